Context: an optimization exercise on an open-source flow, tuned for small area, a short achievable clock period and few clock cycles per item. The choices shown serve that exercise and are no tape-out recipe.
RTL that was checked went through simulation tests only; none was proved equivalent to the original.
Order is by start time. A run may have started before the one above it ended, and the first run may already hold edits.
The series may have gaps, and a smaller design here may also do less where the tests do not look.
Function not checked in runs 3 and 4: the RTL went through the layout flow alone.
Power is estimated from default activity; no workload was simulated.

<file path="design.v">
`timescale 1ns/1ps
module CHIP(CLK, RESET, ENABLE, DATA_IN, DATA_OUT, READY);
input           CLK;         
input           RESET;       
input           ENABLE;      
input   [7:0]   DATA_IN;     
output  [7:0]   DATA_OUT;    
output          READY;       
reg change;
reg jump;
reg READY;
reg [2:0] state, next_state;
reg [5:0] data_count;
reg [7:0] DATA_OUT;
reg [7:0] A[0:7];
reg [7:0] B[0:7];
reg store_sign;
reg [10:0] store_exp;
reg [51:0] store_frac;
reg [105:0] calc_frac;
reg [10:0] calc_exp;
reg [52:0] frac_A;
reg [52:0] frac_B;
reg round_up;
reg [105:0] shift;
wire [63:0] result;
parameter data=3'd0, count=3'd1, show=3'd2;
integer i;
assign result = {store_sign, store_exp, store_frac};
always @(posedge CLK or posedge RESET) begin
    if(RESET) state<=data;
    else state<=next_state;
end
always @(*) begin
    case(state)
        data: next_state = (data_count==6'd0 && change==1'b1) ? count : data;
        count: next_state = (jump==1'b1) ? show : ((data_count==6'd56) ? show : count);
        show: next_state = (data_count==6'd8) ? data : show;
        default: next_state = data;
    endcase
end
always @(posedge CLK or posedge RESET) begin
    if(RESET) data_count<=6'd7;
    else if(state==data) begin
        if(data_count==6'd0 && change==1'b1) data_count<=6'd0;
        else if(data_count==6'd0) data_count<=6'd7;
        else if(ENABLE==1'b1) data_count<=data_count-6'd1;
    end
    else if(state==count) begin
        if(data_count<=6'd1 && jump==1'b1) data_count<=6'd0;
        else if(data_count==6'd56) data_count<=6'd0;
        else data_count<=data_count+6'd1;
    end
    else if(state==show) begin
        if(data_count==6'd8) data_count<=6'd7;
        else data_count<=data_count+6'd1;
    end
end
always @(posedge CLK or posedge RESET) begin
    if(RESET) change<=1'b0;
    else if(state==data) begin
        if(change==1'b1) begin
            if(data_count==6'd0) change<=1'b0;
        end
        else if(data_count==6'd0) change<=1'b1;
    end
end
always @(posedge CLK or posedge RESET) begin
    if(RESET) begin
        for(i=0; i<8; i=i+1) A[i]<=8'd0;
    end
    else if(state==data) begin
        if(change==1'b0 && ENABLE==1'b1) A[data_count]<=DATA_IN;
    end
end
always @(posedge CLK or posedge RESET) begin
    if(RESET) begin
        for(i=0; i<8; i=i+1) B[i]<=8'd0;
    end
    else if(state==data) begin
        if(change==1'b1 && ENABLE==1'b1) B[data_count]<=DATA_IN;
    end
end
always @(posedge CLK or posedge RESET) begin
    if(RESET) store_sign<=1'b0;
    else if(state==count) begin
        if({(A[0][6:0]), A[1][7:4]}==11'b11111111111) begin
            if(({(A[1][3:0]), A[2], A[3], A[4], A[5], A[6], A[7]})==52'd0) store_sign<=A[0][7];
            else if({B[0][6:0], B[1][7:4]}==11'b11111111111 && {(B[1][3:0]), B[2], B[3], B[4], B[5], B[6], B[7]}!=52'd0) store_sign<=B[0][7];
            else if({A[1][3:0], A[2], A[3], A[4], A[5], A[6], A[7]}==52'd0 && {B[1][3:0], B[2], B[3], B[4], B[5], B[6], B[7]}==52'd0) begin
                if({A[0][6:0], A[1][7:4]}==11'b11111111111 && {B[0][6:0], B[1][7:4]}==11'b11111111111)begin
                    store_sign<=(A[0][7])^(B[0][7]);
                end
                else store_sign<=1'b1;            
            end
            else store_sign<=(A[0][7])^(B[0][7]);
        end
        else if({B[0][6:0], B[1][7:4]}==11'b11111111111) begin
            if({A[0][6:0], A[1][7:4]}==11'b11111111111 && {(A[1][3:0]), A[2], A[3], A[4], A[5], A[6], A[7]}!=52'd0) store_sign<=A[0][7];
            else if({B[0][6:0], B[1][7:4]}==11'b11111111111 && {(B[1][3:0]), B[2], B[3], B[4], B[5], B[6], B[7]}!=52'd0) store_sign<=B[0][7];
            else if({(A[1][3:0]), A[2], A[3], A[4], A[5], A[6], A[7]}==52'd0 && {B[1][3:0], B[2], B[3], B[4], B[5], B[6], B[7]}==52'd0) begin
                if({A[0][6:0], A[1][7:4]}==11'b11111111111 && {B[0][6:0], B[1][7:4]}==11'b11111111111) begin
                    store_sign<=(A[0][7])^(B[0][7]);
                end
                else store_sign<=1'b1;
            end
            else store_sign<=(A[0][7])^(B[0][7]);
        end
        else if(data_count==6'd0) store_sign<=(A[0][7])^(B[0][7]);
    end
end
always @(posedge CLK or posedge RESET) begin
    if(RESET) store_exp<=11'd0;
    else if(state==count) begin
        if(({A[0][6:0], A[1][7:4]}==11'b11111111111) || ({B[0][6:0], B[1][7:4]}==11'b11111111111)) store_exp<=11'b11111111111;
        else if(({A[0][6:0], A[1][7:4]}==11'd0 && ({A[1][3:0], A[2], A[3], A[4], A[5], A[6], A[7]})==52'd0) || ({B[0][6:0], B[1][7:4]}==11'd0 && {B[1][3:0], B[2], B[3], B[4], B[5], B[6], B[7]}==52'd0)) store_exp<=11'b00000000000;
        else if(data_count==6'd55) store_exp<=calc_exp;
    end
end
always @(posedge CLK or posedge RESET) begin
    if(RESET) store_frac<=52'd0;
    else if(state==count) begin
        if({A[0][6:0], A[1][7:4]}==11'b11111111111 || {B[0][6:0], B[1][7:4]}==11'b11111111111) begin
            if({A[0][6:0], A[1][7:4]}==11'b11111111111 && {A[1][3:0], A[2], A[3], A[4], A[5], A[6], A[7]}==52'd0) begin
                store_frac[51]<=1'b1;
                store_frac[50:0]<={A[1][2:0], A[2], A[3], A[4], A[5], A[6], A[7]};
            end
            else if({B[0][6:0], B[1][7:4]}==11'b11111111111 && {B[1][3:0], B[2], B[3], B[4], B[5], B[6], B[7]}==52'd0) begin
                store_frac[51]<=1'b1;
                store_frac[50:0]<={B[1][2:0], B[2], B[3], B[4], B[5], B[6], B[7]};
            end
            else if({A[1][3:0], A[2], A[3], A[4], A[5], A[6], A[7]}==52'd0 && {B[1][3:0], B[2], B[3], B[4], B[5], B[6], B[7]}==52'd0) begin
                if({A[0][6:0], A[1][7:4]}==11'b11111111111 && {B[0][6:0], B[1][7:4]}==11'b11111111111) begin
                    store_frac[51]<=1'b0;
                    store_frac[50:0]<=51'b0;
                end
                else begin
                    store_frac[51]<=1'b1;
                    store_frac[50:0]<=51'b0;
                end
            end
            else store_frac<=52'd0;
        end
        else if(({A[0][6:0], A[1][7:4]}==11'd0 && {A[1][3:0], A[2], A[3], A[4], A[5], A[6], A[7]}==52'd0) || ({B[0][6:0], B[1][7:4]}==11'd0 && {B[1][3:0], B[2], B[3], B[4], B[5], B[6], B[7]}==52'd0)) store_frac<=52'd0;
        else if(data_count==6'd55) store_frac<=shift[104:53] + round_up;
    end
end
always @(posedge CLK or posedge RESET) begin
    if(RESET) frac_A<=53'd0;
    else if(state==data) begin
        if(data_count==6'd0) begin
            frac_A<={1'b1, {A[1][3:0], A[2], A[3], A[4], A[5], A[6], A[7]}};
        end
    end
end
always @(posedge CLK or posedge RESET) begin
    if(RESET) frac_B<=53'd0;
    else if(state==data) begin
        if(data_count==6'd0) begin
            frac_B<={1'b1, {B[1][3:0], B[2], B[3], B[4], B[5], B[6], B[7]}};
        end
    end
end
always @(posedge CLK or posedge RESET) begin
    if(RESET) calc_frac<=106'd0;
    else if(state==count) begin
        if(data_count<6'd53) begin
            if(data_count==6'd0) begin
                if(frac_B[0]==1'b0) begin
                    if(frac_B[1]==1'b1) calc_frac[53:0]<={frac_A, 1'b0};
                end
                else if(frac_B[0]==1'b1)begin
                    if(frac_B[1]==1'b0) calc_frac[52:0]<=frac_A;
                    else calc_frac<=(frac_A)+({frac_A, 1'b0});
                end    
            end
            else if(data_count>6'd1) begin
                if(frac_B[data_count]==1'b1) calc_frac<=calc_frac+(frac_A<<(data_count));
            end
        end
    end
    else if(state==show) begin
        calc_frac<=106'd0;
    end
end
always @(posedge CLK or posedge RESET) begin
    if(RESET) calc_exp<=11'd0;
    else if(state==count) begin
        if(data_count==6'd53) calc_exp<={A[0][6:0], A[1][7:4]}+{B[0][6:0], B[1][7:4]}+calc_frac[105];
        else if(data_count==6'd54) calc_exp<=calc_exp-11'b01111111111;
    end
end
always @(posedge CLK or posedge RESET) begin
    if(RESET) READY<=1'b0;
    else if(state==show) begin
        if(data_count==4'd8) READY<=1'b0;
        else READY<=1'b1;
    end
end
always @(posedge CLK or posedge RESET) begin
    if(RESET) DATA_OUT<=8'd0;
    else if(state==show) begin
        case(data_count)
            4'd0: DATA_OUT<=result[7:0];
            4'd1: DATA_OUT<=result[15:8];
            4'd2: DATA_OUT<=result[23:16];
            4'd3: DATA_OUT<=result[31:24];
            4'd4: DATA_OUT<=result[39:32];
            4'd5: DATA_OUT<=result[47:40];
            4'd6: DATA_OUT<=result[55:48];
            4'd7: DATA_OUT<=result[63:56];
        endcase
    end
end
always @(posedge CLK or posedge RESET) begin
    if(RESET) jump<=1'b0;
    else if(state==count) begin
        if({A[0][6:0], A[1][7:4]}==11'b11111111111 || {B[0][6:0], B[1][7:4]}==11'b11111111111) jump<=1'b1;
        else if(({A[0][6:0], A[1][7:4]}==11'd0 && {A[1][3:0], A[2], A[3], A[4], A[5], A[6], A[7]}==52'd0) || ({B[0][6:0], B[1][7:4]}==11'd0 && {B[1][3:0], B[2], B[3], B[4], B[5], B[6], B[7]}==52'd0)) jump<=1'b1;
    end
    else if(state==show) begin
        jump<=1'b0;
    end
end
always @(posedge CLK or posedge RESET) begin
    if(RESET) shift<=106'd0;
    else if(state==count) begin
        if(data_count==6'd53) begin
            shift<=(calc_frac[105]==1'b1) ? calc_frac : (calc_frac<<1);
        end
    end
end
always @(posedge CLK or posedge RESET) begin
    if(RESET) round_up<=1'b0;
    else if(state==count) begin
        if(data_count==6'd54) round_up<=shift[52] & (shift[51] | (|shift[50:0]) | shift[104:53]);
    end
end
endmodule
</file>
<file path="run.sh">
#!/bin/bash
# synth_recipe.tcl (not shown) runs the flow's synth.tcl, then flattens the netlist and writes it again
# the make line also repeats each setting of config.mk as NAME=value (left out here)
make -C /OpenROAD-flow-scripts/flow DESIGN_CONFIG=/design/flow/config.mk WORK_HOME=/design/flow/orfs CLKGATE_MAP_FILE= SYNTH_SCRIPT=/design/flow/synth_recipe.tcl finish
</file>
<file path="config.mk">
export PLATFORM = sky130hd
export DESIGN_NAME = CHIP
export DESIGN_NICKNAME = CHIP
export VERILOG_FILES = /design/flow/design.v
export SDC_FILE = /design/flow/constraint.sdc
export NUM_CORES = 4
export LEC_CHECK = 0
export CAP_MARGIN = 20
export CORE_MARGIN = 2
export CORE_UTILIZATION = 40
export SLEW_MARGIN = 20
</file>
<file path="constraint.sdc">
create_clock -name core_clock -period 8.0 [get_ports {CLK}]
set_input_delay 1.6000 -clock core_clock [delete_from_list [all_inputs] [get_ports {CLK}]]
set_output_delay 1.6000 -clock core_clock [all_outputs]
set_load 0.01 [all_outputs]
</file>
==> impl_metrics.ini, run 1 <==
[worst_setup_path]
slowest_delay_ps = 1250
cpLargestDelayFamily = compound AO/OA/AOI/OAI gates
worstPathRequired_ps = 8550
reg2reg_depth = 19
path_class = register to register
start_kind = register
cp.arrival_ps = 7890
r2r-start = data_count[1]
path_buf_inv = 0
cp-end-kind = register
rrSetupSlack_ps = 660
cpMaxStageDelayCell = dfstp_4
path_max_fanout = 84
crit_chain = mux2i_1 > a21oi_1 > mux2i_1 > nand2_1 > o21ai_0 > nor2_1 > nor2_1 > mux2i_1 > ha_1 > nand2_1 > nor3_1 > and3_1 > o211ai_1 > a2111oi_1 > nor3_1 > o21ai_0 > a21oi_1 > xor2_1 > o21ai_0
timing.rr.end = calc_frac[93]

[worst_hold_path]
min_from = shift[0]
hp-class = register to register
min_delay_path_depth = 2
holdPathEnd = shift[0]

[timing]
setup_viol = 0
fmax_mhz = 136
fin_skew_ps = 30.7
fin_crit_sh = 0.918
worstMarginPinSlew_ps = 1050
fin_crit_ps = 7340
relSlewSlack = 0.298
hold_violations = 0
rsz0062_at_grt = false
maxSlewViolCount = 0

[yosys]
ys_warn_count = 3
synth_area_per_cell_um2 = 8.85
synth_top_flop_cell = dfrtp_1
synthCells = 4382
async_flop_share = 1.00
synthDistinctLibCells = 89
ys_seq_area_frac = 0.348
synth_edf_count = 0
syn_area_mm2 = 0.0388
ys_ff_latch = 539

[cts]
cts_made_buffers = 67
worstSkewPairLatency_ps = 650
cts_setup_buffers = 0
cts_sinks = 539
cts_resized = 0
ctsRootBufferMaster = clkbuf_16
cts_tree = built
clk_pin_slew_worst_paths_ps = 70
cts_hold_buf = 0
cts-htree-levels = 3
cts_buffer_depth = 3

[grt]
grt_overflow = 0
grt_pass1_wl_mm = 208
grt_use_total = 0.274
grt_max_degree = 149
grt_pass1_vias = 32682
antenna_found_initial = 2

[pwr]
irDropWorstVdd_v = 0.000243
power.leakage_uw = 0.0181
total_power_uw = 18100
p_per_area_mw_per_mm2 = 428

[drt]
route.detailed.drc = 0
drt-total-wl_mm = 138
ant_nets = 0
dr_total_vias = 34212
drt-pass1-iter-count = 8
drtIter0Drc = 3762
vias_per_cell = 6.15
wl_per_cell_um = 24.8

[die]
die-width_um = 315
core_mm2 = 0.0964
initial_core_util = 0.402
die_y_um = 315
dieArea_mm2 = 0.0994
row_count = 114
pin_count = 20

[finish]
syn_to_final_growth_pct = 8.94
seqCellArea_mm2 = 0.0135
layout.nets = 4436
drive_gt1_frac = 0.118
multi_input_area_mm2 = 0.0239
final_area_mm2 = 0.0422
layout_common_cells = 600 x nand2_1, 530 x dfrtp_1, 395 x o21ai_0
nFillCells = 9572
mostFrequentLayoutCell = nand2_1

[run]
drv_cap = 0

[placement]
routabilityCongestion = 1.04
post_dp_cell_area_mm2 = 0.0399
post-dp-hpwl_mm = 103
io_buffer_count = 19

[outcome]
status = no timing/DRC/antenna violations
-- logic make-up (layout without fill, tap and decap cells) --
kind of cell,Yosys count,after routing,share of synthesized area
AND/OR/NAND/NOR,1340,1340,0.154
AO/OA/AOI/OAI,1271,1271,0.204
flip-flops,539,539,0.348
multiplexers,483,483,0.151
buffers and inverters,358,264,0.0361
XOR/XNOR,203,203,0.0459
adder cells (fa/ha/maj),188,188,0.0615
other,0,1,0
-- layer usage --
metal,share of wire,global-route usage,vias up
met5,0.00016,0,-
met4,0.041,0.107,4
met3,0.072,0.0462,290
met2,0.44,0.416,1367
met1,0.45,0.388,16783
li1,-,-,15768
-- per-stage QoR --
step	worst slack (ps)	util	hold slack, ps	instances	setup TNS, ps
4_1_cts	939	0.438	474	5564	0
2_1_floorplan	-928	-	440	4382	-497160
3_5_place_dp	998	0.414	461	5444	0
3_3_place_gp	574	0.414	455	5443	0
5_1_grt	478	0.438	493	5564	0
6_report	658	0.438	467	5565	0
-- state kept, by name, summed over array words and instances (netlist names) --
register and cells:
state 2, change 1, B 64, calc_exp 11, jump 1, store_sign 1, frac_B 53, DATA_OUT 8
round_up 1, frac_A 52, data_count 6, store_exp 11, store_frac 52, A 64, calc_frac 106, READY 1
shift 105
-- Yosys cell counts (all sizes together) (79+ instances only) --
library cell | number | share of area
ha | 184 | 0.059
nand2 | 602 | 0.058
o21ai | 416 | 0.054
nor2 | 321 | 0.031
a21oi | 326 | 0.042
xnor2 | 97 | 0.022
clkbuf | 213 | 0.021
inv | 79 | 0.0077
xor2 | 106 | 0.024
mux2i | 185 | 0.048
dfrtp | 536 | 0.35
nand4 | 79 | 0.013
mux2 | 240 | 0.070
a21o | 96 | 0.019
nand3 | 79 | 0.010
-- worst min-delay path, stage by stage (launching register included) --
cell     delay (ps)
dfrtp_1         340
nand2_1          50
nand2_1          50
-- power by group --
part	leakage, µW	switching [µW]	internal, µW
registers	0.00721	1320	3480
logic	0.00976	6340	3680
clock network	0.00113	1320	1910
total	0.0181	8990	9080
-- worst max-delay path by stage --
| stage | end | startpoint | cells past startpoint | slack (ps) |
|---|---|---|---|---|
| after CTS | calc_frac[93] | data_count[1] | 19 | 940 |
| final | calc_frac[93] | data_count[1] | 19 | 660 |
| after global placement | calc_frac[93] | data_count[1] | 20 | 570 |
| after detailed placement | calc_frac[93] | data_count[1] | 19 | 1000 |
| after global routing | calc_frac[93] | data_count[1] | 19 | 480 |
| after floorplan | A[0][0] | RESET | 1 | -930 |
-- layout make-up --
type,count,area share
multi-input cells,3485,0.567
flip-flops and latches,539,0.320
clock buffers,89,0.0445
well taps,1276,0.0378
repair buffers,63,0.0129
clock inverters,31,0.0106
inverters,81,0.00729
diodes,1,0.0000593
Testbench counts, summed over its fixed seeds: cycles 31,488, items 384.
==> run 2: changes to the inputs <==
==> design.v (replaced) <==
`timescale 1ns/1ps
module CHIP(CLK, RESET, ENABLE, DATA_IN, DATA_OUT, READY);
input           CLK;
input           RESET;
input           ENABLE;
input   [7:0]   DATA_IN;
output  [7:0]   DATA_OUT;
output          READY;
reg     [7:0]   DATA_OUT;
reg             READY;
reg     [4:0]   ph;
reg             stp;         
reg             st6;         
reg     [63:0]  A;
reg     [7:0]   bb;          
reg     [3:0]   eblo;        
reg             prevb;       
reg     [53:0]  S;
reg     [53:0]  C;
reg     [7:0]   S_lo;
reg     [7:0]   C_lo;
reg             rcar;
reg             sticky;
reg     [7:0]   prev;
reg             p105;
reg     [10:0]  E;
reg             zf;
reg             nanf;
reg             sgn;
reg             fbnz;
reg             cy;
reg     [4:0]   ph_n;
always @(*) begin
    if (ph == 5'd0) ph_n = ENABLE ? 5'd1 : 5'd0;
    else if (ph == 5'd25) ph_n = 5'd0;
    else ph_n = ph + 5'd1;
end
always @(posedge CLK or posedge RESET) begin
    if (RESET) begin
        ph <= 5'd0;
        READY <= 1'b0;
    end else begin
        ph <= ph_n;
        READY <= (ph >= 5'd17) && (ph <= 5'd24);
    end
end
always @(posedge CLK) begin
    stp <= (ph_n >= 5'd9) && (ph_n <= 5'd15);
    st6 <= (ph_n == 5'd15);
end
always @(posedge CLK) begin
    if (ENABLE && ph[4:3] == 2'b00) A <= {DATA_IN, A[63:8]};
    bb <= DATA_IN;
    eblo <= bb[7:4];
    prevb <= stp & ~st6 & bb[7];
end
wire [7:0]  m   = stp ? (st6 ? {4'b0001, bb[3:0]} : bb) : 8'd0;
wire [8:0]  mx  = {m, prevb};
wire [54:0] am  = {1'b0, 1'b1, A[51:0], 1'b0};    
reg  [3:0]  one, two, neg;
integer k;
always @(*) begin
    for (k = 0; k < 4; k = k + 1) begin
        one[k] = mx[2*k+1] ^ mx[2*k];
        two[k] = (mx[2*k+2] & ~mx[2*k+1] & ~mx[2*k]) | (~mx[2*k+2] & mx[2*k+1] & mx[2*k]);
        neg[k] = mx[2*k+2] & ~(mx[2*k+1] & mx[2*k]);
    end
end
wire [3:0]  bias = {4{stp}} & ~neg;
wire [51:0] kc = 52'hAAAAAAAAAAAAB;
wire [53:0] x0 = (({54{one[0]}} & am[54:1]) | ({54{two[0]}} & am[53:0])) ^ {54{neg[0]}};
wire [53:0] x1 = (({54{one[1]}} & am[54:1]) | ({54{two[1]}} & am[53:0])) ^ {54{neg[1]}};
wire [53:0] x2 = (({54{one[2]}} & am[54:1]) | ({54{two[2]}} & am[53:0])) ^ {54{neg[2]}};
wire [53:0] x3 = ((({54{one[3]}} & am[54:1]) | ({54{two[3]}} & am[53:0])) ^ {54{neg[3]}})
                 | {2'b00, {52{st6}} & kc};
wire [61:0] Sn, Cn;
wire s1, c2, s3, c4, s5, c6, s7, c8, s9, c10, s11, c12, s13, c14, s15, c16, s17, c18, s19, c20, s21, c22, s23, c24, s25, c26, s27, c28, s29, c30, s31, c32, s33, c34, s35, c36, s37, c38, s39, c40, s41, c42, s43, c44, s45, c46, s47, c48, s49, c50, s51, c52, s53, c54, s55, c56, s57, c58, s59, c60, s61, c62, s63, c64, s65, c66, s67, c68, s69, c70, s71, c72, s73, c74, s75, c76, s77, c78, s79, c80, s81, c82, s83, c84, s85, c86, s87, c88, s89, c90, s91, c92, s93, c94, s95, c96, s97, c98, s99, c100, s101, c102, s103, c104, s105, c106, s107, c108, s109, c110, s111, c112, s113, c114, s115, c116, s117, c118, s119, c120, s121, c122, s123, c124, s125, c126, s127, c128, s129, c130, s131, c132, s133, c134, s135, c136, s137, c138, s139, c140, s141, c142, s143, c144, s145, c146, s147, c148, s149, c150, s151, c152, s153, c154, s155, c156, s157, c158, s159, c160, s161, c162, s163, c164, s165, c166, s167, c168, s169, c170, s171, c172, s173, c174, s175, c176, s177, c178, s179, c180, s181, c182, s183, c184, s185, c186, s187, c188, s189, c190, s191, c192, s193, c194, s195, c196, s197, c198, s199, c200, s201, c202, s203, c204, s205, c206, s207, c208, s209, c210, s211, c212, s213, c214, s215, c216, s217, c218, s219, c220, s221, c222, s223, c224, s225, c226, s227, c228, s229, c230, s231, c232, s233, c234, s235, c236, s237, c238, s239, c240, s241, c242, s243, c244, s245, c246, s247, c248, s249, c250, s251, c252, s253, c254, s255, c256, s257, c258, s259, c260, s261, c262, s263, c264, s265, c266, s267, c268, s269, c270, s271, c272, s273, c274, s275, c276, s277, c278, s279, c280, s281, c282, s283, c284, s285, c286, s287, c288, s289, c290, s291, c292, s293, c294, s295, c296, s297, c298, s299, c300, s301, c302, s303, c304, s305, c306, s307, c308, s309, c310, s311, c312, s313, c314, s315, c316, s317, c318, s319, c320, s321, c322, s323, c324, s325, c326, s327, c328, s329, c330, s331, c332, s333, c334, s335, c336, s337, c338, s339, c340, s341, c342, s343, c344, s345, c346, s347, c348, s349, c350, s351, c352, s353, c354, s355, c356, s357, c358, s359, c360, s361, c362, s363, c364, s365, c366, s367, c368, s369, c370, s371, c372, s373, c374, s375, c376, s377, c378, s379, c380, s381, c382, s383, c384, s385, c386, s387, c388, s389, c390, s391, c392, s393, c394, s395, c396, s397, c398, s399, c400, s401, c402, s403, c404, s405, c406, s407, c408, s409, c410, s411, c412, s413, c414, s415, c416, s417, c418, s419, c420, s421, c422, s423, c424, s425, c426;
assign s1 = S[0] ^ C[0] ^ neg[0];
assign c2 = (S[0] & C[0]) | (S[0] & neg[0]) | (C[0] & neg[0]);
assign s3 = S[1] ^ C[1] ^ x0[1];
assign c4 = (S[1] & C[1]) | (S[1] & x0[1]) | (C[1] & x0[1]);
assign s5 = S[2] ^ C[2] ^ neg[1];
assign c6 = (S[2] & C[2]) | (S[2] & neg[1]) | (C[2] & neg[1]);
assign s7 = x0[2] ^ x1[0] ^ s5;
assign c8 = (x0[2] & x1[0]) | (x0[2] & s5) | (x1[0] & s5);
assign s9 = S[3] ^ C[3] ^ x0[3];
assign c10 = (S[3] & C[3]) | (S[3] & x0[3]) | (C[3] & x0[3]);
assign s11 = x1[1] ^ c6 ^ s9;
assign c12 = (x1[1] & c6) | (x1[1] & s9) | (c6 & s9);
assign s13 = S[4] ^ C[4] ^ neg[2];
assign c14 = (S[4] & C[4]) | (S[4] & neg[2]) | (C[4] & neg[2]);
assign s15 = x0[4] ^ x1[2] ^ x2[0];
assign c16 = (x0[4] & x1[2]) | (x0[4] & x2[0]) | (x1[2] & x2[0]);
assign s17 = s13 ^ c10 ^ s15;
assign c18 = (s13 & c10) | (s13 & s15) | (c10 & s15);
assign s19 = S[5] ^ C[5] ^ x0[5];
assign c20 = (S[5] & C[5]) | (S[5] & x0[5]) | (C[5] & x0[5]);
assign s21 = x1[3] ^ x2[1] ^ c14;
assign c22 = (x1[3] & x2[1]) | (x1[3] & c14) | (x2[1] & c14);
assign s23 = c16 ^ s19 ^ s21;
assign c24 = (c16 & s19) | (c16 & s21) | (s19 & s21);
assign s25 = S[6] ^ C[6] ^ neg[3];
assign c26 = (S[6] & C[6]) | (S[6] & neg[3]) | (C[6] & neg[3]);
assign s27 = x0[6] ^ x1[4] ^ x2[2];
assign c28 = (x0[6] & x1[4]) | (x0[6] & x2[2]) | (x1[4] & x2[2]);
assign s29 = x3[0] ^ s25 ^ c20;
assign c30 = (x3[0] & s25) | (x3[0] & c20) | (s25 & c20);
assign s31 = s27 ^ c22 ^ s29;
assign c32 = (s27 & c22) | (s27 & s29) | (c22 & s29);
assign s33 = S[7] ^ C[7] ^ x0[7];
assign c34 = (S[7] & C[7]) | (S[7] & x0[7]) | (C[7] & x0[7]);
assign s35 = x1[5] ^ x2[3] ^ x3[1];
assign c36 = (x1[5] & x2[3]) | (x1[5] & x3[1]) | (x2[3] & x3[1]);
assign s37 = c26 ^ c28 ^ s33;
assign c38 = (c26 & c28) | (c26 & s33) | (c28 & s33);
assign s39 = s35 ^ c30 ^ s37;
assign c40 = (s35 & c30) | (s35 & s37) | (c30 & s37);
assign s41 = S[8] ^ C[8] ^ x0[8];
assign c42 = (S[8] & C[8]) | (S[8] & x0[8]) | (C[8] & x0[8]);
assign s43 = x1[6] ^ x2[4] ^ x3[2];
assign c44 = (x1[6] & x2[4]) | (x1[6] & x3[2]) | (x2[4] & x3[2]);
assign s45 = c34 ^ c36 ^ s41;
assign c46 = (c34 & c36) | (c34 & s41) | (c36 & s41);
assign s47 = s43 ^ c38 ^ s45;
assign c48 = (s43 & c38) | (s43 & s45) | (c38 & s45);
assign s49 = S[9] ^ C[9] ^ x0[9];
assign c50 = (S[9] & C[9]) | (S[9] & x0[9]) | (C[9] & x0[9]);
assign s51 = x1[7] ^ x2[5] ^ x3[3];
assign c52 = (x1[7] & x2[5]) | (x1[7] & x3[3]) | (x2[5] & x3[3]);
assign s53 = c42 ^ c44 ^ s49;
assign c54 = (c42 & c44) | (c42 & s49) | (c44 & s49);
assign s55 = s51 ^ c46 ^ s53;
assign c56 = (s51 & c46) | (s51 & s53) | (c46 & s53);
assign s57 = S[10] ^ C[10] ^ x0[10];
assign c58 = (S[10] & C[10]) | (S[10] & x0[10]) | (C[10] & x0[10]);
assign s59 = x1[8] ^ x2[6] ^ x3[4];
assign c60 = (x1[8] & x2[6]) | (x1[8] & x3[4]) | (x2[6] & x3[4]);
assign s61 = c50 ^ c52 ^ s57;
assign c62 = (c50 & c52) | (c50 & s57) | (c52 & s57);
assign s63 = s59 ^ c54 ^ s61;
assign c64 = (s59 & c54) | (s59 & s61) | (c54 & s61);
assign s65 = S[11] ^ C[11] ^ x0[11];
assign c66 = (S[11] & C[11]) | (S[11] & x0[11]) | (C[11] & x0[11]);
assign s67 = x1[9] ^ x2[7] ^ x3[5];
assign c68 = (x1[9] & x2[7]) | (x1[9] & x3[5]) | (x2[7] & x3[5]);
assign s69 = c58 ^ c60 ^ s65;
assign c70 = (c58 & c60) | (c58 & s65) | (c60 & s65);
assign s71 = s67 ^ c62 ^ s69;
assign c72 = (s67 & c62) | (s67 & s69) | (c62 & s69);
assign s73 = S[12] ^ C[12] ^ x0[12];
assign c74 = (S[12] & C[12]) | (S[12] & x0[12]) | (C[12] & x0[12]);
assign s75 = x1[10] ^ x2[8] ^ x3[6];
assign c76 = (x1[10] & x2[8]) | (x1[10] & x3[6]) | (x2[8] & x3[6]);
assign s77 = c66 ^ c68 ^ s73;
assign c78 = (c66 & c68) | (c66 & s73) | (c68 & s73);
assign s79 = s75 ^ c70 ^ s77;
assign c80 = (s75 & c70) | (s75 & s77) | (c70 & s77);
assign s81 = S[13] ^ C[13] ^ x0[13];
assign c82 = (S[13] & C[13]) | (S[13] & x0[13]) | (C[13] & x0[13]);
assign s83 = x1[11] ^ x2[9] ^ x3[7];
assign c84 = (x1[11] & x2[9]) | (x1[11] & x3[7]) | (x2[9] & x3[7]);
assign s85 = c74 ^ c76 ^ s81;
assign c86 = (c74 & c76) | (c74 & s81) | (c76 & s81);
assign s87 = s83 ^ c78 ^ s85;
assign c88 = (s83 & c78) | (s83 & s85) | (c78 & s85);
assign s89 = S[14] ^ C[14] ^ x0[14];
assign c90 = (S[14] & C[14]) | (S[14] & x0[14]) | (C[14] & x0[14]);
assign s91 = x1[12] ^ x2[10] ^ x3[8];
assign c92 = (x1[12] & x2[10]) | (x1[12] & x3[8]) | (x2[10] & x3[8]);
assign s93 = c82 ^ c84 ^ s89;
assign c94 = (c82 & c84) | (c82 & s89) | (c84 & s89);
assign s95 = s91 ^ c86 ^ s93;
assign c96 = (s91 & c86) | (s91 & s93) | (c86 & s93);
assign s97 = S[15] ^ C[15] ^ x0[15];
assign c98 = (S[15] & C[15]) | (S[15] & x0[15]) | (C[15] & x0[15]);
assign s99 = x1[13] ^ x2[11] ^ x3[9];
assign c100 = (x1[13] & x2[11]) | (x1[13] & x3[9]) | (x2[11] & x3[9]);
assign s101 = c90 ^ c92 ^ s97;
assign c102 = (c90 & c92) | (c90 & s97) | (c92 & s97);
assign s103 = s99 ^ c94 ^ s101;
assign c104 = (s99 & c94) | (s99 & s101) | (c94 & s101);
assign s105 = S[16] ^ C[16] ^ x0[16];
assign c106 = (S[16] & C[16]) | (S[16] & x0[16]) | (C[16] & x0[16]);
assign s107 = x1[14] ^ x2[12] ^ x3[10];
assign c108 = (x1[14] & x2[12]) | (x1[14] & x3[10]) | (x2[12] & x3[10]);
assign s109 = c98 ^ c100 ^ s105;
assign c110 = (c98 & c100) | (c98 & s105) | (c100 & s105);
assign s111 = s107 ^ c102 ^ s109;
assign c112 = (s107 & c102) | (s107 & s109) | (c102 & s109);
assign s113 = S[17] ^ C[17] ^ x0[17];
assign c114 = (S[17] & C[17]) | (S[17] & x0[17]) | (C[17] & x0[17]);
assign s115 = x1[15] ^ x2[13] ^ x3[11];
assign c116 = (x1[15] & x2[13]) | (x1[15] & x3[11]) | (x2[13] & x3[11]);
assign s117 = c106 ^ c108 ^ s113;
assign c118 = (c106 & c108) | (c106 & s113) | (c108 & s113);
assign s119 = s115 ^ c110 ^ s117;
assign c120 = (s115 & c110) | (s115 & s117) | (c110 & s117);
assign s121 = S[18] ^ C[18] ^ x0[18];
assign c122 = (S[18] & C[18]) | (S[18] & x0[18]) | (C[18] & x0[18]);
assign s123 = x1[16] ^ x2[14] ^ x3[12];
assign c124 = (x1[16] & x2[14]) | (x1[16] & x3[12]) | (x2[14] & x3[12]);
assign s125 = c114 ^ c116 ^ s121;
assign c126 = (c114 & c116) | (c114 & s121) | (c116 & s121);
assign s127 = s123 ^ c118 ^ s125;
assign c128 = (s123 & c118) | (s123 & s125) | (c118 & s125);
assign s129 = S[19] ^ C[19] ^ x0[19];
assign c130 = (S[19] & C[19]) | (S[19] & x0[19]) | (C[19] & x0[19]);
assign s131 = x1[17] ^ x2[15] ^ x3[13];
assign c132 = (x1[17] & x2[15]) | (x1[17] & x3[13]) | (x2[15] & x3[13]);
assign s133 = c122 ^ c124 ^ s129;
assign c134 = (c122 & c124) | (c122 & s129) | (c124 & s129);
assign s135 = s131 ^ c126 ^ s133;
assign c136 = (s131 & c126) | (s131 & s133) | (c126 & s133);
assign s137 = S[20] ^ C[20] ^ x0[20];
assign c138 = (S[20] & C[20]) | (S[20] & x0[20]) | (C[20] & x0[20]);
assign s139 = x1[18] ^ x2[16] ^ x3[14];
assign c140 = (x1[18] & x2[16]) | (x1[18] & x3[14]) | (x2[16] & x3[14]);
assign s141 = c130 ^ c132 ^ s137;
assign c142 = (c130 & c132) | (c130 & s137) | (c132 & s137);
assign s143 = s139 ^ c134 ^ s141;
assign c144 = (s139 & c134) | (s139 & s141) | (c134 & s141);
assign s145 = S[21] ^ C[21] ^ x0[21];
assign c146 = (S[21] & C[21]) | (S[21] & x0[21]) | (C[21] & x0[21]);
assign s147 = x1[19] ^ x2[17] ^ x3[15];
assign c148 = (x1[19] & x2[17]) | (x1[19] & x3[15]) | (x2[17] & x3[15]);
assign s149 = c138 ^ c140 ^ s145;
assign c150 = (c138 & c140) | (c138 & s145) | (c140 & s145);
assign s151 = s147 ^ c142 ^ s149;
assign c152 = (s147 & c142) | (s147 & s149) | (c142 & s149);
assign s153 = S[22] ^ C[22] ^ x0[22];
assign c154 = (S[22] & C[22]) | (S[22] & x0[22]) | (C[22] & x0[22]);
assign s155 = x1[20] ^ x2[18] ^ x3[16];
assign c156 = (x1[20] & x2[18]) | (x1[20] & x3[16]) | (x2[18] & x3[16]);
assign s157 = c146 ^ c148 ^ s153;
assign c158 = (c146 & c148) | (c146 & s153) | (c148 & s153);
assign s159 = s155 ^ c150 ^ s157;
assign c160 = (s155 & c150) | (s155 & s157) | (c150 & s157);
assign s161 = S[23] ^ C[23] ^ x0[23];
assign c162 = (S[23] & C[23]) | (S[23] & x0[23]) | (C[23] & x0[23]);
assign s163 = x1[21] ^ x2[19] ^ x3[17];
assign c164 = (x1[21] & x2[19]) | (x1[21] & x3[17]) | (x2[19] & x3[17]);
assign s165 = c154 ^ c156 ^ s161;
assign c166 = (c154 & c156) | (c154 & s161) | (c156 & s161);
assign s167 = s163 ^ c158 ^ s165;
assign c168 = (s163 & c158) | (s163 & s165) | (c158 & s165);
assign s169 = S[24] ^ C[24] ^ x0[24];
assign c170 = (S[24] & C[24]) | (S[24] & x0[24]) | (C[24] & x0[24]);
assign s171 = x1[22] ^ x2[20] ^ x3[18];
assign c172 = (x1[22] & x2[20]) | (x1[22] & x3[18]) | (x2[20] & x3[18]);
assign s173 = c162 ^ c164 ^ s169;
assign c174 = (c162 & c164) | (c162 & s169) | (c164 & s169);
assign s175 = s171 ^ c166 ^ s173;
assign c176 = (s171 & c166) | (s171 & s173) | (c166 & s173);
assign s177 = S[25] ^ C[25] ^ x0[25];
assign c178 = (S[25] & C[25]) | (S[25] & x0[25]) | (C[25] & x0[25]);
assign s179 = x1[23] ^ x2[21] ^ x3[19];
assign c180 = (x1[23] & x2[21]) | (x1[23] & x3[19]) | (x2[21] & x3[19]);
assign s181 = c170 ^ c172 ^ s177;
assign c182 = (c170 & c172) | (c170 & s177) | (c172 & s177);
assign s183 = s179 ^ c174 ^ s181;
assign c184 = (s179 & c174) | (s179 & s181) | (c174 & s181);
assign s185 = S[26] ^ C[26] ^ x0[26];
assign c186 = (S[26] & C[26]) | (S[26] & x0[26]) | (C[26] & x0[26]);
assign s187 = x1[24] ^ x2[22] ^ x3[20];
assign c188 = (x1[24] & x2[22]) | (x1[24] & x3[20]) | (x2[22] & x3[20]);
assign s189 = c178 ^ c180 ^ s185;
assign c190 = (c178 & c180) | (c178 & s185) | (c180 & s185);
assign s191 = s187 ^ c182 ^ s189;
assign c192 = (s187 & c182) | (s187 & s189) | (c182 & s189);
assign s193 = S[27] ^ C[27] ^ x0[27];
assign c194 = (S[27] & C[27]) | (S[27] & x0[27]) | (C[27] & x0[27]);
assign s195 = x1[25] ^ x2[23] ^ x3[21];
assign c196 = (x1[25] & x2[23]) | (x1[25] & x3[21]) | (x2[23] & x3[21]);
assign s197 = c186 ^ c188 ^ s193;
assign c198 = (c186 & c188) | (c186 & s193) | (c188 & s193);
assign s199 = s195 ^ c190 ^ s197;
assign c200 = (s195 & c190) | (s195 & s197) | (c190 & s197);
assign s201 = S[28] ^ C[28] ^ x0[28];
assign c202 = (S[28] & C[28]) | (S[28] & x0[28]) | (C[28] & x0[28]);
assign s203 = x1[26] ^ x2[24] ^ x3[22];
assign c204 = (x1[26] & x2[24]) | (x1[26] & x3[22]) | (x2[24] & x3[22]);
assign s205 = c194 ^ c196 ^ s201;
assign c206 = (c194 & c196) | (c194 & s201) | (c196 & s201);
assign s207 = s203 ^ c198 ^ s205;
assign c208 = (s203 & c198) | (s203 & s205) | (c198 & s205);
assign s209 = S[29] ^ C[29] ^ x0[29];
assign c210 = (S[29] & C[29]) | (S[29] & x0[29]) | (C[29] & x0[29]);
assign s211 = x1[27] ^ x2[25] ^ x3[23];
assign c212 = (x1[27] & x2[25]) | (x1[27] & x3[23]) | (x2[25] & x3[23]);
assign s213 = c202 ^ c204 ^ s209;
assign c214 = (c202 & c204) | (c202 & s209) | (c204 & s209);
assign s215 = s211 ^ c206 ^ s213;
assign c216 = (s211 & c206) | (s211 & s213) | (c206 & s213);
assign s217 = S[30] ^ C[30] ^ x0[30];
assign c218 = (S[30] & C[30]) | (S[30] & x0[30]) | (C[30] & x0[30]);
assign s219 = x1[28] ^ x2[26] ^ x3[24];
assign c220 = (x1[28] & x2[26]) | (x1[28] & x3[24]) | (x2[26] & x3[24]);
assign s221 = c210 ^ c212 ^ s217;
assign c222 = (c210 & c212) | (c210 & s217) | (c212 & s217);
assign s223 = s219 ^ c214 ^ s221;
assign c224 = (s219 & c214) | (s219 & s221) | (c214 & s221);
assign s225 = S[31] ^ C[31] ^ x0[31];
assign c226 = (S[31] & C[31]) | (S[31] & x0[31]) | (C[31] & x0[31]);
assign s227 = x1[29] ^ x2[27] ^ x3[25];
assign c228 = (x1[29] & x2[27]) | (x1[29] & x3[25]) | (x2[27] & x3[25]);
assign s229 = c218 ^ c220 ^ s225;
assign c230 = (c218 & c220) | (c218 & s225) | (c220 & s225);
assign s231 = s227 ^ c222 ^ s229;
assign c232 = (s227 & c222) | (s227 & s229) | (c222 & s229);
assign s233 = S[32] ^ C[32] ^ x0[32];
assign c234 = (S[32] & C[32]) | (S[32] & x0[32]) | (C[32] & x0[32]);
assign s235 = x1[30] ^ x2[28] ^ x3[26];
assign c236 = (x1[30] & x2[28]) | (x1[30] & x3[26]) | (x2[28] & x3[26]);
assign s237 = c226 ^ c228 ^ s233;
assign c238 = (c226 & c228) | (c226 & s233) | (c228 & s233);
assign s239 = s235 ^ c230 ^ s237;
assign c240 = (s235 & c230) | (s235 & s237) | (c230 & s237);
assign s241 = S[33] ^ C[33] ^ x0[33];
assign c242 = (S[33] & C[33]) | (S[33] & x0[33]) | (C[33] & x0[33]);
assign s243 = x1[31] ^ x2[29] ^ x3[27];
assign c244 = (x1[31] & x2[29]) | (x1[31] & x3[27]) | (x2[29] & x3[27]);
assign s245 = c234 ^ c236 ^ s241;
assign c246 = (c234 & c236) | (c234 & s241) | (c236 & s241);
assign s247 = s243 ^ c238 ^ s245;
assign c248 = (s243 & c238) | (s243 & s245) | (c238 & s245);
assign s249 = S[34] ^ C[34] ^ x0[34];
assign c250 = (S[34] & C[34]) | (S[34] & x0[34]) | (C[34] & x0[34]);
assign s251 = x1[32] ^ x2[30] ^ x3[28];
assign c252 = (x1[32] & x2[30]) | (x1[32] & x3[28]) | (x2[30] & x3[28]);
assign s253 = c242 ^ c244 ^ s249;
assign c254 = (c242 & c244) | (c242 & s249) | (c244 & s249);
assign s255 = s251 ^ c246 ^ s253;
assign c256 = (s251 & c246) | (s251 & s253) | (c246 & s253);
assign s257 = S[35] ^ C[35] ^ x0[35];
assign c258 = (S[35] & C[35]) | (S[35] & x0[35]) | (C[35] & x0[35]);
assign s259 = x1[33] ^ x2[31] ^ x3[29];
assign c260 = (x1[33] & x2[31]) | (x1[33] & x3[29]) | (x2[31] & x3[29]);
assign s261 = c250 ^ c252 ^ s257;
assign c262 = (c250 & c252) | (c250 & s257) | (c252 & s257);
assign s263 = s259 ^ c254 ^ s261;
assign c264 = (s259 & c254) | (s259 & s261) | (c254 & s261);
assign s265 = S[36] ^ C[36] ^ x0[36];
assign c266 = (S[36] & C[36]) | (S[36] & x0[36]) | (C[36] & x0[36]);
assign s267 = x1[34] ^ x2[32] ^ x3[30];
assign c268 = (x1[34] & x2[32]) | (x1[34] & x3[30]) | (x2[32] & x3[30]);
assign s269 = c258 ^ c260 ^ s265;
assign c270 = (c258 & c260) | (c258 & s265) | (c260 & s265);
assign s271 = s267 ^ c262 ^ s269;
assign c272 = (s267 & c262) | (s267 & s269) | (c262 & s269);
assign s273 = S[37] ^ C[37] ^ x0[37];
assign c274 = (S[37] & C[37]) | (S[37] & x0[37]) | (C[37] & x0[37]);
assign s275 = x1[35] ^ x2[33] ^ x3[31];
assign c276 = (x1[35] & x2[33]) | (x1[35] & x3[31]) | (x2[33] & x3[31]);
assign s277 = c266 ^ c268 ^ s273;
assign c278 = (c266 & c268) | (c266 & s273) | (c268 & s273);
assign s279 = s275 ^ c270 ^ s277;
assign c280 = (s275 & c270) | (s275 & s277) | (c270 & s277);
assign s281 = S[38] ^ C[38] ^ x0[38];
assign c282 = (S[38] & C[38]) | (S[38] & x0[38]) | (C[38] & x0[38]);
assign s283 = x1[36] ^ x2[34] ^ x3[32];
assign c284 = (x1[36] & x2[34]) | (x1[36] & x3[32]) | (x2[34] & x3[32]);
assign s285 = c274 ^ c276 ^ s281;
assign c286 = (c274 & c276) | (c274 & s281) | (c276 & s281);
assign s287 = s283 ^ c278 ^ s285;
assign c288 = (s283 & c278) | (s283 & s285) | (c278 & s285);
assign s289 = S[39] ^ C[39] ^ x0[39];
assign c290 = (S[39] & C[39]) | (S[39] & x0[39]) | (C[39] & x0[39]);
assign s291 = x1[37] ^ x2[35] ^ x3[33];
assign c292 = (x1[37] & x2[35]) | (x1[37] & x3[33]) | (x2[35] & x3[33]);
assign s293 = c282 ^ c284 ^ s289;
assign c294 = (c282 & c284) | (c282 & s289) | (c284 & s289);
assign s295 = s291 ^ c286 ^ s293;
assign c296 = (s291 & c286) | (s291 & s293) | (c286 & s293);
assign s297 = S[40] ^ C[40] ^ x0[40];
assign c298 = (S[40] & C[40]) | (S[40] & x0[40]) | (C[40] & x0[40]);
assign s299 = x1[38] ^ x2[36] ^ x3[34];
assign c300 = (x1[38] & x2[36]) | (x1[38] & x3[34]) | (x2[36] & x3[34]);
assign s301 = c290 ^ c292 ^ s297;
assign c302 = (c290 & c292) | (c290 & s297) | (c292 & s297);
assign s303 = s299 ^ c294 ^ s301;
assign c304 = (s299 & c294) | (s299 & s301) | (c294 & s301);
assign s305 = S[41] ^ C[41] ^ x0[41];
assign c306 = (S[41] & C[41]) | (S[41] & x0[41]) | (C[41] & x0[41]);
assign s307 = x1[39] ^ x2[37] ^ x3[35];
assign c308 = (x1[39] & x2[37]) | (x1[39] & x3[35]) | (x2[37] & x3[35]);
assign s309 = c298 ^ c300 ^ s305;
assign c310 = (c298 & c300) | (c298 & s305) | (c300 & s305);
assign s311 = s307 ^ c302 ^ s309;
assign c312 = (s307 & c302) | (s307 & s309) | (c302 & s309);
assign s313 = S[42] ^ C[42] ^ x0[42];
assign c314 = (S[42] & C[42]) | (S[42] & x0[42]) | (C[42] & x0[42]);
assign s315 = x1[40] ^ x2[38] ^ x3[36];
assign c316 = (x1[40] & x2[38]) | (x1[40] & x3[36]) | (x2[38] & x3[36]);
assign s317 = c306 ^ c308 ^ s313;
assign c318 = (c306 & c308) | (c306 & s313) | (c308 & s313);
assign s319 = s315 ^ c310 ^ s317;
assign c320 = (s315 & c310) | (s315 & s317) | (c310 & s317);
assign s321 = S[43] ^ C[43] ^ x0[43];
assign c322 = (S[43] & C[43]) | (S[43] & x0[43]) | (C[43] & x0[43]);
assign s323 = x1[41] ^ x2[39] ^ x3[37];
assign c324 = (x1[41] & x2[39]) | (x1[41] & x3[37]) | (x2[39] & x3[37]);
assign s325 = c314 ^ c316 ^ s321;
assign c326 = (c314 & c316) | (c314 & s321) | (c316 & s321);
assign s327 = s323 ^ c318 ^ s325;
assign c328 = (s323 & c318) | (s323 & s325) | (c318 & s325);
assign s329 = S[44] ^ C[44] ^ x0[44];
assign c330 = (S[44] & C[44]) | (S[44] & x0[44]) | (C[44] & x0[44]);
assign s331 = x1[42] ^ x2[40] ^ x3[38];
assign c332 = (x1[42] & x2[40]) | (x1[42] & x3[38]) | (x2[40] & x3[38]);
assign s333 = c322 ^ c324 ^ s329;
assign c334 = (c322 & c324) | (c322 & s329) | (c324 & s329);
assign s335 = s331 ^ c326 ^ s333;
assign c336 = (s331 & c326) | (s331 & s333) | (c326 & s333);
assign s337 = S[45] ^ C[45] ^ x0[45];
assign c338 = (S[45] & C[45]) | (S[45] & x0[45]) | (C[45] & x0[45]);
assign s339 = x1[43] ^ x2[41] ^ x3[39];
assign c340 = (x1[43] & x2[41]) | (x1[43] & x3[39]) | (x2[41] & x3[39]);
assign s341 = c330 ^ c332 ^ s337;
assign c342 = (c330 & c332) | (c330 & s337) | (c332 & s337);
assign s343 = s339 ^ c334 ^ s341;
assign c344 = (s339 & c334) | (s339 & s341) | (c334 & s341);
assign s345 = S[46] ^ C[46] ^ x0[46];
assign c346 = (S[46] & C[46]) | (S[46] & x0[46]) | (C[46] & x0[46]);
assign s347 = x1[44] ^ x2[42] ^ x3[40];
assign c348 = (x1[44] & x2[42]) | (x1[44] & x3[40]) | (x2[42] & x3[40]);
assign s349 = c338 ^ c340 ^ s345;
assign c350 = (c338 & c340) | (c338 & s345) | (c340 & s345);
assign s351 = s347 ^ c342 ^ s349;
assign c352 = (s347 & c342) | (s347 & s349) | (c342 & s349);
assign s353 = S[47] ^ C[47] ^ x0[47];
assign c354 = (S[47] & C[47]) | (S[47] & x0[47]) | (C[47] & x0[47]);
assign s355 = x1[45] ^ x2[43] ^ x3[41];
assign c356 = (x1[45] & x2[43]) | (x1[45] & x3[41]) | (x2[43] & x3[41]);
assign s357 = c346 ^ c348 ^ s353;
assign c358 = (c346 & c348) | (c346 & s353) | (c348 & s353);
assign s359 = s355 ^ c350 ^ s357;
assign c360 = (s355 & c350) | (s355 & s357) | (c350 & s357);
assign s361 = S[48] ^ C[48] ^ x0[48];
assign c362 = (S[48] & C[48]) | (S[48] & x0[48]) | (C[48] & x0[48]);
assign s363 = x1[46] ^ x2[44] ^ x3[42];
assign c364 = (x1[46] & x2[44]) | (x1[46] & x3[42]) | (x2[44] & x3[42]);
assign s365 = c354 ^ c356 ^ s361;
assign c366 = (c354 & c356) | (c354 & s361) | (c356 & s361);
assign s367 = s363 ^ c358 ^ s365;
assign c368 = (s363 & c358) | (s363 & s365) | (c358 & s365);
assign s369 = S[49] ^ C[49] ^ x0[49];
assign c370 = (S[49] & C[49]) | (S[49] & x0[49]) | (C[49] & x0[49]);
assign s371 = x1[47] ^ x2[45] ^ x3[43];
assign c372 = (x1[47] & x2[45]) | (x1[47] & x3[43]) | (x2[45] & x3[43]);
assign s373 = c362 ^ c364 ^ s369;
assign c374 = (c362 & c364) | (c362 & s369) | (c364 & s369);
assign s375 = s371 ^ c366 ^ s373;
assign c376 = (s371 & c366) | (s371 & s373) | (c366 & s373);
assign s377 = S[50] ^ C[50] ^ x0[50];
assign c378 = (S[50] & C[50]) | (S[50] & x0[50]) | (C[50] & x0[50]);
assign s379 = x1[48] ^ x2[46] ^ x3[44];
assign c380 = (x1[48] & x2[46]) | (x1[48] & x3[44]) | (x2[46] & x3[44]);
assign s381 = c370 ^ c372 ^ s377;
assign c382 = (c370 & c372) | (c370 & s377) | (c372 & s377);
assign s383 = s379 ^ c374 ^ s381;
assign c384 = (s379 & c374) | (s379 & s381) | (c374 & s381);
assign s385 = S[51] ^ C[51] ^ x0[51];
assign c386 = (S[51] & C[51]) | (S[51] & x0[51]) | (C[51] & x0[51]);
assign s387 = x1[49] ^ x2[47] ^ x3[45];
assign c388 = (x1[49] & x2[47]) | (x1[49] & x3[45]) | (x2[47] & x3[45]);
assign s389 = c378 ^ c380 ^ s385;
assign c390 = (c378 & c380) | (c378 & s385) | (c380 & s385);
assign s391 = s387 ^ c382 ^ s389;
assign c392 = (s387 & c382) | (s387 & s389) | (c382 & s389);
assign s393 = S[52] ^ C[52] ^ x0[52];
assign c394 = (S[52] & C[52]) | (S[52] & x0[52]) | (C[52] & x0[52]);
assign s395 = x1[50] ^ x2[48] ^ x3[46];
assign c396 = (x1[50] & x2[48]) | (x1[50] & x3[46]) | (x2[48] & x3[46]);
assign s397 = c386 ^ c388 ^ s393;
assign c398 = (c386 & c388) | (c386 & s393) | (c388 & s393);
assign s399 = s395 ^ c390 ^ s397;
assign c400 = (s395 & c390) | (s395 & s397) | (c390 & s397);
assign s401 = S[53] ^ C[53] ^ x0[53];
assign c402 = (S[53] & C[53]) | (S[53] & x0[53]) | (C[53] & x0[53]);
assign s403 = x1[51] ^ x2[49] ^ x3[47];
assign c404 = (x1[51] & x2[49]) | (x1[51] & x3[47]) | (x2[49] & x3[47]);
assign s405 = c394 ^ c396 ^ s401;
assign c406 = (c394 & c396) | (c394 & s401) | (c396 & s401);
assign s407 = s403 ^ c398 ^ s405;
assign c408 = (s403 & c398) | (s403 & s405) | (c398 & s405);
assign s409 = bias[0] ^ x1[52] ^ x2[50];
assign c410 = (bias[0] & x1[52]) | (bias[0] & x2[50]) | (x1[52] & x2[50]);
assign s411 = x3[48] ^ c402 ^ c404;
assign c412 = (x3[48] & c402) | (x3[48] & c404) | (c402 & c404);
assign s413 = s409 ^ c406 ^ s411;
assign c414 = (s409 & c406) | (s409 & s411) | (c406 & s411);
assign s415 = x1[53] ^ x2[51] ^ x3[49];
assign c416 = (x1[53] & x2[51]) | (x1[53] & x3[49]) | (x2[51] & x3[49]);
assign s417 = c410 ^ s415 ^ c412;
assign c418 = (c410 & s415) | (c410 & c412) | (s415 & c412);
assign s419 = bias[1] ^ x2[52] ^ x3[50];
assign c420 = (bias[1] & x2[52]) | (bias[1] & x3[50]) | (x2[52] & x3[50]);
assign s421 = c416 ^ s419 ^ c418;
assign c422 = (c416 & s419) | (c416 & c418) | (s419 & c418);
assign s423 = x2[53] ^ x3[51] ^ c420;
assign c424 = (x2[53] & x3[51]) | (x2[53] & c420) | (x3[51] & c420);
assign s425 = bias[2] ^ x3[52] ^ c424;
assign c426 = (bias[2] & x3[52]) | (bias[2] & c424) | (x3[52] & c424);
assign Sn = {1'b0, bias[3], x3[53], s425, c422, s421, c414, c408, c400, c392, c384, c376, c368, c360, c352, c344, c336, c328, c320, c312, c304, c296, c288, c280, c272, c264, c256, c248, c240, c232, c224, c216, c208, c200, c192, c184, c176, c168, c160, c152, c144, c136, c128, c120, c112, c104, c96, c88, c80, c72, c64, c56, c48, c40, c32, c24, c18, c12, c8, c4, c2, x0[0]};
assign Cn = {1'b0, 1'b0, c426, 1'b0, s423, 1'b0, s417, s413, s407, s399, s391, s383, s375, s367, s359, s351, s343, s335, s327, s319, s311, s303, s295, s287, s279, s271, s263, s255, s247, s239, s231, s223, s215, s207, s199, s191, s183, s175, s167, s159, s151, s143, s135, s127, s119, s111, s103, s95, s87, s79, s71, s63, s55, s47, s39, s31, s23, s17, s11, s7, s3, s1};
always @(posedge CLK) begin
    S <= Sn[61:8];
    C <= Cn[61:8];
    S_lo <= Sn[7:0];
    C_lo <= Cn[7:0];
end
wire        rcin = rcar & (ph != 5'd10);
wire [8:0]  rsum = {1'b0, S_lo} + {1'b0, C_lo} + {8'd0, rcin};
wire [7:0]  res  = rsum[7:0];
wire        rco  = rsum[8];
always @(posedge CLK) begin
    rcar <= rco;
    prev <= res;
    if (ph >= 5'd10 && ph <= 5'd15)
        sticky <= ((ph == 5'd10) ? 1'b0 : sticky) | (|res);
end
wire [50:0] hsum = {S[49:0], rco} + {C[49:0], rco};
wire        fa0 = ~|A[51:0];
wire        aE  = &A[62:52];
wire        aZ  = ~|A[62:52] & fa0;
wire [10:0] eb  = {bb[6:0], eblo};
wire        bE  = &eb;
wire        bZ  = ~|eb & ~fbnz;
wire        sa  = A[63];
wire        sb  = bb[7];
wire        s_n = aE ? (fa0 ? sa : ((bE & fbnz) ? sb : sa ^ sb))
                : bE ? (fbnz ? sb : (fa0 ? 1'b1 : sa ^ sb))
                : sa ^ sb;
always @(posedge CLK) begin
    if (stp)
        fbnz <= ((ph == 5'd9) ? 1'b0 : fbnz) | (|(st6 ? {4'd0, bb[3:0]} : bb));
    if (ph == 5'd16) begin
        p105 <= hsum[50];
        zf   <= aE | bE | aZ | bZ;
        nanf <= (aE & fa0) | (bE & ~fbnz);
        sgn  <= s_n;
        E    <= (aE | bE) ? 11'h7ff : (aZ | bZ) ? 11'd0 : A[62:52] + eb + 11'd1025;
    end else if (ph == 5'd17) begin
        E    <= E + {10'd0, p105 & ~zf};
    end
end
wire        ru1 = prev[4] & (prev[3] | prev[2] | prev[1] | prev[0] | sticky | prev[5]);
wire        ru0 = prev[3] & (prev[2] | prev[1] | prev[0] | sticky | prev[4]);
wire        ru  = p105 ? ru1 : ru0;
wire [7:0]  win = p105 ? {res[4:0], prev[7:5]} : {res[3:0], prev[7:4]};
wire        cin = (ph == 5'd17) ? ru : cy;
wire [7:0]  inc = win + {7'd0, cin};
always @(posedge CLK) begin
    cy <= cin & (&win);
    if (ph == 5'd24)
        DATA_OUT <= {sgn, E[10:4]};
    else if (ph == 5'd23)
        DATA_OUT <= {E[3:0], zf ? {nanf, 3'b000} : inc[3:0]};
    else
        DATA_OUT <= zf ? 8'd0 : inc;
end
endmodule
==> impl_metrics.ini, run 2 <==
[outcome]
status = no timing/DRC/antenna violations

[timing]
fin_crit_ps = 4120
relSlewSlack = 0.276
fin_crit_sh = 0.515
worstMarginPinSlew_ps = 1090
maxSlewViolCount = 0
final.setup.tns_ps = 0
fmax_mhz = 243
hold_violations = 0
rsz0062_at_grt = false
setup_viol = 0
fin_skew_ps = 16.8

[die]
core_mm2 = 0.0456
die_y_um = 220
die-width_um = 220
pin_count = 20
initial_core_util = 0.408
row_count = 78
dieArea_mm2 = 0.0482

[drt]
wl_per_cell_um = 19.4
drt-pass1-iter-count = 5
drt-total-wl_mm = 46.0
route.detailed.drc = 0
dr_total_vias = 12708
top_layer_used = met4
met3_length_mm = 2.75
vias_per_cell = 5.38
ant_nets = 0
met1_length_mm = 20.7
drtIter0Drc = 983
met2_length_mm = 21.4

[finish]
diodes = 0
mostFrequentLayoutCell = inv_1
drive_gt1_frac = 0.0516
final_cells = 2364
layout_common_cells = 281 x inv_1, 226 x xnor2_1, 211 x fa_1
reg_top3 = A (64), S (53), C (50)
largest-register = A
layout.nets = 2054
largest_reg_flops = 64
syn_to_final_growth_pct = 8.39

[yosys]
ys_seq_area_frac = 0.303
async_flop_share = 0.0251
synth_edf_count = 81
synth_area_per_cell_um2 = 10.2
yosys.area.top_type = fa_1
synthCells = 1821
synth_top_cell_area_share = 0.227
synthDistinctLibCells = 68
ys_warn_count = 1
syn_area_mm2 = 0.0186
yosysMostFrequentCell = inv_1
ys_ff_latch = 239
synth_area_leaders = fa_1 23%, dfxtp_1 16%, edfxtp_1 13%
synth_top_flop_cell = dfxtp_1
synth_common_cells = 282 x inv_1, 226 x xnor2_1, 211 x fa_1

[placement]
post-dp-hpwl_mm = 32.5
place_inst = 2309
io_buffer_count = 19
routabilityCongestion = 0.827

[pwr]
power.leakage_uw = 0.00805
total_power_uw = 9680
p_per_area_mw_per_mm2 = 481
irDropWorstVdd_v = 0.000328

[worst_setup_path]
path_max_fanout = 52
cp.arrival_ps = 4560
start_kind = register
path_class = register to register
cp-end-kind = register
rrSetupSlack_ps = 3880
worstPathRequired_ps = 8440

[grt]
grt_max_degree = 65
grt_pass1_vias = 13384
grt_pass1_wl_mm = 74.9
antenna_found_initial = 0
grt_use_total = 0.197
grt_overflow = 0

[cts]
clk_pin_slew_worst_paths_ps = 60
ctsRootBufferMaster = clkbuf_16
cts_made_buffers = 29
cts_sinks = 239
cts-htree-levels = 1
cts_resized = 0
cts_setup_buffers = 0
worstSkewPairLatency_ps = 580
cts_hold_buf = 0
cts_buffer_depth = 3
cts_tree = built

[worst_hold_path]
hp-class = register to register

[run]
drv_cap = 0
## run 2: cell count changes in the layout (fill, tap and decap cells not counted), sizes merged, moves of 207 or more
cell   before  now
nor2      321   60
mux2      240    2
nand2     602   67
o21ai     416   35
dfrtp     536    6
a21oi     326   53
fa          4  211
## run 2: worst paths after layout
check | start | to | cells after the start
max in group asynchronous | RESET | ph[2] | 2
min in group asynchronous | RESET | READY | 2
worst max register to register | stp | C[42] | 10
worst min-delay path | bb[7] | eblo[3] | 0
worst max-delay path | stp | C[42] | 10
worst min register to register | bb[7] | eblo[3] | 0
## run 2: logic make-up (layout without fill, tap and decap cells)
group           Yosys count  in the layout  synth area share
buf+inv                 428            371            0.0887
compound gates          347            347             0.131
fa+ha+maj               302            302             0.289
simple gates            258            258            0.0721
xor+xnor                241            241             0.114
flops                   239            239             0.303
mux                       6              6           0.00337
## run 2: layer usage
| metal | track usage | vias to the layer above |
|---|---|---|
| li1 | - | 5852 |
| met1 | 0.282 | 6346 |
| met2 | 0.316 | 437 |
| met3 | 0.0195 | 73 |
| met4 | 0.0586 | 0 |
| met5 | 0 | - |
## run 2: worst max-delay path, stage by stage (launching register included)
cell and delay [ps]:
dfxtp_1 570, and2_1 230, ha_4 130, nand2b_4 740, clkinv_1 610, xnor2_1 290
ha_1 280, inv_1 50, fa_1 550, inv_1 80, fa_1 450
## run 2: cell type report
| type | instances | area [µm²] |
|---|---|---|
| Clock buffer | 44 | 927 |
| Clock inverter | 10 | 92.6 |
| Fill cell | 4228 | 25400 |
| Inverter | 288 | 1080 |
| Multi-Input combinational cell | 1154 | 11400 |
| Sequential cell | 239 | 5630 |
| Tap cell | 600 | 751 |
| Timing Repair Buffer | 29 | 305 |
## run 2: metrics by stage
step	hold slack [ps]	utilization	setup WS [ps]	cell area, µm²
floorplan	395	-	4620	18600
global placement	449	0.418	3540	19100
detailed placement	435	0.419	3400	19100
CTS	450	0.441	3380	20100
global route	484	0.442	3640	20100
finish	454	0.442	3880	20100
## run 2: report_power, final
group / switching, µW / internal [µW] / total, µW
logic: 3470 / 2450 / 5930
clock network: 552 / 833 / 1390
registers: 469 / 1900 / 2370
total: 4490 / 5190 / 9680
Testbench counts for the RTL of run 2, summed over its fixed seeds: cycles 9,984, items 384.
==> run 3: changes to the inputs <==
==> design.v (replaced) <==
`timescale 1ns/1ps
module CHIP(CLK, RESET, ENABLE, DATA_IN, DATA_OUT, READY);
input           CLK;
input           RESET;
input           ENABLE;
input   [7:0]   DATA_IN;
output  [7:0]   DATA_OUT;
output          READY;
reg     [7:0]   DATA_OUT;
reg             READY;
reg     [4:0]   ph;
reg             stp;         
reg             st6;         
reg     [3:0]   one, two, neg;   
reg     [63:0]  A;
reg     [7:0]   bb;          
reg     [3:0]   eblo;        
reg     [53:0]  S;
reg     [53:0]  C;
reg     [7:0]   S_lo;
reg     [7:0]   C_lo;
reg             rcar;
reg             sticky;
reg     [7:0]   prev;
reg             p105;
reg     [10:0]  E;
reg             zf;
reg             nanf;
reg             sgn;
reg             fbnz;
reg             cy;
reg     [4:0]   ph_n;
always @(*) begin
    if (ph == 5'd0) ph_n = ENABLE ? 5'd1 : 5'd0;
    else if (ph == 5'd25) ph_n = 5'd0;
    else ph_n = ph + 5'd1;
end
always @(posedge CLK or posedge RESET) begin
    if (RESET) begin
        ph <= 5'd0;
        READY <= 1'b0;
    end else begin
        ph <= ph_n;
        READY <= (ph >= 5'd17) && (ph <= 5'd24);
    end
end
always @(posedge CLK) begin
    stp <= (ph_n >= 5'd9) && (ph_n <= 5'd15);
    st6 <= (ph_n == 5'd15);
end
always @(posedge CLK) begin
    if (ENABLE && ph[4:3] == 2'b00) A <= {DATA_IN, A[63:8]};
    bb <= DATA_IN;
    eblo <= bb[7:4];
end
wire        enc  = (ph >= 5'd8) && (ph <= 5'd14);
wire [7:0]  m_n  = enc ? ((ph == 5'd14) ? {4'b0001, DATA_IN[3:0]} : DATA_IN) : 8'd0;
wire [8:0]  mx   = {m_n, enc & (ph != 5'd8) & bb[7]};
wire [54:0] am   = {1'b0, 1'b1, A[51:0], 1'b0};    
reg  [3:0]  one_n, two_n, neg_n;
integer k;
always @(*) begin
    for (k = 0; k < 4; k = k + 1) begin
        one_n[k] = mx[2*k+1] ^ mx[2*k];
        two_n[k] = (mx[2*k+2] & ~mx[2*k+1] & ~mx[2*k]) | (~mx[2*k+2] & mx[2*k+1] & mx[2*k]);
        neg_n[k] = mx[2*k+2] & ~(mx[2*k+1] & mx[2*k]);
    end
end
always @(posedge CLK) begin
    one <= one_n;
    two <= two_n;
    neg <= neg_n;
end
wire [3:0]  bias = {4{stp}} & ~neg;
wire [51:0] kc = 52'hAAAAAAAAAAAAB;
wire [53:0] x0 = (({54{one[0]}} & am[54:1]) | ({54{two[0]}} & am[53:0])) ^ {54{neg[0]}};
wire [53:0] x1 = (({54{one[1]}} & am[54:1]) | ({54{two[1]}} & am[53:0])) ^ {54{neg[1]}};
wire [53:0] x2 = (({54{one[2]}} & am[54:1]) | ({54{two[2]}} & am[53:0])) ^ {54{neg[2]}};
wire [53:0] x3 = ((({54{one[3]}} & am[54:1]) | ({54{two[3]}} & am[53:0])) ^ {54{neg[3]}})
                 | {2'b00, {52{st6}} & kc};
wire [61:0] Sn, Cn;
wire s1, c2, s3, c4, s5, c6, s7, c8, s9, c10, s11, c12, s13, c14, s15, c16, s17, c18, s19, c20, s21, c22, s23, c24, s25, c26, s27, c28, s29, c30, s31, c32, s33, c34, s35, c36, s37, c38, s39, c40, s41, c42, s43, c44, s45, c46, s47, c48, s49, c50, s51, c52, s53, c54, s55, c56, s57, c58, s59, c60, s61, c62, s63, c64, s65, c66, s67, c68, s69, c70, s71, c72, s73, c74, s75, c76, s77, c78, s79, c80, s81, c82, s83, c84, s85, c86, s87, c88, s89, c90, s91, c92, s93, c94, s95, c96, s97, c98, s99, c100, s101, c102, s103, c104, s105, c106, s107, c108, s109, c110, s111, c112, s113, c114, s115, c116, s117, c118, s119, c120, s121, c122, s123, c124, s125, c126, s127, c128, s129, c130, s131, c132, s133, c134, s135, c136, s137, c138, s139, c140, s141, c142, s143, c144, s145, c146, s147, c148, s149, c150, s151, c152, s153, c154, s155, c156, s157, c158, s159, c160, s161, c162, s163, c164, s165, c166, s167, c168, s169, c170, s171, c172, s173, c174, s175, c176, s177, c178, s179, c180, s181, c182, s183, c184, s185, c186, s187, c188, s189, c190, s191, c192, s193, c194, s195, c196, s197, c198, s199, c200, s201, c202, s203, c204, s205, c206, s207, c208, s209, c210, s211, c212, s213, c214, s215, c216, s217, c218, s219, c220, s221, c222, s223, c224, s225, c226, s227, c228, s229, c230, s231, c232, s233, c234, s235, c236, s237, c238, s239, c240, s241, c242, s243, c244, s245, c246, s247, c248, s249, c250, s251, c252, s253, c254, s255, c256, s257, c258, s259, c260, s261, c262, s263, c264, s265, c266, s267, c268, s269, c270, s271, c272, s273, c274, s275, c276, s277, c278, s279, c280, s281, c282, s283, c284, s285, c286, s287, c288, s289, c290, s291, c292, s293, c294, s295, c296, s297, c298, s299, c300, s301, c302, s303, c304, s305, c306, s307, c308, s309, c310, s311, c312, s313, c314, s315, c316, s317, c318, s319, c320, s321, c322, s323, c324, s325, c326, s327, c328, s329, c330, s331, c332, s333, c334, s335, c336, s337, c338, s339, c340, s341, c342, s343, c344, s345, c346, s347, c348, s349, c350, s351, c352, s353, c354, s355, c356, s357, c358, s359, c360, s361, c362, s363, c364, s365, c366, s367, c368, s369, c370, s371, c372, s373, c374, s375, c376, s377, c378, s379, c380, s381, c382, s383, c384, s385, c386, s387, c388, s389, c390, s391, c392, s393, c394, s395, c396, s397, c398, s399, c400, s401, c402, s403, c404, s405, c406, s407, c408, s409, c410, s411, c412, s413, c414, s415, c416, s417, c418, s419, c420, s421, c422, s423, c424, s425, c426;
fa u2 (.a(S[0]), .b(C[0]), .c(neg[0]), .s(s1), .co(c2));
fa u4 (.a(S[1]), .b(C[1]), .c(x0[1]), .s(s3), .co(c4));
fa u6 (.a(S[2]), .b(C[2]), .c(neg[1]), .s(s5), .co(c6));
fa u8 (.a(x0[2]), .b(x1[0]), .c(s5), .s(s7), .co(c8));
fa u10 (.a(S[3]), .b(C[3]), .c(x0[3]), .s(s9), .co(c10));
fa u12 (.a(x1[1]), .b(c6), .c(s9), .s(s11), .co(c12));
fa u14 (.a(S[4]), .b(C[4]), .c(neg[2]), .s(s13), .co(c14));
fa u16 (.a(x0[4]), .b(x1[2]), .c(x2[0]), .s(s15), .co(c16));
fa u18 (.a(s13), .b(c10), .c(s15), .s(s17), .co(c18));
fa u20 (.a(S[5]), .b(C[5]), .c(x0[5]), .s(s19), .co(c20));
fa u22 (.a(x1[3]), .b(x2[1]), .c(c14), .s(s21), .co(c22));
fa u24 (.a(c16), .b(s19), .c(s21), .s(s23), .co(c24));
fa u26 (.a(S[6]), .b(C[6]), .c(neg[3]), .s(s25), .co(c26));
fa u28 (.a(x0[6]), .b(x1[4]), .c(x2[2]), .s(s27), .co(c28));
fa u30 (.a(x3[0]), .b(s25), .c(c20), .s(s29), .co(c30));
fa u32 (.a(s27), .b(c22), .c(s29), .s(s31), .co(c32));
fa u34 (.a(S[7]), .b(C[7]), .c(x0[7]), .s(s33), .co(c34));
fa u36 (.a(x1[5]), .b(x2[3]), .c(x3[1]), .s(s35), .co(c36));
fa u38 (.a(c26), .b(c28), .c(s33), .s(s37), .co(c38));
fa u40 (.a(s35), .b(c30), .c(s37), .s(s39), .co(c40));
fa u42 (.a(S[8]), .b(C[8]), .c(x0[8]), .s(s41), .co(c42));
fa u44 (.a(x1[6]), .b(x2[4]), .c(x3[2]), .s(s43), .co(c44));
fa u46 (.a(c34), .b(c36), .c(s41), .s(s45), .co(c46));
fa u48 (.a(s43), .b(c38), .c(s45), .s(s47), .co(c48));
fa u50 (.a(S[9]), .b(C[9]), .c(x0[9]), .s(s49), .co(c50));
fa u52 (.a(x1[7]), .b(x2[5]), .c(x3[3]), .s(s51), .co(c52));
fa u54 (.a(c42), .b(c44), .c(s49), .s(s53), .co(c54));
fa u56 (.a(s51), .b(c46), .c(s53), .s(s55), .co(c56));
fa u58 (.a(S[10]), .b(C[10]), .c(x0[10]), .s(s57), .co(c58));
fa u60 (.a(x1[8]), .b(x2[6]), .c(x3[4]), .s(s59), .co(c60));
fa u62 (.a(c50), .b(c52), .c(s57), .s(s61), .co(c62));
fa u64 (.a(s59), .b(c54), .c(s61), .s(s63), .co(c64));
fa u66 (.a(S[11]), .b(C[11]), .c(x0[11]), .s(s65), .co(c66));
fa u68 (.a(x1[9]), .b(x2[7]), .c(x3[5]), .s(s67), .co(c68));
fa u70 (.a(c58), .b(c60), .c(s65), .s(s69), .co(c70));
fa u72 (.a(s67), .b(c62), .c(s69), .s(s71), .co(c72));
fa u74 (.a(S[12]), .b(C[12]), .c(x0[12]), .s(s73), .co(c74));
fa u76 (.a(x1[10]), .b(x2[8]), .c(x3[6]), .s(s75), .co(c76));
fa u78 (.a(c66), .b(c68), .c(s73), .s(s77), .co(c78));
fa u80 (.a(s75), .b(c70), .c(s77), .s(s79), .co(c80));
fa u82 (.a(S[13]), .b(C[13]), .c(x0[13]), .s(s81), .co(c82));
fa u84 (.a(x1[11]), .b(x2[9]), .c(x3[7]), .s(s83), .co(c84));
fa u86 (.a(c74), .b(c76), .c(s81), .s(s85), .co(c86));
fa u88 (.a(s83), .b(c78), .c(s85), .s(s87), .co(c88));
fa u90 (.a(S[14]), .b(C[14]), .c(x0[14]), .s(s89), .co(c90));
fa u92 (.a(x1[12]), .b(x2[10]), .c(x3[8]), .s(s91), .co(c92));
fa u94 (.a(c82), .b(c84), .c(s89), .s(s93), .co(c94));
fa u96 (.a(s91), .b(c86), .c(s93), .s(s95), .co(c96));
fa u98 (.a(S[15]), .b(C[15]), .c(x0[15]), .s(s97), .co(c98));
fa u100 (.a(x1[13]), .b(x2[11]), .c(x3[9]), .s(s99), .co(c100));
fa u102 (.a(c90), .b(c92), .c(s97), .s(s101), .co(c102));
fa u104 (.a(s99), .b(c94), .c(s101), .s(s103), .co(c104));
fa u106 (.a(S[16]), .b(C[16]), .c(x0[16]), .s(s105), .co(c106));
fa u108 (.a(x1[14]), .b(x2[12]), .c(x3[10]), .s(s107), .co(c108));
fa u110 (.a(c98), .b(c100), .c(s105), .s(s109), .co(c110));
fa u112 (.a(s107), .b(c102), .c(s109), .s(s111), .co(c112));
fa u114 (.a(S[17]), .b(C[17]), .c(x0[17]), .s(s113), .co(c114));
fa u116 (.a(x1[15]), .b(x2[13]), .c(x3[11]), .s(s115), .co(c116));
fa u118 (.a(c106), .b(c108), .c(s113), .s(s117), .co(c118));
fa u120 (.a(s115), .b(c110), .c(s117), .s(s119), .co(c120));
fa u122 (.a(S[18]), .b(C[18]), .c(x0[18]), .s(s121), .co(c122));
fa u124 (.a(x1[16]), .b(x2[14]), .c(x3[12]), .s(s123), .co(c124));
fa u126 (.a(c114), .b(c116), .c(s121), .s(s125), .co(c126));
fa u128 (.a(s123), .b(c118), .c(s125), .s(s127), .co(c128));
fa u130 (.a(S[19]), .b(C[19]), .c(x0[19]), .s(s129), .co(c130));
fa u132 (.a(x1[17]), .b(x2[15]), .c(x3[13]), .s(s131), .co(c132));
fa u134 (.a(c122), .b(c124), .c(s129), .s(s133), .co(c134));
fa u136 (.a(s131), .b(c126), .c(s133), .s(s135), .co(c136));
fa u138 (.a(S[20]), .b(C[20]), .c(x0[20]), .s(s137), .co(c138));
fa u140 (.a(x1[18]), .b(x2[16]), .c(x3[14]), .s(s139), .co(c140));
fa u142 (.a(c130), .b(c132), .c(s137), .s(s141), .co(c142));
fa u144 (.a(s139), .b(c134), .c(s141), .s(s143), .co(c144));
fa u146 (.a(S[21]), .b(C[21]), .c(x0[21]), .s(s145), .co(c146));
fa u148 (.a(x1[19]), .b(x2[17]), .c(x3[15]), .s(s147), .co(c148));
fa u150 (.a(c138), .b(c140), .c(s145), .s(s149), .co(c150));
fa u152 (.a(s147), .b(c142), .c(s149), .s(s151), .co(c152));
fa u154 (.a(S[22]), .b(C[22]), .c(x0[22]), .s(s153), .co(c154));
fa u156 (.a(x1[20]), .b(x2[18]), .c(x3[16]), .s(s155), .co(c156));
fa u158 (.a(c146), .b(c148), .c(s153), .s(s157), .co(c158));
fa u160 (.a(s155), .b(c150), .c(s157), .s(s159), .co(c160));
fa u162 (.a(S[23]), .b(C[23]), .c(x0[23]), .s(s161), .co(c162));
fa u164 (.a(x1[21]), .b(x2[19]), .c(x3[17]), .s(s163), .co(c164));
fa u166 (.a(c154), .b(c156), .c(s161), .s(s165), .co(c166));
fa u168 (.a(s163), .b(c158), .c(s165), .s(s167), .co(c168));
fa u170 (.a(S[24]), .b(C[24]), .c(x0[24]), .s(s169), .co(c170));
fa u172 (.a(x1[22]), .b(x2[20]), .c(x3[18]), .s(s171), .co(c172));
fa u174 (.a(c162), .b(c164), .c(s169), .s(s173), .co(c174));
fa u176 (.a(s171), .b(c166), .c(s173), .s(s175), .co(c176));
fa u178 (.a(S[25]), .b(C[25]), .c(x0[25]), .s(s177), .co(c178));
fa u180 (.a(x1[23]), .b(x2[21]), .c(x3[19]), .s(s179), .co(c180));
fa u182 (.a(c170), .b(c172), .c(s177), .s(s181), .co(c182));
fa u184 (.a(s179), .b(c174), .c(s181), .s(s183), .co(c184));
fa u186 (.a(S[26]), .b(C[26]), .c(x0[26]), .s(s185), .co(c186));
fa u188 (.a(x1[24]), .b(x2[22]), .c(x3[20]), .s(s187), .co(c188));
fa u190 (.a(c178), .b(c180), .c(s185), .s(s189), .co(c190));
fa u192 (.a(s187), .b(c182), .c(s189), .s(s191), .co(c192));
fa u194 (.a(S[27]), .b(C[27]), .c(x0[27]), .s(s193), .co(c194));
fa u196 (.a(x1[25]), .b(x2[23]), .c(x3[21]), .s(s195), .co(c196));
fa u198 (.a(c186), .b(c188), .c(s193), .s(s197), .co(c198));
fa u200 (.a(s195), .b(c190), .c(s197), .s(s199), .co(c200));
fa u202 (.a(S[28]), .b(C[28]), .c(x0[28]), .s(s201), .co(c202));
fa u204 (.a(x1[26]), .b(x2[24]), .c(x3[22]), .s(s203), .co(c204));
fa u206 (.a(c194), .b(c196), .c(s201), .s(s205), .co(c206));
fa u208 (.a(s203), .b(c198), .c(s205), .s(s207), .co(c208));
fa u210 (.a(S[29]), .b(C[29]), .c(x0[29]), .s(s209), .co(c210));
fa u212 (.a(x1[27]), .b(x2[25]), .c(x3[23]), .s(s211), .co(c212));
fa u214 (.a(c202), .b(c204), .c(s209), .s(s213), .co(c214));
fa u216 (.a(s211), .b(c206), .c(s213), .s(s215), .co(c216));
fa u218 (.a(S[30]), .b(C[30]), .c(x0[30]), .s(s217), .co(c218));
fa u220 (.a(x1[28]), .b(x2[26]), .c(x3[24]), .s(s219), .co(c220));
fa u222 (.a(c210), .b(c212), .c(s217), .s(s221), .co(c222));
fa u224 (.a(s219), .b(c214), .c(s221), .s(s223), .co(c224));
fa u226 (.a(S[31]), .b(C[31]), .c(x0[31]), .s(s225), .co(c226));
fa u228 (.a(x1[29]), .b(x2[27]), .c(x3[25]), .s(s227), .co(c228));
fa u230 (.a(c218), .b(c220), .c(s225), .s(s229), .co(c230));
fa u232 (.a(s227), .b(c222), .c(s229), .s(s231), .co(c232));
fa u234 (.a(S[32]), .b(C[32]), .c(x0[32]), .s(s233), .co(c234));
fa u236 (.a(x1[30]), .b(x2[28]), .c(x3[26]), .s(s235), .co(c236));
fa u238 (.a(c226), .b(c228), .c(s233), .s(s237), .co(c238));
fa u240 (.a(s235), .b(c230), .c(s237), .s(s239), .co(c240));
fa u242 (.a(S[33]), .b(C[33]), .c(x0[33]), .s(s241), .co(c242));
fa u244 (.a(x1[31]), .b(x2[29]), .c(x3[27]), .s(s243), .co(c244));
fa u246 (.a(c234), .b(c236), .c(s241), .s(s245), .co(c246));
fa u248 (.a(s243), .b(c238), .c(s245), .s(s247), .co(c248));
fa u250 (.a(S[34]), .b(C[34]), .c(x0[34]), .s(s249), .co(c250));
fa u252 (.a(x1[32]), .b(x2[30]), .c(x3[28]), .s(s251), .co(c252));
fa u254 (.a(c242), .b(c244), .c(s249), .s(s253), .co(c254));
fa u256 (.a(s251), .b(c246), .c(s253), .s(s255), .co(c256));
fa u258 (.a(S[35]), .b(C[35]), .c(x0[35]), .s(s257), .co(c258));
fa u260 (.a(x1[33]), .b(x2[31]), .c(x3[29]), .s(s259), .co(c260));
fa u262 (.a(c250), .b(c252), .c(s257), .s(s261), .co(c262));
fa u264 (.a(s259), .b(c254), .c(s261), .s(s263), .co(c264));
fa u266 (.a(S[36]), .b(C[36]), .c(x0[36]), .s(s265), .co(c266));
fa u268 (.a(x1[34]), .b(x2[32]), .c(x3[30]), .s(s267), .co(c268));
fa u270 (.a(c258), .b(c260), .c(s265), .s(s269), .co(c270));
fa u272 (.a(s267), .b(c262), .c(s269), .s(s271), .co(c272));
fa u274 (.a(S[37]), .b(C[37]), .c(x0[37]), .s(s273), .co(c274));
fa u276 (.a(x1[35]), .b(x2[33]), .c(x3[31]), .s(s275), .co(c276));
fa u278 (.a(c266), .b(c268), .c(s273), .s(s277), .co(c278));
fa u280 (.a(s275), .b(c270), .c(s277), .s(s279), .co(c280));
fa u282 (.a(S[38]), .b(C[38]), .c(x0[38]), .s(s281), .co(c282));
fa u284 (.a(x1[36]), .b(x2[34]), .c(x3[32]), .s(s283), .co(c284));
fa u286 (.a(c274), .b(c276), .c(s281), .s(s285), .co(c286));
fa u288 (.a(s283), .b(c278), .c(s285), .s(s287), .co(c288));
fa u290 (.a(S[39]), .b(C[39]), .c(x0[39]), .s(s289), .co(c290));
fa u292 (.a(x1[37]), .b(x2[35]), .c(x3[33]), .s(s291), .co(c292));
fa u294 (.a(c282), .b(c284), .c(s289), .s(s293), .co(c294));
fa u296 (.a(s291), .b(c286), .c(s293), .s(s295), .co(c296));
fa u298 (.a(S[40]), .b(C[40]), .c(x0[40]), .s(s297), .co(c298));
fa u300 (.a(x1[38]), .b(x2[36]), .c(x3[34]), .s(s299), .co(c300));
fa u302 (.a(c290), .b(c292), .c(s297), .s(s301), .co(c302));
fa u304 (.a(s299), .b(c294), .c(s301), .s(s303), .co(c304));
fa u306 (.a(S[41]), .b(C[41]), .c(x0[41]), .s(s305), .co(c306));
fa u308 (.a(x1[39]), .b(x2[37]), .c(x3[35]), .s(s307), .co(c308));
fa u310 (.a(c298), .b(c300), .c(s305), .s(s309), .co(c310));
fa u312 (.a(s307), .b(c302), .c(s309), .s(s311), .co(c312));
fa u314 (.a(S[42]), .b(C[42]), .c(x0[42]), .s(s313), .co(c314));
fa u316 (.a(x1[40]), .b(x2[38]), .c(x3[36]), .s(s315), .co(c316));
fa u318 (.a(c306), .b(c308), .c(s313), .s(s317), .co(c318));
fa u320 (.a(s315), .b(c310), .c(s317), .s(s319), .co(c320));
fa u322 (.a(S[43]), .b(C[43]), .c(x0[43]), .s(s321), .co(c322));
fa u324 (.a(x1[41]), .b(x2[39]), .c(x3[37]), .s(s323), .co(c324));
fa u326 (.a(c314), .b(c316), .c(s321), .s(s325), .co(c326));
fa u328 (.a(s323), .b(c318), .c(s325), .s(s327), .co(c328));
fa u330 (.a(S[44]), .b(C[44]), .c(x0[44]), .s(s329), .co(c330));
fa u332 (.a(x1[42]), .b(x2[40]), .c(x3[38]), .s(s331), .co(c332));
fa u334 (.a(c322), .b(c324), .c(s329), .s(s333), .co(c334));
fa u336 (.a(s331), .b(c326), .c(s333), .s(s335), .co(c336));
fa u338 (.a(S[45]), .b(C[45]), .c(x0[45]), .s(s337), .co(c338));
fa u340 (.a(x1[43]), .b(x2[41]), .c(x3[39]), .s(s339), .co(c340));
fa u342 (.a(c330), .b(c332), .c(s337), .s(s341), .co(c342));
fa u344 (.a(s339), .b(c334), .c(s341), .s(s343), .co(c344));
fa u346 (.a(S[46]), .b(C[46]), .c(x0[46]), .s(s345), .co(c346));
fa u348 (.a(x1[44]), .b(x2[42]), .c(x3[40]), .s(s347), .co(c348));
fa u350 (.a(c338), .b(c340), .c(s345), .s(s349), .co(c350));
fa u352 (.a(s347), .b(c342), .c(s349), .s(s351), .co(c352));
fa u354 (.a(S[47]), .b(C[47]), .c(x0[47]), .s(s353), .co(c354));
fa u356 (.a(x1[45]), .b(x2[43]), .c(x3[41]), .s(s355), .co(c356));
fa u358 (.a(c346), .b(c348), .c(s353), .s(s357), .co(c358));
fa u360 (.a(s355), .b(c350), .c(s357), .s(s359), .co(c360));
fa u362 (.a(S[48]), .b(C[48]), .c(x0[48]), .s(s361), .co(c362));
fa u364 (.a(x1[46]), .b(x2[44]), .c(x3[42]), .s(s363), .co(c364));
fa u366 (.a(c354), .b(c356), .c(s361), .s(s365), .co(c366));
fa u368 (.a(s363), .b(c358), .c(s365), .s(s367), .co(c368));
fa u370 (.a(S[49]), .b(C[49]), .c(x0[49]), .s(s369), .co(c370));
fa u372 (.a(x1[47]), .b(x2[45]), .c(x3[43]), .s(s371), .co(c372));
fa u374 (.a(c362), .b(c364), .c(s369), .s(s373), .co(c374));
fa u376 (.a(s371), .b(c366), .c(s373), .s(s375), .co(c376));
fa u378 (.a(S[50]), .b(C[50]), .c(x0[50]), .s(s377), .co(c378));
fa u380 (.a(x1[48]), .b(x2[46]), .c(x3[44]), .s(s379), .co(c380));
fa u382 (.a(c370), .b(c372), .c(s377), .s(s381), .co(c382));
fa u384 (.a(s379), .b(c374), .c(s381), .s(s383), .co(c384));
fa u386 (.a(S[51]), .b(C[51]), .c(x0[51]), .s(s385), .co(c386));
fa u388 (.a(x1[49]), .b(x2[47]), .c(x3[45]), .s(s387), .co(c388));
fa u390 (.a(c378), .b(c380), .c(s385), .s(s389), .co(c390));
fa u392 (.a(s387), .b(c382), .c(s389), .s(s391), .co(c392));
fa u394 (.a(S[52]), .b(C[52]), .c(x0[52]), .s(s393), .co(c394));
fa u396 (.a(x1[50]), .b(x2[48]), .c(x3[46]), .s(s395), .co(c396));
fa u398 (.a(c386), .b(c388), .c(s393), .s(s397), .co(c398));
fa u400 (.a(s395), .b(c390), .c(s397), .s(s399), .co(c400));
fa u402 (.a(S[53]), .b(C[53]), .c(x0[53]), .s(s401), .co(c402));
fa u404 (.a(x1[51]), .b(x2[49]), .c(x3[47]), .s(s403), .co(c404));
fa u406 (.a(c394), .b(c396), .c(s401), .s(s405), .co(c406));
fa u408 (.a(s403), .b(c398), .c(s405), .s(s407), .co(c408));
fa u410 (.a(bias[0]), .b(x1[52]), .c(x2[50]), .s(s409), .co(c410));
fa u412 (.a(x3[48]), .b(c402), .c(c404), .s(s411), .co(c412));
fa u414 (.a(s409), .b(c406), .c(s411), .s(s413), .co(c414));
fa u416 (.a(x1[53]), .b(x2[51]), .c(x3[49]), .s(s415), .co(c416));
fa u418 (.a(c410), .b(s415), .c(c412), .s(s417), .co(c418));
fa u420 (.a(bias[1]), .b(x2[52]), .c(x3[50]), .s(s419), .co(c420));
fa u422 (.a(c416), .b(s419), .c(c418), .s(s421), .co(c422));
fa u424 (.a(x2[53]), .b(x3[51]), .c(c420), .s(s423), .co(c424));
fa u426 (.a(bias[2]), .b(x3[52]), .c(c424), .s(s425), .co(c426));
assign Sn = {1'b0, bias[3], x3[53], s425, c422, s421, c414, c408, c400, c392, c384, c376, c368, c360, c352, c344, c336, c328, c320, c312, c304, c296, c288, c280, c272, c264, c256, c248, c240, c232, c224, c216, c208, c200, c192, c184, c176, c168, c160, c152, c144, c136, c128, c120, c112, c104, c96, c88, c80, c72, c64, c56, c48, c40, c32, c24, c18, c12, c8, c4, c2, x0[0]};
assign Cn = {1'b0, 1'b0, c426, 1'b0, s423, 1'b0, s417, s413, s407, s399, s391, s383, s375, s367, s359, s351, s343, s335, s327, s319, s311, s303, s295, s287, s279, s271, s263, s255, s247, s239, s231, s223, s215, s207, s199, s191, s183, s175, s167, s159, s151, s143, s135, s127, s119, s111, s103, s95, s87, s79, s71, s63, s55, s47, s39, s31, s23, s17, s11, s7, s3, s1};
always @(posedge CLK) begin
    S <= Sn[61:8];
    C <= Cn[61:8];
    S_lo <= Sn[7:0];
    C_lo <= Cn[7:0];
end
wire        rcin = rcar & (ph != 5'd10);
wire [8:0]  rsum = {1'b0, S_lo} + {1'b0, C_lo} + {8'd0, rcin};
wire [7:0]  res  = rsum[7:0];
wire        rco  = rsum[8];
always @(posedge CLK) begin
    rcar <= rco;
    prev <= res;
    if (ph >= 5'd10 && ph <= 5'd15)
        sticky <= ((ph == 5'd10) ? 1'b0 : sticky) | (|res);
end
reg  [48:0] tg, tp;
integer l, q;
always @(*) begin
    tg = S[48:0] & C[48:0];
    tp = S[48:0] | C[48:0];
    for (l = 1; l < 64; l = l * 2)
        for (q = 0; q < 49; q = q + 1)
            if ((q % (2 * l)) == 0 && q + l < 49) begin
                tg[q] = tg[q + l] | (tp[q + l] & tg[q]);
                tp[q] = tp[q + l] & tp[q];
            end
end
wire        c49  = tg[0] | (tp[0] & rco);
wire        hs49 = S[49] ^ C[49] ^ c49;
wire        fa0 = ~|A[51:0];
wire        aE  = &A[62:52];
wire        aZ  = ~|A[62:52] & fa0;
wire [10:0] eb  = {bb[6:0], eblo};
wire        bE  = &eb;
wire        bZ  = ~|eb & ~fbnz;
wire        sa  = A[63];
wire        sb  = bb[7];
wire        s_n = aE ? (fa0 ? sa : ((bE & fbnz) ? sb : sa ^ sb))
                : bE ? (fbnz ? sb : (fa0 ? 1'b1 : sa ^ sb))
                : sa ^ sb;
always @(posedge CLK) begin
    if (stp)
        fbnz <= ((ph == 5'd9) ? 1'b0 : fbnz) | (|(st6 ? {4'd0, bb[3:0]} : bb));
    if (ph == 5'd16) begin
        p105 <= hs49;
        zf   <= aE | bE | aZ | bZ;
        nanf <= (aE & fa0) | (bE & ~fbnz);
        sgn  <= s_n;
        E    <= (aE | bE) ? 11'h7ff : (aZ | bZ) ? 11'd0 : A[62:52] + eb + 11'd1025;
    end else if (ph == 5'd17) begin
        E    <= E + {10'd0, p105 & ~zf};
    end
end
wire        ru1 = prev[4] & (prev[3] | prev[2] | prev[1] | prev[0] | sticky | prev[5]);
wire        ru0 = prev[3] & (prev[2] | prev[1] | prev[0] | sticky | prev[4]);
wire        ru  = p105 ? ru1 : ru0;
wire [7:0]  win = p105 ? {res[4:0], prev[7:5]} : {res[3:0], prev[7:4]};
wire        cin = (ph == 5'd17) ? ru : cy;
wire [7:0]  inc = win + {7'd0, cin};
always @(posedge CLK) begin
    cy <= cin & (&win);
    if (ph == 5'd24)
        DATA_OUT <= {sgn, E[10:4]};
    else if (ph == 5'd23)
        DATA_OUT <= {E[3:0], zf ? {nanf, 3'b000} : inc[3:0]};
    else
        DATA_OUT <= zf ? 8'd0 : inc;
end
endmodule
module fa(a, b, c, s, co);
input a, b, c;
output s, co;
assign s = a ^ b ^ c;
assign co = (a & b) | (a & c) | (b & c);
endmodule
--- a/config.mk
+++ b/config.mk
@@ -9,3 +9,6 @@
 export CORE_MARGIN = 2
 export CORE_UTILIZATION = 40
+export SETUP_SLACK_MARGIN = 5
 export SLEW_MARGIN = 20
+export SYNTH_HIERARCHICAL = 1
+export SYNTH_MINIMUM_KEEP_SIZE = 0
==> impl_metrics.ini, run 3 <==
[outcome]
status = no timing/DRC/antenna violations

[worst_setup_path]
path_buf_inv = 1
critPathLaunch = ph[4]
crit_chain = inv_2 > nand2_4 > nor2_4 > nand3_2 > and2_4 > fa_2 > fa_2 > a211oi_2 > nor2_2 > o31a_1 > o41ai_2 > o21a_1 > o32a_1 > nand4_1
path_class = register to register
cpMaxStageDelayCell = dfrtp_1
slowest_delay_ps = 410
start_kind = register
path_max_fanout = 3
cpLargestDelayFamily = compound AO/OA/AOI/OAI gates
cp.arrival_ps = 3640
cp-end-kind = register
worstPathRequired_ps = 8330
r2r-start = ph[4]
cp_common_cell = fa_2

[timing]
hold_violations = 0
final.setup.tns_ps = 0
fin_crit_sh = 0.414
rsz0062_at_grt = true
relSlewSlack = 0.276
worstMarginPinSlew_ps = 1080
setup_viol = 0
fin_crit_ps = 3320
maxSlewViolCount = 0
fmax_mhz = 302
fin_skew_ps = 24.8

[yosys]
ys_seq_area_frac = 0.334
synth_top_flop_cell = dfxtp_1
synthCells = 1547
ys_warn_count = 7
yosysMostFrequentCell = fa_1
ys_ff_latch = 250
synth_common_cells = 216 x fa_1, 211 x a22oi_1, 201 x xnor2_1
yosys.area.top_type = fa_1
synth_edf_count = 81
syn_area_mm2 = 0.0175
async_flop_share = 0.0240
synth_area_per_cell_um2 = 11.3
synthDistinctLibCells = 68
synth_top_cell_area_share = 0.247
synth_area_leaders = fa_1 25%, dfxtp_1 19%, edfxtp_1 14%

[placement]
routabilityCongestion = 0.851
post-dp-hpwl_mm = 29.7
io_buffer_count = 19
post_dp_cell_area_mm2 = 0.0179

[pwr]
p_per_area_mw_per_mm2 = 429
internal-power_uw = 4750
switching_power_uw = 3570
irDropWorstVdd_v = 0.000267
clkPwrFrac = 0.168
pwr-share-seq = 0.317
p_comb_frac = 0.515
swShare = 0.429
power.leakage_uw = 0.00727

[grt]
grt_overflow = 0
antenna_found_initial = 0
grt_pass1_wl_mm = 71.3
grt_pass1_vias = 12478
grt_use_total = 0.201
grt_max_degree = 66

[cts]
cts_hold_buf = 0
clk_pin_slew_worst_paths_ps = 60
cts_made_buffers = 30
cts_sinks = 250
worstSkewPairLatency_ps = 590
cts-htree-levels = 1
cts_tree = built
ctsRootBufferMaster = clkbuf_16
cts_buffer_depth = 3

[die]
dieArea_mm2 = 0.0455
pin_count = 20
die_y_um = 213
core_mm2 = 0.0432
die-width_um = 213
row_count = 76
initial_core_util = 0.406

[finish]
largest_reg_flops = 64
syn_to_final_growth_pct = 10.7
reg_top3 = A (64), S (53), C (50)
drive_gt1_frac = 0.0845
diodes = 0
largest-register = A
mostFrequentLayoutCell = fa_1
layout_common_cells = 214 x fa_1, 211 x a22oi_1, 201 x xnor2_1
layout.nets = 1755
final_area_mm2 = 0.0194
post-route-util = 0.449

[drt]
wl_per_cell_um = 21.8
ant_nets = 0
drt-pass1-iter-count = 7
dr_total_vias = 12044
vias_per_cell = 5.74
route.detailed.drc = 0
drtIter0Drc = 1099
drt-total-wl_mm = 45.7

[run]
drv_cap = 0

[worst_hold_path]
min_from = bb[5]
hp-class = register to register
run 3: modules after synthesis (local to each module, per instance):
module | area (µm²) | cells | flip-flops and latches | copies in the design
CHIP | 13300 | 1334 | 250 | 1
fa | 20.0 | 1 | 0 | 213
run 3: worst paths after layout:
check                      endpoint  slack, ps  cells past startpoint
max                            p105       4680                     14
min                         eblo[1]        400                      0
max reg2reg                    p105       4680                     14
min reg2reg                 eblo[1]        400                      0
max in group asynchronous     READY       6500                      2
min in group asynchronous     ph[0]       1280                      2
run 3: logic make-up (layout without fill, tap and decap cells):
| group | after synthesis | count (layout) | synth area share |
|---|---|---|---|
| AOI/OAI and AO/OA | 390 | 390 | 0.156 |
| DFF | 250 | 250 | 0.334 |
| muxes | 3 | 3 | 0.00179 |
| adders and majority gates | 256 | 256 | 0.275 |
| xor gates and xnor gates | 244 | 244 | 0.122 |
| other | 1 | 5 | 0.000214 |
| buffers and inverters | 158 | 121 | 0.0371 |
| and+or+nand+nor | 245 | 245 | 0.0741 |
run 3: repair_timing:
action	CTS	global route
resized for setup	25	17
buffers inserted	11	13
pin swaps	4	11
setup endpoints to repair	115	27
run 3: layout make-up:
type,instances,area [µm²]
multi-input cells,1143,11200
clock buffers,47,910
flip-flops and latches,250,5890
inverters,21,78.8
well taps,585,732
fillers,3952,23800
clock inverters,9,116
repair buffers,44,499
run 3: layer usage:
layer,vias up,wire [µm],track usage
li1,5353,-,-
met1,6122,20200,0.277
met2,465,21600,0.331
met3,104,2670,0.0303
met4,0,1310,0.0568
met5,-,0,0
run 3: power groups by stage:
stage / Sequential (µW) / Combinational (µW) / Clock, µW
after floorplan: 2200 / 3140 / 0
after global placement: 2720 / 3960 / 0
after detailed placement: 2720 / 4060 / 0
after CTS: 2660 / 4200 / 1430
after global routing: 2710 / 4870 / 1470
final: 2630 / 4280 / 1400
run 3: stage by stage:
step	total power (µW)	hold slack, ps	setup WS [ps]	instances
finish	8310	404	4680	2099
global route	9050	417	4590	2099
CTS	8290	407	4770	2086
detailed placement	6780	409	4510	2019
global placement	6680	405	4570	2019
floorplan	5340	373	4800	1551
==> run 4: changes to the inputs <==
--- a/config.mk
+++ b/config.mk
@@ -9,5 +9,4 @@
 export CORE_MARGIN = 2
 export CORE_UTILIZATION = 40
-export SETUP_SLACK_MARGIN = 5
 export SLEW_MARGIN = 20
 export SYNTH_HIERARCHICAL = 1
==> impl_metrics.ini, run 4 <==
[outcome]
status = no timing/DRC/antenna violations

[worst_setup_path]
path_class = register to register
rrSetupSlack_ps = 4400
path_max_fanout = 8
cpMaxStageDelayCell = or4_1
cp.arrival_ps = 3920
start_kind = register
cp-end-kind = register
crit_chain = inv_2 > nand2_1 > nor2_1 > nand3_1 > and2_1 > fa_1 > fa_1 > a211oi_1 > nor2_1 > o21ai_0 > a21oi_1 > or4_1 > or3_1
worstPathRequired_ps = 8320
path_buf_inv = 1
slowest_delay_ps = 480
r2r-start = ph[4]
timing.rr.end = sticky
cpLargestDelayFamily = simple AND/OR/NAND/NOR gates
reg2reg_depth = 13

[yosys]
ys_warn_count = 7
yosysMostFrequentCell = fa_1
synth_top_flop_cell = dfxtp_1
ys_seq_area_frac = 0.334
syn_area_mm2 = 0.0175
ys_ff_latch = 250
async_flop_share = 0.0240
synth_edf_count = 81
synthCells = 1547
synth_area_per_cell_um2 = 11.3
synth_area_leaders = fa_1 25%, dfxtp_1 19%, edfxtp_1 14%
synth_common_cells = 216 x fa_1, 211 x a22oi_1, 201 x xnor2_1
yosys.area.top_type = fa_1
synthDistinctLibCells = 68
synth_top_cell_area_share = 0.247

[finish]
layout_common_cells = 216 x fa_1, 211 x a22oi_1, 201 x xnor2_1
post-route-util = 0.440
largest-register = A
drive_gt1_frac = 0.0589
final_area_mm2 = 0.0190
layout.nets = 1735
reg_top3 = A (64), S (53), C (50)
largest_reg_flops = 64
diodes = 0
mostFrequentLayoutCell = fa_1
syn_to_final_growth_pct = 8.51

[drt]
drt-pass1-iter-count = 5
vias_per_cell = 5.62
ant_nets = 0
drtIter0Drc = 1021
route.detailed.drc = 0
wl_per_cell_um = 20.5
drt-total-wl_mm = 42.6
dr_total_vias = 11682

[die]
die_y_um = 213
initial_core_util = 0.406
core_mm2 = 0.0432
dieArea_mm2 = 0.0455
row_count = 76
pin_count = 20
die-width_um = 213

[pwr]
p_per_area_mw_per_mm2 = 429
irDropWorstVdd_v = 0.000251
power.leakage_uw = 0.00707
total_power_uw = 8150

[grt]
grt_overflow = 0
grt_pass1_wl_mm = 69.4
grt_pass1_vias = 12207
grt_max_degree = 66
grt_use_total = 0.195
antenna_found_initial = 0

[timing]
whs_ps = 421
fin_crit_ps = 3600
hold_violations = 0
setup_viol = 0
relSlewSlack = 0.219
maxSlewViolCount = 0
fmax_mhz = 278
fin_crit_sh = 0.450
rsz0062_at_grt = false
final.setup.tns_ps = 0
worstMarginPinSlew_ps = 1170
fin_skew_ps = 13.3

[cts]
cts_sinks = 250
cts-htree-levels = 1
clk_pin_slew_worst_paths_ps = 60
ctsRootBufferMaster = clkbuf_16
cts_buffer_depth = 3
cts_tree = built
cts_setup_buffers = 0
worstSkewPairLatency_ps = 580
cts_hold_buf = 0
cts_resized = 0
cts_made_buffers = 30

[placement]
post_dp_cell_area_mm2 = 0.0180
io_buffer_count = 19
post-dp-hpwl_mm = 29.9
routabilityCongestion = 0.843

[run]
drv_cap = 0

[worst_hold_path]
min_delay_path_depth = 0
min_from = bb[7]
holdPathEnd = eblo[3]
hp-class = register to register
[run 4: how the worst max path moves through the flow]
stage               slack (ps)  depth (start not counted)  startpoint     end
CTS                       4430                         13       ph[4]  sticky
floorplan                 4330                          4      ENABLE     stp
finish                    4400                         13       ph[4]  sticky
detailed placement        4440                         13       ph[4]  sticky
global route              4100                         13       ph[4]  sticky
global placement          4470                         13       ph[4]  sticky
[run 4: cell families after synthesis]
| logic type | share of synthesized area |
|---|---|
| compound gates | 0.156 |
| flops | 0.334 |
| other cells | 0.000214 |
| simple gates | 0.0741 |
| xor+xnor | 0.122 |
| buf+inv | 0.0371 |
| fa+ha+maj | 0.275 |
| mux | 0.00179 |
[run 4: area by class of cell]
type                            count  area [µm²]
Clock inverter                     22         265
Inverter                           21        78.8
Timing Repair Buffer               24         240
Clock buffer                       34         776
Tap cell                          585         732
Multi-Input combinational cell   1143       11000
Fill cell                        4047       24200
Sequential cell                   250        5880
[run 4: where the power goes]
part / internal [µW] / leakage (µW) / switching (µW)
Sequential: 1890 / 0.00221 / 759
Clock: 837 / 0.000500 / 583
Combinational: 1920 / 0.00436 / 2150
[run 4: modules after synthesis, one instance, submodules excluded]
module  flip-flops and latches  cell area (µm²)  copies in the design  cells inside
CHIP                       250            13300                     1          1334
fa                           0             20.0                   213             1
[run 4: metal layers]
metal	track usage	wire (µm)	vias up
met1	0.276	19200	5953
met2	0.315	19900	352
met3	0.0232	2220	65
met4	0.0615	1220	0
li1	-	-	5312
met5	0	0	-
[run 4: stage by stage]
stage               instances  setup slack, ps
detailed placement       2023             4440
finish                   2079             4400
global placement         2022             4470
CTS                      2079             4430
floorplan                1551             4330
global route             2079             4100
[run 4: worst register-to-register path: cells and delay by family, from the launching register on]
| kind | cells | cell delay, ps |
|---|---|---|
| and+or+nand+nor | 7 | 1460 |
| adders and majority gates | 2 | 850 |
| DFF | 1 | 420 |
| AOI/OAI and AO/OA | 3 | 490 |
| buffers and inverters | 1 | 140 |
==> run 5: changes to the inputs <==
--- a/design.v
+++ b/design.v
@@ -13,4 +13,16 @@
 reg             st6;         
 reg     [3:0]   one, two, neg;   
+reg     [3:0]   onb, twb, ngb;   
+reg             lo8;         
+reg             enc;         
+reg             e8;          
+reg             e14;         
+reg             st0;         
+reg             r10;         
+reg             stk;         
+reg             x16;         
+reg             x17;         
+reg             o23;         
+reg             o24;         
 reg     [63:0]  A;
 reg     [7:0]   bb;          
@@ -24,9 +36,14 @@
 reg     [7:0]   prev;
 reg             p105;
+reg             p105n;       
 reg     [10:0]  E;
 reg             zf;
+reg             ex;
 reg             nanf;
 reg             sgn;
 reg             fbnz;
+reg             fa0;         
+reg             aE;          
+reg             aZe;         
 reg             cy;
 reg     [4:0]   ph_n;
@@ -37,24 +54,31 @@
 end
 always @(posedge CLK or posedge RESET) begin
-    if (RESET) begin
-        ph <= 5'd0;
-        READY <= 1'b0;
-    end else begin
-        ph <= ph_n;
-        READY <= (ph >= 5'd17) && (ph <= 5'd24);
-    end
+    if (RESET) ph <= 5'd0;
+    else ph <= ph_n;
 end
+always @(posedge CLK)
+    READY <= ~RESET & (ph >= 5'd17) & (ph <= 5'd24);
 always @(posedge CLK) begin
     stp <= (ph_n >= 5'd9) && (ph_n <= 5'd15);
     st6 <= (ph_n == 5'd15);
+    lo8 <= (ph_n < 5'd8);
+    enc <= (ph_n >= 5'd8) && (ph_n <= 5'd14);
+    e8  <= (ph_n == 5'd8);
+    e14 <= (ph_n == 5'd14);
+    st0 <= (ph_n == 5'd9);
+    r10 <= (ph_n == 5'd10);
+    stk <= (ph_n >= 5'd10) && (ph_n <= 5'd15);
+    x16 <= (ph_n == 5'd16);
+    x17 <= (ph_n == 5'd17);
+    o23 <= (ph_n == 5'd23);
+    o24 <= (ph_n == 5'd24);
 end
 always @(posedge CLK) begin
-    if (ENABLE && ph[4:3] == 2'b00) A <= {DATA_IN, A[63:8]};
+    if (ENABLE && lo8) A <= {DATA_IN, A[63:8]};
     bb <= DATA_IN;
     eblo <= bb[7:4];
 end
-wire        enc  = (ph >= 5'd8) && (ph <= 5'd14);
-wire [7:0]  m_n  = enc ? ((ph == 5'd14) ? {4'b0001, DATA_IN[3:0]} : DATA_IN) : 8'd0;
-wire [8:0]  mx   = {m_n, enc & (ph != 5'd8) & bb[7]};
+wire [7:0]  m_n  = enc ? (e14 ? {4'b0001, DATA_IN[3:0]} : DATA_IN) : 8'd0;
+wire [8:0]  mx   = {m_n, enc & ~e8 & bb[7]};
 wire [54:0] am   = {1'b0, 1'b1, A[51:0], 1'b0};    
 reg  [3:0]  one_n, two_n, neg_n;
@@ -71,11 +95,22 @@
     two <= two_n;
     neg <= neg_n;
+    onb <= ~one_n;
+    twb <= ~two_n;
+    ngb <= ~neg_n;
 end
-wire [3:0]  bias = {4{stp}} & ~neg;
+wire [3:0]  bias = {4{stp}} & ngb;
 wire [51:0] kc = 52'hAAAAAAAAAAAAB;
-wire [53:0] x0 = (({54{one[0]}} & am[54:1]) | ({54{two[0]}} & am[53:0])) ^ {54{neg[0]}};
-wire [53:0] x1 = (({54{one[1]}} & am[54:1]) | ({54{two[1]}} & am[53:0])) ^ {54{neg[1]}};
-wire [53:0] x2 = (({54{one[2]}} & am[54:1]) | ({54{two[2]}} & am[53:0])) ^ {54{neg[2]}};
-wire [53:0] x3 = ((({54{one[3]}} & am[54:1]) | ({54{two[3]}} & am[53:0])) ^ {54{neg[3]}})
+function [53:0] brow;
+    input o, t, n, ob, tb, nb;
+    input [54:0] a;
+    begin
+        brow[26:0]  = (({27{o}} & a[27:1]) | ({27{t}} & a[26:0])) ^ {27{n}};
+        brow[53:27] = (({27{~ob}} & a[54:28]) | ({27{~tb}} & a[53:27])) ^ {27{~nb}};
+    end
+endfunction
+wire [53:0] x0 = brow(one[0], two[0], neg[0], onb[0], twb[0], ngb[0], am);
+wire [53:0] x1 = brow(one[1], two[1], neg[1], onb[1], twb[1], ngb[1], am);
+wire [53:0] x2 = brow(one[2], two[2], neg[2], onb[2], twb[2], ngb[2], am);
+wire [53:0] x3 = brow(one[3], two[3], neg[3], onb[3], twb[3], ngb[3], am)
                  | {2'b00, {52{st6}} & kc};
 wire [61:0] Sn, Cn;
@@ -302,31 +337,29 @@
     C_lo <= Cn[7:0];
 end
-wire        rcin = rcar & (ph != 5'd10);
-wire [8:0]  rsum = {1'b0, S_lo} + {1'b0, C_lo} + {8'd0, rcin};
-wire [7:0]  res  = rsum[7:0];
-wire        rco  = rsum[8];
+wire        rcin = rcar & ~r10;
+wire [9:0]  rsum = {1'b0, S_lo, rcin} + {1'b0, C_lo, rcin};
+wire [7:0]  res  = rsum[8:1];
+wire        rco  = rsum[9];
 always @(posedge CLK) begin
     rcar <= rco;
     prev <= res;
-    if (ph >= 5'd10 && ph <= 5'd15)
-        sticky <= ((ph == 5'd10) ? 1'b0 : sticky) | (|res);
+    if (stk)
+        sticky <= (~r10 & sticky) | (|((S_lo ^ C_lo) ^ {S_lo[6:0] | C_lo[6:0], rcin}));
 end
-reg  [48:0] tg, tp;
+reg  [56:0] tg, tp;
 integer l, q;
 always @(*) begin
-    tg = S[48:0] & C[48:0];
-    tp = S[48:0] | C[48:0];
+    tg = {S[48:0], S_lo} & {C[48:0], C_lo};
+    tp = {S[48:0], S_lo} | {C[48:0], C_lo};
     for (l = 1; l < 64; l = l * 2)
-        for (q = 0; q < 49; q = q + 1)
-            if ((q % (2 * l)) == 0 && q + l < 49) begin
+        for (q = 0; q < 57; q = q + 1)
+            if ((q % (2 * l)) == 0 && q + l < 57) begin
                 tg[q] = tg[q + l] | (tp[q + l] & tg[q]);
                 tp[q] = tp[q + l] & tp[q];
             end
 end
-wire        c49  = tg[0] | (tp[0] & rco);
+wire        c49  = tg[0] | (tp[0] & rcin);
 wire        hs49 = S[49] ^ C[49] ^ c49;
-wire        fa0 = ~|A[51:0];
-wire        aE  = &A[62:52];
-wire        aZ  = ~|A[62:52] & fa0;
+wire        aZ  = aZe & fa0;
 wire [10:0] eb  = {bb[6:0], eblo};
 wire        bE  = &eb;
@@ -338,14 +371,19 @@
                 : sa ^ sb;
 always @(posedge CLK) begin
+    fa0 <= ~|A[51:0];
+    aE  <= &A[62:52];
+    aZe <= ~|A[62:52];
     if (stp)
-        fbnz <= ((ph == 5'd9) ? 1'b0 : fbnz) | (|(st6 ? {4'd0, bb[3:0]} : bb));
-    if (ph == 5'd16) begin
+        fbnz <= (~st0 & fbnz) | (|(st6 ? {4'd0, bb[3:0]} : bb));
+    if (x16) begin
         p105 <= hs49;
+        p105n <= ~hs49;
         zf   <= aE | bE | aZ | bZ;
         nanf <= (aE & fa0) | (bE & ~fbnz);
         sgn  <= s_n;
-        E    <= (aE | bE) ? 11'h7ff : (aZ | bZ) ? 11'd0 : A[62:52] + eb + 11'd1025;
-    end else if (ph == 5'd17) begin
-        E    <= E + {10'd0, p105 & ~zf};
+        ex   <= aE | bE;
+        E    <= A[62:52] + eb;
+    end else if (x17) begin
+        E    <= ex ? 11'h7ff : zf ? 11'd0 : E + {1'b1, 8'd0, p105, ~p105};
     end
 end
@@ -353,12 +391,12 @@
 wire        ru0 = prev[3] & (prev[2] | prev[1] | prev[0] | sticky | prev[4]);
 wire        ru  = p105 ? ru1 : ru0;
-wire [7:0]  win = p105 ? {res[4:0], prev[7:5]} : {res[3:0], prev[7:4]};
-wire        cin = (ph == 5'd17) ? ru : cy;
+wire [7:0]  win = p105n ? {res[3:0], prev[7:4]} : {res[4:0], prev[7:5]};
+wire        cin = x17 ? ru : cy;
 wire [7:0]  inc = win + {7'd0, cin};
 always @(posedge CLK) begin
     cy <= cin & (&win);
-    if (ph == 5'd24)
+    if (o24)
         DATA_OUT <= {sgn, E[10:4]};
-    else if (ph == 5'd23)
+    else if (o23)
         DATA_OUT <= {E[3:0], zf ? {nanf, 3'b000} : inc[3:0]};
     else
==> flow/run.sh (new file) <==
#!/bin/bash
# Layout flow: the standard flow (standard.sh), unchanged for synthesis and
# floorplan/power grid, with these settings for the steps after synthesis:
#  - the delay cells (clkdlybuf4s*, dlygate4sd*, dlymetal6s*) join the platform's
#    don't-use list, so that port, fanout and repair buffers are plain buffers;
#  - timing repair may change a cell's footprint (MATCH_CELL_FOOTPRINT=0);
#  - timing repair aims 0.4 ns beyond the clock period (SETUP_SLACK_MARGIN=5.4)
#    using sizing, pin swaps and cloning only.
# Each step's output goes to a log file in the folder the flow runs in; ORFS keeps
# its own logs under orfs/logs.
set -euo pipefail
cd "$(dirname "$0")/.."
PLATFORM_DONT_USE="sky130_fd_sc_hd__probe_p_8 sky130_fd_sc_hd__probec_p_8 sky130_fd_sc_hd__lpflow_bleeder_1 sky130_fd_sc_hd__lpflow_clkbufkapwr_1 sky130_fd_sc_hd__lpflow_clkbufkapwr_16 sky130_fd_sc_hd__lpflow_clkbufkapwr_2 sky130_fd_sc_hd__lpflow_clkbufkapwr_4 sky130_fd_sc_hd__lpflow_clkbufkapwr_8 sky130_fd_sc_hd__lpflow_clkinvkapwr_1 sky130_fd_sc_hd__lpflow_clkinvkapwr_16 sky130_fd_sc_hd__lpflow_clkinvkapwr_2 sky130_fd_sc_hd__lpflow_clkinvkapwr_4 sky130_fd_sc_hd__lpflow_clkinvkapwr_8 sky130_fd_sc_hd__lpflow_decapkapwr_12 sky130_fd_sc_hd__lpflow_decapkapwr_3 sky130_fd_sc_hd__lpflow_decapkapwr_4 sky130_fd_sc_hd__lpflow_decapkapwr_6 sky130_fd_sc_hd__lpflow_decapkapwr_8 sky130_fd_sc_hd__lpflow_inputiso0n_1 sky130_fd_sc_hd__lpflow_inputiso0p_1 sky130_fd_sc_hd__lpflow_inputiso1n_1 sky130_fd_sc_hd__lpflow_inputiso1p_1 sky130_fd_sc_hd__lpflow_inputisolatch_1 sky130_fd_sc_hd__lpflow_isobufsrc_1 sky130_fd_sc_hd__lpflow_isobufsrc_16 sky130_fd_sc_hd__lpflow_isobufsrc_2 sky130_fd_sc_hd__lpflow_isobufsrc_4 sky130_fd_sc_hd__lpflow_isobufsrc_8 sky130_fd_sc_hd__lpflow_isobufsrckapwr_16 sky130_fd_sc_hd__lpflow_lsbuf_lh_hl_isowell_tap_1 sky130_fd_sc_hd__lpflow_lsbuf_lh_hl_isowell_tap_2 sky130_fd_sc_hd__lpflow_lsbuf_lh_hl_isowell_tap_4 sky130_fd_sc_hd__lpflow_lsbuf_lh_isowell_4 sky130_fd_sc_hd__lpflow_lsbuf_lh_isowell_tap_1 sky130_fd_sc_hd__lpflow_lsbuf_lh_isowell_tap_2 sky130_fd_sc_hd__lpflow_lsbuf_lh_isowell_tap_4"
DELAY_CELLS="sky130_fd_sc_hd__clkdlybuf4s15_1 sky130_fd_sc_hd__clkdlybuf4s15_2 sky130_fd_sc_hd__clkdlybuf4s18_1 sky130_fd_sc_hd__clkdlybuf4s18_2 sky130_fd_sc_hd__clkdlybuf4s25_1 sky130_fd_sc_hd__clkdlybuf4s25_2 sky130_fd_sc_hd__clkdlybuf4s50_1 sky130_fd_sc_hd__clkdlybuf4s50_2 sky130_fd_sc_hd__dlygate4sd1_1 sky130_fd_sc_hd__dlygate4sd2_1 sky130_fd_sc_hd__dlygate4sd3_1 sky130_fd_sc_hd__dlymetal6s2s_1 sky130_fd_sc_hd__dlymetal6s4s_1 sky130_fd_sc_hd__dlymetal6s6s_1"
bash standard.sh synth > synth.log 2>&1
bash standard.sh "DONT_USE_CELLS=$PLATFORM_DONT_USE $DELAY_CELLS" MATCH_CELL_FOOTPRINT=0 \
    SETUP_SLACK_MARGIN=5.4 SETUP_MOVE_SEQUENCE=sizeup,swap,clone finish > layout.log 2>&1
==> standard.sh (new file) <==
#!/bin/bash
# synth_recipe.tcl (not shown) runs the flow's synth.tcl, then flattens the netlist and writes it again
# the make line also repeats each setting of config.mk as NAME=value (left out here)
make -C /OpenROAD-flow-scripts/flow DESIGN_CONFIG=/design/flow/config.mk WORK_HOME=/design/flow/orfs CLKGATE_MAP_FILE= SYNTH_SCRIPT=/design/flow/synth_recipe.tcl "${@:-finish}"
--- a/config.mk
+++ b/config.mk
@@ -8,5 +8,6 @@
 export CAP_MARGIN = 20
 export CORE_MARGIN = 2
-export CORE_UTILIZATION = 40
+export CORE_UTILIZATION = 65
+export SETUP_SLACK_MARGIN = 5
 export SLEW_MARGIN = 20
 export SYNTH_HIERARCHICAL = 1
removed: run.sh
==> impl_metrics.ini, run 5 <==
[pwr]
irDropWorstVdd_v = 0.000254
power.leakage_uw = 0.00770
total_power_uw = 8790
p_per_area_mw_per_mm2 = 436

[drt]
drt-pass1-iter-count = 5
drt-total-wl_mm = 43.9
wl_per_cell_um = 21.8
ant_nets = 0
route.detailed.drc = 0
drtIter0Drc = 1330
vias_per_cell = 6.22
dr_total_vias = 12513

[yosys]
ys_ff_latch = 278
synth_area_leaders = fa_1 24%, dfxtp_1 21%, edfxtp_1 14%
yosys.area.top_type = fa_1
synthCells = 1656
ys_seq_area_frac = 0.350
async_flop_share = 0.0180
yosysMostFrequentCell = fa_1
synth_top_cell_area_share = 0.236
synth_common_cells = 216 x fa_1, 207 x xnor2_1, 190 x dfxtp_1
syn_area_mm2 = 0.0184
synth_area_per_cell_um2 = 11.1
ys_warn_count = 7
synth_edf_count = 83
synth_top_flop_cell = dfxtp_1
synthDistinctLibCells = 72

[finish]
layout_common_cells = 207 x fa_1, 203 x xnor2_1, 165 x dfxtp_1
final_area_mm2 = 0.0201
drive_gt1_frac = 0.117
final_cells = 2013
largest-register = A
layout.nets = 1873
reg_top3 = A (64), S (53), C (50)
diodes = 0
mostFrequentLayoutCell = fa_1
largest_reg_flops = 64
syn_to_final_growth_pct = 9.67

[placement]
routabilityCongestion = 0.900
post_dp_cell_area_mm2 = 0.0185
io_buffer_count = 19
post-dp-hpwl_mm = 31.6
place_inst = 1951

[worst_setup_path]
path_max_fanout = 26
slowest_delay_ps = 580
cp-end-kind = register
cpMaxStageDelayCell = dfxtp_4
crit_chain = o22ai_2 > xnor2_1 > fa_1 > fa_1 > fa_2
cp_common_cell = fa_1
path_class = register to register
start_kind = register
cp.arrival_ps = 3010
reg2reg_depth = 5
rrSetupSlack_ps = 5370
worstPathRequired_ps = 8380
timing.rr.end = C[20]
r2r-start = onb[0]

[worst_hold_path]
holdPathEnd = eblo[2]
hp-class = register to register
min_from = bb[6]
min_delay_path_depth = 0

[cts]
worstSkewPairLatency_ps = 520
cts_sinks = 278
clk_pin_slew_worst_paths_ps = 60
ctsRootBufferMaster = clkbuf_16
cts_setup_buffers = 0
cts_made_buffers = 34
cts_hold_buf = 0
cts-htree-levels = 2
cts_buffer_depth = 3
cts_tree = built

[timing]
fin_skew_ps = 14.5
relSlewSlack = 0.314
rsz0062_at_grt = true
final.setup.tns_ps = 0
hold_violations = 0
fin_crit_ps = 2630
fmax_mhz = 380
maxSlewViolCount = 0
setup_viol = 0
worstMarginPinSlew_ps = 1030
fin_crit_sh = 0.329

[grt]
grt_pass1_wl_mm = 70.2
gr-usage-met1 = 0.448
grt_max_degree = 65
grt_pass1_vias = 12671
antenna_found_initial = 0
use_met2 = 0.490
grt_use_total = 0.309
grt_overflow = 0
grt_util_met3 = 0.0462
busiest_layer = met2

[die]
pin_count = 20
dieArea_mm2 = 0.0296
die_y_um = 172
die-width_um = 172
core_mm2 = 0.0278
initial_core_util = 0.661
row_count = 61

[run]
drv_cap = 0

[outcome]
status = no timing/DRC/antenna violations
[run 5: routing by layer]
metal | wire [µm] | share of wire | vias to the layer above
met5 | 0 | 0 | -
met4 | 1050 | 0.024 | 0
met3 | 2770 | 0.063 | 75
met2 | 20900 | 0.48 | 451
met1 | 19200 | 0.44 | 6281
li1 | - | - | 5706
[run 5: worst max path at each step]
| stage | from | endpoint | slack [ps] |
|---|---|---|---|
| floorplan | two[3] | C[13] | 5400 |
| global placement | neg[1] | C[5] | 4340 |
| detailed placement | neg[0] | C[18] | 4320 |
| CTS | A[26] | C[19] | 5290 |
| global route | p105n | DATA_OUT[6] | 5270 |
| finish | onb[0] | C[20] | 5370 |
[run 5: timing repair]
| action | in CTS | in global routing |
|---|---|---|
| pin swaps | 7 | 12 |
| hold endpoints to repair | 0 | 0 |
| resized for setup | 111 | 70 |
| setup endpoints to repair | 108 | 88 |
[run 5: area by class of cell]
| type | count | area (µm²) |
|---|---|---|
| fill | 1996 | 7650 |
| sequential | 278 | 6510 |
| multi-input combinational | 1181 | 11400 |
| timing repair buffer | 29 | 194 |
| inverter | 85 | 332 |
| clock inverter | 21 | 241 |
| tap | 378 | 473 |
| clock buffer | 41 | 970 |
[run 5: power by group]
part           internal [µW]  switching [µW]  total, µW
Clock                   1000             628       1630
Sequential              2090             745       2840
Combinational           2020            2300       4320
Total                   5110            3670       8790
[run 5: modules after synthesis, one instance, submodules excluded]
module / flip-flops and latches / copies in the design
fa: 0 / 213
CHIP: 278 / 1
[run 5: through the flow]
stage,util,hold slack [ps],setup slack (ps)
global route,0.725,431,5270
detailed placement,0.667,406,4320
floorplan,-,372,5400
finish,0.725,413,5370
CTS,0.716,414,5290
global placement,0.667,400,4340
[run 5: cell families after synthesis]
group | Yosys count | share of synthesized area
AOI/OAI and AO/OA | 399 | 0.144
DFF | 278 | 0.350
and+or+nand+nor | 264 | 0.0782
adders and majority gates | 257 | 0.263
xor gates and xnor gates | 255 | 0.122
buffers and inverters | 201 | 0.0418
other | 1 | 0.000204
muxes | 1 | 0.000545
[run 5: critical path: cells and delay by family (launching register included)]
family	cells	cell delay [ps]
fa+ha+maj	3	1470
flops	1	580
xor+xnor	1	280
compound gates	1	150
Testbench counts for the RTL of run 5, summed over its fixed seeds: cycles 9,984, items 384.
==> run 6: changes to the inputs <==
==> run.sh (new file) <==
#!/bin/bash
# synth_recipe.tcl (not shown) runs the flow's synth.tcl, then flattens the netlist and writes it again
# the make line also repeats each setting of config.mk as NAME=value (left out here)
make -C /OpenROAD-flow-scripts/flow DESIGN_CONFIG=/design/flow/config.mk WORK_HOME=/design/flow/orfs CLKGATE_MAP_FILE= SYNTH_SCRIPT=/design/flow/synth_recipe.tcl finish
removed: flow/run.sh
removed: standard.sh
==> impl_metrics.ini, run 6 <==
[worst_hold_path]
holdPathEnd = eblo[0]
min_from = bb[4]
min_delay_path_depth = 0
hp-class = register to register

[timing]
maxSlewViolCount = 0
setup_viol = 0
rsz0062_at_grt = false
fin_skew_ps = 21.3
final.setup.tns_ps = 0
fin_crit_sh = 0.360
fin_crit_ps = 2880
relSlewSlack = 0.252
worstMarginPinSlew_ps = 1110
hold_violations = 0
fmax_mhz = 347

[placement]
post-dp-hpwl_mm = 30.7
io_buffer_count = 19
post_dp_cell_area_mm2 = 0.0187
routabilityCongestion = 0.881

[die]
initial_core_util = 0.661
core_mm2 = 0.0278
die_y_um = 172
die-width_um = 172
pin_count = 20
row_count = 61
dieArea_mm2 = 0.0296

[yosys]
ys_ff_latch = 278
synth_top_cell_area_share = 0.236
ys_warn_count = 7
yosysMostFrequentCell = fa_1
synth_edf_count = 83
ys_seq_area_frac = 0.350
synthCells = 1656
synth_top_flop_cell = dfxtp_1
syn_area_mm2 = 0.0184
synth_area_leaders = fa_1 24%, dfxtp_1 21%, edfxtp_1 14%
async_flop_share = 0.0180
synth_common_cells = 216 x fa_1, 207 x xnor2_1, 190 x dfxtp_1
synthDistinctLibCells = 72
synth_area_per_cell_um2 = 11.1
yosys.area.top_type = fa_1

[drt]
ant_nets = 0
drt-total-wl_mm = 42.7
drt-pass1-iter-count = 5
drtIter0Drc = 1161
route.detailed.drc = 0
dr_total_vias = 12478
wl_per_cell_um = 21.3
vias_per_cell = 6.21

[cts]
cts_buffer_depth = 3
worstSkewPairLatency_ps = 580
cts_hold_buf = 0
cts_made_buffers = 31
cts_setup_buffers = 0
cts-htree-levels = 1
clk_pin_slew_worst_paths_ps = 60
cts_sinks = 278
cts_tree = built
ctsRootBufferMaster = clkbuf_16

[worst_setup_path]
r2r-start = onb[3]
cp_common_cell = fa_1
path_buf_inv = 0
rrSetupSlack_ps = 5120
reg2reg_depth = 7
cpLargestDelayFamily = adder cells
crit_chain = o22ai_1 > xor2_1 > nand2b_1 > fa_1 > fa_1 > fa_1 > fa_1
path_max_fanout = 26
path_class = register to register
timing.rr.end = S[48]
slowest_delay_ps = 700
worstPathRequired_ps = 8440
cp.arrival_ps = 3320
start_kind = register
cpMaxStageDelayCell = dfxtp_2
cp-end-kind = register

[finish]
largest_reg_flops = 64
seqCellArea_mm2 = 0.00644
diodes = 0
layout.nets = 1869
reg_top3 = A (64), S (53), C (50)
final_area_mm2 = 0.0197
nFillCells = 2048
largest-register = A
layout_common_cells = 216 x fa_1, 207 x xnor2_1, 174 x dfxtp_1
multi_input_area_mm2 = 0.0112
drive_gt1_frac = 0.0571
mostFrequentLayoutCell = fa_1
syn_to_final_growth_pct = 7.42

[pwr]
swShare = 0.421
p_per_area_mw_per_mm2 = 430
internal-power_uw = 4910
power.leakage_uw = 0.00764
p_comb_frac = 0.499
pwr-share-seq = 0.329
switching_power_uw = 3560
clkPwrFrac = 0.172
irDropWorstVdd_v = 0.000235

[grt]
grt_overflow = 0
grt_pass1_vias = 12741
grt_pass1_wl_mm = 69.1
antenna_found_initial = 0
grt_max_degree = 65
grt_use_total = 0.301

[outcome]
status = no timing/DRC/antenna violations

[run]
drv_cap = 0
==> run 6: cell counts after synthesis <==
No cell type changed its count.
==> run 6: metrics by stage <==
stage	setup WS, ps	hold slack, ps	power (µW)	utilization	std cells
after floorplan	5130	372	5720	-	1660
after global placement	4760	402	6860	0.672	1950
after detailed placement	4730	408	7000	0.672	1950
after CTS	5040	420	8500	0.710	2008
after global routing	5040	425	9230	0.710	2008
final	5120	419	8470	0.710	2008
==> run 6: final cells by class <==
class / count / area share
clock buffer: 45 / 0.0459
sequential: 278 / 0.327
timing repair buffer: 28 / 0.0125
inverter: 85 / 0.0162
multi-input combinational: 1181 / 0.567
tap: 378 / 0.0240
clock inverter: 13 / 0.00761
==> run 6: worst max-delay path by stage <==
stage / from / to / slack, ps / cells past startpoint
2_1_floorplan: twb[1] / S[48] / 5130 / 8
3_3_place_gp: ENABLE / A[12] / 4760 / 3
3_5_place_dp: ENABLE / A[17] / 4730 / 3
4_1_cts: two[2] / C[0] / 5040 / 5
5_1_grt: prev[1] / DATA_OUT[6] / 5040 / 14
6_report: onb[3] / S[48] / 5120 / 7
==> run 6: kinds of logic (layout without fill, tap and decap cells) <==
family	Yosys count	count (layout)	synth area share
AOI/OAI and AO/OA	399	399	0.144
muxes	1	1	0.000545
and+or+nand+nor	264	264	0.0782
adders and majority gates	257	257	0.263
xor gates and xnor gates	255	255	0.122
buffers and inverters	201	171	0.0418
DFF	278	278	0.350
other	1	5	0.000204
==> run 6: per-module statistics from Yosys, one instance, submodules excluded <==
module	flip-flops and latches	area [µm²]
fa	0	20.0
CHIP	278	14100
==> run 6: timing repair <==
item                                    CTS  global route
cloned                                    0             0
endpoints found under the setup margin   66            52
gates resized for setup                  22             3
==> run 6: power groups by stage <==
stage / sequential, µW / combinational (µW) / clock, µW
3_3_place_gp: 2790 / 4070 / 0
5_1_grt: 2860 / 4830 / 1530
3_5_place_dp: 2800 / 4190 / 0
6_report: 2790 / 4230 / 1450
4_1_cts: 2780 / 4240 / 1470
2_1_floorplan: 2430 / 3290 / 0
==> run 6: layer usage <==
metal,up-vias,share of wire,track usage
li1,5681,-,-
met1,6291,0.44,0.441
met5,-,0,0
met2,436,0.48,0.489
met3,70,0.060,0.0336
met4,0,0.020,0.0687
==> run 7: changes to the inputs <==
==> flow/run.sh (new file) <==
#!/bin/bash
# Layout flow: the standard flow (standard.sh), unchanged for synthesis and
# floorplan/power grid, with these settings for the steps after synthesis:
#  - the delay cells (clkdlybuf4s*, dlygate4sd*, dlymetal6s*) join the platform's
#    don't-use list, so that port, fanout and repair buffers are plain buffers;
#  - timing repair may change a cell's footprint (MATCH_CELL_FOOTPRINT=0);
#  - timing repair aims 0.4 ns beyond the clock period (SETUP_SLACK_MARGIN=5.4)
#    using sizing, pin swaps and cloning only;
#  - clock tree synthesis clusters up to 24 sinks within 60 um per leaf buffer
#    and inserts no dummy loads (CTS_ARGS).
# Each step's output goes to a log file in the folder the flow runs in; ORFS keeps
# its own logs under orfs/logs.
set -euo pipefail
cd "$(dirname "$0")/.."
PLATFORM_DONT_USE="sky130_fd_sc_hd__probe_p_8 sky130_fd_sc_hd__probec_p_8 sky130_fd_sc_hd__lpflow_bleeder_1 sky130_fd_sc_hd__lpflow_clkbufkapwr_1 sky130_fd_sc_hd__lpflow_clkbufkapwr_16 sky130_fd_sc_hd__lpflow_clkbufkapwr_2 sky130_fd_sc_hd__lpflow_clkbufkapwr_4 sky130_fd_sc_hd__lpflow_clkbufkapwr_8 sky130_fd_sc_hd__lpflow_clkinvkapwr_1 sky130_fd_sc_hd__lpflow_clkinvkapwr_16 sky130_fd_sc_hd__lpflow_clkinvkapwr_2 sky130_fd_sc_hd__lpflow_clkinvkapwr_4 sky130_fd_sc_hd__lpflow_clkinvkapwr_8 sky130_fd_sc_hd__lpflow_decapkapwr_12 sky130_fd_sc_hd__lpflow_decapkapwr_3 sky130_fd_sc_hd__lpflow_decapkapwr_4 sky130_fd_sc_hd__lpflow_decapkapwr_6 sky130_fd_sc_hd__lpflow_decapkapwr_8 sky130_fd_sc_hd__lpflow_inputiso0n_1 sky130_fd_sc_hd__lpflow_inputiso0p_1 sky130_fd_sc_hd__lpflow_inputiso1n_1 sky130_fd_sc_hd__lpflow_inputiso1p_1 sky130_fd_sc_hd__lpflow_inputisolatch_1 sky130_fd_sc_hd__lpflow_isobufsrc_1 sky130_fd_sc_hd__lpflow_isobufsrc_16 sky130_fd_sc_hd__lpflow_isobufsrc_2 sky130_fd_sc_hd__lpflow_isobufsrc_4 sky130_fd_sc_hd__lpflow_isobufsrc_8 sky130_fd_sc_hd__lpflow_isobufsrckapwr_16 sky130_fd_sc_hd__lpflow_lsbuf_lh_hl_isowell_tap_1 sky130_fd_sc_hd__lpflow_lsbuf_lh_hl_isowell_tap_2 sky130_fd_sc_hd__lpflow_lsbuf_lh_hl_isowell_tap_4 sky130_fd_sc_hd__lpflow_lsbuf_lh_isowell_4 sky130_fd_sc_hd__lpflow_lsbuf_lh_isowell_tap_1 sky130_fd_sc_hd__lpflow_lsbuf_lh_isowell_tap_2 sky130_fd_sc_hd__lpflow_lsbuf_lh_isowell_tap_4"
DELAY_CELLS="sky130_fd_sc_hd__clkdlybuf4s15_1 sky130_fd_sc_hd__clkdlybuf4s15_2 sky130_fd_sc_hd__clkdlybuf4s18_1 sky130_fd_sc_hd__clkdlybuf4s18_2 sky130_fd_sc_hd__clkdlybuf4s25_1 sky130_fd_sc_hd__clkdlybuf4s25_2 sky130_fd_sc_hd__clkdlybuf4s50_1 sky130_fd_sc_hd__clkdlybuf4s50_2 sky130_fd_sc_hd__dlygate4sd1_1 sky130_fd_sc_hd__dlygate4sd2_1 sky130_fd_sc_hd__dlygate4sd3_1 sky130_fd_sc_hd__dlymetal6s2s_1 sky130_fd_sc_hd__dlymetal6s4s_1 sky130_fd_sc_hd__dlymetal6s6s_1"
bash standard.sh synth > synth.log 2>&1
bash standard.sh "DONT_USE_CELLS=$PLATFORM_DONT_USE $DELAY_CELLS" MATCH_CELL_FOOTPRINT=0 \
    SETUP_SLACK_MARGIN=5.4 SETUP_MOVE_SEQUENCE=sizeup,swap,clone \
    "CTS_ARGS=-sink_clustering_enable -repair_clock_nets -dont_use_dummy_load -sink_clustering_size 24 -sink_clustering_max_diameter 60" \
    finish > layout.log 2>&1
==> standard.sh (new file) <==
#!/bin/bash
# synth_recipe.tcl (not shown) runs the flow's synth.tcl, then flattens the netlist and writes it again
# the make line also repeats each setting of config.mk as NAME=value (left out here)
make -C /OpenROAD-flow-scripts/flow DESIGN_CONFIG=/design/flow/config.mk WORK_HOME=/design/flow/orfs CLKGATE_MAP_FILE= SYNTH_SCRIPT=/design/flow/synth_recipe.tcl "${@:-finish}"
removed: run.sh
==> impl_metrics.ini, run 7 <==
[finish]
mostFrequentLayoutCell = fa_1
syn_to_final_growth_pct = 7.57
multi_input_area_mm2 = 0.0115
layout.nets = 1866
drive_gt1_frac = 0.116
layout_common_cells = 204 x fa_1, 199 x xnor2_1, 164 x dfxtp_1
largest_reg_flops = 64
final_cells = 1978
diodes = 0
seqCellArea_mm2 = 0.00651
nFillCells = 2054
largest-register = A
reg_top3 = A (64), S (53), C (50)

[yosys]
ys_warn_count = 7
synth_area_leaders = fa_1 24%, dfxtp_1 21%, edfxtp_1 14%
synthDistinctLibCells = 72
syn_area_mm2 = 0.0184
synth_top_flop_cell = dfxtp_1
synth_edf_count = 83
synth_common_cells = 216 x fa_1, 207 x xnor2_1, 190 x dfxtp_1
ys_ff_latch = 278
ys_seq_area_frac = 0.350
synthCells = 1656
async_flop_share = 0.0180
yosysMostFrequentCell = fa_1
synth_top_cell_area_share = 0.236
synth_area_per_cell_um2 = 11.1
yosys.area.top_type = fa_1

[die]
die-width_um = 172
die_y_um = 172
pin_count = 20
dieArea_mm2 = 0.0296
initial_core_util = 0.661
core_mm2 = 0.0278
row_count = 61

[timing]
relSlewSlack = 0.310
worstMarginPinSlew_ps = 1030
fin_crit_ps = 2640
setup_viol = 0
hold_violations = 0
final.setup.tns_ps = 0
fmax_mhz = 379
fin_crit_sh = 0.330
fin_skew_ps = 50.5
maxSlewViolCount = 0
rsz0062_at_grt = true

[worst_setup_path]
cp-end-kind = register
cp_common_cell = fa_1
cpLargestDelayFamily = adder cells
slowest_delay_ps = 600
crit_chain = o22ai_1 > xnor2_1 > fa_1 > fa_1 > fa_1
path_max_fanout = 26
start_kind = register
cp.arrival_ps = 3030
worstPathRequired_ps = 8390
path_class = register to register
path_buf_inv = 0
cpMaxStageDelayCell = dfxtp_4

[cts]
clk_pin_slew_worst_paths_ps = 70
cts_sinks = 278
cts_made_buffers = 27
cts_tree = built
ctsRootBufferMaster = clkbuf_16
cts_hold_buf = 0
cts-htree-levels = 1
cts_buffer_depth = 3
cts_setup_buffers = 0
worstSkewPairLatency_ps = 560

[drt]
dr_total_vias = 12411
ant_nets = 0
wl_per_cell_um = 21.8
drt-pass1-iter-count = 5
route.detailed.drc = 0
vias_per_cell = 6.27
drtIter0Drc = 957
drt-total-wl_mm = 43.2

[pwr]
p_per_area_mw_per_mm2 = 417
switching_power_uw = 3530
swShare = 0.428
internal-power_uw = 4710
power.leakage_uw = 0.00748
p_comb_frac = 0.525
clkPwrFrac = 0.131
irDropWorstVdd_v = 0.000258
pwr-share-seq = 0.345

[grt]
grt_max_degree = 65
grt_pass1_vias = 12412
antenna_found_initial = 0
grt_use_total = 0.303
grt_overflow = 0
grt_pass1_wl_mm = 69.0

[run]
drv_cap = 0

[outcome]
status = no timing/DRC/antenna violations

[placement]
routabilityCongestion = 0.900
io_buffer_count = 19
post-dp-hpwl_mm = 31.6
place_inst = 1951

[worst_hold_path]
hp-class = register to register
-- run 7: cell counts after synthesis --
No cell type changed its count.
-- run 7: worst paths after layout --
| path | cells past startpoint | slack (ps) | start | end |
|---|---|---|---|---|
| max | 5 | 5360 | onb[0] | C[26] |
| min | 0 | 420 | bb[5] | eblo[1] |
| max in group asynchronous | 2 | 6880 | RESET | ph[3] |
| max reg2reg | 5 | 5360 | onb[0] | C[26] |
| min reg2reg | 0 | 420 | bb[5] | eblo[1] |
| min in group asynchronous | 2 | 950 | RESET | ph[4] |
-- run 7: power by group through the flow --
stage / Sequential [µW] / Clock, µW / Combinational (µW)
3_3_place_gp: 2820 / 0 / 4070
4_1_cts: 2810 / 1100 / 4270
5_1_grt: 2930 / 1150 / 4880
2_1_floorplan: 2430 / 0 / 3300
3_5_place_dp: 2830 / 0 / 4210
6_report: 2840 / 1080 / 4320
-- run 7: per-layer routing --
layer / GRT usage / part of all wire / wire [µm]
met3: 0.0369 / 0.059 / 2540
met1: 0.450 / 0.45 / 19300
met4: 0.0691 / 0.018 / 791
met5: 0 / 0 / 0
met2: 0.481 / 0.48 / 20600
-- run 7: modules after synthesis, one instance, submodules excluded --
module	cell area, µm²	copies in the design	flip-flops and latches	cells inside
fa	20.0	213	0	1
CHIP	14100	1	278	1443
-- run 7: timing repair --
item | CTS | global route
gates resized for setup | 121 | 99
endpoints found under the setup margin | 113 | 69
pin swaps | 8 | 31
gates cloned | 0 | 0
-- run 7: final cells by class --
| type | count | share of cell area |
|---|---|---|
| Multi-Input combinational cell | 1181 | 0.584 |
| Sequential cell | 278 | 0.330 |
| Clock buffer | 27 | 0.0342 |
| Tap cell | 378 | 0.0239 |
| Inverter | 85 | 0.0169 |
| Timing Repair Buffer | 29 | 0.0112 |
-- run 7: logic make-up (layout without fill, tap and decap cells) --
logic type | count (synthesis) | after routing | share of synthesized area
other | 1 | 5 | 0.000204
multiplexers | 1 | 1 | 0.000545
flip-flops | 278 | 278 | 0.350
AO/OA/AOI/OAI | 399 | 399 | 0.144
AND/OR/NAND/NOR | 264 | 264 | 0.0782
buffers and inverters | 201 | 141 | 0.0418
adder cells (fa/ha/maj) | 257 | 257 | 0.263
XOR/XNOR | 255 | 255 | 0.122
-- run 7: per-stage QoR --
step	worst slack [ps]	hold slack (ps)	utilization	power, µW	area, µm²
global route	5280	432	0.711	8960	19700
finish	5360	415	0.711	8240	19700
detailed placement	4320	406	0.667	7040	18500
global placement	4340	400	0.667	6890	18500
CTS	5370	412	0.698	8180	19400
floorplan	5400	372	-	5730	18400
==> run 8: changes to the inputs <==
--- a/design.v
+++ b/design.v
@@ -37,5 +37,4 @@
 reg             p105;
 reg             p105n;       
-reg     [10:0]  E;
 reg             zf;
 reg             ex;
@@ -76,4 +75,6 @@
 always @(posedge CLK) begin
     if (ENABLE && lo8) A <= {DATA_IN, A[63:8]};
+    else if (x16) A[62:52] <= A[62:52] + eb;
+    else if (x17) A[62:52] <= ex ? 11'h7ff : zf ? 11'd0 : A[62:52] + {1'b1, 8'd0, p105, ~p105};
     bb <= DATA_IN;
     eblo <= bb[7:4];
@@ -347,17 +348,17 @@
         sticky <= (~r10 & sticky) | (|((S_lo ^ C_lo) ^ {S_lo[6:0] | C_lo[6:0], rcin}));
 end
-reg  [56:0] tg, tp;
+reg  [48:0] tg, tp;
 integer l, q;
 always @(*) begin
-    tg = {S[48:0], S_lo} & {C[48:0], C_lo};
-    tp = {S[48:0], S_lo} | {C[48:0], C_lo};
+    tg = S[48:0] & C[48:0];
+    tp = S[48:0] | C[48:0];
     for (l = 1; l < 64; l = l * 2)
-        for (q = 0; q < 57; q = q + 1)
-            if ((q % (2 * l)) == 0 && q + l < 57) begin
+        for (q = 0; q < 49; q = q + 1)
+            if ((q % (2 * l)) == 0 && q + l < 49) begin
                 tg[q] = tg[q + l] | (tp[q + l] & tg[q]);
                 tp[q] = tp[q + l] & tp[q];
             end
 end
-wire        c49  = tg[0] | (tp[0] & rcin);
+wire        c49  = tg[0] | (tp[0] & rco);
 wire        hs49 = S[49] ^ C[49] ^ c49;
 wire        aZ  = aZe & fa0;
@@ -377,13 +378,10 @@
         fbnz <= (~st0 & fbnz) | (|(st6 ? {4'd0, bb[3:0]} : bb));
     if (x16) begin
-        p105 <= hs49;
-        p105n <= ~hs49;
         zf   <= aE | bE | aZ | bZ;
         nanf <= (aE & fa0) | (bE & ~fbnz);
         sgn  <= s_n;
+        p105 <= hs49;
+        p105n <= ~hs49;
         ex   <= aE | bE;
-        E    <= A[62:52] + eb;
-    end else if (x17) begin
-        E    <= ex ? 11'h7ff : zf ? 11'd0 : E + {1'b1, 8'd0, p105, ~p105};
     end
 end
@@ -393,11 +391,20 @@
 wire [7:0]  win = p105n ? {res[3:0], prev[7:4]} : {res[4:0], prev[7:5]};
 wire        cin = x17 ? ru : cy;
-wire [7:0]  inc = win + {7'd0, cin};
+function [7:0] incr;
+    input [7:0] w;
+    input c;
+    integer k;
+    begin
+        for (k = 0; k < 8; k = k + 1)
+            incr[k] = w[k] ^ (c & ((w | ~({8{1'b1}} >> (8 - k))) == 8'hff));
+    end
+endfunction
+wire [7:0]  inc = incr(win, cin);
 always @(posedge CLK) begin
     cy <= cin & (&win);
     if (o24)
-        DATA_OUT <= {sgn, E[10:4]};
+        DATA_OUT <= {sgn, A[62:56]};
     else if (o23)
-        DATA_OUT <= {E[3:0], zf ? {nanf, 3'b000} : inc[3:0]};
+        DATA_OUT <= {A[55:52], zf ? {nanf, 3'b000} : inc[3:0]};
     else
         DATA_OUT <= zf ? 8'd0 : inc;
--- a/flow/run.sh
+++ b/flow/run.sh
@@ -7,6 +7,6 @@
 #  - timing repair aims 0.4 ns beyond the clock period (SETUP_SLACK_MARGIN=5.4)
 #    using sizing, pin swaps and cloning only;
-#  - clock tree synthesis clusters up to 24 sinks within 60 um per leaf buffer
-#    and inserts no dummy loads (CTS_ARGS).
+#  - clock tree synthesis uses clkbuf_8 buffers, clusters up to 16 sinks within
+#    50 um per leaf buffer and inserts no dummy loads (CTS_ARGS).
 # Each step's output goes to a log file in the folder the flow runs in; ORFS keeps
 # its own logs under orfs/logs.
@@ -18,4 +18,4 @@
 bash standard.sh "DONT_USE_CELLS=$PLATFORM_DONT_USE $DELAY_CELLS" MATCH_CELL_FOOTPRINT=0 \
     SETUP_SLACK_MARGIN=5.4 SETUP_MOVE_SEQUENCE=sizeup,swap,clone \
-    "CTS_ARGS=-sink_clustering_enable -repair_clock_nets -dont_use_dummy_load -sink_clustering_size 24 -sink_clustering_max_diameter 60" \
+    "CTS_ARGS=-sink_clustering_enable -repair_clock_nets -dont_use_dummy_load -sink_clustering_size 16 -sink_clustering_max_diameter 50 -buf_list sky130_fd_sc_hd__clkbuf_8" \
     finish > layout.log 2>&1
==> impl_metrics.ini, run 8 <==
[pwr]
p_comb_frac = 0.598
total_power_uw = 9670
power.leakage_uw = 0.00748
p_per_area_mw_per_mm2 = 495
switching_power_uw = 4460
pwr-share-seq = 0.314
clkPwrFrac = 0.088
swShare = 0.461
irDropWorstVdd_v = 0.000343
internal-power_uw = 5210

[finish]
diodes = 0
largest-register = A
mostFrequentLayoutCell = xnor2_1
layout.nets = 1858
largest_reg_flops = 64
drive_gt1_frac = 0.145
final_cells = 1935
syn_to_final_growth_pct = 8.95
layout_common_cells = 195 x xnor2_1, 192 x fa_1, 159 x dfxtp_1
reg_top3 = A (64), S (53), C (50)

[yosys]
synth_area_leaders = fa_1 24%, dfxtp_1 21%, edfxtp_1 12%
synth_top_cell_area_share = 0.241
yosysMostFrequentCell = fa_1
synth_common_cells = 216 x fa_1, 212 x xnor2_1, 190 x dfxtp_1
ys_warn_count = 7
ys_ff_latch = 267
async_flop_share = 0.0187
synthDistinctLibCells = 67
ys_seq_area_frac = 0.340
synth_top_flop_cell = dfxtp_1
yosys.area.top_type = fa_1
syn_area_mm2 = 0.0179
synthCells = 1634
synth_edf_count = 72
synth_area_per_cell_um2 = 11.0

[cts]
clk_pin_slew_worst_paths_ps = 80
worstSkewPairLatency_ps = 560
cts_sinks = 267
cts_buffer_depth = 3
cts_made_buffers = 34
ctsRootBufferMaster = clkbuf_8
cts_hold_buf = 0
cts_tree = built
cts_setup_buffers = 0
cts-htree-levels = 2

[grt]
grt_pass1_vias = 12424
grt_max_degree = 53
grt_use_total = 0.315
grt_overflow = 0
grt_pass1_wl_mm = 69.9
antenna_found_initial = 1

[placement]
place_inst = 1896
io_buffer_count = 19
post-dp-hpwl_mm = 32.1
routabilityCongestion = 0.892

[worst_hold_path]
min_from = bb[7]
holdPathEnd = eblo[3]
min_delay_path_depth = 0
hp-class = register to register

[timing]
worstMarginPinSlew_ps = 905
setup_viol = 0
hold_violations = 0
relSlewSlack = 0.396
fmax_mhz = 363
fin_crit_ps = 2760
final.setup.tns_ps = 0
fin_crit_sh = 0.345
rsz0062_at_grt = true
maxSlewViolCount = 0
fin_skew_ps = 58.9

[drt]
route.detailed.drc = 0
ant_nets = 0
dr_total_vias = 12521
wl_per_cell_um = 23.3
drtIter0Drc = 1292
vias_per_cell = 6.47
drt-total-wl_mm = 45.1
drt-pass1-iter-count = 7

[worst_setup_path]
cp-end-kind = register
r2r-start = S_lo[2]
rrSetupSlack_ps = 5240
path_max_fanout = 4
path_class = register to register
start_kind = register
timing.rr.end = p105
cp.arrival_ps = 3030
worstPathRequired_ps = 8270
reg2reg_depth = 9

[die]
die_y_um = 170
pin_count = 20
dieArea_mm2 = 0.0289
core_mm2 = 0.0270
initial_core_util = 0.663
die-width_um = 170
row_count = 60

[run]
drv_cap = 0

[outcome]
status = no timing/DRC/antenna violations
run 8: changes by cell type after synthesis, moves of 8 or more:
cell | before | now
clkbuf_1 | 77 | 85
edfxtp_1 | 83 | 72
nor2_1 | 48 | 62
inv_1 | 83 | 74
buf_2 | 11 | 2
nand2_1 | 45 | 59
run 8: logic make-up after synthesis:
family / share of synthesized area
AOI/OAI and AO/OA: 0.146
and+or+nand+nor: 0.0774
DFF: 0.340
xor gates and xnor gates: 0.126
adders and majority gates: 0.267
buffers and inverters: 0.0398
muxes: 0.00398
other: 0.000209
run 8: worst max-delay path, cell delays in order, from the launching register on:
cell and delay, ps:
dfxtp_2 350, ha_4 170, or3_4 380, o221a_4 250, a41o_1 220, nor4_4 220
o41ai_4 150, a31oi_4 340, o2111ai_4 200, xor2_1 190
run 8: area by class of cell:
type,instances,area [µm²]
timing repair inverter,1,8.76
sequential,267,6190
clock buffer,34,468
timing repair buffer,36,350
tap,341,427
inverter,74,305
multi-input combinational,1182,11800
fill,1928,7490
run 8: timing repair:
item / CTS / global route
endpoints found under the setup margin: 187 / 91
gates resized for setup: 171 / 103
endpoints found under the hold margin: 0 / 0
pin swaps: 24 / 38
cloned: 3 / 2
run 8: worst max-delay path by stage:
stage / startpoint / to / slack, ps
floorplan: ngb[2] / S[48] / 5400
global placement: ENABLE / A[44] / 4230
global route: S_lo[1] / p105 / 5180
finish: S_lo[2] / p105 / 5240
CTS: S_lo[0] / p105 / 5220
detailed placement: ENABLE / A[41] / 4070
run 8: metal layers:
| metal | global-route usage | up-vias | share of wire | wire length (µm) |
|---|---|---|---|---|
| met4 | 0.0832 | 0 | 0.026 | 1170 |
| met1 | 0.454 | 6346 | 0.43 | 19600 |
| met3 | 0.0433 | 85 | 0.065 | 2920 |
| met5 | 0 | - | 0 | 0 |
| met2 | 0.508 | 491 | 0.47 | 21400 |
| li1 | - | 5599 | - | - |
run 8: modules after synthesis (local to each module, per instance):
module | flip-flops and latches | times used
fa | 0 | 213
CHIP | 267 | 1
run 8: power by group through the flow:
stage                     logic [µW]  clock network (µW)  registers, µW
after global placement          5230                   0           2960
after floorplan                 4320                   0           2430
final                           5780                 852           3030
after global routing            6470                 921           3110
after CTS                       5600                 864           2980
after detailed placement        5440                   0           2970
run 8: metrics by stage:
step                 util  setup slack (ps)  instance area (µm²)  hold slack, ps
floorplan               -              5400                18000             370
global placement    0.668              4230                18100             413
detailed placement  0.669              4070                18100             412
CTS                 0.705              5220                19000             417
global route        0.723              5180                19500             431
finish              0.723              5240                19500             430
Testbench counts for the RTL of run 8, summed over its fixed seeds: cycles 9,984, items 384.
==> run 9: changes to the inputs <==
--- a/design.v
+++ b/design.v
@@ -378,9 +378,9 @@
         fbnz <= (~st0 & fbnz) | (|(st6 ? {4'd0, bb[3:0]} : bb));
     if (x16) begin
+        p105 <= hs49;
+        p105n <= ~hs49;
         zf   <= aE | bE | aZ | bZ;
         nanf <= (aE & fa0) | (bE & ~fbnz);
         sgn  <= s_n;
-        p105 <= hs49;
-        p105n <= ~hs49;
         ex   <= aE | bE;
     end
@@ -391,14 +391,5 @@
 wire [7:0]  win = p105n ? {res[3:0], prev[7:4]} : {res[4:0], prev[7:5]};
 wire        cin = x17 ? ru : cy;
-function [7:0] incr;
-    input [7:0] w;
-    input c;
-    integer k;
-    begin
-        for (k = 0; k < 8; k = k + 1)
-            incr[k] = w[k] ^ (c & ((w | ~({8{1'b1}} >> (8 - k))) == 8'hff));
-    end
-endfunction
-wire [7:0]  inc = incr(win, cin);
+wire [7:0]  inc = win + {7'd0, cin};
 always @(posedge CLK) begin
     cy <= cin & (&win);
--- a/flow/run.sh
+++ b/flow/run.sh
@@ -7,6 +7,6 @@
 #  - timing repair aims 0.4 ns beyond the clock period (SETUP_SLACK_MARGIN=5.4)
 #    using sizing, pin swaps and cloning only;
-#  - clock tree synthesis uses clkbuf_8 buffers, clusters up to 16 sinks within
-#    50 um per leaf buffer and inserts no dummy loads (CTS_ARGS).
+#  - clock tree synthesis clusters up to 24 sinks within 60 um per leaf buffer
+#    and inserts no dummy loads (CTS_ARGS).
 # Each step's output goes to a log file in the folder the flow runs in; ORFS keeps
 # its own logs under orfs/logs.
@@ -18,4 +18,4 @@
 bash standard.sh "DONT_USE_CELLS=$PLATFORM_DONT_USE $DELAY_CELLS" MATCH_CELL_FOOTPRINT=0 \
     SETUP_SLACK_MARGIN=5.4 SETUP_MOVE_SEQUENCE=sizeup,swap,clone \
-    "CTS_ARGS=-sink_clustering_enable -repair_clock_nets -dont_use_dummy_load -sink_clustering_size 16 -sink_clustering_max_diameter 50 -buf_list sky130_fd_sc_hd__clkbuf_8" \
+    "CTS_ARGS=-sink_clustering_enable -repair_clock_nets -dont_use_dummy_load -sink_clustering_size 24 -sink_clustering_max_diameter 60" \
     finish > layout.log 2>&1
==> impl_metrics.ini, run 9 <==
[yosys]
synth_edf_count = 72
synth_area_leaders = fa_1 24%, dfxtp_1 21%, edfxtp_1 12%
yosys.area.top_type = fa_1
synth_top_cell_area_share = 0.242
ys_seq_area_frac = 0.341
synth_common_cells = 216 x fa_1, 206 x xnor2_1, 190 x dfxtp_1
ys_warn_count = 7
synth_area_per_cell_um2 = 11.0
syn_area_mm2 = 0.0179
yosysMostFrequentCell = fa_1
synth_top_flop_cell = dfxtp_1
synthCells = 1629
async_flop_share = 0.0187
synthDistinctLibCells = 64
ys_ff_latch = 267

[worst_hold_path]
min_delay_path_depth = 0
holdPathEnd = eblo[0]
min_from = bb[4]
hp-class = register to register

[timing]
worstMarginPinSlew_ps = 1050
setup_viol = 0
fin_crit_sh = 0.335
maxSlewViolCount = 0
hold_violations = 0
rsz0062_at_grt = true
fin_crit_ps = 2680
fin_skew_ps = 38.2
final.setup.tns_ps = 0
fmax_mhz = 373
relSlewSlack = 0.296

[finish]
nFillCells = 1951
diodes = 0
layout.nets = 1838
syn_to_final_growth_pct = 9.25
reg_top3 = A (64), S (53), C (50)
post-route-util = 0.724
drive_gt1_frac = 0.158
layout_common_cells = 197 x fa_1, 196 x xnor2_1, 148 x dfxtp_1
mostFrequentLayoutCell = fa_1
largest-register = A
largest_reg_flops = 64

[worst_setup_path]
start_kind = register
path_class = register to register
cp.arrival_ps = 3080
reg2reg_depth = 5
slowest_delay_ps = 580
path_buf_inv = 0
cpLargestDelayFamily = adder cells
timing.rr.end = C[39]
path_max_fanout = 26
rrSetupSlack_ps = 5320
cp_common_cell = fa_1
worstPathRequired_ps = 8400
crit_chain = o22ai_1 > xnor2_1 > fa_1 > fa_1 > fa_1
r2r-start = onb[0]
cp-end-kind = register
cpMaxStageDelayCell = dfxtp_4

[drt]
drt-pass1-iter-count = 6
drt-total-wl_mm = 44.3
dr_total_vias = 12523
drtIter0Drc = 1061
vias_per_cell = 6.54
ant_nets = 0
route.detailed.drc = 0
wl_per_cell_um = 23.1

[die]
initial_core_util = 0.663
die-width_um = 170
pin_count = 20
die_y_um = 170
dieArea_mm2 = 0.0288
core_mm2 = 0.0270
row_count = 60

[cts]
cts_hold_buf = 0
cts_tree = built
worstSkewPairLatency_ps = 540
cts_sinks = 267
cts_setup_buffers = 0
cts-htree-levels = 1
cts_buffer_depth = 3
cts_made_buffers = 26
ctsRootBufferMaster = clkbuf_16
clk_pin_slew_worst_paths_ps = 80

[pwr]
power.leakage_uw = 0.00736
irDropWorstVdd_v = 0.000330
p_per_area_mw_per_mm2 = 495
total_power_uw = 9660

[grt]
grt_use_total = 0.315
antenna_found_initial = 0
grt_pass1_vias = 12624
grt_max_degree = 29
grt_overflow = 0
grt_pass1_wl_mm = 70.9

[run]
drv_cap = 0

[placement]
post-dp-hpwl_mm = 32.0
io_buffer_count = 19
routabilityCongestion = 0.905

[outcome]
status = no timing/DRC/antenna violations
[run 9: kinds of logic (layout without fill, tap and decap cells)]
group,Yosys count,count (layout),share of synthesized area
adders and majority gates,255,255,0.269
DFF,267,267,0.341
buffers and inverters,193,133,0.0407
other,1,5,0.000210
AOI/OAI and AO/OA,387,387,0.145
and+or+nand+nor,272,272,0.0795
muxes,4,4,0.00245
xor gates and xnor gates,250,250,0.123
[run 9: per-module statistics from Yosys, one instance, submodules excluded]
module,area (µm²),flip-flops and latches
CHIP,13600,267
fa,20.0,0
[run 9: metrics by stage]
step	cell area (µm²)	hold slack [ps]	cells	setup slack, ps
global route	19500	445	1914	5290
finish	19500	425	1914	5320
detailed placement	18000	412	1886	4210
floorplan	18000	370	1633	4710
global placement	18000	413	1886	4270
CTS	19000	425	1914	5340
[run 9: worst max path at each step]
| stage | endpoint | depth (start not counted) | start | slack, ps |
|---|---|---|---|---|
| final | C[39] | 5 | onb[0] | 5320 |
| after global routing | C[39] | 5 | twb[0] | 5290 |
| after CTS | S[48] | 7 | A[51] | 5340 |
| after detailed placement | A[10] | 4 | ENABLE | 4210 |
| after global placement | A[14] | 4 | ENABLE | 4270 |
| after floorplan | A[52] | 3 | ENABLE | 4710 |
[run 9: where the power goes]
part | switching [µW] | leakage, µW | internal, µW
clock network | 479 | 0.000320 | 566
logic | 2970 | 0.00471 | 2650
registers | 908 | 0.00233 | 2080
[run 9: timing repair]
item / 4_1_cts / 5_1_grt
gates cloned: 2 / 0
endpoints found under the setup margin: 151 / 106
pin swaps: 14 / 58
resized for setup: 142 / 146
[run 9: cell type report]
type	instances	area (µm²)	share of cell area
flip-flops and latches	267	6200	0.318
repair buffers	28	208	0.0106
multi-input cells	1173	11700	0.600
well taps	341	427	0.0219
inverters	77	305	0.0156
clock buffers	26	651	0.0333
repair inverters	2	12.5	0.000641
[run 9: worst register-to-register path: cells and delay by family, from the launching register on]
| kind | cells | cell delay (ps) |
|---|---|---|
| fa+ha+maj | 3 | 1520 |
| compound gates | 1 | 190 |
| flops | 1 | 580 |
| xor+xnor | 1 | 240 |
[run 9: metal layers]
metal,GRT usage,share of wire,up-vias
met5,0,0,-
met4,0.0754,0.025,0
met3,0.0447,0.080,76
met2,0.490,0.46,579
met1,0.472,0.43,6305
li1,-,-,5563
Testbench counts for the RTL of run 9, summed over its fixed seeds: cycles 9,984, items 384.
==> run 10: changes to the inputs <==
--- a/flow/run.sh
+++ b/flow/run.sh
@@ -7,6 +7,7 @@
 #  - timing repair aims 0.4 ns beyond the clock period (SETUP_SLACK_MARGIN=5.4)
 #    using sizing, pin swaps and cloning only;
-#  - clock tree synthesis clusters up to 24 sinks within 60 um per leaf buffer
-#    and inserts no dummy loads (CTS_ARGS).
+#  - clock tree synthesis uses a clkbuf_16 root and clkbuf_8 buffers below it,
+#    clusters up to 20 sinks within 50 um per leaf buffer and inserts no dummy
+#    loads (CTS_ARGS).
 # Each step's output goes to a log file in the folder the flow runs in; ORFS keeps
 # its own logs under orfs/logs.
@@ -18,4 +19,4 @@
 bash standard.sh "DONT_USE_CELLS=$PLATFORM_DONT_USE $DELAY_CELLS" MATCH_CELL_FOOTPRINT=0 \
     SETUP_SLACK_MARGIN=5.4 SETUP_MOVE_SEQUENCE=sizeup,swap,clone \
-    "CTS_ARGS=-sink_clustering_enable -repair_clock_nets -dont_use_dummy_load -sink_clustering_size 24 -sink_clustering_max_diameter 60" \
+    "CTS_ARGS=-sink_clustering_enable -repair_clock_nets -dont_use_dummy_load -sink_clustering_size 20 -sink_clustering_max_diameter 50 -buf_list sky130_fd_sc_hd__clkbuf_8 -root_buf sky130_fd_sc_hd__clkbuf_16" \
     finish > layout.log 2>&1
==> impl_metrics.ini, run 10 <==
[pwr]
swShare = 0.458
power.leakage_uw = 0.00737
irDropWorstVdd_v = 0.000307
internal-power_uw = 5220
switching_power_uw = 4410
p_comb_frac = 0.594
clkPwrFrac = 0.095
pwr-share-seq = 0.311
p_per_area_mw_per_mm2 = 492

[timing]
hold_violations = 0
setup_viol = 0
fmax_mhz = 363
relSlewSlack = 0.298
maxSlewViolCount = 0
final.setup.tns_ps = 0
fin_crit_ps = 2750
rsz0062_at_grt = true
fin_skew_ps = 57.6
worstMarginPinSlew_ps = 1050
fin_crit_sh = 0.344

[run]
drv_cap = 0

[grt]
grt_pass1_vias = 12676
grt_use_total = 0.316
grt_pass1_wl_mm = 70.9
gr-usage-met1 = 0.471
grt_overflow = 0
grt_util_met3 = 0.0484
grt_max_degree = 29
use_met2 = 0.491
antenna_found_initial = 0
busiest_layer = met2

[yosys]
synthDistinctLibCells = 64
synth_edf_count = 72
synth_top_cell_area_share = 0.242
synth_area_leaders = fa_1 24%, dfxtp_1 21%, edfxtp_1 12%
ys_ff_latch = 267
synth_common_cells = 216 x fa_1, 206 x xnor2_1, 190 x dfxtp_1
yosys.area.top_type = fa_1
syn_area_mm2 = 0.0179
synthCells = 1629
yosysMostFrequentCell = fa_1
ys_seq_area_frac = 0.341
synth_area_per_cell_um2 = 11.0
async_flop_share = 0.0187
ys_warn_count = 7
synth_top_flop_cell = dfxtp_1

[die]
core_mm2 = 0.0270
row_count = 60
dieArea_mm2 = 0.0288
die_y_um = 170
die-width_um = 170
initial_core_util = 0.663
pin_count = 20

[worst_setup_path]
path_class = register to register
start_kind = register
worstPathRequired_ps = 8360
rrSetupSlack_ps = 5250
r2r-start = twb[0]
cpMaxStageDelayCell = dfxtp_4
critPathLaunch = twb[0]
slowest_delay_ps = 700
reg2reg_depth = 5
crit_end = C[38]
crit_chain = o22ai_4 > xnor2_2 > fa_2 > fa_2 > fa_2
cp.arrival_ps = 3120
cp_common_cell = fa_2
path_max_fanout = 27
timing.rr.end = C[38]
cp-end-kind = register

[cts]
ctsRootBufferMaster = clkbuf_16
worstSkewPairLatency_ps = 500
cts-htree-levels = 2
cts_sinks = 267
cts_hold_buf = 0
clk_pin_slew_worst_paths_ps = 100
cts_made_buffers = 34
cts_setup_buffers = 0
cts_buffer_depth = 3
cts_tree = built

[finish]
layout_common_cells = 187 x fa_1, 185 x xnor2_1, 151 x dfxtp_1
drive_gt1_frac = 0.176
post-route-util = 0.727
mostFrequentLayoutCell = fa_1
layout.nets = 1847
largest_reg_flops = 64
largest-register = A
reg_top3 = A (64), S (53), C (50)
diodes = 0
syn_to_final_growth_pct = 9.56

[outcome]
status = no timing/DRC/antenna violations

[placement]
post-dp-hpwl_mm = 32.0
routabilityCongestion = 0.905
io_buffer_count = 19

[drt]
drtIter0Drc = 1167
ant_nets = 0
route.detailed.drc = 0
drt-total-wl_mm = 44.4
vias_per_cell = 6.53
drt-pass1-iter-count = 5
dr_total_vias = 12557
wl_per_cell_um = 23.1

[worst_hold_path]
hp-class = register to register
## run 10: per-module statistics from Yosys (local to each module, per instance)
module,cells,times used
CHIP,1416,1
fa,1,213
## run 10: how the worst min path moves through the flow
| stage | start | endpoint | slack, ps | depth (start not counted) |
|---|---|---|---|---|
| after floorplan | bb[7] | eblo[3] | 370 | 0 |
| after global placement | bb[6] | eblo[2] | 410 | 0 |
| after detailed placement | bb[4] | eblo[0] | 410 | 0 |
| after CTS | bb[4] | eblo[0] | 390 | 0 |
| after global routing | bb[4] | eblo[0] | 400 | 0 |
| final | bb[4] | eblo[0] | 390 | 0 |
## run 10: routing by layer
metal  vias up  wire length [µm]  share of wire
met2       536             20600           0.46
li1       5586                 -              -
met4         0               992          0.022
met3        86              3300          0.074
met5         -                 0              0
met1      6349             19500           0.44
## run 10: power by group through the flow
stage          clock [µW]  combinational [µW]  sequential (µW)
2_1_floorplan           0                4290             2390
3_3_place_gp            0                5220             2910
3_5_place_dp            0                5380             2910
4_1_cts               924                5490             2920
5_1_grt               974                6460             3070
6_report              910                5720             3000
## run 10: area by class of cell
class	instances	area, µm²
multi-input cells	1173	11900
fillers	1942	7370
flip-flops and latches	267	6200
clock buffers	34	524
well taps	341	427
inverters	77	300
repair buffers	28	174
repair inverters	3	17.5
## run 10: logic make-up after synthesis
group / synth area share
adders and majority gates: 0.269
buffers and inverters: 0.0407
DFF: 0.341
AOI/OAI and AO/OA: 0.145
and+or+nand+nor: 0.0795
other: 0.000210
muxes: 0.00245
xor gates and xnor gates: 0.123
## run 10: stage by stage
stage / setup WS (ps) / instance area (µm²) / instances / total power (µW) / hold slack [ps]
5_1_grt: 5210 / 19600 / 1923 / 10500 / 403
3_5_place_dp: 4210 / 18000 / 1886 / 8300 / 412
6_report: 5250 / 19600 / 1923 / 9630 / 390
3_3_place_gp: 4270 / 18000 / 1886 / 8120 / 413
2_1_floorplan: 4710 / 18000 / 1633 / 6680 / 370
4_1_cts: 5300 / 18800 / 1922 / 9340 / 394
## run 10: what timing repair did
item,in CTS,in global routing
pin swaps,17,80
gates resized for setup,141,164
hold endpoints to repair,0,0
endpoints found under the setup margin,146,134
gates cloned,2,1
## run 10: worst max-delay path, delay by kind of cell (launching register included)
| family | cells | cell delay [ps] |
|---|---|---|
| adders and majority gates | 3 | 1550 |
| xor gates and xnor gates | 1 | 170 |
| AOI/OAI and AO/OA | 1 | 150 |
| DFF | 1 | 700 |
==> run 11: changes to the inputs <==
==> design.v (replaced) <==
`timescale 1ns/1ps
module CHIP(CLK, RESET, ENABLE, DATA_IN, DATA_OUT, READY);
input           CLK;
input           RESET;
input           ENABLE;
input   [7:0]   DATA_IN;
output  [7:0]   DATA_OUT;
output          READY;
reg     [7:0]   DATA_OUT;
reg             READY;
reg     [4:0]   ph;
reg             stp;         
reg             st6;         
reg     [3:0]   one, two, neg;   
reg     [3:0]   onb, twb, ngb;   
reg             lo8;         
reg             enc;         
reg             e8;          
reg             e14;         
reg             st0;         
reg             r10;         
reg             stk;         
reg             x16;         
reg             x17;         
reg             o23;         
reg             o24;         
reg     [63:0]  A;
reg     [7:0]   bb;          
reg     [3:0]   eblo;        
reg     [53:0]  S;
reg     [53:0]  C;
reg     [7:0]   S_lo;
reg     [7:0]   C_lo;
reg             rcar;
reg             sticky;
reg     [7:0]   prev;
reg             p105r;       
reg             p105;        
reg             zf;
reg             ex;
reg             nanf;
reg             sgn;
reg             fbnz;
reg             fa0;         
reg             aE;          
reg             aZe;         
reg             cy;
reg     [4:0]   ph_n;
always @(*) begin
    if (ph == 5'd0) ph_n = ENABLE ? 5'd1 : 5'd0;
    else if (ph == 5'd25) ph_n = 5'd0;
    else ph_n = ph + 5'd1;
end
always @(posedge CLK or posedge RESET) begin
    if (RESET) ph <= 5'd0;
    else ph <= ph_n;
end
always @(posedge CLK)
    READY <= ~RESET & (ph >= 5'd17) & (ph <= 5'd24);
always @(posedge CLK) begin
    stp <= (ph_n >= 5'd9) && (ph_n <= 5'd15);
    st6 <= (ph_n == 5'd15);
    lo8 <= (ph_n < 5'd8);
    enc <= (ph_n >= 5'd8) && (ph_n <= 5'd14);
    e8  <= (ph_n == 5'd8);
    e14 <= (ph_n == 5'd14);
    st0 <= (ph_n == 5'd9);
    r10 <= (ph_n == 5'd10);
    stk <= (ph_n >= 5'd10) && (ph_n <= 5'd15);
    x16 <= (ph_n == 5'd16);
    x17 <= (ph_n == 5'd17);
    o23 <= (ph_n == 5'd23);
    o24 <= (ph_n == 5'd24);
end
always @(posedge CLK) begin
    if (ENABLE && lo8) A <= {DATA_IN, A[63:8]};
    else if (x16) A[62:52] <= A[62:52] + eb;
    else if (x17) A[62:52] <= ex ? 11'h7ff : zf ? 11'd0 : A[62:52] + {1'b1, 8'd0, p105r, ~p105r};
    bb <= DATA_IN;
    eblo <= bb[7:4];
end
wire [7:0]  m_n  = enc ? (e14 ? {4'b0001, DATA_IN[3:0]} : DATA_IN) : 8'd0;
wire [8:0]  mx   = {m_n, enc & ~e8 & bb[7]};
wire [54:0] am   = {1'b0, 1'b1, A[51:0], 1'b0};    
reg  [3:0]  one_n, two_n, neg_n;
integer k;
always @(*) begin
    for (k = 0; k < 4; k = k + 1) begin
        one_n[k] = mx[2*k+1] ^ mx[2*k];
        two_n[k] = (mx[2*k+2] & ~mx[2*k+1] & ~mx[2*k]) | (~mx[2*k+2] & mx[2*k+1] & mx[2*k]);
        neg_n[k] = mx[2*k+2] & ~(mx[2*k+1] & mx[2*k]);
    end
end
always @(posedge CLK) begin
    one <= one_n;
    two <= two_n;
    neg <= neg_n;
    onb <= ~one_n;
    twb <= ~two_n;
    ngb <= ~neg_n;
end
wire [3:0]  bias = {4{stp}} & ngb;
wire [51:0] kc = 52'hAAAAAAAAAAAAB;
function [53:0] brow;
    input o, t, n, ob, tb, nb;
    input [54:0] a;
    begin
        brow[26:0]  = (({27{o}} & a[27:1]) | ({27{t}} & a[26:0])) ^ {27{n}};
        brow[53:27] = (({27{~ob}} & a[54:28]) | ({27{~tb}} & a[53:27])) ^ {27{~nb}};
    end
endfunction
wire [53:0] x0 = brow(one[0], two[0], neg[0], onb[0], twb[0], ngb[0], am);
wire [53:0] x1 = brow(one[1], two[1], neg[1], onb[1], twb[1], ngb[1], am);
wire [53:0] x2 = brow(one[2], two[2], neg[2], onb[2], twb[2], ngb[2], am);
wire [53:0] x3 = brow(one[3], two[3], neg[3], onb[3], twb[3], ngb[3], am)
                 | {2'b00, {52{st6}} & kc};
wire [61:0] Sn, Cn;
wire fs1, fc1, fs2, fc2, fs3, fc3, fs4, fc4, fs5, fc5, fs6, fc6, fs7, fc7, fs8, fc8, fs9, fc9, fs10, fc10, fs11, fc11, fs12, fc12, fs13, fc13, fs14, fc14, fs15, fc15, fs16, fc16, fs17, fc17, fs18, fc18, fs19, fc19, fs20, fc20, fs21, fc21, fs22, fc22, fs23, fc23, fs24, fc24, fs25, fc25, fs26, fc26, fs27, fc27, fs28, fc28, fs29, fc29, fs30, fc30, fs31, fc31, fs32, fc32, fs33, fc33, fs34, fc34, fs35, fc35, fs36, fc36, fs37, fc37, fs38, fc38, fs39, fc39, fs40, fc40, fs41, fc41, fs42, fc42, fs43, fc43, fs44, fc44, fs45, fc45, fs46, fc46, fs47, fc47, fs48, fc48, fs49, fc49, fs50, fc50, fs51, fc51, fs52, fc52, fs53, fc53, fs54, fc54, fs55, fc55, fs56, fc56, fs57, fc57, fs58, fc58, fs59, fc59, fs60, fc60, fs61, fc61, fs62, fc62, fs63, fc63, fs64, fc64, fs65, fc65, fs66, fc66, fs67, fc67, fs68, fc68, fs69, fc69, fs70, fc70, fs71, fc71, fs72, fc72, fs73, fc73, fs74, fc74, fs75, fc75, fs76, fc76, fs77, fc77, fs78, fc78, fs79, fc79, fs80, fc80, fs81, fc81, fs82, fc82, fs83, fc83, fs84, fc84, fs85, fc85, fs86, fc86, fs87, fc87, fs88, fc88, fs89, fc89, fs90, fc90, fs91, fc91, fs92, fc92, fs93, fc93, fs94, fc94, fs95, fc95, fs96, fc96, fs97, fc97, fs98, fc98, fs99, fc99, fs100, fc100, fs101, fc101, fs102, fc102, fs103, fc103, fs104, fc104, fs105, fc105, fs106, fc106, fs107, fc107, fs108, fc108, fs109, fc109, fs110, fc110, fs111, fc111, fs112, fc112, fs113, fc113, fs114, fc114, fs115, fc115, fs116, fc116, fs117, fc117, fs118, fc118, fs119, fc119, fs120, fc120, fs121, fc121, fs122, fc122, fs123, fc123, fs124, fc124, fs125, fc125, fs126, fc126, fs127, fc127, fs128, fc128, fs129, fc129, fs130, fc130, fs131, fc131, fs132, fc132, fs133, fc133, fs134, fc134, fs135, fc135, fs136, fc136, fs137, fc137, fs138, fc138, fs139, fc139, fs140, fc140, fs141, fc141, fs142, fc142, fs143, fc143, fs144, fc144, fs145, fc145, fs146, fc146, fs147, fc147, fs148, fc148, fs149, fc149, fs150, fc150, fs151, fc151, fs152, fc152, fs153, fc153, fs154, fc154, fs155, fc155, fs156, fc156, fs157, fc157, fs158, fc158, fs159, fc159, fs160, fc160, fs161, fc161, fs162, fc162, fs163, fc163, fs164, fc164, fs165, fc165, fs166, fc166, fs167, fc167, fs168, fc168, fs169, fc169, fs170, fc170, fs171, fc171, fs172, fc172, fs173, fc173, fs174, fc174, fs175, fc175, fs176, fc176, fs177, fc177, fs178, fc178, fs179, fc179, fs180, fc180, fs181, fc181, fs182, fc182, fs183, fc183, fs184, fc184, fs185, fc185, fs186, fc186, fs187, fc187, fs188, fc188, fs189, fc189, fs190, fc190, fs191, fc191, fs192, fc192, fs193, fc193, fs194, fc194, fs195, fc195, fs196, fc196, fs197, fc197, fs198, fc198, fs199, fc199, fs200, fc200, fs201, fc201, fs202, fc202, fs203, fc203, fs204, fc204, fs205, fc205, fs206, fc206, fs207, fc207, fs208, fc208, fs209, fc209, fs210, fc210, hs211, hc211, fs212, fc212, hs213, hc213;
fa u1 (.a(S[0]), .b(C[0]), .c(neg[0]), .s(fs1), .co(fc1));
fa u2 (.a(S[1]), .b(C[1]), .c(x0[1]), .s(fs2), .co(fc2));
fa u3 (.a(S[2]), .b(C[2]), .c(neg[1]), .s(fs3), .co(fc3));
fa u4 (.a(x0[2]), .b(x1[0]), .c(fs3), .s(fs4), .co(fc4));
fa u5 (.a(S[3]), .b(C[3]), .c(x0[3]), .s(fs5), .co(fc5));
fa u6 (.a(x1[1]), .b(fc3), .c(fs5), .s(fs6), .co(fc6));
fa u7 (.a(S[4]), .b(C[4]), .c(neg[2]), .s(fs7), .co(fc7));
fa u8 (.a(x0[4]), .b(x1[2]), .c(x2[0]), .s(fs8), .co(fc8));
fa u9 (.a(fs7), .b(fc5), .c(fs8), .s(fs9), .co(fc9));
fa u10 (.a(S[5]), .b(C[5]), .c(x0[5]), .s(fs10), .co(fc10));
fa u11 (.a(x1[3]), .b(x2[1]), .c(fc7), .s(fs11), .co(fc11));
fa u12 (.a(fc8), .b(fs10), .c(fs11), .s(fs12), .co(fc12));
fa u13 (.a(S[6]), .b(C[6]), .c(neg[3]), .s(fs13), .co(fc13));
fa u14 (.a(x0[6]), .b(x1[4]), .c(x2[2]), .s(fs14), .co(fc14));
fa u15 (.a(x3[0]), .b(fs13), .c(fc10), .s(fs15), .co(fc15));
fa u16 (.a(fs14), .b(fc11), .c(fs15), .s(fs16), .co(fc16));
fa u17 (.a(S[7]), .b(C[7]), .c(x0[7]), .s(fs17), .co(fc17));
fa u18 (.a(x1[5]), .b(x2[3]), .c(x3[1]), .s(fs18), .co(fc18));
fa u19 (.a(fc13), .b(fc14), .c(fs17), .s(fs19), .co(fc19));
fa u20 (.a(fs18), .b(fc15), .c(fs19), .s(fs20), .co(fc20));
fa u21 (.a(S[8]), .b(C[8]), .c(x0[8]), .s(fs21), .co(fc21));
fa u22 (.a(x1[6]), .b(x2[4]), .c(x3[2]), .s(fs22), .co(fc22));
fa u23 (.a(fc17), .b(fc18), .c(fs21), .s(fs23), .co(fc23));
fa u24 (.a(fs22), .b(fc19), .c(fs23), .s(fs24), .co(fc24));
fa u25 (.a(S[9]), .b(C[9]), .c(x0[9]), .s(fs25), .co(fc25));
fa u26 (.a(x1[7]), .b(x2[5]), .c(x3[3]), .s(fs26), .co(fc26));
fa u27 (.a(fc21), .b(fc22), .c(fs25), .s(fs27), .co(fc27));
fa u28 (.a(fs26), .b(fc23), .c(fs27), .s(fs28), .co(fc28));
fa u29 (.a(S[10]), .b(C[10]), .c(x0[10]), .s(fs29), .co(fc29));
fa u30 (.a(x1[8]), .b(x2[6]), .c(x3[4]), .s(fs30), .co(fc30));
fa u31 (.a(fc25), .b(fc26), .c(fs29), .s(fs31), .co(fc31));
fa u32 (.a(fs30), .b(fc27), .c(fs31), .s(fs32), .co(fc32));
fa u33 (.a(S[11]), .b(C[11]), .c(x0[11]), .s(fs33), .co(fc33));
fa u34 (.a(x1[9]), .b(x2[7]), .c(x3[5]), .s(fs34), .co(fc34));
fa u35 (.a(fc29), .b(fc30), .c(fs33), .s(fs35), .co(fc35));
fa u36 (.a(fs34), .b(fc31), .c(fs35), .s(fs36), .co(fc36));
fa u37 (.a(S[12]), .b(C[12]), .c(x0[12]), .s(fs37), .co(fc37));
fa u38 (.a(x1[10]), .b(x2[8]), .c(x3[6]), .s(fs38), .co(fc38));
fa u39 (.a(fc33), .b(fc34), .c(fs37), .s(fs39), .co(fc39));
fa u40 (.a(fs38), .b(fc35), .c(fs39), .s(fs40), .co(fc40));
fa u41 (.a(S[13]), .b(C[13]), .c(x0[13]), .s(fs41), .co(fc41));
fa u42 (.a(x1[11]), .b(x2[9]), .c(x3[7]), .s(fs42), .co(fc42));
fa u43 (.a(fc37), .b(fc38), .c(fs41), .s(fs43), .co(fc43));
fa u44 (.a(fs42), .b(fc39), .c(fs43), .s(fs44), .co(fc44));
fa u45 (.a(S[14]), .b(C[14]), .c(x0[14]), .s(fs45), .co(fc45));
fa u46 (.a(x1[12]), .b(x2[10]), .c(x3[8]), .s(fs46), .co(fc46));
fa u47 (.a(fc41), .b(fc42), .c(fs45), .s(fs47), .co(fc47));
fa u48 (.a(fs46), .b(fc43), .c(fs47), .s(fs48), .co(fc48));
fa u49 (.a(S[15]), .b(C[15]), .c(x0[15]), .s(fs49), .co(fc49));
fa u50 (.a(x1[13]), .b(x2[11]), .c(x3[9]), .s(fs50), .co(fc50));
fa u51 (.a(fc45), .b(fc46), .c(fs49), .s(fs51), .co(fc51));
fa u52 (.a(fs50), .b(fc47), .c(fs51), .s(fs52), .co(fc52));
fa u53 (.a(S[16]), .b(C[16]), .c(x0[16]), .s(fs53), .co(fc53));
fa u54 (.a(x1[14]), .b(x2[12]), .c(x3[10]), .s(fs54), .co(fc54));
fa u55 (.a(fc49), .b(fc50), .c(fs53), .s(fs55), .co(fc55));
fa u56 (.a(fs54), .b(fc51), .c(fs55), .s(fs56), .co(fc56));
fa u57 (.a(S[17]), .b(C[17]), .c(x0[17]), .s(fs57), .co(fc57));
fa u58 (.a(x1[15]), .b(x2[13]), .c(x3[11]), .s(fs58), .co(fc58));
fa u59 (.a(fc53), .b(fc54), .c(fs57), .s(fs59), .co(fc59));
fa u60 (.a(fs58), .b(fc55), .c(fs59), .s(fs60), .co(fc60));
fa u61 (.a(S[18]), .b(C[18]), .c(x0[18]), .s(fs61), .co(fc61));
fa u62 (.a(x1[16]), .b(x2[14]), .c(x3[12]), .s(fs62), .co(fc62));
fa u63 (.a(fc57), .b(fc58), .c(fs61), .s(fs63), .co(fc63));
fa u64 (.a(fs62), .b(fc59), .c(fs63), .s(fs64), .co(fc64));
fa u65 (.a(S[19]), .b(C[19]), .c(x0[19]), .s(fs65), .co(fc65));
fa u66 (.a(x1[17]), .b(x2[15]), .c(x3[13]), .s(fs66), .co(fc66));
fa u67 (.a(fc61), .b(fc62), .c(fs65), .s(fs67), .co(fc67));
fa u68 (.a(fs66), .b(fc63), .c(fs67), .s(fs68), .co(fc68));
fa u69 (.a(S[20]), .b(C[20]), .c(x0[20]), .s(fs69), .co(fc69));
fa u70 (.a(x1[18]), .b(x2[16]), .c(x3[14]), .s(fs70), .co(fc70));
fa u71 (.a(fc65), .b(fc66), .c(fs69), .s(fs71), .co(fc71));
fa u72 (.a(fs70), .b(fc67), .c(fs71), .s(fs72), .co(fc72));
fa u73 (.a(S[21]), .b(C[21]), .c(x0[21]), .s(fs73), .co(fc73));
fa u74 (.a(x1[19]), .b(x2[17]), .c(x3[15]), .s(fs74), .co(fc74));
fa u75 (.a(fc69), .b(fc70), .c(fs73), .s(fs75), .co(fc75));
fa u76 (.a(fs74), .b(fc71), .c(fs75), .s(fs76), .co(fc76));
fa u77 (.a(S[22]), .b(C[22]), .c(x0[22]), .s(fs77), .co(fc77));
fa u78 (.a(x1[20]), .b(x2[18]), .c(x3[16]), .s(fs78), .co(fc78));
fa u79 (.a(fc73), .b(fc74), .c(fs77), .s(fs79), .co(fc79));
fa u80 (.a(fs78), .b(fc75), .c(fs79), .s(fs80), .co(fc80));
fa u81 (.a(S[23]), .b(C[23]), .c(x0[23]), .s(fs81), .co(fc81));
fa u82 (.a(x1[21]), .b(x2[19]), .c(x3[17]), .s(fs82), .co(fc82));
fa u83 (.a(fc77), .b(fc78), .c(fs81), .s(fs83), .co(fc83));
fa u84 (.a(fs82), .b(fc79), .c(fs83), .s(fs84), .co(fc84));
fa u85 (.a(S[24]), .b(C[24]), .c(x0[24]), .s(fs85), .co(fc85));
fa u86 (.a(x1[22]), .b(x2[20]), .c(x3[18]), .s(fs86), .co(fc86));
fa u87 (.a(fc81), .b(fc82), .c(fs85), .s(fs87), .co(fc87));
fa u88 (.a(fs86), .b(fc83), .c(fs87), .s(fs88), .co(fc88));
fa u89 (.a(S[25]), .b(C[25]), .c(x0[25]), .s(fs89), .co(fc89));
fa u90 (.a(x1[23]), .b(x2[21]), .c(x3[19]), .s(fs90), .co(fc90));
fa u91 (.a(fc85), .b(fc86), .c(fs89), .s(fs91), .co(fc91));
fa u92 (.a(fs90), .b(fc87), .c(fs91), .s(fs92), .co(fc92));
fa u93 (.a(S[26]), .b(C[26]), .c(x0[26]), .s(fs93), .co(fc93));
fa u94 (.a(x1[24]), .b(x2[22]), .c(x3[20]), .s(fs94), .co(fc94));
fa u95 (.a(fc89), .b(fc90), .c(fs93), .s(fs95), .co(fc95));
fa u96 (.a(fs94), .b(fc91), .c(fs95), .s(fs96), .co(fc96));
fa u97 (.a(S[27]), .b(C[27]), .c(x0[27]), .s(fs97), .co(fc97));
fa u98 (.a(x1[25]), .b(x2[23]), .c(x3[21]), .s(fs98), .co(fc98));
fa u99 (.a(fc93), .b(fc94), .c(fs97), .s(fs99), .co(fc99));
fa u100 (.a(fs98), .b(fc95), .c(fs99), .s(fs100), .co(fc100));
fa u101 (.a(S[28]), .b(C[28]), .c(x0[28]), .s(fs101), .co(fc101));
fa u102 (.a(x1[26]), .b(x2[24]), .c(x3[22]), .s(fs102), .co(fc102));
fa u103 (.a(fc97), .b(fc98), .c(fs101), .s(fs103), .co(fc103));
fa u104 (.a(fs102), .b(fc99), .c(fs103), .s(fs104), .co(fc104));
fa u105 (.a(S[29]), .b(C[29]), .c(x0[29]), .s(fs105), .co(fc105));
fa u106 (.a(x1[27]), .b(x2[25]), .c(x3[23]), .s(fs106), .co(fc106));
fa u107 (.a(fc101), .b(fc102), .c(fs105), .s(fs107), .co(fc107));
fa u108 (.a(fs106), .b(fc103), .c(fs107), .s(fs108), .co(fc108));
fa u109 (.a(S[30]), .b(C[30]), .c(x0[30]), .s(fs109), .co(fc109));
fa u110 (.a(x1[28]), .b(x2[26]), .c(x3[24]), .s(fs110), .co(fc110));
fa u111 (.a(fc105), .b(fc106), .c(fs109), .s(fs111), .co(fc111));
fa u112 (.a(fs110), .b(fc107), .c(fs111), .s(fs112), .co(fc112));
fa u113 (.a(S[31]), .b(C[31]), .c(x0[31]), .s(fs113), .co(fc113));
fa u114 (.a(x1[29]), .b(x2[27]), .c(x3[25]), .s(fs114), .co(fc114));
fa u115 (.a(fc109), .b(fc110), .c(fs113), .s(fs115), .co(fc115));
fa u116 (.a(fs114), .b(fc111), .c(fs115), .s(fs116), .co(fc116));
fa u117 (.a(S[32]), .b(C[32]), .c(x0[32]), .s(fs117), .co(fc117));
fa u118 (.a(x1[30]), .b(x2[28]), .c(x3[26]), .s(fs118), .co(fc118));
fa u119 (.a(fc113), .b(fc114), .c(fs117), .s(fs119), .co(fc119));
fa u120 (.a(fs118), .b(fc115), .c(fs119), .s(fs120), .co(fc120));
fa u121 (.a(S[33]), .b(C[33]), .c(x0[33]), .s(fs121), .co(fc121));
fa u122 (.a(x1[31]), .b(x2[29]), .c(x3[27]), .s(fs122), .co(fc122));
fa u123 (.a(fc117), .b(fc118), .c(fs121), .s(fs123), .co(fc123));
fa u124 (.a(fs122), .b(fc119), .c(fs123), .s(fs124), .co(fc124));
fa u125 (.a(S[34]), .b(C[34]), .c(x0[34]), .s(fs125), .co(fc125));
fa u126 (.a(x1[32]), .b(x2[30]), .c(x3[28]), .s(fs126), .co(fc126));
fa u127 (.a(fc121), .b(fc122), .c(fs125), .s(fs127), .co(fc127));
fa u128 (.a(fs126), .b(fc123), .c(fs127), .s(fs128), .co(fc128));
fa u129 (.a(S[35]), .b(C[35]), .c(x0[35]), .s(fs129), .co(fc129));
fa u130 (.a(x1[33]), .b(x2[31]), .c(x3[29]), .s(fs130), .co(fc130));
fa u131 (.a(fc125), .b(fc126), .c(fs129), .s(fs131), .co(fc131));
fa u132 (.a(fs130), .b(fc127), .c(fs131), .s(fs132), .co(fc132));
fa u133 (.a(S[36]), .b(C[36]), .c(x0[36]), .s(fs133), .co(fc133));
fa u134 (.a(x1[34]), .b(x2[32]), .c(x3[30]), .s(fs134), .co(fc134));
fa u135 (.a(fc129), .b(fc130), .c(fs133), .s(fs135), .co(fc135));
fa u136 (.a(fs134), .b(fc131), .c(fs135), .s(fs136), .co(fc136));
fa u137 (.a(S[37]), .b(C[37]), .c(x0[37]), .s(fs137), .co(fc137));
fa u138 (.a(x1[35]), .b(x2[33]), .c(x3[31]), .s(fs138), .co(fc138));
fa u139 (.a(fc133), .b(fc134), .c(fs137), .s(fs139), .co(fc139));
fa u140 (.a(fs138), .b(fc135), .c(fs139), .s(fs140), .co(fc140));
fa u141 (.a(S[38]), .b(C[38]), .c(x0[38]), .s(fs141), .co(fc141));
fa u142 (.a(x1[36]), .b(x2[34]), .c(x3[32]), .s(fs142), .co(fc142));
fa u143 (.a(fc137), .b(fc138), .c(fs141), .s(fs143), .co(fc143));
fa u144 (.a(fs142), .b(fc139), .c(fs143), .s(fs144), .co(fc144));
fa u145 (.a(S[39]), .b(C[39]), .c(x0[39]), .s(fs145), .co(fc145));
fa u146 (.a(x1[37]), .b(x2[35]), .c(x3[33]), .s(fs146), .co(fc146));
fa u147 (.a(fc141), .b(fc142), .c(fs145), .s(fs147), .co(fc147));
fa u148 (.a(fs146), .b(fc143), .c(fs147), .s(fs148), .co(fc148));
fa u149 (.a(S[40]), .b(C[40]), .c(x0[40]), .s(fs149), .co(fc149));
fa u150 (.a(x1[38]), .b(x2[36]), .c(x3[34]), .s(fs150), .co(fc150));
fa u151 (.a(fc145), .b(fc146), .c(fs149), .s(fs151), .co(fc151));
fa u152 (.a(fs150), .b(fc147), .c(fs151), .s(fs152), .co(fc152));
fa u153 (.a(S[41]), .b(C[41]), .c(x0[41]), .s(fs153), .co(fc153));
fa u154 (.a(x1[39]), .b(x2[37]), .c(x3[35]), .s(fs154), .co(fc154));
fa u155 (.a(fc149), .b(fc150), .c(fs153), .s(fs155), .co(fc155));
fa u156 (.a(fs154), .b(fc151), .c(fs155), .s(fs156), .co(fc156));
fa u157 (.a(S[42]), .b(C[42]), .c(x0[42]), .s(fs157), .co(fc157));
fa u158 (.a(x1[40]), .b(x2[38]), .c(x3[36]), .s(fs158), .co(fc158));
fa u159 (.a(fc153), .b(fc154), .c(fs157), .s(fs159), .co(fc159));
fa u160 (.a(fs158), .b(fc155), .c(fs159), .s(fs160), .co(fc160));
fa u161 (.a(S[43]), .b(C[43]), .c(x0[43]), .s(fs161), .co(fc161));
fa u162 (.a(x1[41]), .b(x2[39]), .c(x3[37]), .s(fs162), .co(fc162));
fa u163 (.a(fc157), .b(fc158), .c(fs161), .s(fs163), .co(fc163));
fa u164 (.a(fs162), .b(fc159), .c(fs163), .s(fs164), .co(fc164));
fa u165 (.a(S[44]), .b(C[44]), .c(x0[44]), .s(fs165), .co(fc165));
fa u166 (.a(x1[42]), .b(x2[40]), .c(x3[38]), .s(fs166), .co(fc166));
fa u167 (.a(fc161), .b(fc162), .c(fs165), .s(fs167), .co(fc167));
fa u168 (.a(fs166), .b(fc163), .c(fs167), .s(fs168), .co(fc168));
fa u169 (.a(S[45]), .b(C[45]), .c(x0[45]), .s(fs169), .co(fc169));
fa u170 (.a(x1[43]), .b(x2[41]), .c(x3[39]), .s(fs170), .co(fc170));
fa u171 (.a(fc165), .b(fc166), .c(fs169), .s(fs171), .co(fc171));
fa u172 (.a(fs170), .b(fc167), .c(fs171), .s(fs172), .co(fc172));
fa u173 (.a(S[46]), .b(C[46]), .c(x0[46]), .s(fs173), .co(fc173));
fa u174 (.a(x1[44]), .b(x2[42]), .c(x3[40]), .s(fs174), .co(fc174));
fa u175 (.a(fc169), .b(fc170), .c(fs173), .s(fs175), .co(fc175));
fa u176 (.a(fs174), .b(fc171), .c(fs175), .s(fs176), .co(fc176));
fa u177 (.a(S[47]), .b(C[47]), .c(x0[47]), .s(fs177), .co(fc177));
fa u178 (.a(x1[45]), .b(x2[43]), .c(x3[41]), .s(fs178), .co(fc178));
fa u179 (.a(fc173), .b(fc174), .c(fs177), .s(fs179), .co(fc179));
fa u180 (.a(fs178), .b(fc175), .c(fs179), .s(fs180), .co(fc180));
fa u181 (.a(S[48]), .b(C[48]), .c(x0[48]), .s(fs181), .co(fc181));
fa u182 (.a(x1[46]), .b(x2[44]), .c(x3[42]), .s(fs182), .co(fc182));
fa u183 (.a(fc177), .b(fc178), .c(fs181), .s(fs183), .co(fc183));
fa u184 (.a(fs182), .b(fc179), .c(fs183), .s(fs184), .co(fc184));
fa u185 (.a(S[49]), .b(C[49]), .c(x0[49]), .s(fs185), .co(fc185));
fa u186 (.a(x1[47]), .b(x2[45]), .c(x3[43]), .s(fs186), .co(fc186));
fa u187 (.a(fc181), .b(fc182), .c(fs185), .s(fs187), .co(fc187));
fa u188 (.a(fs186), .b(fc183), .c(fs187), .s(fs188), .co(fc188));
fa u189 (.a(S[50]), .b(C[50]), .c(x0[50]), .s(fs189), .co(fc189));
fa u190 (.a(x1[48]), .b(x2[46]), .c(x3[44]), .s(fs190), .co(fc190));
fa u191 (.a(fc185), .b(fc186), .c(fs189), .s(fs191), .co(fc191));
fa u192 (.a(fs190), .b(fc187), .c(fs191), .s(fs192), .co(fc192));
fa u193 (.a(S[51]), .b(C[51]), .c(x0[51]), .s(fs193), .co(fc193));
fa u194 (.a(x1[49]), .b(x2[47]), .c(x3[45]), .s(fs194), .co(fc194));
fa u195 (.a(fc189), .b(fc190), .c(fs193), .s(fs195), .co(fc195));
fa u196 (.a(fs194), .b(fc191), .c(fs195), .s(fs196), .co(fc196));
fa u197 (.a(S[52]), .b(C[52]), .c(x0[52]), .s(fs197), .co(fc197));
fa u198 (.a(x1[50]), .b(x2[48]), .c(x3[46]), .s(fs198), .co(fc198));
fa u199 (.a(fc193), .b(fc194), .c(fs197), .s(fs199), .co(fc199));
fa u200 (.a(fs198), .b(fc195), .c(fs199), .s(fs200), .co(fc200));
fa u201 (.a(S[53]), .b(C[53]), .c(x0[53]), .s(fs201), .co(fc201));
fa u202 (.a(x1[51]), .b(x2[49]), .c(x3[47]), .s(fs202), .co(fc202));
fa u203 (.a(fc197), .b(fc198), .c(fs201), .s(fs203), .co(fc203));
fa u204 (.a(fs202), .b(fc199), .c(fs203), .s(fs204), .co(fc204));
fa u205 (.a(bias[0]), .b(x1[52]), .c(x2[50]), .s(fs205), .co(fc205));
fa u206 (.a(x3[48]), .b(fc201), .c(fc202), .s(fs206), .co(fc206));
fa u207 (.a(fs205), .b(fc203), .c(fs206), .s(fs207), .co(fc207));
fa u208 (.a(x1[53]), .b(x2[51]), .c(x3[49]), .s(fs208), .co(fc208));
fa u209 (.a(fc205), .b(fs208), .c(fc206), .s(fs209), .co(fc209));
fa u210 (.a(bias[1]), .b(x2[52]), .c(x3[50]), .s(fs210), .co(fc210));
ha v211 (.a(fc208), .b(fs210), .s(hs211), .co(hc211));
fa u212 (.a(x2[53]), .b(x3[51]), .c(fc210), .s(fs212), .co(fc212));
ha v213 (.a(bias[2]), .b(x3[52]), .s(hs213), .co(hc213));
assign Sn = {1'b0, bias[3], x3[53], fc212, hc211, fc209, fc207, fc204, fc200, fc196, fc192, fc188, fc184, fc180, fc176, fc172, fc168, fc164, fc160, fc156, fc152, fc148, fc144, fc140, fc136, fc132, fc128, fc124, fc120, fc116, fc112, fc108, fc104, fc100, fc96, fc92, fc88, fc84, fc80, fc76, fc72, fc68, fc64, fc60, fc56, fc52, fc48, fc44, fc40, fc36, fc32, fc28, fc24, fc20, fc16, fc12, fc9, fc6, fc4, fc2, fc1, x0[0]};
assign Cn = {1'b0, 1'b0, hc213, hs213, fs212, hs211, fs209, fs207, fs204, fs200, fs196, fs192, fs188, fs184, fs180, fs176, fs172, fs168, fs164, fs160, fs156, fs152, fs148, fs144, fs140, fs136, fs132, fs128, fs124, fs120, fs116, fs112, fs108, fs104, fs100, fs96, fs92, fs88, fs84, fs80, fs76, fs72, fs68, fs64, fs60, fs56, fs52, fs48, fs44, fs40, fs36, fs32, fs28, fs24, fs20, fs16, fs12, fs9, fs6, fs4, fs2, fs1};
always @(posedge CLK) begin
    S <= Sn[61:8];
    C <= Cn[61:8];
    S_lo <= Sn[7:0];
    C_lo <= Cn[7:0];
end
wire        rcin = rcar & ~r10;
wire [9:0]  rsum = {1'b0, S_lo, rcin} + {1'b0, C_lo, rcin};
wire [7:0]  res  = rsum[8:1];
wire        rco  = rsum[9];
always @(posedge CLK) begin
    rcar <= rco;
    prev <= res;
    if (stk)
        sticky <= (~r10 & sticky) | (|((S_lo ^ C_lo) ^ {S_lo[6:0] | C_lo[6:0], rcin}));
end
reg  [48:0] tg, tp;
integer l, q;
always @(*) begin
    tg = S[48:0] & C[48:0];
    tp = S[48:0] | C[48:0];
    for (l = 1; l < 64; l = l * 2)
        for (q = 0; q < 49; q = q + 1)
            if ((q % (2 * l)) == 0 && q + l < 49) begin
                tg[q] = tg[q + l] | (tp[q + l] & tg[q]);
                tp[q] = tp[q + l] & tp[q];
            end
end
wire        c49  = tg[0] | (tp[0] & rco);
wire        hs49 = S[49] ^ C[49] ^ c49;
wire        aZ  = aZe & fa0;
wire [10:0] eb  = {bb[6:0], eblo};
wire        bE  = &eb;
wire        bZ  = ~|eb & ~fbnz;
wire        sa  = A[63];
wire        sb  = bb[7];
wire        s_n = aE ? (fa0 ? sa : ((bE & fbnz) ? sb : sa ^ sb))
                : bE ? (fbnz ? sb : (fa0 ? 1'b1 : sa ^ sb))
                : sa ^ sb;
always @(posedge CLK) begin
    p105r <= hs49;
    if (x17) p105 <= p105r;
    fa0 <= ~|A[51:0];
    aE  <= &A[62:52];
    aZe <= ~|A[62:52];
    if (stp)
        fbnz <= (~st0 & fbnz) | (|(st6 ? {4'd0, bb[3:0]} : bb));
    if (x16) begin
        zf   <= aE | bE | aZ | bZ;
        nanf <= (aE & fa0) | (bE & ~fbnz);
        sgn  <= s_n;
        ex   <= aE | bE;
    end
end
wire        ru1 = prev[4] & (prev[3] | prev[2] | prev[1] | prev[0] | sticky | prev[5]);
wire        ru0 = prev[3] & (prev[2] | prev[1] | prev[0] | sticky | prev[4]);
wire        ps  = x17 ? p105r : p105;
wire        ru  = p105r ? ru1 : ru0;
wire [7:0]  win = ps ? {res[4:0], prev[7:5]} : {res[3:0], prev[7:4]};
wire        cin = x17 ? ru : cy;
wire [7:0]  inc = win + {7'd0, cin};
always @(posedge CLK) begin
    cy <= cin & (&win);
    if (o24)
        DATA_OUT <= {sgn, A[62:56]};
    else if (o23)
        DATA_OUT <= {A[55:52], zf ? {nanf, 3'b000} : inc[3:0]};
    else
        DATA_OUT <= zf ? 8'd0 : inc;
end
endmodule
module fa(a, b, c, s, co);
input a, b, c;
output s, co;
assign s = a ^ b ^ c;
assign co = (a & b) | (a & c) | (b & c);
endmodule
module ha(a, b, s, co);
input a, b;
output s, co;
assign s = a ^ b;
assign co = a & b;
endmodule
--- a/flow/run.sh
+++ b/flow/run.sh
@@ -7,7 +7,6 @@
 #  - timing repair aims 0.4 ns beyond the clock period (SETUP_SLACK_MARGIN=5.4)
 #    using sizing, pin swaps and cloning only;
-#  - clock tree synthesis uses a clkbuf_16 root and clkbuf_8 buffers below it,
-#    clusters up to 20 sinks within 50 um per leaf buffer and inserts no dummy
-#    loads (CTS_ARGS).
+#  - clock tree synthesis clusters up to 24 sinks within 60 um per leaf buffer
+#    and inserts no dummy loads (CTS_ARGS).
 # Each step's output goes to a log file in the folder the flow runs in; ORFS keeps
 # its own logs under orfs/logs.
@@ -19,4 +18,4 @@
 bash standard.sh "DONT_USE_CELLS=$PLATFORM_DONT_USE $DELAY_CELLS" MATCH_CELL_FOOTPRINT=0 \
     SETUP_SLACK_MARGIN=5.4 SETUP_MOVE_SEQUENCE=sizeup,swap,clone \
-    "CTS_ARGS=-sink_clustering_enable -repair_clock_nets -dont_use_dummy_load -sink_clustering_size 20 -sink_clustering_max_diameter 50 -buf_list sky130_fd_sc_hd__clkbuf_8 -root_buf sky130_fd_sc_hd__clkbuf_16" \
+    "CTS_ARGS=-sink_clustering_enable -repair_clock_nets -dont_use_dummy_load -sink_clustering_size 24 -sink_clustering_max_diameter 60" \
     finish > layout.log 2>&1
==> impl_metrics.ini, run 11 <==
[pwr]
clkPwrFrac = 0.110
pwr-share-seq = 0.311
irDropWorstVdd_v = 0.000265
swShare = 0.450
p_comb_frac = 0.579
p_per_area_mw_per_mm2 = 492
internal-power_uw = 5270
total_power_uw = 9570
switching_power_uw = 4300
power.leakage_uw = 0.00749

[die]
dieArea_mm2 = 0.0290
pin_count = 20
die_y_um = 170
die-width_um = 170
row_count = 60
initial_core_util = 0.665
core_mm2 = 0.0270

[finish]
layout.nets = 1869
syn_to_final_growth_pct = 8.32
mostFrequentLayoutCell = fa_1
largest_reg_flops = 64
post-route-util = 0.720
diodes = 0
reg_top3 = A (64), S (53), C (52)
largest-register = A
final_area_mm2 = 0.0195
drive_gt1_frac = 0.128
layout_common_cells = 199 x fa_1, 192 x xnor2_1, 163 x dfxtp_1

[drt]
wl_per_cell_um = 22.6
drt-total-wl_mm = 43.9
dr_total_vias = 12459
vias_per_cell = 6.41
drtIter0Drc = 1114
route.detailed.drc = 0
ant_nets = 0
drt-pass1-iter-count = 5

[grt]
grt_use_total = 0.312
grt_overflow = 0
grt_pass1_wl_mm = 70.1
grt_max_degree = 64
grt_pass1_vias = 12869
antenna_found_initial = 0

[worst_setup_path]
rrSetupSlack_ps = 5370
reg2reg_depth = 5
path_max_fanout = 26
start_kind = register
worstPathRequired_ps = 8430
timing.rr.end = C[25]
r2r-start = onb[0]
path_class = register to register
cp.arrival_ps = 3060
cp-end-kind = register
critPathLaunch = onb[0]
crit_end = C[25]

[timing]
final.setup.tns_ps = 0
setup_viol = 0
hold_violations = 0
rsz0062_at_grt = true
maxSlewViolCount = 0
fmax_mhz = 380
fin_crit_sh = 0.329
fin_skew_ps = 64.7
fin_crit_ps = 2630
relSlewSlack = 0.432
worstMarginPinSlew_ps = 851

[cts]
worstSkewPairLatency_ps = 550
ctsRootBufferMaster = clkbuf_16
clk_pin_slew_worst_paths_ps = 80
cts_setup_buffers = 0
cts_tree = built
cts_buffer_depth = 3
cts-htree-levels = 1
cts_made_buffers = 26
cts_sinks = 269

[outcome]
status = no timing/DRC/antenna violations

[yosys]
synth_area_per_cell_um2 = 10.8
async_flop_share = 0.0186
synth_top_flop_cell = dfxtp_1
synthCells = 1659
ys_warn_count = 7
syn_area_mm2 = 0.0180
synth_common_cells = 214 x fa_1, 204 x xnor2_1, 194 x dfxtp_1
yosysMostFrequentCell = fa_1
yosys.area.top_type = fa_1
synthDistinctLibCells = 67
ys_seq_area_frac = 0.340
synth_area_leaders = fa_1 24%, dfxtp_1 22%, edfxtp_1 12%
ys_ff_latch = 269
synth_top_cell_area_share = 0.238
synth_edf_count = 70

[placement]
post_dp_cell_area_mm2 = 0.0181
routabilityCongestion = 0.868
post-dp-hpwl_mm = 32.1
io_buffer_count = 19

[run]
drv_cap = 0

[worst_hold_path]
hp-class = register to register
-- run 11: how the worst min path moves through the flow --
stage,from,to,slack (ps),depth (start not counted)
global route,bb[4],eblo[0],440,0
CTS,bb[4],eblo[0],420,0
global placement,bb[6],eblo[2],400,0
finish,bb[4],eblo[0],420,0
detailed placement,bb[7],eblo[3],410,0
floorplan,bb[7],eblo[3],370,0
-- run 11: per-stage QoR --
step	setup WS, ps	hold WS (ps)	std cells
2_1_floorplan	5380	370	1661
3_3_place_gp	4280	404	1917
3_5_place_dp	4350	406	1918
4_1_cts	5370	424	1945
5_1_grt	5290	435	1945
6_report	5370	424	1945
-- run 11: per-module statistics from Yosys, one instance, submodules excluded --
module  flops+latches  cells inside  cell area (µm²)  copies in the design
CHIP              269          1446            13700                     1
fa                  0             1             20.0                   211
ha                  0             1             12.5                     2
-- run 11: area by class of cell --
class / count / area [µm²]
clock buffer: 26 / 651
inverter: 75 / 299
multi-input combinational: 1206 / 11700
sequential: 269 / 6210
tap: 341 / 427
fill: 1997 / 7560
timing repair buffer: 28 / 225
-- run 11: metal layers --
| metal | track usage | vias up | part of all wire |
|---|---|---|---|
| li1 | - | 5643 | - |
| met1 | 0.446 | 6285 | 0.43 |
| met2 | 0.507 | 448 | 0.47 |
| met3 | 0.0444 | 83 | 0.067 |
| met4 | 0.0773 | 0 | 0.027 |
| met5 | 0 | - | 0 |
-- run 11: power by group through the flow --
stage	Sequential (µW)	Clock, µW	Combinational, µW
2_1_floorplan	2390	0	4240
3_3_place_gp	2890	0	5120
3_5_place_dp	2910	0	5390
4_1_cts	2920	1060	5460
5_1_grt	3060	1120	6290
6_report	2980	1050	5540
-- run 11: logic make-up after synthesis --
kind of cell | after synthesis | share of synthesized area
xor+xnor | 254 | 0.124
compound gates | 391 | 0.144
mux | 3 | 0.00188
simple gates | 297 | 0.0833
other cells | 1 | 0.000209
flops | 269 | 0.340
buf+inv | 187 | 0.0393
fa+ha+maj | 257 | 0.268
-- run 11: critical path, cell delays in order (launching register included) --
cell and delay [ps]:
dfxtp_4 610, o22ai_1 170, xnor2_1 270, fa_1 500, fa_1 520, fa_1 410
-- run 11: what timing repair did --
item | in CTS | in global routing
resized for setup | 132 | 115
cloned | 1 | 0
endpoints found under the setup margin | 127 | 83
hold buffers | 0 | 0
endpoints found under the hold margin | 0 | 0
pin swaps | 9 | 45
Testbench counts for the RTL of run 11, summed over its fixed seeds: cycles 9,984, items 384.
==> run 12: changes to the inputs <==
--- a/flow/run.sh
+++ b/flow/run.sh
@@ -6,5 +6,5 @@
 #  - timing repair may change a cell's footprint (MATCH_CELL_FOOTPRINT=0);
 #  - timing repair aims 0.4 ns beyond the clock period (SETUP_SLACK_MARGIN=5.4)
-#    using sizing, pin swaps and cloning only;
+#    using sizing, pin swaps, buffering and cloning;
 #  - clock tree synthesis clusters up to 24 sinks within 60 um per leaf buffer
 #    and inserts no dummy loads (CTS_ARGS).
@@ -17,5 +17,5 @@
 bash standard.sh synth > synth.log 2>&1
 bash standard.sh "DONT_USE_CELLS=$PLATFORM_DONT_USE $DELAY_CELLS" MATCH_CELL_FOOTPRINT=0 \
-    SETUP_SLACK_MARGIN=5.4 SETUP_MOVE_SEQUENCE=sizeup,swap,clone \
+    SETUP_SLACK_MARGIN=5.4 SETUP_MOVE_SEQUENCE=sizeup,swap,buffer,clone \
     "CTS_ARGS=-sink_clustering_enable -repair_clock_nets -dont_use_dummy_load -sink_clustering_size 24 -sink_clustering_max_diameter 60" \
     finish > layout.log 2>&1
==> impl_metrics.ini, run 12 <==
[drt]
ant_nets = 0
wl_per_cell_um = 22.1
drtIter0Drc = 1210
dr_total_vias = 12835
drt-pass1-iter-count = 5
vias_per_cell = 6.34
drt-total-wl_mm = 44.7
route.detailed.drc = 0

[die]
initial_core_util = 0.665
row_count = 60
die-width_um = 170
die_y_um = 170
pin_count = 20
core_mm2 = 0.0270
dieArea_mm2 = 0.0290

[timing]
whs_ps = 417
worstMarginPinSlew_ps = 856
rsz0062_at_grt = true
relSlewSlack = 0.428
fin_skew_ps = 67.6
setup_viol = 0
fin_crit_ps = 2650
fin_crit_sh = 0.331
hold_violations = 0
fmax_mhz = 377
maxSlewViolCount = 0
final.setup.tns_ps = 0

[placement]
io_buffer_count = 19
routabilityCongestion = 0.868
post-dp-hpwl_mm = 32.1
place_inst = 1918
post_dp_cell_area_mm2 = 0.0181

[cts]
ctsRootBufferMaster = clkbuf_16
cts_made_buffers = 26
cts_sinks = 269
cts_hold_buf = 0
worstSkewPairLatency_ps = 570
cts_tree = built
clk_pin_slew_worst_paths_ps = 90
cts-htree-levels = 1
cts_buffer_depth = 3

[worst_setup_path]
worstPathRequired_ps = 8400
crit_end = C[39]
cp-end-kind = register
reg2reg_depth = 5
path_class = register to register
r2r-start = onb[0]
critPathLaunch = onb[0]
rrSetupSlack_ps = 5350
start_kind = register
timing.rr.end = C[39]
cp.arrival_ps = 3050
path_max_fanout = 26

[yosys]
synth_top_family_by_area = adder cells
synth_area_leaders = fa_1 24%, dfxtp_1 22%, edfxtp_1 12%
yosysMostFrequentCell = fa_1
yosys.area.top_type = fa_1
synth_fa_ha_area_frac = 0.268
synth_edf_count = 70
synth_top_cell_area_share = 0.238
syn_area_mm2 = 0.0180
synth_compound_area_frac = 0.144
ys_seq_area_frac = 0.340
synthDistinctLibCells = 67
synth_top_flop_cell = dfxtp_1
synthXorXnorAreaFrac = 0.124
ys_ff_latch = 269
synthCells = 1659
yosys.area_share.simple = 0.0833
synth_area_per_cell_um2 = 10.8
ys_warn_count = 7
synth_common_cells = 214 x fa_1, 204 x xnor2_1, 194 x dfxtp_1
async_flop_share = 0.0186
synthMuxAreaShare = 0.00188

[pwr]
clkPwrFrac = 0.109
p_per_area_mw_per_mm2 = 487
p_comb_frac = 0.592
internal-power_uw = 5340
irDropWorstVdd_v = 0.000265
power.leakage_uw = 0.00777
switching_power_uw = 4340
pwr-share-seq = 0.299
swShare = 0.448

[worst_hold_path]
hp-class = register to register

[finish]
post-route-util = 0.735
syn_to_final_growth_pct = 10.6
mostFrequentLayoutCell = fa_1
largest-register = A
diodes = 0
reg_top3 = A (64), S (53), C (52)
nFillCells = 1935
final_cells = 2026
final_area_mm2 = 0.0199
layout.nets = 1950
largest_reg_flops = 64
layout_common_cells = 202 x fa_1, 190 x xnor2_1, 162 x dfxtp_1
drive_gt1_frac = 0.141

[run]
drv_cap = 0

[grt]
grt_pass1_wl_mm = 70.0
grt_overflow = 0
grt_use_total = 0.312
grt_pass1_vias = 12887
antenna_found_initial = 0
grt_max_degree = 64

[outcome]
status = no timing/DRC/antenna violations
==> run 12: cell counts after synthesis <==
Identical to the previous run, type by type.
==> run 12: worst max-delay path, stage by stage (launching register included) <==
cell and delay, ps:
dfxtp_4 630, o22ai_2 160, xnor2_1 230, fa_1 480
fa_1 520, fa_1 450
==> run 12: cells by family after synthesis <==
logic type,after synthesis
buffers and inverters,187
XOR/XNOR,254
other,1
AND/OR/NAND/NOR,297
AO/OA/AOI/OAI,391
multiplexers,3
adder cells (fa/ha/maj),257
flip-flops,269
==> run 12: area by class of cell <==
type / instances / area (µm²) / share of cell area
Multi-Input combinational cell: 1205 / 11600 / 0.584
Sequential cell: 269 / 6210 / 0.313
Timing Repair Buffer: 110 / 694 / 0.0349
Clock buffer: 26 / 651 / 0.0327
Tap cell: 341 / 427 / 0.0215
Inverter: 75 / 294 / 0.0148
==> run 12: power by group through the flow <==
| stage | registers [µW] | clock network (µW) | logic, µW |
|---|---|---|---|
| 2_1_floorplan | 2390 | 0 | 4240 |
| 3_3_place_gp | 2890 | 0 | 5120 |
| 3_5_place_dp | 2910 | 0 | 5390 |
| 4_1_cts | 2880 | 1060 | 5510 |
| 5_1_grt | 2960 | 1120 | 6480 |
| 6_report | 2890 | 1050 | 5730 |
==> run 12: worst min-delay path by stage <==
stage | startpoint | to | slack, ps | depth (start not counted)
6_report | bb[4] | eblo[0] | 420 | 0
5_1_grt | bb[4] | eblo[0] | 430 | 0
4_1_cts | bb[4] | eblo[0] | 420 | 0
3_5_place_dp | bb[7] | eblo[3] | 410 | 0
3_3_place_gp | bb[6] | eblo[2] | 400 | 0
2_1_floorplan | bb[7] | eblo[3] | 370 | 0
==> run 12: per-module statistics from Yosys (local to each module, per instance) <==
module / copies in the design / area [µm²] / cells inside
CHIP: 1 / 13700 / 1446
fa: 211 / 20.0 / 1
ha: 2 / 12.5 / 1
==> run 12: routing by layer <==
layer | vias up | part of all wire | global-route usage
met1 | 6425 | 0.43 | 0.446
met3 | 78 | 0.069 | 0.0456
li1 | 5811 | - | -
met2 | 521 | 0.48 | 0.506
met5 | - | 0 | 0
met4 | 0 | 0.026 | 0.0795
==> run 12: timing repair <==
item | 4_1_cts | 5_1_grt
setup buffers | 25 | 57
resized for setup | 114 | 124
pin swaps | 0 | 39
endpoints found under the setup margin | 127 | 80
==> run 12: stage by stage <==
step | worst slack [ps] | total power, µW
2_1_floorplan | 5380 | 6640
3_3_place_gp | 4280 | 8010
3_5_place_dp | 4350 | 8290
4_1_cts | 5390 | 9450
5_1_grt | 5290 | 10600
6_report | 5350 | 9680
==> run 13: changes to the inputs <==
--- a/flow/run.sh
+++ b/flow/run.sh
@@ -6,6 +6,6 @@
 #  - timing repair may change a cell's footprint (MATCH_CELL_FOOTPRINT=0);
 #  - timing repair aims 0.4 ns beyond the clock period (SETUP_SLACK_MARGIN=5.4)
-#    using sizing, pin swaps, buffering and cloning;
-#  - clock tree synthesis clusters up to 24 sinks within 60 um per leaf buffer
+#    using sizing, pin swaps and cloning only;
+#  - clock tree synthesis clusters up to 28 sinks within 70 um per leaf buffer
 #    and inserts no dummy loads (CTS_ARGS).
 # Each step's output goes to a log file in the folder the flow runs in; ORFS keeps
@@ -17,5 +17,5 @@
 bash standard.sh synth > synth.log 2>&1
 bash standard.sh "DONT_USE_CELLS=$PLATFORM_DONT_USE $DELAY_CELLS" MATCH_CELL_FOOTPRINT=0 \
-    SETUP_SLACK_MARGIN=5.4 SETUP_MOVE_SEQUENCE=sizeup,swap,buffer,clone \
-    "CTS_ARGS=-sink_clustering_enable -repair_clock_nets -dont_use_dummy_load -sink_clustering_size 24 -sink_clustering_max_diameter 60" \
+    SETUP_SLACK_MARGIN=5.4 SETUP_MOVE_SEQUENCE=sizeup,swap,clone \
+    "CTS_ARGS=-sink_clustering_enable -repair_clock_nets -dont_use_dummy_load -sink_clustering_size 28 -sink_clustering_max_diameter 70" \
     finish > layout.log 2>&1
==> impl_metrics.ini, run 13 <==
[outcome]
status = no timing/DRC/antenna violations

[pwr]
pwr-share-seq = 0.315
p_comb_frac = 0.587
switching_power_uw = 4290
p_per_area_mw_per_mm2 = 490
total_power_uw = 9450
power.leakage_uw = 0.00740
clkPwrFrac = 0.098
irDropWorstVdd_v = 0.000277
swShare = 0.454
internal-power_uw = 5160

[worst_setup_path]
cp.arrival_ps = 3060
path_max_fanout = 10
path_buf_inv = 0
start_kind = register
cp-end-kind = register
cpLargestDelayFamily = adder cells
slowest_delay_ps = 700
cpMaxStageDelayCell = edfxtp_1
path_class = register to register
cp_common_cell = fa_1
worstPathRequired_ps = 8400
crit_chain = a22oi_1 > xnor2_1 > fa_1 > fa_1 > fa_1

[placement]
io_buffer_count = 19
routabilityCongestion = 0.868
post-dp-hpwl_mm = 32.1

[yosys]
synth_top_flop_cell = dfxtp_1
synth_edf_count = 70
syn_area_mm2 = 0.0180
synth_common_cells = 214 x fa_1, 204 x xnor2_1, 194 x dfxtp_1
synthDistinctLibCells = 67
async_flop_share = 0.0186
synthCells = 1659
synth_top_cell_area_share = 0.238
synth_area_leaders = fa_1 24%, dfxtp_1 22%, edfxtp_1 12%
ys_warn_count = 7
synth_area_per_cell_um2 = 10.8
yosysMostFrequentCell = fa_1
ys_seq_area_frac = 0.340
yosys.area.top_type = fa_1
ys_ff_latch = 269

[cts]
clk_pin_slew_worst_paths_ps = 90
cts_made_buffers = 21
cts_tree = built
ctsRootBufferMaster = clkbuf_16
cts_buffer_depth = 3
worstSkewPairLatency_ps = 540
cts_setup_buffers = 0
cts-htree-levels = 1
cts_hold_buf = 0
cts_sinks = 269

[finish]
largest-register = A
largest_reg_flops = 64
reg_top3 = A (64), S (53), C (52)
layout.nets = 1865
drive_gt1_frac = 0.121
layout_common_cells = 198 x fa_1, 195 x xnor2_1, 163 x dfxtp_1
diodes = 0
mostFrequentLayoutCell = fa_1
syn_to_final_growth_pct = 7.39

[timing]
worstMarginPinSlew_ps = 879
maxSlewViolCount = 0
fin_crit_sh = 0.333
hold_violations = 0
relSlewSlack = 0.413
final.setup.tns_ps = 0
fin_crit_ps = 2660
setup_viol = 0
rsz0062_at_grt = true
fin_skew_ps = 56.1
fmax_mhz = 376

[worst_hold_path]
hp-class = register to register

[die]
row_count = 60
initial_core_util = 0.665
dieArea_mm2 = 0.0290
pin_count = 20
die-width_um = 170
die_y_um = 170
core_mm2 = 0.0270

[drt]
drt-pass1-iter-count = 6
drt-total-wl_mm = 44.0
dr_total_vias = 12497
wl_per_cell_um = 22.7
ant_nets = 0
drtIter0Drc = 1139
vias_per_cell = 6.44
route.detailed.drc = 0

[grt]
antenna_found_initial = 1
grt_pass1_vias = 12801
grt_max_degree = 64
grt_pass1_wl_mm = 69.8
grt_overflow = 0
grt_use_total = 0.311

[run]
drv_cap = 0
-- run 13: repair_timing --
action / in CTS / in global routing
endpoints found under the setup margin: 124 / 91
gates resized for setup: 126 / 112
gates cloned: 1 / 1
pin swaps: 9 / 39
-- run 13: modules after synthesis (local to each module, per instance) --
module	cell area (µm²)	times used	flip-flops and latches	cells
CHIP	13700	1	269	1446
fa	20.0	211	0	1
ha	12.5	2	0	1
-- run 13: power groups by stage --
stage          logic, µW  registers, µW  clock network (µW)
3_3_place_gp        5120           2890                   0
4_1_cts             5470           2920                 938
5_1_grt             6280           3060                 983
6_report            5550           2980                 927
2_1_floorplan       4240           2390                   0
3_5_place_dp        5390           2910                   0
-- run 13: stage by stage --
step	cells	utilization	instance area, µm²	worst slack (ps)	hold WS (ps)
3_5_place_dp	1918	0.671	18100	4350	406
3_3_place_gp	1917	0.670	18100	4280	404
5_1_grt	1941	0.714	19300	5300	436
2_1_floorplan	1661	-	18100	5380	370
4_1_cts	1940	0.699	18900	5310	424
6_report	1941	0.714	19300	5340	425
-- run 13: worst paths after layout --
path                       start      end  slack (ps)  cells after the start
setup / recovery           A[12]     C[4]        5340                      5
hold / removal             bb[4]  eblo[0]         430                      0
setup reg to reg           A[12]     C[4]        5340                      5
hold reg to reg            bb[4]  eblo[0]         430                      0
max in group asynchronous  RESET    ph[4]        6830                      2
min in group asynchronous  RESET    ph[0]         930                      2
-- run 13: area by class of cell --
class | count | area [µm²]
sequential | 269 | 6210
tap | 341 | 427
multi-input combinational | 1207 | 11600
inverter | 75 | 309
timing repair buffer | 28 | 208
clock buffer | 21 | 526
fill | 2003 | 7720
-- run 13: logic make-up after synthesis --
logic type,synth area share
fa+ha+maj,0.268
simple gates,0.0833
other cells,0.000209
compound gates,0.144
mux,0.00188
buf+inv,0.0393
flops,0.340
xor+xnor,0.124
-- run 13: per-layer routing --
layer | track usage | vias to the layer above | routed length (µm)
met1 | 0.456 | 6302 | 19200
met5 | 0 | - | 0
met4 | 0.0806 | 0 | 1130
met2 | 0.505 | 493 | 20900
li1 | - | 5629 | -
met3 | 0.0265 | 73 | 2760

-- port drivers added, routing unchanged --
Ports are ideal in the flow. The routed layouts listed here were re-timed in OpenROAD. Step 1 (the two cells are an assumption about what drives the block):
set clk [get_ports {CLK}]
set_driving_cell -lib_cell sky130_fd_sc_hd__clkbuf_16 $clk
set_driving_cell -lib_cell sky130_fd_sc_hd__buf_2 [delete_from_list [all_inputs] $clk]
Step 2 moves the port delays by t, midway between the first and last clock arrival at a register: inputs arrive t later, outputs are due t later. That takes back most of the time a late clock gives input paths. Slacks: no drivers / after step 1 / after step 2; pairs: no drivers / after step 1.
run | shift t [ns] | setup WS [ns] | worst setup path at the end | clock arrival spread, ns
run 1 | 0.710 | 0.658 / 0.658 / 0.658 | register to register | 0.032 / 0.032
run 2 | 0.625 | 3.883 / 3.883 / 3.883 | register to register | 0.017 / 0.018
run 3 | 0.627 | 4.684 / 4.684 / 4.631 | input to register | 0.025 / 0.024
run 4 | 0.625 | 4.397 / 4.397 / 4.397 | register to register | 0.014 / 0.013
run 5 | 0.569 | 5.368 / 5.368 / 5.093 | input to register | 0.014 / 0.015
run 6 | 0.623 | 5.122 / 5.122 / 4.716 | input to register | 0.024 / 0.023
run 7 | 0.584 | 5.363 / 5.363 / 5.087 | input to register | 0.050 / 0.050
run 8 | 0.571 | 5.242 / 5.242 / 4.999 | input to register | 0.066 / 0.065
run 9 | 0.577 | 5.321 / 5.321 / 4.913 | input to register | 0.048 / 0.047
run 10 | 0.527 | 5.246 / 5.246 / 5.020 | input to register | 0.058 / 0.058
run 11 | 0.583 | 5.371 / 5.364 / 4.935 | input to register | 0.079 / 0.079
run 12 | 0.581 | 5.349 / 5.349 / 4.937 | input to register | 0.083 / 0.084
run 13 | 0.571 | 5.338 / 5.338 / 4.933 | input to register | 0.056 / 0.057
After both steps setup and hold are still met in every run listed. For run 11, which loses most, drivers alone change the setup slack by -0.007 ns; drivers and shift together by -0.436 ns.
